This is an optimization exercise on Yosys and OpenROAD, whose aim is small area and a short achievable clock period, not a production implementation. RTL that was checked went through simulation tests only; none was proved equivalent to the original. Runs are listed by start time; runs that overlapped did not see each other's results, and the first one shown may already differ from the original design. Some runs may be left out. An edit can pass the tests and still lose a function that they never use. Function not checked in runs 2 to 4: the RTL went through the layout flow alone. Power and IR drop assume default switching activity.

==> design/flow/run.sh <==
#!/bin/bash
# synth_recipe.tcl (not shown) runs the flow's synth.tcl, then flattens the netlist and writes it again
# the make line also repeats each setting of config.mk as NAME=value (left out here)
make -C /OpenROAD-flow-scripts/flow DESIGN_CONFIG=/design/flow/config.mk WORK_HOME=/design/flow/orfs CLKGATE_MAP_FILE= SYNTH_SCRIPT=/design/flow/synth_recipe.tcl finish
==> design/flow/config.mk <==
export PLATFORM = sky130hd
export DESIGN_NAME = CPU
export DESIGN_NICKNAME = CPU
export VERILOG_FILES = /design/flow/design.v
export SDC_FILE = /design/flow/constraint.sdc
export NUM_CORES = 4
export LEC_CHECK = 0
export CAP_MARGIN = 20
export CORE_MARGIN = 2
export CORE_UTILIZATION = 40
export PLACE_DENSITY = 0.6
export SLEW_MARGIN = 20
==> design/flow/constraint.sdc <==
create_clock -name core_clock -period 7.5 [get_ports {clk}]
set_input_delay 1.5000 -clock core_clock [delete_from_list [all_inputs] [get_ports {clk}]]
set_output_delay 1.5000 -clock core_clock [all_outputs]
set_load 0.01 [all_outputs]
==> design/flow/design.v <==
 `timescale 1ns/1ps
module SignExtension (
    input  wire [5:0]  immediate,
    input  wire        mode,   
    output wire [15:0] extended_immediate
);
    assign extended_immediate = (mode)
        ? {{10{immediate[5]}}, immediate}
        : {10'b0, immediate};
endmodule
 `timescale 1ns/1ps
module RegisterFile (
    input  wire        clk,
    input  wire        reset,
    input  wire [2:0]  rs,
    input  wire [2:0]  rt,
    input  wire [2:0]  rd,
    input  wire [15:0] wd,
    input  wire        we,       
    input  wire [15:0] rr_in,    
    input  wire        rr_we,    
    output wire [15:0] rs_data,
    output wire [15:0] rt_data,
    output wire [15:0] rr_out
);
    reg [15:0] regfile [7:0];
    reg [15:0] RR;
    integer i;
    always @(posedge clk or posedge reset) begin
        if (reset) begin
            for (i=0; i<8; i=i+1) begin
                regfile[i] <= 16'b0;
            end
            RR <= 16'b0;
        end else begin
            if (we && rd != 3'b000) begin
                regfile[rd] <= wd;
            end
            if (rr_we) begin
                RR <= rr_in;
            end
        end
    end
    assign rs_data = (rs == 3'b000) ? 16'b0 : regfile[rs];
    assign rt_data = (rt == 3'b000) ? 16'b0 : regfile[rt];
    assign rr_out  = RR;
endmodule
   `timescale 1ns/1ps
module ALU (
    input wire [15:0] a,
    input wire [15:0] b,
    input wire [3:0]  alu_control,  
    input wire [2:0]  Function,     
    input wire        signed_op,
    output reg [15:0] result,
    output reg        Z, 
    output reg        C, 
    output reg        V, 
    output reg        N
);
    always @(*) begin
        C      = 0;
        V      = 0;
        result = 16'b0;
        case (alu_control)
            4'b0000: begin
                case (Function)
                    3'b000: begin
                        result = a & b;
                    end
                    3'b001: begin
                        if (signed_op) begin
                            {C, result} = $signed(a) + $signed(b);
                            V = (a[15] == b[15]) && (result[15] != a[15]);
                        end else begin
                            {C, result} = a + b;
                            V = (a[15] & b[15] & ~result[15]) |
                                (~a[15] & ~b[15] & result[15]);
                        end
                    end
                    3'b010: begin
                        if (signed_op) begin
                            {C, result} = $signed(a) - $signed(b);
                            V = (a[15] != b[15]) && (result[15] != a[15]);
                        end else begin
                            {C, result} = a - b;
                            V = (a[15] & ~b[15] & ~result[15]) |
                                (~a[15] & b[15] & result[15]);
                        end
                    end
                    3'b011: begin
                        result = a << b[3:0];
                    end
                    3'b100: begin
                        result = a >> b[3:0];
                    end
                    default: result = 16'b0;
                endcase
            end
            4'b0010: begin
                result = a & b;
            end
            4'b0011: begin
                if (signed_op) begin
                    {C, result} = $signed(a) + $signed(b);
                    V = (a[15] == b[15]) && (result[15] != a[15]);
                end else begin
                    {C, result} = a + b;
                    V = (a[15] & b[15] & ~result[15]) |
                        (~a[15] & ~b[15] & result[15]);
                end
            end
            default: result = 16'b0;
        endcase
        N = result[15];
        Z = (result == 16'b0);
    end
endmodule
`timescale 1ns/1ps
module ControlUnit (
    input  wire [3:0] opcode,   
    input  wire [2:0] funct,    
    output reg        alu_src,
    output reg        mem_to_reg,
    output reg        reg_write,
    output reg        mem_read,
    output reg        mem_write,
    output reg [2:0]  branch,
    output reg [3:0]  alu_op,
    output reg        jump,
    output reg        call,
    output reg        ret,
    output reg        sign_extend,
    output reg        for_loop   
);
    always @(*) begin
        alu_src     = 0;
        mem_to_reg  = 0;
        reg_write   = 0;
        mem_read    = 0;
        mem_write   = 0;
        branch      = 3'b000;
        alu_op      = 4'b0000;  
        jump        = 0;
        call        = 0;
        ret         = 0;
        sign_extend = 0;
        for_loop    = 0;
        case (opcode)
            4'b0000: begin
                reg_write = 1;
                alu_op    = 4'b0000;
            end
            4'b0010: begin
                alu_src     = 1;
                reg_write   = 1;
                alu_op      = 4'b0010;
                sign_extend = 0;  
            end
            4'b0011: begin
                alu_src     = 1;
                reg_write   = 1;
                alu_op      = 4'b0011;
                sign_extend = 1;  
            end
            4'b0100: begin
                alu_src    = 1;
                mem_to_reg = 1;
                mem_read   = 1;
                reg_write  = 1;
                alu_op     = 3'b001; 
                sign_extend= 1;
            end
            4'b0101: begin
                alu_src     = 1;
                mem_write   = 1;
                alu_op      = 3'b001;
                sign_extend = 1;
            end
            4'b0110: begin
                branch      = 3'b001;  
                alu_op      = 3'b010;   
                sign_extend = 1;
            end
            4'b0111: begin
                branch      = 3'b010;  
                alu_op      = 3'b010;   
                sign_extend = 1;
            end
            4'b1000: begin
                for_loop    = 1;        
                reg_write   = 1;        
                alu_op      = 3'b010;  
                alu_src     = 0;        
            end
            4'b0001: begin
                case(funct)
                    3'b000: jump = 1;
                    3'b001: begin
                        call      = 1;
                        reg_write = 1;  
                    end
                    3'b010: ret = 1;
                    default: ;
                endcase
            end
            default: begin
            end
        endcase
    end
endmodule
`timescale 1ns/1ps
module ForwardingUnit (
    input  wire [2:0] id_ex_rs,	   				 
    input  wire [2:0] id_ex_rt,		  			 
    input  wire [2:0] ex_mem_rd,				 
    input  wire       ex_mem_reg_write,			 
    input  wire [2:0] mem_wb_rd,		 		 
    input  wire       mem_wb_reg_write,			 
    output reg  [1:0] forward_a,				 
    output reg  [1:0] forward_b				     
); 
    always @(*) begin
        forward_a = 2'b00;
        forward_b = 2'b00;
        if (ex_mem_reg_write && (ex_mem_rd != 3'b000) && (ex_mem_rd == id_ex_rs))
            forward_a = 2'b01;
        else if (mem_wb_reg_write && (mem_wb_rd != 3'b000) && (mem_wb_rd == id_ex_rs))
            forward_a = 2'b10;
        if (ex_mem_reg_write && (ex_mem_rd != 3'b000) && (ex_mem_rd == id_ex_rt))
            forward_b = 2'b01;	  
        else if (mem_wb_reg_write && (mem_wb_rd != 3'b000) && (mem_wb_rd == id_ex_rt))
            forward_b = 2'b10;    
    end
endmodule
 `timescale 1ns/1ps
module HazardDetectionUnit (
    input  wire       id_ex_mem_read,  
    input  wire [2:0] id_ex_rt,        
    input  wire [2:0] if_id_rs,        
    input  wire [2:0] if_id_rt,        
    output reg        stall
);
    always @(*) begin
        stall = 0;
        if (id_ex_mem_read &&
           ((id_ex_rt == if_id_rs) || (id_ex_rt == if_id_rt))) begin
            stall = 1;
        end
    end
endmodule
`timescale 1ns/1ps
module IF_ID (
    input  wire        clk,
    input  wire        rst,
    input  wire [15:0] pc_in,
    input  wire [15:0] instruction_in,
    input  wire        flush,
    input  wire        stall,
    output reg [15:0]  pc_out,
    output reg [15:0]  instruction_out
);
    always @(posedge clk or posedge rst) begin
        if (rst) begin
            pc_out          <= 16'b0;
            instruction_out <= 16'b0;
        end
        else if (flush) begin
            pc_out          <= 16'b0;
            instruction_out <= 16'b0;
        end
        else if (!stall) begin
            pc_out          <= pc_in;
            instruction_out <= instruction_in;
        end
    end
endmodule
`timescale 1ns/1ps
module ID_EX (
    input  wire clk,
    input  wire rst,
    input  wire [15:0] pc_in,
    input  wire [15:0] rd1_in,
    input  wire [15:0] rd2_in,
    input  wire [15:0] imm_in,
    input  wire [2:0]  rd_in,
    input  wire [2:0]  rs_in,
    input  wire [2:0]  rt_in,
    input  wire [2:0]  funct_in,
    input  wire [3:0]  alu_op_in,
    input  wire        alu_src_in,
    input  wire        mem_to_reg_in,
    input  wire        reg_write_in,
    input  wire        mem_read_in,
    input  wire        mem_write_in,
    input  wire [2:0]  branch_in,
    input  wire        jump_in,
    input  wire        call_in,
    input  wire        ret_in,
    input  wire        sign_extend_in,
    input  wire        for_loop_in,
    input  wire        stall,
    output reg [15:0]  pc_out,
    output reg [15:0]  rd1_out,
    output reg [15:0]  rd2_out,
    output reg [15:0]  imm_out,
    output reg [2:0]   rd_out,
    output reg [2:0]   rs_out,
    output reg [2:0]   rt_out,
    output reg [2:0]   funct_out,
    output reg [3:0]   alu_op_out,
    output reg         alu_src_out,
    output reg         mem_to_reg_out,
    output reg         reg_write_out,
    output reg         mem_read_out,
    output reg         mem_write_out,
    output reg [2:0]   branch_out,
    output reg         jump_out,
    output reg         call_out,
    output reg         ret_out,
    output reg         sign_extend_out,
    output reg         for_loop_out  
);
    always @(posedge clk or posedge rst) begin
        if (rst) begin
            pc_out          <= 16'b0;
            rd1_out         <= 16'b0;
            rd2_out         <= 16'b0;
            imm_out         <= 16'b0;
            rd_out          <= 3'b0;
            rs_out          <= 3'b0;
            rt_out          <= 3'b0;
            funct_out       <= 3'b0;
            alu_op_out      <= 4'b0;
            alu_src_out     <= 1'b0;
            mem_to_reg_out  <= 1'b0;
            reg_write_out   <= 1'b0;
            mem_read_out    <= 1'b0;
            mem_write_out   <= 1'b0;
            branch_out      <= 3'b0;
            jump_out        <= 1'b0;
            call_out        <= 1'b0;
            ret_out         <= 1'b0;
            sign_extend_out <= 1'b0;
            for_loop_out    <= 1'b0;
        end
        else if (stall) begin
            pc_out          <= pc_out;
            rd1_out         <= rd1_out;
            rd2_out         <= rd2_out;
            imm_out         <= imm_out;
            rd_out          <= rd_out;
            rs_out          <= rs_out;
            rt_out          <= rt_out;
            funct_out       <= funct_out;
            alu_op_out      <= alu_op_out;
            alu_src_out     <= alu_src_out;
            mem_to_reg_out  <= mem_to_reg_out;
            reg_write_out   <= reg_write_out;
            mem_read_out    <= mem_read_out;
            mem_write_out   <= mem_write_out;
            branch_out      <= branch_out;
            jump_out        <= jump_out;
            call_out        <= call_out;
            ret_out         <= ret_out;
            sign_extend_out <= sign_extend_out;
            for_loop_out    <= for_loop_out;
        end
        else begin
            pc_out          <= pc_in;
            rd1_out         <= rd1_in;
            rd2_out         <= rd2_in;
            imm_out         <= imm_in;
            rd_out          <= rd_in;
            rs_out          <= rs_in;
            rt_out          <= rt_in;
            funct_out       <= funct_in;
            alu_op_out      <= alu_op_in;
            alu_src_out     <= alu_src_in;
            mem_to_reg_out  <= mem_to_reg_in;
            reg_write_out   <= reg_write_in;
            mem_read_out    <= mem_read_in;
            mem_write_out   <= mem_write_in;
            branch_out      <= branch_in;
            jump_out        <= jump_in;
            call_out        <= call_in;
            ret_out         <= ret_in;
            sign_extend_out <= sign_extend_in;
            for_loop_out    <= for_loop_in;
        end
    end
endmodule
`timescale 1ns/1ps
module EX_MEM(
    input  wire clk,
    input  wire rst,
    input  wire [15:0] alu_result_in,
    input  wire [15:0] rd2_in,
    input  wire [2:0]  rd_in,
    input  wire [2:0]  funct_in,
    input  wire        mem_to_reg_in,
    input  wire        reg_write_in,
    input  wire        mem_read_in,
    input  wire        mem_write_in,
    input  wire [2:0]  branch_in,
    input  wire        jump_in,
    input  wire        call_in,
    input  wire        ret_in,
    input  wire [15:0] pc_in,
    input  wire [2:0]  rs_in,
    input  wire [2:0]  rt_in,
    input  wire        for_loop_in,       
    input  wire [15:0] rd1_in_forAddress,  
    output reg [15:0]  alu_result_out,
    output reg [15:0]  rd2_out,
    output reg [2:0]   rd_out,
    output reg [2:0]   funct_out,		  
    output reg         mem_to_reg_out,
    output reg         reg_write_out,
    output reg         mem_read_out,
    output reg         mem_write_out,
    output reg [2:0]   branch_out,
    output reg         jump_out,
    output reg         call_out,
    output reg         ret_out,
    output reg [15:0]  pc_out,
    output reg [2:0]   rs_out,
    output reg [2:0]   rt_out,
    output reg         for_loop_out,      
    output reg [15:0]  for_address_out    
);
    always @(posedge clk or posedge rst) begin
        if (rst) begin
            alu_result_out   <= 16'b0;
            rd2_out          <= 16'b0;
            rd_out           <= 3'b0;
            funct_out        <= 3'b0;
            mem_to_reg_out   <= 1'b0;
            reg_write_out    <= 1'b0;
            mem_read_out     <= 1'b0;
            mem_write_out    <= 1'b0;
            branch_out       <= 3'b0;
            jump_out         <= 1'b0;
            call_out         <= 1'b0;
            ret_out          <= 1'b0;
            pc_out           <= 16'b0;
            rs_out           <= 3'b0;
            rt_out           <= 3'b0;
            for_loop_out     <= 1'b0;
            for_address_out  <= 16'b0;
        end else begin
            alu_result_out   <= alu_result_in;
            rd2_out          <= rd2_in;
            rd_out           <= rd_in;
            funct_out        <= funct_in;
            mem_to_reg_out   <= mem_to_reg_in;
            reg_write_out    <= reg_write_in;
            mem_read_out     <= mem_read_in;
            mem_write_out    <= mem_write_in;
            branch_out       <= branch_in;
            jump_out         <= jump_in;
            call_out         <= call_in;
            ret_out          <= ret_in;
            pc_out           <= pc_in;
            rs_out           <= rs_in;
            rt_out           <= rt_in;
            for_loop_out     <= for_loop_in;
            for_address_out  <= rd1_in_forAddress;
        end
    end
endmodule
`timescale 1ns/1ps
module MEM_WB (
    input  wire        clk,
    input  wire        rst,
    input  wire [15:0] alu_result_in,
    input  wire [15:0] mem_data_in,
    input  wire [2:0]  rd_in,
    input  wire        mem_to_reg_in,
    input  wire        reg_write_in,
    input  wire [2:0]  funct_in,
    output reg [15:0]  alu_result_out,
    output reg [15:0]  mem_data_out,
    output reg [2:0]   rd_out,
    output reg         mem_to_reg_out,
    output reg         reg_write_out,
    output reg [2:0]   funct_out
);
    always @(posedge clk or posedge rst) begin
        if (rst) begin
            alu_result_out  <= 16'b0;
            mem_data_out    <= 16'b0;
            rd_out          <= 3'b0;
            mem_to_reg_out  <= 1'b0;
            reg_write_out   <= 1'b0;
            funct_out       <= 3'b0;
        end else begin
            alu_result_out  <= alu_result_in;
            mem_data_out    <= mem_data_in;
            rd_out          <= rd_in;
            mem_to_reg_out  <= mem_to_reg_in;
            reg_write_out   <= reg_write_in;
            funct_out       <= funct_in;
        end
    end
endmodule
 `timescale 1ns/1ps
module InstructionMemory (
    input  wire [15:0] addr, 
    input  wire        clk,
    input  wire [15:0] imem_rdata,
    output reg  [15:0] instruction
);
    always @(posedge clk) begin
        if (addr < 64)
            instruction <= imem_rdata;
        else
            instruction <= 16'hF000;
    end
endmodule
`timescale 1ns/1ps
module DataMemory (
    input  wire        clk,
    input  wire [15:0] addr,      
    input  wire [15:0] wd,        
    input  wire        we,        
    output reg  [15:0] rd,        
    input  wire [15:0] dmem_rdata,
    output wire        dmem_we,
    output wire [15:0] dmem_wdata
);
    assign dmem_we    = we && addr < 256;
    assign dmem_wdata = wd;
    always @(posedge clk) begin
        if (addr < 256)
            rd <= dmem_rdata;
        else
            rd <= 16'h0000;
    end
endmodule
`timescale 1ns/1ps
module PerformanceCounters (
    input  wire       clk,
    input  wire       rst,
    input  wire       instruction_executed,
    input  wire       load_instruction,
    input  wire       store_instruction,
    input  wire       alu_instruction,
    input  wire       control_instruction,
    input  wire       stall_cycle,
    output reg [15:0] total_instructions,
    output reg [15:0] total_loads,
    output reg [15:0] total_stores,
    output reg [15:0] total_alus,
    output reg [15:0] total_controls,
    output reg [15:0] total_cycles,
    output reg [15:0] total_stall_cycles
);
    always @(posedge clk or posedge rst) begin
        if (rst) begin
            total_instructions <= 0;
            total_loads        <= 0;
            total_stores       <= 0;
            total_alus         <= 0;
            total_controls     <= 0;
            total_cycles       <= 0;
            total_stall_cycles <= 0;
        end else begin
            total_cycles <= total_cycles + 1;
            if (stall_cycle)
                total_stall_cycles <= total_stall_cycles + 1;
            if (instruction_executed) begin
                total_instructions <= total_instructions + 1;
                if (load_instruction)
                    total_loads <= total_loads + 1;
                if (store_instruction)
                    total_stores <= total_stores + 1;
                if (alu_instruction)
                    total_alus <= total_alus + 1;
                if (control_instruction)
                    total_controls <= total_controls + 1;
            end
        end
    end
endmodule
`timescale 1ns/1ps
module CPU (
    input  wire clk,
    input  wire rst,
    output wire [15:0] total_instructions,
    output wire [15:0] total_loads,
    output wire [15:0] total_stores,
    output wire [15:0] total_alus,
    output wire [15:0] total_controls,
    output wire [15:0] total_cycles,
    output wire [15:0] total_stall_cycles,
    output reg  done,
    output wire [15:0] imem_addr,
    input  wire [15:0] imem_rdata,
    output wire [15:0] dmem_addr,
    output wire [15:0] dmem_wdata,
    output wire        dmem_we,
    input  wire [15:0] dmem_rdata
);
    reg [15:0] pc;
    wire [15:0] instruction;
    InstructionMemory imem(
        .addr(pc),
        .clk(clk),
        .imem_rdata(imem_rdata),
        .instruction(instruction)
    );
    assign imem_addr = pc;
    wire flush, stall;
    wire [15:0] if_id_pc, if_id_instruction;
    IF_ID if_id_reg(
        .clk(clk),
        .rst(rst),
        .pc_in(pc),
        .instruction_in(instruction),
        .flush(flush),
        .stall(stall),
        .pc_out(if_id_pc),
        .instruction_out(if_id_instruction)
    );
    wire [3:0] opcode = if_id_instruction[15:12];
    wire [2:0] rd     = if_id_instruction[11:9];
    wire [2:0] rs     = if_id_instruction[8:6];
    wire [2:0] rt     = if_id_instruction[5:3];
    wire [2:0] funct  = if_id_instruction[2:0];
    wire [5:0] imm6   = if_id_instruction[5:0];
    wire [15:0] rd1, rd2, rr_out;
    wire [2:0] mem_wb_rd;
    wire [15:0] mem_wb_wd;
    wire mem_wb_reg_write;
    wire alu_src, mem_to_reg, reg_write;
    wire mem_read, mem_write;
    wire [2:0] branch;
    wire [3:0] alu_op;
    wire jump, call, ret, sign_extend, for_loop;
    ControlUnit ctrl(
        .opcode(opcode),
        .funct(funct),
        .alu_src(alu_src),
        .mem_to_reg(mem_to_reg),
        .reg_write(reg_write),
        .mem_read(mem_read),
        .mem_write(mem_write),
        .branch(branch),
        .alu_op(alu_op),
        .jump(jump),
        .call(call),
        .ret(ret),
        .sign_extend(sign_extend),
        .for_loop(for_loop)
    );
    wire [15:0] next_pc_val = pc + 1;
    RegisterFile regfile(
        .clk(clk),
        .reset(rst),
        .rs(rs),
        .rt(rt),
        .rd(mem_wb_rd),
        .wd(mem_wb_wd),
        .we(mem_wb_reg_write),
        .rr_in(next_pc_val),
        .rr_we(call),
        .rs_data(rd1),
        .rt_data(rd2),
        .rr_out(rr_out)
    );
    wire [15:0] extended_imm;
    SignExtension sext(
        .immediate(imm6),
        .mode(sign_extend),
        .extended_immediate(extended_imm)
    );
    wire id_ex_mem_read;
    wire [2:0] id_ex_rt_internal;
    HazardDetectionUnit hazard(
        .id_ex_mem_read(id_ex_mem_read),
        .id_ex_rt(id_ex_rt_internal),
        .if_id_rs(rs),
        .if_id_rt(rt),
        .stall(stall)
    );
    wire [15:0] id_ex_pc, id_ex_rd1, id_ex_rd2, id_ex_imm;
    wire [2:0]  id_ex_rd, id_ex_funct;
    wire [3:0]  id_ex_alu_op;
    wire        id_ex_alu_src, id_ex_mem_to_reg, id_ex_reg_write;
    wire        id_ex_mem_write;
    wire [2:0]  id_ex_branch;
    wire        id_ex_jump, id_ex_call, id_ex_ret, id_ex_sign_extend;
    wire        id_ex_for_loop;
    wire [2:0]  id_ex_rs_internal;
    ID_EX id_ex_reg_inst(
        .clk(clk),
        .rst(rst),
        .pc_in(if_id_pc),
        .rd1_in(rd1),
        .rd2_in(rd2),
        .imm_in(extended_imm),
        .rd_in(rd),
        .rs_in(rs),
        .rt_in(rt),
        .funct_in(funct),
        .alu_op_in(alu_op),
        .alu_src_in(alu_src),
        .mem_to_reg_in(mem_to_reg),
        .reg_write_in(reg_write),
        .mem_read_in(mem_read),
        .mem_write_in(mem_write),
        .branch_in(branch),
        .jump_in(jump),
        .call_in(call),
        .ret_in(ret),
        .sign_extend_in(sign_extend),
        .for_loop_in(for_loop),
        .stall(stall),
        .pc_out(id_ex_pc),
        .rd1_out(id_ex_rd1),
        .rd2_out(id_ex_rd2),
        .imm_out(id_ex_imm),
        .rd_out(id_ex_rd),
        .rs_out(id_ex_rs_internal),
        .rt_out(id_ex_rt_internal),
        .funct_out(id_ex_funct),
        .alu_op_out(id_ex_alu_op),
        .alu_src_out(id_ex_alu_src),
        .mem_to_reg_out(id_ex_mem_to_reg),
        .reg_write_out(id_ex_reg_write),
        .mem_read_out(id_ex_mem_read),
        .mem_write_out(id_ex_mem_write),
        .branch_out(id_ex_branch),
        .jump_out(id_ex_jump),
        .call_out(id_ex_call),
        .ret_out(id_ex_ret),
        .sign_extend_out(id_ex_sign_extend),
        .for_loop_out(id_ex_for_loop)
    );
    wire [1:0] forward_a, forward_b;
    wire ex_mem_reg_write;
    wire ex_mem_rd;  
    wire [15:0] ex_mem_alu_result;
    ForwardingUnit fwd(
        .id_ex_rs(id_ex_rs_internal),
        .id_ex_rt(id_ex_rt_internal),
        .ex_mem_rd(ex_mem_rd),
        .ex_mem_reg_write(ex_mem_reg_write),
        .mem_wb_rd(mem_wb_rd),
        .mem_wb_reg_write(mem_wb_reg_write),
        .forward_a(forward_a),
        .forward_b(forward_b)
    );
    wire [15:0] forwarded_a = (forward_a == 2'b01) ? ex_mem_alu_result
                           : (forward_a == 2'b10) ? mem_wb_wd
                           : id_ex_rd1;
    wire [15:0] forwarded_b = (forward_b == 2'b01) ? ex_mem_alu_result
                           : (forward_b == 2'b10) ? mem_wb_wd
                           : id_ex_rd2;
    wire [15:0] normal_b    = (id_ex_alu_src) ? id_ex_imm : forwarded_b;
    wire [15:0] for_a = forwarded_b;   
    wire [15:0] for_b = 16'h0001;      
    wire [15:0] alu_in_a = (id_ex_for_loop) ? for_a : forwarded_a;
    wire [15:0] alu_in_b = (id_ex_for_loop) ? for_b : normal_b;
    wire [15:0] alu_result;
    wire Z, C, V, N;
    ALU alu_inst(
        .a(alu_in_a),
        .b(alu_in_b),
        .alu_control(id_ex_alu_op),
        .Function(id_ex_funct),
        .signed_op(id_ex_sign_extend),
        .result(alu_result),
        .Z(Z), .C(C), .V(V), .N(N)
    );
    wire [15:0] ex_mem_rd2;
    wire [2:0]  ex_mem_rd_out;
    wire [2:0]  ex_mem_funct;
    wire        ex_mem_mem_to_reg;
    wire        ex_mem_mem_read;
    wire        ex_mem_mem_write;
    wire [2:0]  ex_mem_branch;
    wire        ex_mem_jump;
    wire        ex_mem_call;
    wire        ex_mem_ret;
    wire [15:0] ex_mem_pc;
    wire [2:0]  ex_mem_rs;
    wire [2:0]  ex_mem_rt;
    wire        ex_mem_for_loop;
    wire [15:0] ex_mem_for_addr;  
    EX_MEM ex_mem_reg_inst(
        .clk(clk),
        .rst(rst),
        .alu_result_in(alu_result),
        .rd2_in(forwarded_b),
        .rd_in(id_ex_rd),
        .funct_in(id_ex_funct),
        .mem_to_reg_in(id_ex_mem_to_reg),
        .reg_write_in(id_ex_reg_write),
        .mem_read_in(id_ex_mem_read),
        .mem_write_in(id_ex_mem_write),
        .branch_in(id_ex_branch),
        .jump_in(id_ex_jump),
        .call_in(id_ex_call),
        .ret_in(id_ex_ret),
        .pc_in(id_ex_pc),
        .rs_in(id_ex_rs_internal),
        .rt_in(id_ex_rt_internal),
        .for_loop_in(id_ex_for_loop),
        .rd1_in_forAddress(id_ex_rd1),  
        .alu_result_out(ex_mem_alu_result),
        .rd2_out(ex_mem_rd2),
        .rd_out(ex_mem_rd_out),
        .funct_out(ex_mem_funct),
        .mem_to_reg_out(ex_mem_mem_to_reg),
        .reg_write_out(ex_mem_reg_write),
        .mem_read_out(ex_mem_mem_read),
        .mem_write_out(ex_mem_mem_write),
        .branch_out(ex_mem_branch),
        .jump_out(ex_mem_jump),
        .call_out(ex_mem_call),
        .ret_out(ex_mem_ret),
        .pc_out(ex_mem_pc),
        .rs_out(ex_mem_rs),
        .rt_out(ex_mem_rt),
        .for_loop_out(ex_mem_for_loop),
        .for_address_out(ex_mem_for_addr)
    );
    assign ex_mem_rd = ex_mem_rd_out;
    wire [15:0] mem_data_out;
    DataMemory dmem(
        .clk(clk),
        .addr(ex_mem_alu_result),
        .wd(ex_mem_rd2),
        .we(ex_mem_mem_write),
        .rd(mem_data_out),
        .dmem_rdata(dmem_rdata),
        .dmem_we(dmem_we),
        .dmem_wdata(dmem_wdata)
    );
    assign dmem_addr = ex_mem_alu_result;
    wire [15:0] mem_wb_alu_result, mem_wb_mem_data;
    wire        mem_wb_mem_to_reg;
    MEM_WB mem_wb_reg_inst(
        .clk(clk),
        .rst(rst),
        .alu_result_in(ex_mem_alu_result),
        .mem_data_in(mem_data_out),
        .rd_in(ex_mem_rd_out),
        .mem_to_reg_in(ex_mem_mem_to_reg),
        .reg_write_in(ex_mem_reg_write),
        .funct_in(ex_mem_funct),
        .alu_result_out(mem_wb_alu_result),
        .mem_data_out(mem_wb_mem_data),
        .rd_out(mem_wb_rd),
        .mem_to_reg_out(mem_wb_mem_to_reg),
        .reg_write_out(mem_wb_reg_write),
        .funct_out( )
    );
    assign mem_wb_wd = (mem_wb_mem_to_reg) ? mem_wb_mem_data : mem_wb_alu_result;
    wire instruction_executed = 1'b1; 
    wire load_instruction     = ex_mem_mem_read;
    wire store_instruction    = ex_mem_mem_write;
    wire alu_instruction      = ~(load_instruction | store_instruction);
    wire control_instruction  = (ex_mem_branch != 3'b000) || ex_mem_jump || ex_mem_call || ex_mem_ret || ex_mem_for_loop;
    wire stall_cycle          = stall;
    PerformanceCounters perf_counters_inst(
        .clk(clk),
        .rst(rst),
        .instruction_executed(instruction_executed),
        .load_instruction(load_instruction),
        .store_instruction(store_instruction),
        .alu_instruction(alu_instruction),
        .control_instruction(control_instruction),
        .stall_cycle(stall_cycle),
        .total_instructions(total_instructions),
        .total_loads(total_loads),
        .total_stores(total_stores),
        .total_alus(total_alus),
        .total_controls(total_controls),
        .total_cycles(total_cycles),
        .total_stall_cycles(total_stall_cycles)
    );
    localparam TOTAL_INSTR = 9;  
    localparam PIPE_DEPTH  = 5;
    reg [31:0] fetched_count;
    always @(posedge clk or posedge rst) begin
        if (rst) begin
            pc            <= 16'b0;
            fetched_count <= 0;
            done          <= 1'b0;
        end
        else if (!done) begin
            if (stall) begin
                pc <= pc;
            end
            else begin
                if (ex_mem_for_loop) begin
                    if (ex_mem_alu_result != 16'b0) begin
                        pc <= ex_mem_for_addr; 
                    end
                    else begin
                        pc <= pc + 1;
                    end
                end
                else if (ex_mem_branch == 3'b001 && (Z==1)) begin  
                    pc <= ex_mem_pc + id_ex_imm;  
                end
                else if (ex_mem_branch == 3'b010 && (Z==0)) begin  
                    pc <= ex_mem_pc + id_ex_imm;
                end
                else if (ex_mem_jump) begin
                    pc <= { ex_mem_pc[15:9], ex_mem_alu_result[8:0] };
                end
                else if (ex_mem_call) begin
                    pc <= ex_mem_alu_result;
                end
                else if (ex_mem_ret) begin
                    pc <= rr_out;
                end
                else begin
                    pc <= pc + 1;
                end
            end
            fetched_count <= fetched_count + 1;
            if (fetched_count >= (TOTAL_INSTR + PIPE_DEPTH))
                done <= 1'b1;
        end
        else begin
            pc <= pc;
        end
    end
    assign flush = 1'b0;  
endmodule
==> results of run 1 <==
## final cells by class
cell class	instances	share of cell area
Inverter	78	0.008695
Tap cell	950	0.03485
Sequential cell	539	0.3909
Antenna cell	1	0.00007338
Timing Repair Buffer	297	0.08115
Clock buffer	77	0.04942
Clock inverter	37	0.01589
Multi-Input combinational cell	2304	0.4190
## routing by layer
metal,track usage,vias up
met5,0,-
met4,0.1142,0
met3,0.05104,263
met2,0.4017,1121
met1,0.3828,12031
li1,-,11395
## Yosys cell counts, drive strengths merged, types with 58 or more instances
master | count | share of area
nand3 | 100 | 0.017
dfrtp | 507 | 0.44
nand4 | 64 | 0.014
clkbuf | 144 | 0.019
inv | 76 | 0.0099
ha | 58 | 0.025
o21ai | 205 | 0.036
nor2 | 273 | 0.036
xnor2 | 132 | 0.041
a21oi | 235 | 0.041
xor2 | 59 | 0.018
nand2 | 481 | 0.063
## critical path: stages, from the launching register on
cell and delay [ns]:
sky130_fd_sc_hd__dfrtp_1 0.51, sky130_fd_sc_hd__or2_1 0.30, sky130_fd_sc_hd__o21a_1 0.26, sky130_fd_sc_hd__nor3_4 0.49, sky130_fd_sc_hd__a211oi_1 0.24, sky130_fd_sc_hd__nor2_1 0.25
sky130_fd_sc_hd__ha_1 0.29, sky130_fd_sc_hd__inv_1 0.09, sky130_fd_sc_hd__fa_1 0.45, sky130_fd_sc_hd__nor2_1 0.15, sky130_fd_sc_hd__o221ai_1 0.19, sky130_fd_sc_hd__o2bb2ai_1 0.20
sky130_fd_sc_hd__o31a_1 0.32, sky130_fd_sc_hd__o22ai_2 0.23, sky130_fd_sc_hd__mux2_4 0.33, sky130_fd_sc_hd__a211oi_2 0.24, sky130_fd_sc_hd__a41oi_1 0.15, sky130_fd_sc_hd__a311o_1 0.37
sky130_fd_sc_hd__nor4_1 0.33, sky130_fd_sc_hd__nand4b_1 0.35, sky130_fd_sc_hd__or4_4 0.69, sky130_fd_sc_hd__and2_4 0.27, sky130_fd_sc_hd__o311ai_1 0.31
## what timing repair did
item,in CTS,in global routing
setup buffers,0,0
resized for setup,0,2
endpoints found under the setup margin,0,14
## how the worst min path moves through the flow
stage	start	end	slack (ns)	cells past startpoint
global route	dmem.rd[13]	mem_wb_reg_inst.mem_data_out[13]	0.33	0
detailed placement	dmem.rd[4]	mem_wb_reg_inst.mem_data_out[4]	0.32	0
CTS	dmem.rd[4]	mem_wb_reg_inst.mem_data_out[4]	0.33	0
floorplan	dmem.rd[0]	mem_wb_reg_inst.mem_data_out[0]	0.32	0
finish	dmem.rd[4]	mem_wb_reg_inst.mem_data_out[4]	0.33	0
global placement	dmem.rd[12]	mem_wb_reg_inst.mem_data_out[12]	0.32	0
## logic make-up (layout without fill, tap and decap cells)
group / after synthesis / count (layout)
multiplexers: 92 / 92
AND/OR/NAND/NOR: 1171 / 1171
XOR/XNOR: 191 / 191
AO/OA/AOI/OAI: 789 / 789
adder cells (fa/ha/maj): 61 / 61
flip-flops: 539 / 539
other: 0 / 1
buffers and inverters: 271 / 489
## per-stage QoR
step           worst slack (ns)  instance area (sq um)  instances  power, uW  setup TNS (ns)
6_report                 0.3939                  34100       4283       8169               0
5_1_grt                 0.01912                  34100       4282       8544               0
4_1_cts                  0.3809                  34070       4281       8237               0
3_5_place_dp             0.4175                  31850       4167       4920               0
3_3_place_gp             0.5910                  31840       4167       4907               0
2_1_floorplan           -0.8824                  28680       3114       4390         -447.37
## report_power, final
| part | total, uW | internal (uW) | switching (uW) |
|---|---|---|---|
| logic | 1310 | 612 | 698 |
| clock network | 3290 | 1980 | 1310 |
| registers | 3570 | 3240 | 327 |
==> impl_results.md, run 1 <==
- Power density of the placed cells: 239.5 nW/um^2
- Critical Path Sink Type: flip-flop
- Horizontal extent of the die: 271.8 um
- Final nets: 3375
- Count of input and output buffers: 195
- Detailed-routed wire length on met3: 8394 um
- Clock tree from TritonCTS: built
- Global-route wire length before repair: 153000 um
- Layout cells sized above 1: 0.09904
- Maximum clock skew at final layout: 0.02353 ns
- Met2 routed WL: 43290 um
- Flip-flop count of the largest register, all copies and words added: 112
- Clock latency reported for the late side of the worst-skew pair: 0.66 ns
- Detailed Route WL: 100400 um
- Regs by FF count: regfile.regfile (112), fetched_count (32)
- Storage element area: 13330 sq um
- Cell count after synthesis: 3114
- Number of buffers added to fix hold violations after cts: 0
- Maximum clock rate: 140.7 MHz
- Chip Height: 271.8 um
- Fraction of synthesized cell area in xor and xnor cells: 0.05860
- Most common cell after layout, fill and taps aside: sky130_fd_sc_hd__dfrtp_1
- Number of nets still failing antenna checks after routing: 0
- CTS buffer count: 60
- Vias in the first global route: 23592
- Mean instance size in the synthesized netlist: 9.209 sq um
- FP Rows: 98
- Register-to-Register Path Depth: 22
- Number of register bits inferred by synthesis: 539
- Reg-to-Reg Start: mem_wb_reg_inst.rd_out[0]
- Initial detailed-routing violation count: 2751
- CTS HTree Levels: 2
- Simple-gate share of the synthesized area: 0.1881
- Half-perimeter wire length after placement: 71110 um
- Clk buf depth: 3
- Root buffer cell: sky130_fd_sc_hd__clkbuf_16
- Post-route met1 wirelength: 43790 um
- Multi-input gate area: 14290 sq um
- Crit path to: pc[4]
- Global-route usage over all layers: 0.2694
- Startpoint of the worst setup timing path: mem_wb_reg_inst.rd_out[0]
- Portion of netlist area occupied by mux cells: 0.04389
- Top_reg_cell synth: sky130_fd_sc_hd__dfrtp_1
- Top fanout value on the critical path: 12
- Final worst path period share: 0.9475
- Most flop-heavy register: regfile.regfile
- Kind of launch point of the worst setup path: flip-flop
- Net count of the mapped netlist: 3209
- Routed length per instance: 23.44 um
- Total clock sinks: 539
- Placeable core region: 71240 sq um
- Via-to-Cell Ratio: 5.793
- Placer congestion estimate: 1.037
- Top-level port count: 196
- Detailed Routing Iterations Pass 1: 8
- Remaining global-route overflow: 0
- Worst hold slack after final layout: 0.3271 ns
- Commonest cells after routing, fill and taps aside: sky130_fd_sc_hd__dfrtp_1 (504), sky130_fd_sc_hd__nand2_1 (481), sky130_fd_sc_hd__nor2_1 (270)
- Worst slew slack as a fraction of its limit: 0.3096
- Share of synthesized registers carrying an async set or reset: 0.9406
- Util after Layout: 0.4787
- Kind of path behind the tightest hold check: reg2reg
- Adder-cell share of the synthesized area: 0.02740
- Max-slew violation total from the final report: 0
- Max Cap Viol: 0
- Synth warnings: 15
- Area fraction in compound gates after synthesis: 0.1776
- Leakage dissipation: 0.01477 uW
- Count of flip-flops with a built-in enable after synthesis: 0
- Clock slew at the register clock pins of the worst setup and hold paths: 0.06 ns
- Worst R2R End: pc[4]
- Highest metal layer with signal wires: met4
- Starting Density: 0.4025
- RSZ-0062 raised after global routing: no
- Min cycle time layout: 7.106 ns
- Required time of the critical path: 8.04 ns
- Final setup violation count: 0
- Die Footprint: 73850 sq um
- Largest net degree at the start of global routing: 172
- Vias post-DR: 24810
- Peak supply drop: 0.2402 mV
- Initial antenna violation count: 6
- Worst EP arrival: 7.64 ns
- Register-to-register setup slack: 0.39 ns
- Slew of the pin with the lowest slew margin: 1.032 ns
- Result of the run: timing/DRC/antenna clean
- Cell area after synthesis: 28680 sq um
- Critical setup path kind: reg2reg
- Sequential cell area fraction in the yosys report: 0.4648
- Total count of hold-check failures in the final report: 0
- Layout filler cell count: 6830
- Count of unique library cells instantiated by Yosys: 106
- Total DRC errors in the routed layout: 0
- Main combinational cell family by area after synthesis: simple AND/OR/NAND/NOR gates
- Layout overhead on the synthesized area: 18.93%
==> run 2, diff against run 1 <==
==> design/flow/design.v (replaced) <==
`timescale 1ns/1ps
module CPU (
    input  wire clk,
    input  wire rst,
    output wire [15:0] total_instructions,
    output wire [15:0] total_loads,
    output wire [15:0] total_stores,
    output wire [15:0] total_alus,
    output wire [15:0] total_controls,
    output wire [15:0] total_cycles,
    output wire [15:0] total_stall_cycles,
    output reg  done,
    output wire [15:0] imem_addr,
    input  wire [15:0] imem_rdata,
    output wire [15:0] dmem_addr,
    output wire [15:0] dmem_wdata,
    output wire        dmem_we,
    input  wire [15:0] dmem_rdata
);
    reg [15:0] pc;
    reg [3:0]  fc;
    reg        stall;
    reg [15:0] rr;
    reg [15:0] instr;                
    reg [15:0] if_pc;                
    reg [15:0] if_ir;
    reg [15:0] id_pc, id_rd1, id_rd2;
    reg [2:0]  id_rd, id_rt, id_fn;
    reg        id_sxb;
    reg        id_rw, id_lw, id_sw, id_ctl, id_for;
    reg        id_beq, id_bne, id_jmp, id_call, id_ret;
    reg        id_and, id_add, id_sub, id_sll, id_srl;
    reg        id_a_ex, id_a_wb, id_a_r1;
    reg        id_b_ex, id_b_wb, id_b_r2, id_b_im;
    reg        id_f_ex, id_f_wb, id_f_r2;
    reg [15:0] ex_alu, ex_wd;
    reg [15:0] ex_x;                 
    reg [2:0]  ex_rd;                
    reg        ex_rw, ex_lw, ex_sw, ex_ctl;
    reg        ex_fortk, ex_beq, ex_bne, ex_jmp, ex_call, ex_ret;
    reg [15:0] dm_rd;                
    reg [15:0] wb_wd;
    reg [2:0]  wb_rd;
    reg        wb_we;
    reg [15:0] rf [1:7];
    reg [7:1]  rv;
    reg [15:0] c_cyc, c_ld, c_st, c_alu, c_ctl, c_stl;
    assign imem_addr          = pc;
    assign dmem_addr          = ex_alu;
    assign dmem_wdata         = ex_wd;
    assign dmem_we            = ex_sw;
    assign total_instructions = c_cyc;
    assign total_cycles       = c_cyc;
    assign total_loads        = c_ld;
    assign total_stores       = c_st;
    assign total_alus         = c_alu;
    assign total_controls     = c_ctl;
    assign total_stall_cycles = c_stl;
    always @(posedge clk)
        instr <= (pc[15:6] == 10'd0) ? imem_rdata : 16'hF000;
    always @(posedge clk)
        if_pc <= pc;
    always @(posedge clk or posedge rst)
        if (rst) if_ir <= 16'b0;
        else     if_ir <= instr;
    wire [3:0] op   = if_ir[15:12];
    wire [2:0] d_rd = if_ir[11:9];
    wire [2:0] d_rs = if_ir[8:6];
    wire [2:0] d_rt = if_ir[5:3];
    wire [2:0] d_fn = if_ir[2:0];
    wire d_r    = (op == 4'd0);
    wire d_j    = (op == 4'd1);
    wire d_andi = (op == 4'd2);
    wire d_addi = (op == 4'd3);
    wire d_lw   = (op == 4'd4);
    wire d_sw   = (op == 4'd5);
    wire d_beq  = (op == 4'd6);
    wire d_bne  = (op == 4'd7);
    wire d_for  = (op == 4'd8);
    wire d_oth  = op[3] & (op[2:0] != 3'd0);
    wire d_byfn = d_r | d_j | d_oth;         
    wire d_jmp  = d_j & (d_fn == 3'd0);
    wire d_call = d_j & (d_fn == 3'd1);
    wire d_ret  = d_j & (d_fn == 3'd2);
    wire d_rw   = d_r | d_andi | d_addi | d_lw | d_for | d_call;
    wire d_sx   = d_addi | d_lw | d_sw | d_beq | d_bne;
    wire d_ctl  = d_beq | d_bne | d_jmp | d_call | d_ret | d_for;
    wire d_and  = (d_byfn & (d_fn == 3'd0)) | d_andi | d_beq | d_bne;
    wire d_add  = (d_byfn & (d_fn == 3'd1)) | d_addi;
    wire d_sub  = d_byfn & (d_fn == 3'd2);
    wire d_sll  = d_byfn & (d_fn == 3'd3);
    wire d_srl  = d_byfn & (d_fn == 3'd4);
    wire d_bim  = d_andi | d_addi;
    wire [15:0] rs_val = (d_rs != 3'd0 && rv[d_rs]) ? rf[d_rs] : 16'b0;
    wire [15:0] rt_val = (d_rt != 3'd0 && rv[d_rt]) ? rf[d_rt] : 16'b0;
    wire [2:0] n_rd = stall ? id_rd : d_rd;
    wire [2:0] n_rt = stall ? id_rt : d_rt;
    wire       ns   = ~stall;
    wire exfw   = id_rw & id_rd[0];                 
    wire wbv    = ex_rw & (ex_rd != 3'd0);          
    wire n_a_ex = exfw & (d_rs == 3'd1);
    wire n_a_wb = ~n_a_ex & wbv & (ex_rd == d_rs);
    wire n_f_ex = exfw & (n_rt == 3'd1);
    wire n_f_wb = ~n_f_ex & wbv & (ex_rd == n_rt);
    wire n_bim  = ns & d_bim;
    always @(posedge clk) begin
        id_pc   <= if_pc;
        id_rd1  <= rs_val;
        id_rd2  <= stall ? id_rd2 : rt_val;
        id_rd   <= n_rd;
        id_rt   <= n_rt;
        id_fn   <= d_fn;
        id_sxb  <= d_sx & if_ir[5];
        id_rw   <= stall | d_rw;
        id_lw   <= stall | d_lw;
        id_sw   <= ns & d_sw;
        id_ctl  <= ns & d_ctl;
        id_for  <= ns & d_for;
        id_beq  <= ns & d_beq;
        id_bne  <= ns & d_bne;
        id_jmp  <= ns & d_jmp;
        id_call <= ns & d_call;
        id_ret  <= ns & d_ret;
        id_and  <= ns & d_and;
        id_add  <= ns & d_add;
        id_sub  <= ns & d_sub;
        id_sll  <= ns & d_sll;
        id_srl  <= ns & d_srl;
        id_a_ex <= n_a_ex;
        id_a_wb <= n_a_wb;
        id_a_r1 <= ~n_a_ex & ~n_a_wb;
        id_f_ex <= n_f_ex;
        id_f_wb <= n_f_wb;
        id_f_r2 <= ~n_f_ex & ~n_f_wb;
        id_b_ex <= ~n_bim & n_f_ex;
        id_b_wb <= ~n_bim & n_f_wb;
        id_b_r2 <= ~n_bim & ~n_f_ex & ~n_f_wb;
        id_b_im <= n_bim;
    end
    always @(posedge clk or posedge rst)
        if (rst) stall <= 1'b0;
        else     stall <= stall | (d_lw & ((d_rt == instr[8:6]) | (d_rt == instr[5:3])));
    always @(posedge clk or posedge rst)
        if (rst)         rr <= 16'b0;
        else if (d_call) rr <= pc + 16'd1;
    wire [15:0] imm = {{10{id_sxb}}, id_rt, id_fn};
    wire [15:0] A  = ({16{id_a_ex}} & ex_alu) | ({16{id_a_wb}} & wb_wd)
                   | ({16{id_a_r1}} & id_rd1);
    wire [15:0] B  = ({16{id_b_ex}} & ex_alu) | ({16{id_b_wb}} & wb_wd)
                   | ({16{id_b_r2}} & id_rd2) | ({16{id_b_im}} & imm);
    wire [15:0] FB = ({16{id_f_ex}} & ex_alu) | ({16{id_f_wb}} & wb_wd)
                   | ({16{id_f_r2}} & id_rd2);
    wire [15:0] r_and = A & B;
    wire [15:0] r_add = A + B;
    wire [15:0] r_sub = A - B;
    wire [15:0] r_sll = A << B[3:0];
    wire [15:0] r_srl = A >> B[3:0];
    wire [15:0] result = ({16{id_and}} & r_and) | ({16{id_add}} & r_add)
                       | ({16{id_sub}} & r_sub) | ({16{id_sll}} & r_sll)
                       | ({16{id_srl}} & r_srl) | {15'b0, id_for & FB[0]};
    wire [15:0] m_r   = 16'hFFFF >> B[3:0];
    wire [15:0] m_l   = 16'hFFFF << B[3:0];
    wire nz_and = |r_and;
    wire nz_add = ((A ^ B) != {A[14:0] | B[14:0], 1'b0});
    wire nz_sub = (A != B);
    wire nz_sll = |(A & m_r);
    wire nz_srl = |(A & m_l);
    wire nz = (id_and & nz_and) | (id_add & nz_add) | (id_sub & nz_sub)
            | (id_sll & nz_sll) | (id_srl & nz_srl) | (id_for & FB[0]);
    always @(posedge clk or posedge rst)
        if (rst) begin
            ex_alu   <= 16'b0;
            ex_wd    <= 16'b0;
            ex_rw    <= 1'b0;
            ex_lw    <= 1'b0;
            ex_sw    <= 1'b0;
            ex_ctl   <= 1'b0;
            ex_fortk <= 1'b0;
            ex_beq   <= 1'b0;
            ex_bne   <= 1'b0;
            ex_jmp   <= 1'b0;
            ex_call  <= 1'b0;
            ex_ret   <= 1'b0;
        end else begin
            ex_alu   <= result;
            ex_wd    <= FB;
            ex_rw    <= id_rw;
            ex_lw    <= id_lw;
            ex_sw    <= id_sw;
            ex_ctl   <= id_ctl;
            ex_fortk <= id_for & FB[0];
            ex_beq   <= id_beq;
            ex_bne   <= id_bne;
            ex_jmp   <= id_jmp;
            ex_call  <= id_call;
            ex_ret   <= id_ret;
        end
    always @(posedge clk) begin
        ex_x  <= id_for ? id_rd1 : id_pc;
        ex_rd <= id_rd;
    end
    always @(posedge clk) begin
        dm_rd <= (ex_alu[15:8] == 8'd0) ? dmem_rdata : 16'b0;
        wb_wd <= ex_lw ? dm_rd : ex_alu;
        wb_rd <= ex_rd;
        wb_we <= ex_rw & (ex_rd != 3'd0);
    end
    integer i;
    always @(posedge clk)
        for (i = 1; i < 8; i = i + 1)
            if (wb_we && wb_rd == i) rf[i] <= wb_wd;
    always @(posedge clk or posedge rst)
        if (rst) rv <= 7'b0;
        else for (i = 1; i < 8; i = i + 1)
            if (wb_we && wb_rd == i) rv[i] <= 1'b1;
    wire        hold = done | stall;
    wire [15:0] pc1  = pc + 16'd1;
    wire [15:0] tgt  = ex_x + imm;
    wire        take = ~hold & ((ex_beq & ~nz) | (ex_bne & nz));
    wire [15:0] oth  = hold     ? pc
                     : ex_fortk ? ex_x
                     : ex_jmp   ? {ex_x[15:9], ex_alu[8:0]}
                     : ex_call  ? ex_alu
                     : ex_ret   ? rr
                     : pc1;
    always @(posedge clk or posedge rst)
        if (rst) begin
            pc   <= 16'b0;
            fc   <= 4'd0;
            done <= 1'b0;
        end else begin
            pc <= take ? tgt : oth;
            if (!done) begin
                fc <= fc + 4'd1;
                if (fc == 4'd14) done <= 1'b1;
            end
        end
    wire [15:0] c_sel = ex_lw ? c_ld : ex_sw ? c_st : c_alu;
    wire [15:0] c_inc = c_sel + 16'd1;
    always @(posedge clk or posedge rst)
        if (rst) begin
            c_cyc <= 16'b0;
            c_ld  <= 16'b0;
            c_st  <= 16'b0;
            c_alu <= 16'b0;
            c_ctl <= 16'b0;
            c_stl <= 16'b0;
        end else begin
            c_cyc <= c_cyc + 16'd1;
            if (ex_lw)               c_ld  <= c_inc;
            if (ex_sw)               c_st  <= c_inc;
            if (!(ex_lw | ex_sw))    c_alu <= c_inc;
            if (ex_ctl)              c_ctl <= c_ctl + 16'd1;
            if (stall)               c_stl <= c_stl + 16'd1;
        end
endmodule
--- a/design/flow/config.mk
+++ b/design/flow/config.mk
@@ -9,4 +9,5 @@
 export CORE_MARGIN = 2
 export CORE_UTILIZATION = 40
 export PLACE_DENSITY = 0.6
+export SETUP_SLACK_MARGIN = 4.5
 export SLEW_MARGIN = 20
==> run 2 against run 1 <==
  * Highest routed layer is now met5
  * Largest power group is now combinational logic
  * Worst hold slack lost 0.0073 ns
  * Still clean on timing, DRC and antenna
  * Power rose by 29%
  * Non-clock buffer count grew 91
  * Largest cell class is now flip-flops and latches
  * Utilization up 3.7 points
  * Final area is 11% lower
==> impl_results.md, run 2 <==
- Top_reg_cell synth: sky130_fd_sc_hd__dfrtp_1
- Global-route wire length before repair: 126000 um (-18%)
- Cell accounting for the most synthesized area: sky130_fd_sc_hd__dfrtp_1
- Final setup violation count: 0 (unchanged)
- Clock latency reported for the late side of the worst-skew pair: 0.60 ns (-0.06 ns)
- Most flop-heavy register: rf
- Vias in the first global route: 19595 (-17%)
- Layout cells sized above 1: 0.2086 (+0.1095)
- Clock tree from TritonCTS: built
- Remaining global-route overflow: 0 (unchanged)
- Worst EP arrival: 4.43 ns (-3.21 ns)
- Accumulated negative setup slack: 0 ns (unchanged)
- Max-slew violation total from the final report: 0 (unchanged)
- Initial antenna violation count: 6 (unchanged)
- Gate family responsible for the most delay along the worst path: simple AND/OR/NAND/NOR gates
- Leading cell types by total area after synthesis: sky130_fd_sc_hd__dfrtp_1 (21%), sky130_fd_sc_hd__edfxtp_1 (17%), sky130_fd_sc_hd__dfxtp_1 (13%), sky130_fd_sc_hd__ha_1 (4.6%), sky130_fd_sc_hd__xnor2_1 (3.6%)
- Number of register bits inferred by synthesis: 481 (-11%)
- Kind of path behind the tightest hold check: reg2reg
- Kind of launch point of the worst setup path: flip-flop
- Worst slew slack as a fraction of its limit: 0.2946 (-0.01503)
- Leakage dissipation: 0.01302 uW (-12%)
- Total count of hold-check failures in the final report: 0 (unchanged)
- Count of input and output buffers: 195 (unchanged)
- Top-area cell type share of the netlist area: 0.2092 (-0.2333)
- Final worst path period share: 0.5229 (-0.4245)
- CTS HTree Levels: 2 (unchanged)
- Number of buffers added to fix hold violations after cts: 0 (unchanged)
- Largest net degree at the start of global routing: 155 (-9.9%)
- Total DRC errors in the routed layout: 0 (unchanged)
- Most common cell after layout, fill and taps aside: sky130_fd_sc_hd__nand2_1
- Cell count after synthesis: 2319 (-26%)
- Crit path cell chain: nand2_1 -> nand2_2 -> ha_2 -> nor4_2 -> or4b_4 -> o21ai_2 -> o2111ai_2 -> a211oi_2 -> o311a_4 -> a31oi_4 -> or4b_1 -> o221ai_1
- Sequential cell area fraction in the yosys report: 0.5014 (+0.03663)
- Final nets: 2739 (-19%)
- Top fanout value on the critical path: 10 (-2)
- Half-perimeter wire length after placement: 56500 um (-21%)
- Post-Layout Cell Count: 3430 (-20%)
- Maximum clock rate: 255.0 MHz (+81%)
- Initial detailed-routing violation count: 2181 (-21%)
- Critical Path Sink Type: flip-flop
- Number of nets still failing antenna checks after routing: 0 (unchanged)
- Net count of the mapped netlist: 2444 (-24%)
- Commonest cells after routing, fill and taps aside: sky130_fd_sc_hd__nand2_1 (198), sky130_fd_sc_hd__nor2_1 (184), sky130_fd_sc_hd__buf_4 (161)
- Placeable core region: 58910 sq um (-17%)
- Vias post-DR: 20206 (-19%)
- Number of instances in the placed design: 3168 (-24%)
- Critical Path Slowest Stage Cell: sky130_fd_sc_hd__dfxtp_1
- RSZ-0062 raised after global routing: yes
- Most used standard cells in the synthesized netlist: sky130_fd_sc_hd__nand2_1 (214), sky130_fd_sc_hd__dfrtp_1 (199), sky130_fd_sc_hd__nor2_1 (187)
- Horizontal extent of the die: 248.0 um (-8.8%)
- Global-route usage over all layers: 0.2731 (+0.003695)
- Detailed Routing Iterations Pass 1: 8 (unchanged)
- Slew of the pin with the lowest slew margin: 1.045 ns (+0.01310 ns)
- Number of buffer and inverter instances along the worst setup path: 0 (-1)
- Share of synthesized registers carrying an async set or reset: 0.4137 (-0.5269)
- Power density of the placed cells: 345.6 nW/um^2 (+44%)
- CTS buffer count: 52 (-13%)
- Layout overhead on the synthesized area: 27.70%
- Routed length per instance: 24.95 um (+6.5%)
- FP Rows: 89 (-9.2%)
- Result of the run: timing/DRC/antenna clean
- Cell area after synthesis: 23810 sq um (-17%)
- Chip Height: 248.0 um (-8.8%)
- Total power after layout: 10510 uW (+29%)
- Util after Layout: 0.5161 (+0.03735)
- Layout filler cell count: 5273 (-23%)
- Instance count along the most critical hold path: 0 (unchanged)
- Clock slew at the register clock pins of the worst setup and hold paths: 0.07 ns (about the same)
- Root buffer cell: sky130_fd_sc_hd__clkbuf_16
- Most used standard cell by instance count after synthesis: sky130_fd_sc_hd__nand2_1
- Count of flip-flops with a built-in enable after synthesis: 131 (+131)
- Top-level port count: 196 (unchanged)
- Peak per-stage delay on the critical path: 0.63 ns (-0.06 ns)
- Total clock sinks: 481 (-11%)
- Min cycle time layout: 3.922 ns (-3.184 ns)
- Via-to-Cell Ratio: 5.891 (+1.7%)
- Maximum clock skew at final layout: 0.01929 ns (-0.004240 ns)
- Detailed Route WL: 85590 um (-15%)
- Starting Density: 0.4041 (+0.001608)
- Critical setup path kind: reg2reg
- Die Footprint: 61480 sq um (-17%)
- Synth warnings: 18 (+3)
- Mean instance size in the synthesized netlist: 10.27 sq um (+11%)
- Flip-flop count of the largest register, all copies and words added: 112 (unchanged)
- Required time of the critical path: 8.00 ns (-0.04 ns)
- Count of unique library cells instantiated by Yosys: 95 (-10%)
- Placer congestion estimate: 0.9784 (-5.7%)
- Logic depth of the worst setup path including buffers: 12 (-45%)
- Max Cap Viol: 0 (unchanged)
- Register-to-Register Path Depth: 12 (-45%)
- Clk buf depth: 3 (unchanged)
- Peak supply drop: 0.1923 mV (-20%)
==> run 2: cell count changes after synthesis, moves of 49 or more <==
cell / delta
sky130_fd_sc_hd__dfrtp_1: -308
sky130_fd_sc_hd__nand2_1: -267
sky130_fd_sc_hd__edfxtp_1: +131
sky130_fd_sc_hd__o21ai_0: -123
sky130_fd_sc_hd__dfxtp_1: +119
sky130_fd_sc_hd__a21oi_1: -94
sky130_fd_sc_hd__nor2_1: -85
sky130_fd_sc_hd__a22oi_1: +52
sky130_fd_sc_hd__nand3_1: -51
sky130_fd_sc_hd__clkbuf_1: -49
==> run 2: report_power, final <==
part	internal [uW]	leakage, uW	total (uW)	switching (uW)
logic	1680	0.00702	3880	2200
clock network	1700	0.000910	2780	1080
registers	3280	0.00508	3850	579
==> run 2: worst paths after layout <==
check | startpoint | end | slack [ns]
max reg2reg | wb_wd[9] | pc[6] | 3.58
max in group asynchronous | rst | c_stl[7] | 4.70
min in group asynchronous | rst | c_st[10] | 1.50
min | id_call | ex_call | 0.32
min reg2reg | id_call | ex_call | 0.32
max | wb_wd[9] | pc[6] | 3.58
==> run 2: metal layers <==
layer / global-route usage / share of wire
met5: 0 / 0.00065
met4: 0.1240 / 0.049
met3: 0.04715 / 0.079
met2: 0.4354 / 0.45
met1: 0.3629 / 0.42
==> run 2: area by class of cell <==
| cell class | instances | area, sq um | area share |
|---|---|---|---|
| clock inverter | 21 | 270.3 | 0.008890 |
| tap | 773 | 967.2 | 0.03181 |
| multi-input combinational | 1600 | 11550 | 0.3799 |
| inverter | 89 | 365.4 | 0.01202 |
| timing repair inverter | 2 | 15.01 | 0.0004939 |
| antenna | 1 | 2.502 | 0.00008231 |
| clock buffer | 75 | 1607 | 0.05285 |
| timing repair buffer | 388 | 3591 | 0.1181 |
| sequential | 481 | 12030 | 0.3959 |
==> run 2: per-stage QoR <==
stage          hold slack, ns  cell area, sq um  worst slack (ns)
5_1_grt                0.3300             30400             3.455
2_1_floorplan          0.3096             24000             3.408
6_report               0.3198             30400             3.578
3_5_place_dp           0.3121             26410             2.413
4_1_cts                0.3242             29900             3.541
3_3_place_gp           0.3135             26410             2.571
==> run 2: repair_timing <==
action	in CTS	in global routing
endpoints found under the setup margin	258	107
gates cloned	13	2
endpoints found under the hold margin	0	0
gates resized for setup	374	48
buffers inserted	118	32
pin swaps	75	33
==> run 2: cells by family (layout without fill, tap and decap cells) <==
logic type      after synthesis  count (layout)  synth area share
simple gates                677             679            0.1351
other cells                   0               1                 0
flops                       481             481            0.5014
mux                         105             105           0.04756
compound gates              568             571            0.1642
buf+inv                     243             575           0.04625
xor+xnor                    153             153           0.05629
fa+ha+maj                    92              92           0.04919
==> run 2: worst register-to-register path, cell delays in order, from the launching register on <==
cell and delay, ns:
sky130_fd_sc_hd__dfxtp_1 0.63, sky130_fd_sc_hd__nand2_1 0.14, sky130_fd_sc_hd__nand2_2 0.28, sky130_fd_sc_hd__ha_2 0.43
sky130_fd_sc_hd__nor4_2 0.22, sky130_fd_sc_hd__or4b_4 0.50, sky130_fd_sc_hd__o21ai_2 0.14, sky130_fd_sc_hd__o2111ai_2 0.14
sky130_fd_sc_hd__a211oi_2 0.20, sky130_fd_sc_hd__o311a_4 0.32, sky130_fd_sc_hd__a31oi_4 0.15, sky130_fd_sc_hd__or4b_1 0.58
sky130_fd_sc_hd__o221ai_1 0.09
==> run 3, diff against run 2 <==
--- a/design/flow/design.v
+++ b/design/flow/design.v
@@ -158,15 +158,16 @@
     wire [15:0] result = ({16{id_and}} & r_and) | ({16{id_add}} & r_add)
                        | ({16{id_sub}} & r_sub) | ({16{id_sll}} & r_sll)
                        | ({16{id_srl}} & r_srl) | {15'b0, id_for & FB[0]};
-    wire [15:0] m_r   = 16'hFFFF >> B[3:0];
-    wire [15:0] m_l   = 16'hFFFF << B[3:0];
-    wire nz_and = |r_and;
-    wire nz_add = ((A ^ B) != {A[14:0] | B[14:0], 1'b0});
-    wire nz_sub = (A != B);
-    wire nz_sll = |(A & m_r);
-    wire nz_srl = |(A & m_l);
-    wire nz = (id_and & nz_and) | (id_add & nz_add) | (id_sub & nz_sub)
-            | (id_sll & nz_sll) | (id_srl & nz_srl) | (id_for & FB[0]);
+    wire [15:0] m_r = 16'hFFFF >> B[3:0];
+    wire [15:0] m_l = 16'hFFFF << B[3:0];
+    wire [15:0] x_ab = A ^ B;
+    wire [15:0] o_ab = A | B;
+    wire [15:0] zv = ({16{id_add}} & (x_ab ^ {o_ab[14:0], 1'b0}))
+                   | ({16{id_sub}} & x_ab)
+                   | ({16{id_and}} & A & B)
+                   | ({16{id_sll}} & A & m_r)
+                   | ({16{id_srl}} & A & m_l);
+    wire nz = (|zv) | (id_for & FB[0]);
     always @(posedge clk or posedge rst)
         if (rst) begin
             ex_alu   <= 16'b0;
@@ -216,20 +217,21 @@
     wire        hold = done | stall;
     wire [15:0] pc1  = pc + 16'd1;
     wire [15:0] tgt  = ex_x + imm;
-    wire        take = ~hold & ((ex_beq & ~nz) | (ex_bne & nz));
-    wire [15:0] oth  = hold     ? pc
+    wire [15:0] base = hold     ? pc
                      : ex_fortk ? ex_x
                      : ex_jmp   ? {ex_x[15:9], ex_alu[8:0]}
                      : ex_call  ? ex_alu
                      : ex_ret   ? rr
                      : pc1;
+    wire [15:0] pc_nz = (~hold & ex_bne) ? tgt : base;
+    wire [15:0] pc_z  = (~hold & ex_beq) ? tgt : base;
     always @(posedge clk or posedge rst)
         if (rst) begin
             pc   <= 16'b0;
             fc   <= 4'd0;
             done <= 1'b0;
         end else begin
-            pc <= take ? tgt : oth;
+            pc <= nz ? pc_nz : pc_z;
             if (!done) begin
                 fc <= fc + 4'd1;
                 if (fc == 4'd14) done <= 1'b1;
==> run 3 against run 2 <==
  * Utilization rose by 0.12 points
  * First-iteration DRC count fell by 4.5%
  * Worst hold slack got worse by 0.0022 ns
  * Register-to-register slack gained 0.05 ns
  * Final area down 1.5%
  * Critical endpoint is now pc[2]
  * Via count is 0.56% lower
  * Critical path depth up 2
  * Largest cell class unchanged
  * Power increased by 18%
  * Non-clock buffer count down 19
  * Sequential cell count did not move
==> impl_results.md, run 3 <==
- Top fanout value on the critical path: 7 (-3)
- Kind of launch point of the worst setup path: flip-flop
- FP Rows: 88 (-1.1%)
- Final setup violation count: 0 (unchanged)
- Register-to-register setup slack: 3.63 ns (+0.05 ns)
- Synth warnings: 18 (unchanged)
- Global-route track usage on met2: 0.4408 (+0.005404)
- Met1 track demand over resource in global routing: 0.3775 (+0.01456)
- Sequential cell area fraction in the yosys report: 0.5071 (+0.005676)
- Final nets: 2705 (-1.2%)
- Detailed Routing Iterations Pass 1: 6 (-2)
- Number of register bits inferred by synthesis: 481 (unchanged)
- Reg-to-Reg Start: ex_alu[13]
- Clock slew at the register clock pins of the worst setup and hold paths: 0.06 ns (about the same)
- Accumulated negative setup slack: 0 ns (unchanged)
- Die Footprint: 60810 sq um (-1.1%)
- Crit path cell chain: a22oi_2 -> and3_4 -> inv_1 -> ha_4 -> xnor2_1 -> nor4_2 -> o2111ai_1 -> o31a_1 -> a2111oi_4 -> o2111ai_2 -> buf_4 -> o31a_4 -> or4_1 -> nand3_1
- Maximum clock rate: 258.4 MHz (+1.3%)
- Most common cell after layout, fill and taps aside: sky130_fd_sc_hd__nand2_1
- Critical Path Sink Type: flip-flop
- Placeable core region: 57920 sq um (-1.7%)
- Maximum clock skew at final layout: 0.02733 ns (+0.008043 ns)
- Half-perimeter wire length after placement: 58440 um (+3.4%)
- Slew of the pin with the lowest slew margin: 1.122 ns (+0.07730 ns)
- Post-Layout Cell Count: 3397 (-0.96%)
- RSZ-0062 raised after global routing: yes
- Cell area after synthesis: 23540 sq um (-1.1%)
- CTS HTree Levels: 2 (unchanged)
- Number of instances in the placed design: 3159 (-0.28%)
- Flip-flop count of the largest register, all copies and words added: 112 (unchanged)
- Max Cap Viol: 0 (unchanged)
- Clock tree from TritonCTS: built
- Top_reg_cell synth: sky130_fd_sc_hd__dfrtp_1
- Cell accounting for the most synthesized area: sky130_fd_sc_hd__dfrtp_1
- Worst slew slack as a fraction of its limit: 0.2491 (-0.04546)
- Count of input and output buffers: 195 (unchanged)
- Gate family responsible for the most delay along the worst path: compound AO/OA/AOI/OAI gates
- Min cycle time layout: 3.870 ns (-0.05176 ns)
- Critical setup path kind: reg2reg
- CTS buffer count: 51 (-1.9%)
- Clk buf depth: 3 (unchanged)
- Number of buffer and inverter instances along the worst setup path: 2 (+2)
- Remaining global-route overflow: 0 (unchanged)
- Placer congestion estimate: 0.9914 (+1.3%)
- Horizontal extent of the die: 246.6 um (-0.55%)
- Met3 track demand over resource in global routing: 0.05251 (+0.005360)
- Origin of the worst min-delay path: instr[0]
- Leading cell types by total area after synthesis: sky130_fd_sc_hd__dfrtp_1 (21%), sky130_fd_sc_hd__edfxtp_1 (17%), sky130_fd_sc_hd__dfxtp_1 (13%), sky130_fd_sc_hd__ha_1 (4.3%), sky130_fd_sc_hd__xnor2_1 (3.7%)
- Most flop-heavy register: rf
- Critical Path Slowest Stage Cell: sky130_fd_sc_hd__or4_1
- Multi-input gate area: 11420 sq um (-1.1%)
- Result of the run: timing/DRC/antenna clean
- Final worst path period share: 0.5160 (-0.006901)
- Global-route wire length before repair: 127700 um (+1.4%)
- Worst-case hold path end point: if_ir[0]
- Clock latency reported for the late side of the worst-skew pair: 0.63 ns (+0.03 ns)
- Chip Height: 246.6 um (-0.55%)
- Layout filler cell count: 5252 (-0.40%)
- Register-to-Register Path Depth: 14 (+2)
- Vias post-DR: 20093 (-0.56%)
- Worst R2R End: pc[2]
- Switching fraction of total power: 0.4112 (+0.04437)
- Detailed Route WL: 86110 um (+0.60%)
- Share of synthesized registers carrying an async set or reset: 0.4137 (unchanged)
- Initial antenna violation count: 2 (-4)
- Peak per-stage delay on the critical path: 0.52 ns (-0.11 ns)
- Top-area cell type share of the netlist area: 0.2115 (+0.002368)
- Cell count after synthesis: 2314 (-0.22%)
- Worst EP arrival: 4.42 ns (about the same)
- Root buffer cell: sky130_fd_sc_hd__clkbuf_16
- Net Switching: 5083 uW (+32%)
- Peak supply drop: 0.1817 mV (-5.5%)
- Most used standard cell by instance count after synthesis: sky130_fd_sc_hd__nand2_1
- Count of unique library cells instantiated by Yosys: 77 (-19%)
- Count of flip-flops with a built-in enable after synthesis: 131 (unchanged)
- Busiest grt layer: met2
- Net count of the mapped netlist: 2430 (-0.57%)
- Layout cells sized above 1: 0.2014 (-0.007140)
- Total clock sinks: 481 (unchanged)
- Vias in the first global route: 19475 (-0.61%)
- Starting Density: 0.4065 (+0.002322)
- Number of buffers added to fix hold violations after cts: 0 (unchanged)
- Leakage dissipation: 0.01274 uW (-2.1%)
- Layout overhead on the synthesized area: 27.26%
- Global-route usage over all layers: 0.2807 (+0.007591)
- Max-slew violation total from the final report: 0 (unchanged)
- Via-to-Cell Ratio: 5.915 (+0.41%)
- Kind of path behind the tightest hold check: reg2reg
- Instance count along the most critical hold path: 0 (unchanged)
- Register share of total power: 0.312 (-0.055)
- Combinational group share of total power: 0.479 (+0.110)
- Cell internal power dissipation: 7279 uW (+9.4%)
- Clock power frac: 0.209 (-0.055)
- Initial detailed-routing violation count: 2083 (-4.5%)
- Power density of the placed cells: 412.7 nW/um^2 (+19%)
- Required time of the critical path: 8.04 ns (+0.04 ns)
- Commonest cells after routing, fill and taps aside: sky130_fd_sc_hd__nand2_1 (187), sky130_fd_sc_hd__nor2_1 (186), sky130_fd_sc_hd__dfrtp_1 (161)
- Storage element area: 12040 sq um (about the same)
- Total count of hold-check failures in the final report: 0 (unchanged)
- Routed length per instance: 25.35 um (+1.6%)
- Largest net degree at the start of global routing: 75 (-52%)
- Top-level port count: 196 (unchanged)
- Mean instance size in the synthesized netlist: 10.17 sq um (-0.91%)
- Number of nets still failing antenna checks after routing: 0 (unchanged)
- Total DRC errors in the routed layout: 0 (unchanged)
- Most used standard cells in the synthesized netlist: sky130_fd_sc_hd__nand2_1 (202), sky130_fd_sc_hd__dfrtp_1 (199), sky130_fd_sc_hd__nor2_1 (190)
## run 3: cell count changes in the layout (fill, tap and decap cells not counted), sizes merged, moves of 8 or more
| cell | before | now |
|---|---|---|
| xor2 | 55 | 46 |
| nand4 | 31 | 19 |
| a22oi | 85 | 104 |
| nand2 | 215 | 203 |
| buf | 190 | 172 |
| ha | 88 | 80 |
| o211ai | 34 | 25 |
| o21ai | 81 | 94 |
## run 3: worst max path at each step
| stage | startpoint | end | slack, ns | cells past startpoint |
|---|---|---|---|---|
| 4_1_cts | id_rd2[5] | pc[12] | 3.76 | 14 |
| 2_1_floorplan | rst | c_alu[0] | 3.43 | 1 |
| 5_1_grt | id_rd2[5] | pc[9] | 3.55 | 14 |
| 3_5_place_dp | id_b_r2 | pc[1] | 2.60 | 13 |
| 3_3_place_gp | id_b_r2 | pc[3] | 2.78 | 13 |
| 6_report | ex_alu[13] | pc[2] | 3.63 | 14 |
## run 3: per-layer routing
layer,wire [um],vias up
li1,-,8979
met2,38790,978
met5,13,-
met1,36200,9936
met3,6823,198
met4,4285,2
## run 3: power groups by stage
| stage | Sequential, uW | Combinational, uW | Clock (uW) |
|---|---|---|---|
| after global routing | 3910 | 6310 | 2730 |
| after detailed placement | 3950 | 4830 | 0 |
| final | 3860 | 5920 | 2580 |
| after CTS | 3850 | 5580 | 2620 |
| after floorplan | 3720 | 3190 | 0 |
| after global placement | 3930 | 4820 | 0 |
## run 3: cell families after synthesis
kind of cell    share of synthesized area
buf+inv                           0.04380
xor+xnor                          0.05395
compound gates                     0.1734
simple gates                       0.1305
flops                              0.5071
fa+ha+maj                         0.04465
mux                               0.04661
## run 3: cell type report
cell class	count	area share
flip-flops and latches	481	0.4018
multi-input cells	1593	0.3812
repair buffers	369	0.1128
clock buffers	74	0.04958
well taps	765	0.03195
inverters	91	0.01332
clock inverters	21	0.008144
repair inverters	2	0.001086
diodes	1	0.00008353
## run 3: worst reg2reg max path: cells and delay by family (launching register included)
family | cells | cell delay, ns
buffers and inverters | 2 | 0.26
XOR/XNOR | 1 | 0.15
AO/OA/AOI/OAI | 6 | 1.51
AND/OR/NAND/NOR | 4 | 1.15
adder cells (fa/ha/maj) | 1 | 0.26
flip-flops | 1 | 0.48
## run 3: metrics by stage
step | power, uW | hold slack (ns) | setup slack [ns] | utilization | area, sq um
floorplan | 6908 | 0.3096 | 3.426 | - | 23760
finish | 12360 | 0.3176 | 3.630 | 0.5173 | 29960
CTS | 12060 | 0.3199 | 3.758 | 0.5122 | 29660
detailed placement | 8771 | 0.3143 | 2.603 | 0.4520 | 26180
global route | 12950 | 0.3188 | 3.548 | 0.5172 | 29960
global placement | 8752 | 0.3132 | 2.778 | 0.4520 | 26180
## run 3: repair_timing
item,CTS,global route
setup endpoints to repair,222,49
gates resized for setup,394,49
cloned,11,0
pin swaps,45,43
setup buffers,119,11
==> run 4, diff against run 3 <==
--- a/design/flow/design.v
+++ b/design/flow/design.v
@@ -1,3 +1,39 @@
+`timescale 1ns/1ps
+module PrefixAdd #(parameter N = 16) (
+    input  wire [N-1:0] a,
+    input  wire [N-1:0] b,
+    input  wire         cin,
+    output wire [N-1:0] s
+);
+    reg [N-1:0] g, p;
+    integer i, k;
+    always @(*) begin
+        g = a & b;
+        p = a | b;
+        g[0] = g[0] | (p[0] & cin);
+        for (k = 1; k < N; k = k * 2)
+            for (i = N - 1; i >= k; i = i - 1) begin
+                g[i] = g[i] | (p[i] & g[i-k]);
+                p[i] = p[i] & p[i-k];
+            end
+    end
+    wire [N-1:0] c = {g[N-2:0], cin};
+    assign s = (a ^ c) ^ b;
+endmodule
+module PrefixInc #(parameter N = 16) (
+    input  wire [N-1:0] a,
+    output wire [N-1:0] s
+);
+    reg [N-1:0] p;
+    integer i, k;
+    always @(*) begin
+        p = a;
+        for (k = 1; k < N; k = k * 2)
+            for (i = N - 1; i >= k; i = i - 1)
+                p[i] = p[i] & p[i-k];
+    end
+    assign s = a ^ {p[N-2:0], 1'b1};
+endmodule
 `timescale 1ns/1ps
 module CPU (
     input  wire clk,
@@ -45,6 +81,7 @@
     reg [15:0] rf [1:7];
     reg [7:1]  rv;
     reg [15:0] c_cyc, c_ld, c_st, c_alu, c_ctl, c_stl;
+    wire [15:0] pc1, tgt;
     assign imem_addr          = pc;
     assign dmem_addr          = ex_alu;
     assign dmem_wdata         = ex_wd;
@@ -142,7 +179,7 @@
         else     stall <= stall | (d_lw & ((d_rt == instr[8:6]) | (d_rt == instr[5:3])));
     always @(posedge clk or posedge rst)
         if (rst)         rr <= 16'b0;
-        else if (d_call) rr <= pc + 16'd1;
+        else if (d_call) rr <= pc1;
     wire [15:0] imm = {{10{id_sxb}}, id_rt, id_fn};
     wire [15:0] A  = ({16{id_a_ex}} & ex_alu) | ({16{id_a_wb}} & wb_wd)
                    | ({16{id_a_r1}} & id_rd1);
@@ -151,22 +188,24 @@
     wire [15:0] FB = ({16{id_f_ex}} & ex_alu) | ({16{id_f_wb}} & wb_wd)
                    | ({16{id_f_r2}} & id_rd2);
     wire [15:0] r_and = A & B;
-    wire [15:0] r_add = A + B;
-    wire [15:0] r_sub = A - B;
-    wire [15:0] r_sll = A << B[3:0];
-    wire [15:0] r_srl = A >> B[3:0];
+    wire [15:0] r_add, r_sub;
+    PrefixAdd #(16) u_add (.a(A), .b(B),  .cin(1'b0), .s(r_add));
+    PrefixAdd #(16) u_sub (.a(A), .b(~B), .cin(1'b1), .s(r_sub));
+    wire [15:0] r_sll = A << FB[3:0];
+    wire [15:0] r_srl = A >> FB[3:0];
     wire [15:0] result = ({16{id_and}} & r_and) | ({16{id_add}} & r_add)
                        | ({16{id_sub}} & r_sub) | ({16{id_sll}} & r_sll)
                        | ({16{id_srl}} & r_srl) | {15'b0, id_for & FB[0]};
-    wire [15:0] m_r = 16'hFFFF >> B[3:0];
-    wire [15:0] m_l = 16'hFFFF << B[3:0];
-    wire [15:0] x_ab = A ^ B;
+    wire [15:0] m_r = 16'hFFFF >> FB[3:0];
+    wire [15:0] m_l = 16'hFFFF << FB[3:0];
     wire [15:0] o_ab = A | B;
-    wire [15:0] zv = ({16{id_add}} & (x_ab ^ {o_ab[14:0], 1'b0}))
-                   | ({16{id_sub}} & x_ab)
-                   | ({16{id_and}} & A & B)
-                   | ({16{id_sll}} & A & m_r)
-                   | ({16{id_srl}} & A & m_l);
+    wire [15:0] z_add = (A ^ {o_ab[14:0], 1'b0}) ^ B;
+    wire [95:0] zv = {{16{id_add}} & z_add,
+                      {16{id_sub}} & A & ~B,
+                      {16{id_sub}} & ~A & B,
+                      {16{id_and}} & A & B,
+                      {16{id_sll}} & A & m_r,
+                      {16{id_srl}} & A & m_l};
     wire nz = (|zv) | (id_for & FB[0]);
     always @(posedge clk or posedge rst)
         if (rst) begin
@@ -215,8 +254,8 @@
         else for (i = 1; i < 8; i = i + 1)
             if (wb_we && wb_rd == i) rv[i] <= 1'b1;
     wire        hold = done | stall;
-    wire [15:0] pc1  = pc + 16'd1;
-    wire [15:0] tgt  = ex_x + imm;
+    PrefixInc #(16) u_pc1 (.a(pc), .s(pc1));
+    PrefixAdd #(16) u_tgt (.a(ex_x), .b(imm), .cin(1'b0), .s(tgt));
     wire [15:0] base = hold     ? pc
                      : ex_fortk ? ex_x
                      : ex_jmp   ? {ex_x[15:9], ex_alu[8:0]}
@@ -238,7 +277,11 @@
             end
         end
     wire [15:0] c_sel = ex_lw ? c_ld : ex_sw ? c_st : c_alu;
-    wire [15:0] c_inc = c_sel + 16'd1;
+    wire [15:0] c_inc, cyc_inc, ctl_inc, stl_inc;
+    PrefixInc #(16) u_cinc (.a(c_sel), .s(c_inc));
+    PrefixInc #(16) u_cyc  (.a(c_cyc), .s(cyc_inc));
+    PrefixInc #(16) u_ctl  (.a(c_ctl), .s(ctl_inc));
+    PrefixInc #(16) u_stl  (.a(c_stl), .s(stl_inc));
     always @(posedge clk or posedge rst)
         if (rst) begin
             c_cyc <= 16'b0;
@@ -248,11 +291,11 @@
             c_ctl <= 16'b0;
             c_stl <= 16'b0;
         end else begin
-            c_cyc <= c_cyc + 16'd1;
+            c_cyc <= cyc_inc;
             if (ex_lw)               c_ld  <= c_inc;
             if (ex_sw)               c_st  <= c_inc;
             if (!(ex_lw | ex_sw))    c_alu <= c_inc;
-            if (ex_ctl)              c_ctl <= c_ctl + 16'd1;
-            if (stall)               c_stl <= c_stl + 16'd1;
+            if (ex_ctl)              c_ctl <= ctl_inc;
+            if (stall)               c_stl <= stl_inc;
         end
 endmodule
--- a/design/flow/config.mk
+++ b/design/flow/config.mk
@@ -9,5 +9,5 @@
 export CORE_MARGIN = 2
 export CORE_UTILIZATION = 40
 export PLACE_DENSITY = 0.6
-export SETUP_SLACK_MARGIN = 4.5
+export SETUP_SLACK_MARGIN = 5.0
 export SLEW_MARGIN = 20
==> run 4 against run 3 <==
  * Clock-buffer cell count shrank 1
  * Final area grew 6.9%
  * Critical endpoint is now pc[13]
  * Critical path type unchanged
  * Still clean on timing, DRC and antenna
  * Setup slack better by 0.22 ns
==> impl_results.md, run 4 <==
- Count of flip-flops with a built-in enable after synthesis: 131 (unchanged)
- Worst R2R End: pc[13]
- Kind of path behind the tightest hold check: reg2reg
- Register-to-register setup slack: 3.85 ns (+0.22 ns)
- Total power after layout: 9260 uW (-25%)
- Most used standard cells in the synthesized netlist: sky130_fd_sc_hd__nor2_1 (223), sky130_fd_sc_hd__dfrtp_1 (199), sky130_fd_sc_hd__nand2_1 (184)
- CTS buffer count: 52 (+2.0%)
- Synth warnings: 20 (+2)
- Horizontal extent of the die: 244.6 um (-0.81%)
- Top-area cell type share of the netlist area: 0.2151 (+0.003544)
- Layout cells sized above 1: 0.3578 (+0.1564)
- Total DRC errors in the routed layout: 0 (unchanged)
- Maximum clock rate: 274.1 MHz (+6.1%)
- Worst hold slack after final layout: 0.3251 ns (+0.007452 ns)
- Util after Layout: 0.5571 (+0.03986)
- Required time of the critical path: 7.96 ns (-0.08 ns)
- Share of synthesized registers carrying an async set or reset: 0.4137 (unchanged)
- Worst EP arrival: 4.10 ns (-0.32 ns)
- Top fanout value on the critical path: 7 (unchanged)
- Placer congestion estimate: 0.9424 (-4.9%)
- Root buffer cell: sky130_fd_sc_hd__clkbuf_16
- Detailed Route WL: 85810 um (-0.34%)
- Post-Layout Cell Count: 3582 (+5.4%)
- Leading cell types by total area after synthesis: sky130_fd_sc_hd__dfrtp_1 (22%), sky130_fd_sc_hd__edfxtp_1 (17%), sky130_fd_sc_hd__dfxtp_1 (13%), sky130_fd_sc_hd__xnor2_1 (3.8%), sky130_fd_sc_hd__nor2_1 (3.6%)
- Startpoint of the worst setup timing path: ex_alu[0]
- Count of input and output buffers: 195 (unchanged)
- Peak supply drop: 0.2024 mV (+11%)
- Maximum clock skew at final layout: 0.06291 ns (+0.03557 ns)
- Leakage dissipation: 0.01363 uW (+7.0%)
- Critical Path Slowest Stage Cell: sky130_fd_sc_hd__or4_4
- Global-route usage over all layers: 0.2810 (+0.0003043)
- CTS HTree Levels: 2 (unchanged)
- Number of buffer and inverter instances along the worst setup path: 5 (+3)
- Via-to-Cell Ratio: 5.861 (-0.92%)
- Top-level port count: 196 (unchanged)
- Number of instances in the placed design: 3126 (-1.0%)
- Largest net degree at the start of global routing: 71 (-5.3%)
- Logic depth of the worst setup path including buffers: 15 (+1)
- Commonest cells after routing, fill and taps aside: sky130_fd_sc_hd__buf_4 (303), sky130_fd_sc_hd__nor2_1 (200), sky130_fd_sc_hd__nand2_1 (172)
- Clock slew at the register clock pins of the worst setup and hold paths: 0.06 ns (about the same)
- Ant diodes: 0 (-1)
- Net count of the mapped netlist: 2343 (-3.6%)
- Critical Path Sink Type: flip-flop
- Mean instance size in the synthesized netlist: 10.12 sq um (-0.49%)
- Starting Density: 0.4028 (-0.003634)
- Min cycle time layout: 3.648 ns (-0.2223 ns)
- Number of nets still failing antenna checks after routing: 0 (unchanged)
- Remaining global-route overflow: 0 (unchanged)
- Most common cell after layout, fill and taps aside: sky130_fd_sc_hd__buf_4
- Clk buf depth: 3 (unchanged)
- Top_reg_cell synth: sky130_fd_sc_hd__dfrtp_1
- Total count of hold-check failures in the final report: 0 (unchanged)
- Vias in the first global route: 20673 (+6.2%)
- Worst slew slack as a fraction of its limit: 0.2612 (+0.01205)
- Initial detailed-routing violation count: 2637 (+27%)
- Count of unique library cells instantiated by Yosys: 84 (+9.1%)
- Initial antenna violation count: 1 (-1)
- Critical setup path kind: reg2reg
- Placeable core region: 57480 sq um (-0.76%)
- Slew of the pin with the lowest slew margin: 1.107 ns (-0.01545 ns)
- Clock tree from TritonCTS: built
- Half-perimeter wire length after placement: 53700 um (-8.1%)
- Clock latency reported for the late side of the worst-skew pair: 0.64 ns (about the same)
- Layout overhead on the synthesized area: 38.31%
- Routed length per instance: 23.96 um (-5.5%)
- Cell count after synthesis: 2287 (-1.2%)
- RSZ-0062 raised after global routing: yes
- Max-slew violation total from the final report: 0 (unchanged)
- Max Cap Viol: 0 (unchanged)
- Power density of the placed cells: 289.2 nW/um^2 (-30%)
- Flip-flop count of the largest register, all copies and words added: 112 (unchanged)
- Kind of launch point of the worst setup path: flip-flop
- Crit path to: pc[13]
- Peak per-stage delay on the critical path: 0.54 ns (+0.02 ns)
- Crit path cell chain: a222oi_1 -> buf_4 -> buf_12 -> inv_2 -> xnor2_1 -> nand4_1 -> or4_4 -> a221oi_2 -> nand4b_1 -> mux2i_2 -> buf_6 -> buf_6 -> mux2i_1 -> a221oi_2 -> o21ai_1
- Most used standard cell by instance count after synthesis: sky130_fd_sc_hd__nor2_1
- Final worst path period share: 0.4864 (-0.02964)
- Detailed Routing Iterations Pass 1: 10 (+4)
- Gate family responsible for the most delay along the worst path: compound AO/OA/AOI/OAI gates
- Cell area after synthesis: 23150 sq um (-1.6%)
- Most flop-heavy register: rf
- Total clock sinks: 481 (unchanged)
- Result of the run: timing/DRC/antenna clean
- FP Rows: 88 (unchanged)
- Chip Height: 244.6 um (-0.81%)
- Register-to-Register Path Depth: 15 (+1)
- Reg-to-Reg Start: ex_alu[0]
- Final nets: 2829 (+4.6%)
- Vias post-DR: 20993 (+4.5%)
- Global-route wire length before repair: 128800 um (+0.86%)
- Die Footprint: 59820 sq um (-1.6%)
- Number of register bits inferred by synthesis: 481 (unchanged)
- Accumulated negative setup slack: 0 ns (unchanged)
- Sequential cell area fraction in the yosys report: 0.5156 (+0.008495)
- Final setup violation count: 0 (unchanged)
- Cell accounting for the most synthesized area: sky130_fd_sc_hd__dfrtp_1
## run 4: cell types whose count changed in the layout (fill, tap and decap cells not counted), moves of 14 or more
cell / before / now
sky130_fd_sc_hd__buf_2: 3 / 79
sky130_fd_sc_hd__o21ai_1: 7 / 26
sky130_fd_sc_hd__ha_1: 62 / 16
sky130_fd_sc_hd__nor2_1: 186 / 200
sky130_fd_sc_hd__xor2_1: 45 / 70
sky130_fd_sc_hd__dlygate4sd2_1: 143 / 0
sky130_fd_sc_hd__nand2_1: 187 / 172
sky130_fd_sc_hd__buf_6: 8 / 155
sky130_fd_sc_hd__o21ai_0: 80 / 66
sky130_fd_sc_hd__buf_4: 148 / 303
sky130_fd_sc_hd__inv_1: 76 / 30
sky130_fd_sc_hd__ha_4: 17 / 3
## run 4: per-stage QoR
step	area, sq um	setup slack (ns)
5_1_grt	32020	3.651
2_1_floorplan	23370	3.426
4_1_cts	31080	3.961
6_report	32020	3.852
3_5_place_dp	25890	2.776
3_3_place_gp	25890	2.705
## run 4: cells by family (layout without fill, tap and decap cells)
group                    Yosys count  after routing  synth area share
XOR/XNOR                         173            173           0.06604
adder cells (fa/ha/maj)           36             36           0.01827
buffers and inverters            210            740           0.03934
flip-flops                       481            481            0.5156
AND/OR/NAND/NOR                  676            676            0.1368
AO/OA/AOI/OAI                    613            613            0.1774
multiplexers                      98             98           0.04653
## run 4: report_power, final
group | internal, uW | switching (uW) | total, uW
Combinational | 1440 | 1550 | 2980
Clock | 1660 | 1090 | 2750
Sequential | 3100 | 420 | 3520
Total | 6200 | 3060 | 9260
## run 4: timing repair
item	CTS	global route
cloned	12	0
endpoints found under the setup margin	323	262
gates resized for setup	1044	114
setup buffers	289	57
pin swaps	64	59
hold buffers	0	0
## run 4: cell type report
| class | instances | area (sq um) |
|---|---|---|
| Timing Repair Buffer | 598 | 5371 |
| Timing Repair inverter | 2 | 12.51 |
| Sequential cell | 481 | 12050 |
| Tap cell | 765 | 957.2 |
| Multi-Input combinational cell | 1596 | 11560 |
| Fill cell | 4979 | 25450 |
| Inverter | 42 | 191.4 |
| Clock inverter | 25 | 349.1 |
| Clock buffer | 73 | 1523 |
## run 4: per-layer routing
layer  up-vias  global-route usage  part of all wire  wire length [um]
li1       9344                   -                 -                 -
met2      1076              0.4396              0.45             38870
met1     10359              0.3840              0.42             35910
met4         0              0.1142             0.044              3744
met5         -                   0                 0                 0
met3       214             0.05202             0.085              7283
## run 4: worst min path at each step
stage / start / endpoint / slack (ns) / cells after the start
2_1_floorplan: if_pc[0] / id_pc[0] / 0.31 / 0
3_3_place_gp: if_pc[4] / id_pc[4] / 0.31 / 0
3_5_place_dp: if_pc[7] / id_pc[7] / 0.31 / 0
4_1_cts: if_pc[7] / id_pc[7] / 0.33 / 0
5_1_grt: if_pc[2] / id_pc[2] / 0.33 / 0
6_report: id_lw / ex_lw / 0.33 / 0
## run 4: worst reg2reg max path: cells and delay by family, from the launching register on
family / cells / cell delay, ns
DFF: 1 / 0.44
and+or+nand+nor: 3 / 0.85
buffers and inverters: 5 / 0.68
muxes: 2 / 0.35
xor gates and xnor gates: 1 / 0.15
AOI/OAI and AO/OA: 4 / 1.01
==> run 5, diff against run 4 <==
--- a/design/flow/design.v
+++ b/design/flow/design.v
@@ -148,33 +148,55 @@
         id_rt   <= n_rt;
         id_fn   <= d_fn;
         id_sxb  <= d_sx & if_ir[5];
-        id_rw   <= stall | d_rw;
-        id_lw   <= stall | d_lw;
-        id_sw   <= ns & d_sw;
-        id_ctl  <= ns & d_ctl;
-        id_for  <= ns & d_for;
-        id_beq  <= ns & d_beq;
-        id_bne  <= ns & d_bne;
-        id_jmp  <= ns & d_jmp;
-        id_call <= ns & d_call;
-        id_ret  <= ns & d_ret;
-        id_and  <= ns & d_and;
-        id_add  <= ns & d_add;
-        id_sub  <= ns & d_sub;
-        id_sll  <= ns & d_sll;
-        id_srl  <= ns & d_srl;
         id_a_ex <= n_a_ex;
         id_a_wb <= n_a_wb;
         id_a_r1 <= ~n_a_ex & ~n_a_wb;
-        id_f_ex <= n_f_ex;
-        id_f_wb <= n_f_wb;
-        id_f_r2 <= ~n_f_ex & ~n_f_wb;
         id_b_ex <= ~n_bim & n_f_ex;
         id_b_wb <= ~n_bim & n_f_wb;
         id_b_r2 <= ~n_bim & ~n_f_ex & ~n_f_wb;
         id_b_im <= n_bim;
     end
     always @(posedge clk or posedge rst)
+        if (rst) begin
+            id_rw   <= 1'b0;
+            id_lw   <= 1'b0;
+            id_sw   <= 1'b0;
+            id_ctl  <= 1'b0;
+            id_for  <= 1'b0;
+            id_beq  <= 1'b0;
+            id_bne  <= 1'b0;
+            id_jmp  <= 1'b0;
+            id_call <= 1'b0;
+            id_ret  <= 1'b0;
+            id_and  <= 1'b0;
+            id_add  <= 1'b0;
+            id_sub  <= 1'b0;
+            id_sll  <= 1'b0;
+            id_srl  <= 1'b0;
+            id_f_ex <= 1'b0;
+            id_f_wb <= 1'b0;
+            id_f_r2 <= 1'b0;
+        end else begin
+            id_rw   <= stall | d_rw;
+            id_lw   <= stall | d_lw;
+            id_sw   <= ns & d_sw;
+            id_ctl  <= ns & d_ctl;
+            id_for  <= ns & d_for;
+            id_beq  <= ns & d_beq;
+            id_bne  <= ns & d_bne;
+            id_jmp  <= ns & d_jmp;
+            id_call <= ns & d_call;
+            id_ret  <= ns & d_ret;
+            id_and  <= ns & d_and;
+            id_add  <= ns & d_add;
+            id_sub  <= ns & d_sub;
+            id_sll  <= ns & d_sll;
+            id_srl  <= ns & d_srl;
+            id_f_ex <= n_f_ex;
+            id_f_wb <= n_f_wb;
+            id_f_r2 <= ~n_f_ex & ~n_f_wb;
+        end
+    always @(posedge clk or posedge rst)
         if (rst) stall <= 1'b0;
         else     stall <= stall | (d_lw & ((d_rt == instr[8:6]) | (d_rt == instr[5:3])));
     always @(posedge clk or posedge rst)
@@ -243,8 +265,10 @@
         dm_rd <= (ex_alu[15:8] == 8'd0) ? dmem_rdata : 16'b0;
         wb_wd <= ex_lw ? dm_rd : ex_alu;
         wb_rd <= ex_rd;
-        wb_we <= ex_rw & (ex_rd != 3'd0);
     end
+    always @(posedge clk or posedge rst)
+        if (rst) wb_we <= 1'b0;
+        else     wb_we <= ex_rw & (ex_rd != 3'd0);
     integer i;
     always @(posedge clk)
         for (i = 1; i < 8; i = i + 1)
--- a/design/flow/config.mk
+++ b/design/flow/config.mk
@@ -9,5 +9,5 @@
 export CORE_MARGIN = 2
 export CORE_UTILIZATION = 40
 export PLACE_DENSITY = 0.6
-export SETUP_SLACK_MARGIN = 5.0
+export SETUP_SLACK_MARGIN = 4.5
 export SLEW_MARGIN = 20
==> run 5 against run 4 <==
  * Global-route usage fell by 1.2 points
  * Largest cell class unchanged
  * First-iteration DRC count fell by 16%
  * Highest routed layer is now met5
  * Via count fell by 4.5%
  * Worst hold slack improved by 0.00055 ns
  * Critical path depth fell by 3
  * Non-clock buffer count fell by 198
  * Still clean on timing, DRC and antenna
  * Sequential power rose by 13%
  * Setup slack improved by 0.16 ns
  * Critical endpoint unchanged
  * Register-to-register slack improved by 0.16 ns
==> impl_results.md, run 5 <==
- Maximum clock skew at final layout: 0.02500 ns (-0.03791 ns)
- Routed length per instance: 24.31 um (+1.5%)
- Synth warnings: 20 (unchanged)
- Share of synthesized registers carrying an async set or reset: 0.4532 (+0.03950)
- Critical Path Sink Type: flip-flop
- RSZ-0062 raised after global routing: yes
- Most common cell after layout, fill and taps aside: sky130_fd_sc_hd__nand2_1
- Max Cap Viol: 0 (unchanged)
- Multi-input gate area: 11130 sq um (-3.8%)
- Clock latency reported for the late side of the worst-skew pair: 0.61 ns (-0.03 ns)
- Top-area cell type share of the netlist area: 0.2355 (+0.02046)
- Sequential cell area fraction in the yosys report: 0.5195 (+0.003939)
- Clock slew at the register clock pins of the worst setup and hold paths: 0.06 ns (about the same)
- Final worst path period share: 0.4651 (-0.02131)
- Starting Density: 0.4030 (about the same)
- Remaining global-route overflow: 0 (unchanged)
- Commonest cells after routing, fill and taps aside: sky130_fd_sc_hd__nand2_1 (204), sky130_fd_sc_hd__nor2_1 (203), sky130_fd_sc_hd__dfrtp_1 (169), sky130_fd_sc_hd__buf_4 (169), sky130_fd_sc_hd__dlygate4sd2_1 (139)
- Clk buf depth: 3 (unchanged)
- Cell accounting for the most synthesized area: sky130_fd_sc_hd__dfrtp_1
- Final worst slack: 4.012 ns (+0.1598 ns)
- Mean instance size in the synthesized netlist: 10.11 sq um (about the same)
- Initial antenna violation count: 5 (+4)
- Total count of hold-check failures in the final report: 0 (unchanged)
- Peak per-stage delay on the critical path: 0.47 ns (-0.07 ns)
- Worst setup slack before clock tree synthesis: 3.076 ns (+0.2993 ns)
- Critical setup path kind: reg2reg
- Final nets: 2640 (-6.7%)
- Chip Height: 244.6 um (about the same)
- Half-perimeter wire length after placement: 55040 um (+2.5%)
- Most used standard cells in the synthesized netlist: sky130_fd_sc_hd__nand2_1 (224), sky130_fd_sc_hd__dfrtp_1 (218), sky130_fd_sc_hd__nor2_1 (215)
- Worst EP arrival: 3.99 ns (-0.11 ns)
- Detailed Route WL: 82480 um (-3.9%)
- Total clock sinks: 481 (unchanged)
- Worst slew slack as a fraction of its limit: 0.2946 (+0.03341)
- Number of register bits inferred by synthesis: 481 (unchanged)
- FP Rows: 88 (unchanged)
- Cell count after synthesis: 2290 (+0.13%)
- Number of buffers added to fix hold violations after cts: 0 (unchanged)
- Global-route wire length before repair: 122900 um (-4.6%)
- Total DRC errors in the routed layout: 0 (unchanged)
- Vias post-DR: 20045 (-4.5%)
- Result of the run: timing/DRC/antenna clean
- Count of unique library cells instantiated by Yosys: 86 (+2.4%)
- Accumulated negative setup slack: 0 ns (unchanged)
- Kind of path behind the tightest hold check: reg2reg
- CTS buffer count: 52 (unchanged)
- Required time of the critical path: 8.01 ns (+0.05 ns)
- Flip-flop count of the largest register, all copies and words added: 112 (unchanged)
- Power density of the placed cells: 362.9 nW/um^2 (+25%)
- Crit path cell chain: a22o_2 -> or2_2 -> and2_4 -> nor4_4 -> o2111ai_2 -> o41ai_4 -> and4b_1 -> nand4_1 -> mux2i_2 -> nor2_4 -> buf_8 -> mux2i_1
- Min cycle time layout: 3.488 ns (-0.1598 ns)
- Placeable core region: 57480 sq um (unchanged)
- Layout filler cell count: 5152 (+3.5%)
- Clock tree from TritonCTS: built
- Top-level port count: 196 (unchanged)
- CTS HTree Levels: 2 (unchanged)
- Initial detailed-routing violation count: 2205 (-16%)
- Net count of the mapped netlist: 2346 (+0.13%)
- Slew of the pin with the lowest slew margin: 1.054 ns (-0.05250 ns)
- Peak supply drop: 0.2282 mV (+13%)
- Most flop-heavy register: rf
- Layout cells sized above 1: 0.2318 (-0.1260)
- Layout overhead on the synthesized area: 28.68%
- Final setup violation count: 0 (unchanged)
- Placer congestion estimate: 0.9948 (+5.6%)
- Detailed Routing Iterations Pass 1: 7 (-3)
- Largest net degree at the start of global routing: 147 (+110%)
- Top_reg_cell synth: sky130_fd_sc_hd__dfrtp_1
- Leakage dissipation: 0.01262 uW (-7.4%)
- Number of nets still failing antenna checks after routing: 0 (unchanged)
- Root buffer cell: sky130_fd_sc_hd__clkbuf_16
- Horizontal extent of the die: 244.6 um (about the same)
- Via-to-Cell Ratio: 5.908 (+0.80%)
- Storage element area: 12150 sq um (+0.79%)
- Vias in the first global route: 19642 (-5.0%)
- Util after Layout: 0.5185 (-0.03860)
- Most used standard cell by instance count after synthesis: sky130_fd_sc_hd__nand2_1
- Kind of launch point of the worst setup path: flip-flop
- Maximum clock rate: 286.7 MHz (+4.6%)
- Cell area after synthesis: 23160 sq um (about the same)
- Top fanout value on the critical path: 8 (+1)
- Count of input and output buffers: 195 (unchanged)
- Die Footprint: 59840 sq um (about the same)
- Leading cell types by total area after synthesis: sky130_fd_sc_hd__dfrtp_1 (24%), sky130_fd_sc_hd__edfxtp_1 (17%), sky130_fd_sc_hd__dfxtp_1 (11%), sky130_fd_sc_hd__xnor2_1 (4.0%), sky130_fd_sc_hd__nand2_1 (3.6%)
- Global-route usage over all layers: 0.2686 (-0.01246)
- Count of flip-flops with a built-in enable after synthesis: 131 (unchanged)
- Critical Path Slowest Stage Cell: sky130_fd_sc_hd__dfrtp_2
- Max-slew violation total from the final report: 0 (unchanged)
==> run 5: kinds of logic after synthesis <==
kind of cell    after synthesis  synth area share
mux                         107           0.05062
buf+inv                     214           0.03814
xor+xnor                    169           0.06391
compound gates              573            0.1656
flops                       481            0.5195
fa+ha+maj                    36           0.01826
simple gates                710            0.1440
==> run 5: power by group <==
part	switching, uW	internal (uW)
Clock	1060	1490
Combinational	2400	1880
Sequential	701	3280
Total	4170	6650
==> run 5: repair_timing <==
action	4_1_cts	5_1_grt
gates resized for setup	371	106
pin swaps	56	61
cloned	5	1
setup buffers	130	29
setup endpoints to repair	205	63
==> run 5: cell type report <==
type | count | share of cell area
Multi-Input combinational cell | 1595 | 0.3734
Tap cell | 765 | 0.03212
Timing Repair Buffer | 400 | 0.1221
Clock inverter | 27 | 0.008817
Antenna cell | 1 | 0.00008397
Clock buffer | 70 | 0.04832
Inverter | 53 | 0.007347
Sequential cell | 481 | 0.4076
Timing Repair inverter | 1 | 0.0001679
==> run 5: path summary, 6_finish.rpt <==
kind,from,slack (ns),to,depth (start not counted)
worst max-delay path,ex_alu[5],4.01,pc[13],12
worst min-delay path,if_pc[6],0.33,id_pc[6],0
worst max register to register,ex_alu[5],4.01,pc[13],12
worst min register to register,if_pc[6],0.33,id_pc[6],0
max in group asynchronous,rst,5.22,if_ir[5],3
min in group asynchronous,rst,1.39,ex_wd[0],3
==> run 5: critical path, delay by kind of cell (launching register included) <==
family | cells | cell delay, ns
multiplexers | 2 | 0.44
AO/OA/AOI/OAI | 3 | 0.78
AND/OR/NAND/NOR | 6 | 1.52
buffers and inverters | 1 | 0.17
flip-flops | 1 | 0.47
==> run 5: per-stage QoR <==
step           cell area (sq um)  instances  power [uW]  hold slack (ns)
6_report                   29800       3393       10820           0.3256
5_1_grt                    29800       3392       11340           0.3276
4_1_cts                    29150       3361       10570           0.3254
3_5_place_dp               25850       3129        7583           0.3121
3_3_place_gp               25850       3129        7560           0.3106
2_1_floorplan              23360       2290        6033           0.3096
==> run 5: routing by layer <==
layer	global-route usage	routed length [um]
met1	0.3610	34230
met3	0.05795	7380
met4	0.1031	3490
met5	0	38
met2	0.4244	37340
==> run 6, diff against run 5 <==
==> design/flow/flow/run.sh (new file) <==
#!/bin/bash
# The standard layout (standard synthesis, floorplan, placement, CTS,
# routing), with one change: every input and output port is buffered with
# sky130_fd_sc_hd__buf_2 instead of ORFS's default port buffer cell.
set -euo pipefail
export BUFFER_PORTS_ARGS="-buffer_cell sky130_fd_sc_hd__buf_2"
bash standard.sh > standard_flow.log 2>&1
==> design/flow/standard.sh (new file) <==
#!/bin/bash
# synth_recipe.tcl (not shown) runs the flow's synth.tcl, then flattens the netlist and writes it again
# the make line also repeats each setting of config.mk as NAME=value (left out here)
make -C /OpenROAD-flow-scripts/flow DESIGN_CONFIG=/design/flow/config.mk WORK_HOME=/design/flow/orfs CLKGATE_MAP_FILE= SYNTH_SCRIPT=/design/flow/synth_recipe.tcl "${@:-finish}"
--- a/design/flow/config.mk
+++ b/design/flow/config.mk
@@ -5,9 +5,13 @@
 export SDC_FILE = /design/flow/constraint.sdc
 export NUM_CORES = 4
 export LEC_CHECK = 0
+export ABC_AREA = 1
 export CAP_MARGIN = 20
 export CORE_MARGIN = 2
 export CORE_UTILIZATION = 40
+export CTS_BUF_LIST = sky130_fd_sc_hd__clkbuf_16
+export CTS_CLUSTER_DIAMETER = 80
+export CTS_CLUSTER_SIZE = 24
 export PLACE_DENSITY = 0.6
-export SETUP_SLACK_MARGIN = 4.5
+export SETUP_SLACK_MARGIN = 4.7
 export SLEW_MARGIN = 20
removed: design/flow/run.sh
==> run 6 against run 5 <==
  * Global-route usage is 0.49 points lower
  * Clock-buffer cell count is 39 lower
  * Maximum frequency is 23% higher
  * Setup slack better by 0.64 ns
  * Highest routed layer unchanged
  * Power is 8.5% higher
  * Synthesized cell count is 45% higher
  * First-iteration DRC count is 20% higher
  * Non-clock buffer count is 115 lower
  * Still clean on timing, DRC and antenna
==> impl_results.md, run 6 <==
- Maximum clock skew at final layout: 0.03519 ns (+0.01020 ns)
- Global-route wire length before repair: 133700 um (+8.8%)
- Max-slew violation total from the final report: 0 (unchanged)
- RSZ-0062 raised after global routing: yes
- Gate family responsible for the most delay along the worst path: flip-flops
- Kind of path behind the tightest hold check: reg2reg
- Largest net degree at the start of global routing: 118 (-20%)
- Final worst slack: 4.653 ns (+0.6417 ns)
- Starting Density: 0.4043 (+0.001384)
- Cell accounting for the most synthesized area: sky130_fd_sc_hd__dfrtp_1
- Worst setup slack before clock tree synthesis: 4.023 ns (+0.9472 ns)
- Highest metal layer with signal wires: met5
- Maximum clock rate: 351.3 MHz (+23%)
- Leading cell types by total area after synthesis: sky130_fd_sc_hd__dfrtp_1 (21%), sky130_fd_sc_hd__edfxtp_1 (15%), sky130_fd_sc_hd__nand2_1 (15%), sky130_fd_sc_hd__dfxtp_1 (10%), sky130_fd_sc_hd__nor2_1 (5.0%)
- Detailed Routing Iterations Pass 1: 8 (+1)
- Clock latency reported for the late side of the worst-skew pair: 0.65 ns (+0.04 ns)
- Kind of launch point of the worst setup path: flip-flop
- Horizontal extent of the die: 256.5 um (+4.9%)
- CTS HTree Levels: 1 (-1)
- Required time of the critical path: 6.00 ns (-2.01 ns)
- Critical Path Slowest Stage Cell: sky130_fd_sc_hd__dfrtp_4
- Top_reg_cell synth: sky130_fd_sc_hd__dfrtp_1
- Total count of hold-check failures in the final report: 0 (unchanged)
- CTS buffer count: 31 (-40%)
- Vias post-DR: 23393 (+17%)
- Share of synthesized registers carrying an async set or reset: 0.4532 (unchanged)
- Final setup violation count: 0 (unchanged)
- Peak supply drop: 0.2171 mV (-4.9%)
- Initial detailed-routing violation count: 2638 (+20%)
- Mean instance size in the synthesized netlist: 7.676 sq um (-24%)
- Initial antenna violation count: 7 (+2)
- Min cycle time layout: 2.847 ns (-0.6417 ns)
- Clock tree from TritonCTS: built
- Accumulated negative setup slack: 0 ns (unchanged)
- Top-area cell type share of the netlist area: 0.2139 (-0.02167)
- Top fanout value on the critical path: 2 (-6)
- Layout cells sized above 1: 0.1572 (-0.07458)
- Most used standard cell by instance count after synthesis: sky130_fd_sc_hd__nand2_1
- Commonest cells after routing, fill and taps aside: sky130_fd_sc_hd__nand2_1 (1020), sky130_fd_sc_hd__inv_1 (336), sky130_fd_sc_hd__nor2_1 (335)
- Flip-flop count of the largest register, all copies and words added: 112 (unchanged)
- Global-route usage over all layers: 0.2637 (-0.004884)
- Final nets: 3567 (+35%)
- Layout filler cell count: 6446 (+25%)
- Detailed-routed wire length on met3: 7842 um (+6.3%)
- Most used standard cells in the synthesized netlist: sky130_fd_sc_hd__nand2_1 (1026), sky130_fd_sc_hd__nor2_1 (343), sky130_fd_sc_hd__inv_1 (332)
- Detailed Route WL: 88660 um (+7.5%)
- Crit path cell chain: buf_6
- Chip Height: 256.5 um (+4.9%)
- Sequential cell area fraction in the yosys report: 0.4717 (-0.04778)
- Most common cell after layout, fill and taps aside: sky130_fd_sc_hd__nand2_1
- FP Rows: 92 (+4.5%)
- Count of input and output buffers: 195 (unchanged)
- Most flop-heavy register: rf
- Placer congestion estimate: 1.015 (+2.0%)
- Critical Path Sink Type: output port
- Critical setup path kind: reg2out
- Top-level port count: 196 (unchanged)
- Result of the run: timing/DRC/antenna clean
- Total clock sinks: 481 (unchanged)
- Power density of the placed cells: 403.1 nW/um^2 (+11%)
- Worst EP arrival: 1.35 ns (-2.64 ns)
- Util after Layout: 0.4615 (-0.05701)
- Layout overhead on the synthesized area: 14.14%
- Count of unique library cells instantiated by Yosys: 59 (-31%)
- Number of buffers added to fix hold violations after cts: 0 (unchanged)
- Cell area after synthesis: 25510 sq um (+10%)
- Number of nets still failing antenna checks after routing: 0 (unchanged)
- Clk buf depth: 3 (unchanged)
- Number of register bits inferred by synthesis: 481 (unchanged)
- Via-to-Cell Ratio: 5.337 (-9.7%)
- Vias in the first global route: 21847 (+11%)
- Root buffer cell: sky130_fd_sc_hd__clkbuf_16
- Die Footprint: 65800 sq um (+10%)
- Placeable core region: 63080 sq um (+9.8%)
- Worst slew slack as a fraction of its limit: 0.2993 (+0.004698)
- Half-perimeter wire length after placement: 63210 um (+15%)
- Slew of the pin with the lowest slew margin: 1.040 ns (-0.01414 ns)
- Peak per-stage delay on the critical path: 0.57 ns (+0.10 ns)
- Routed length per instance: 20.23 um (-17%)
- Remaining global-route overflow: 0 (unchanged)
- Cell count after synthesis: 3323 (+45%)
- Post-route met1 wirelength: 39260 um (+15%)
- Net count of the mapped netlist: 3379 (+44%)
- Leakage dissipation: 0.01440 uW (+14%)
- Met2 routed WL: 38030 um (+1.8%)
- Number of buffer and inverter instances along the worst setup path: 1 (unchanged)
- Max Cap Viol: 0 (unchanged)
- Final worst path period share: 0.3795 (-0.08557)
- Count of flip-flops with a built-in enable after synthesis: 131 (unchanged)
- Clock slew at the register clock pins of the worst setup and hold paths: 0.09 ns (+0.03 ns)
- Total DRC errors in the routed layout: 0 (unchanged)
- Synth warnings: 20 (unchanged)
-- run 6: metal layers --
layer | global-route usage | vias to the layer above
met5 | 0 | -
met4 | 0.09109 | 12
met3 | 0.04221 | 188
met2 | 0.4042 | 1120
met1 | 0.3778 | 10928
li1 | - | 11145
-- run 6: repair_timing --
action,4_1_cts,5_1_grt
setup buffers,49,15
endpoints found under the setup margin,142,78
gates resized for setup,80,50
gates cloned,1,1
hold endpoints to repair,0,0
pin swaps,2,5
-- run 6: worst paths after layout --
check / slack (ns) / cells after the start / endpoint / startpoint
max: 4.65 / 1 / dmem_addr[7] / ex_alu[7]
min: 0.33 / 0 / if_ir[0] / instr[0]
max reg2reg: 4.83 / 8 / ex_alu[4] / ex_alu[0]
min reg2reg: 0.33 / 0 / if_ir[0] / instr[0]
max in group asynchronous: 5.24 / 4 / ex_lw / rst
min in group asynchronous: 0.85 / 2 / c_cyc[6] / rst
-- run 6: worst register-to-register path, delay by kind of cell, from the launching register on --
family	cells	cell delay, ns
flops	1	0.49
fa+ha+maj	1	0.36
compound gates	3	0.78
simple gates	4	0.89
-- run 6: layout make-up --
type | instances | area [sq um] | share of cell area
sequential | 481 | 12100 | 0.4157
multi-input combinational | 2359 | 11640 | 0.3999
timing repair buffer | 285 | 1844 | 0.06335
inverter | 353 | 1356 | 0.04659
tap | 846 | 1059 | 0.03636
clock buffer | 31 | 775.7 | 0.02665
clock inverter | 27 | 329.1 | 0.01130
antenna | 1 | 2.502 | 0.00008596
-- run 6: logic make-up (layout without fill, tap and decap cells) --
family / after synthesis / after routing / synth area share
fa+ha+maj: 22 / 22 / 0.01109
mux: 17 / 17 / 0.007456
buf+inv: 484 / 696 / 0.07962
flops: 481 / 481 / 0.4717
xor+xnor: 85 / 85 / 0.02919
other cells: 0 / 1 / 0
simple gates: 1805 / 1806 / 0.3048
compound gates: 429 / 429 / 0.09610
-- run 6: where the power goes --
part	leakage (uW)	internal, uW	switching, uW	total, uW
clock network	0.000567	891	1050	1940
logic	0.00865	1800	4080	5880
registers	0.00518	3310	608	3920
-- run 6: per-stage QoR --
step | hold slack [ns] | cells | power (uW) | area (sq um)
final | 0.3317 | 4383 | 11740 | 29110
after global routing | 0.3357 | 4382 | 12500 | 29110
after CTS | 0.3328 | 4366 | 11470 | 28780
after detailed placement | 0.3121 | 4258 | 9382 | 27060
after global placement | 0.3103 | 4257 | 9389 | 27040
after floorplan | 0.3096 | 3323 | 7483 | 25510
==> run 7, diff against run 6 <==
--- a/design/flow/design.v
+++ b/design/flow/design.v
@@ -22,17 +22,19 @@
 endmodule
 module PrefixInc #(parameter N = 16) (
     input  wire [N-1:0] a,
+    input  wire         cin,
     output wire [N-1:0] s
 );
     reg [N-1:0] p;
     integer i, k;
     always @(*) begin
         p = a;
+        p[0] = a[0] & cin;
         for (k = 1; k < N; k = k * 2)
             for (i = N - 1; i >= k; i = i - 1)
                 p[i] = p[i] & p[i-k];
     end
-    assign s = a ^ {p[N-2:0], 1'b1};
+    assign s = a ^ {p[N-2:0], cin};
 endmodule
 `timescale 1ns/1ps
 module CPU (
@@ -278,7 +280,7 @@
         else for (i = 1; i < 8; i = i + 1)
             if (wb_we && wb_rd == i) rv[i] <= 1'b1;
     wire        hold = done | stall;
-    PrefixInc #(16) u_pc1 (.a(pc), .s(pc1));
+    PrefixInc #(16) u_pc1 (.a(pc), .cin(1'b1), .s(pc1));
     PrefixAdd #(16) u_tgt (.a(ex_x), .b(imm), .cin(1'b0), .s(tgt));
     wire [15:0] base = hold     ? pc
                      : ex_fortk ? ex_x
@@ -300,12 +302,13 @@
                 if (fc == 4'd14) done <= 1'b1;
             end
         end
-    wire [15:0] c_sel = ex_lw ? c_ld : ex_sw ? c_st : c_alu;
-    wire [15:0] c_inc, cyc_inc, ctl_inc, stl_inc;
-    PrefixInc #(16) u_cinc (.a(c_sel), .s(c_inc));
-    PrefixInc #(16) u_cyc  (.a(c_cyc), .s(cyc_inc));
-    PrefixInc #(16) u_ctl  (.a(c_ctl), .s(ctl_inc));
-    PrefixInc #(16) u_stl  (.a(c_stl), .s(stl_inc));
+    wire [15:0] ld_n, st_n, alu_n, cyc_n, ctl_n, stl_n;
+    PrefixInc #(16) u_ld  (.a(c_ld),  .cin(ex_lw),            .s(ld_n));
+    PrefixInc #(16) u_st  (.a(c_st),  .cin(ex_sw),            .s(st_n));
+    PrefixInc #(16) u_alu (.a(c_alu), .cin(~(ex_lw | ex_sw)), .s(alu_n));
+    PrefixInc #(16) u_cyc (.a(c_cyc), .cin(1'b1),             .s(cyc_n));
+    PrefixInc #(16) u_ctl (.a(c_ctl), .cin(ex_ctl),           .s(ctl_n));
+    PrefixInc #(16) u_stl (.a(c_stl), .cin(stall),            .s(stl_n));
     always @(posedge clk or posedge rst)
         if (rst) begin
             c_cyc <= 16'b0;
@@ -315,11 +318,11 @@
             c_ctl <= 16'b0;
             c_stl <= 16'b0;
         end else begin
-            c_cyc <= cyc_inc;
-            if (ex_lw)               c_ld  <= c_inc;
-            if (ex_sw)               c_st  <= c_inc;
-            if (!(ex_lw | ex_sw))    c_alu <= c_inc;
-            if (ex_ctl)              c_ctl <= ctl_inc;
-            if (stall)               c_stl <= stl_inc;
+            c_cyc <= cyc_n;
+            c_ld  <= ld_n;
+            c_st  <= st_n;
+            c_alu <= alu_n;
+            c_ctl <= ctl_n;
+            c_stl <= stl_n;
         end
 endmodule
==> run 7 against run 6 <==
  * Critical path depth stayed put
  * Maximum frequency rose by 1.1%
  * Clock-buffer cell count grew 1
  * Wire length shrank 3.9%
  * Non-clock buffer count is 12 lower
  * Worst hold slack got worse by 0.0021 ns
==> impl_results.md, run 7 <==
- Detailed Route WL: 85200 um (-3.9%)
- Via-to-Cell Ratio: 5.340 (about the same)
- Flip-flop count of the largest register, all copies and words added: 112 (unchanged)
- Min cycle time layout: 2.817 ns (-0.02997 ns)
- Critical Path Slowest Stage Cell: sky130_fd_sc_hd__dfrtp_4
- Count of input and output buffers: 195 (unchanged)
- Total power after layout: 9895 uW (-16%)
- Worst hold slack after final layout: 0.3297 ns (-0.002065 ns)
- Kind of launch point of the worst setup path: flip-flop
- Net count of the mapped netlist: 3186 (-5.7%)
- Crit path cell chain: buf_6
- Leading cell types by total area after synthesis: sky130_fd_sc_hd__dfrtp_1 (22%), sky130_fd_sc_hd__edfxtp_1 (16%), sky130_fd_sc_hd__nand2_1 (14%), sky130_fd_sc_hd__dfxtp_1 (11%), sky130_fd_sc_hd__nor2_1 (4.9%)
- Reg-to-Reg Start: ex_alu[5]
- Clock tree from TritonCTS: built
- Global-route usage over all layers: 0.2592 (-0.004530)
- Kind of path behind the tightest hold check: reg2reg
- Combinational group share of total power: 0.440 (-0.061)
- Maximum clock skew at final layout: 0.04033 ns (+0.005137 ns)
- Power density of the placed cells: 348.6 nW/um^2 (-14%)
- Layout Cell Area excl Fill: 28390 sq um (-2.5%)
- Initial antenna violation count: 1 (-6)
- Starting Density: 0.4033 (-0.0009925)
- Clock latency reported for the late side of the worst-skew pair: 0.63 ns (-0.02 ns)
- Result of the run: timing/DRC/antenna clean
- Worst R2R End: pc[14]
- Adder-cell share of the synthesized area: 0.01491 (+0.003820)
- Top-area cell type share of the netlist area: 0.2196 (+0.005687)
- Cell accounting for the most synthesized area: sky130_fd_sc_hd__dfrtp_1
- Worst EP arrival: 1.32 ns (-0.03 ns)
- Most common cell after layout, fill and taps aside: sky130_fd_sc_hd__nand2_1
- Remaining global-route overflow: 0 (unchanged)
- Final worst path period share: 0.3755 (-0.003996)
- Final worst slack: 4.683 ns (+0.02997 ns)
- Maximum clock rate: 355.0 MHz (+1.1%)
- Chip Height: 253.2 um (-1.3%)
- Number of register bits inferred by synthesis: 481 (unchanged)
- Cell internal power dissipation: 5400 uW (-10%)
- Switching fraction of total power: 0.4543 (-0.03419)
- Worst setup slack before clock tree synthesis: 3.829 ns (-0.1938 ns)
- Storage element area: 12120 sq um (+0.11%)
- Cell count after synthesis: 3123 (-6.0%)
- Die Footprint: 64120 sq um (-2.5%)
- Sequential cell area fraction in the yosys report: 0.4843 (+0.01254)
- Horizontal extent of the die: 253.2 um (-1.3%)
- Max-slew violation total from the final report: 0 (unchanged)
- Placer congestion estimate: 0.9833 (-3.1%)
- Layout filler cell count: 6116 (-5.1%)
- Main combinational cell family by area after synthesis: simple AND/OR/NAND/NOR gates
- Cell area after synthesis: 24850 sq um (-2.6%)
- Startpoint of the worst setup timing path: ex_alu[8]
- Worst slew slack as a fraction of its limit: 0.3150 (+0.01569)
- RSZ-0062 raised after global routing: yes
- Slew of the pin with the lowest slew margin: 1.018 ns (-0.02193 ns)
- CTS HTree Levels: 1 (unchanged)
- Number of buffers added to fix hold violations after cts: 0 (unchanged)
- Clock slew at the register clock pins of the worst setup and hold paths: 0.10 ns (about the same)
- Register share of total power: 0.369 (+0.035)
- Clock power frac: 0.191 (+0.026)
- Total count of hold-check failures in the final report: 0 (unchanged)
- Top fanout value on the critical path: 2 (unchanged)
- Critical Path Sink Type: output port
- Final setup violation count: 0 (unchanged)
- Count of unique library cells instantiated by Yosys: 56 (-5.1%)
- Number of nets still failing antenna checks after routing: 0 (unchanged)
- Required time of the critical path: 6.00 ns (about the same)
- Instance count along the most critical hold path: 0 (unchanged)
- Register-to-register setup slack: 4.76 ns (-0.07 ns)
- Initial detailed-routing violation count: 2339 (-11%)
- Count of flip-flops with a built-in enable after synthesis: 131 (unchanged)
- CTS buffer count: 30 (-3.2%)
- Simple-gate share of the synthesized area: 0.2908 (-0.01400)
- Final nets: 3383 (-5.2%)
- Commonest cells after routing, fill and taps aside: sky130_fd_sc_hd__nand2_1 (908), sky130_fd_sc_hd__nor2_1 (318), sky130_fd_sc_hd__inv_1 (290)
- Most used standard cell by instance count after synthesis: sky130_fd_sc_hd__nand2_1
- Instance area at placement: 26460 sq um (-2.2%)
- Max Cap Viol: 0 (unchanged)
- Register-to-Register Path Depth: 15 (+7)
- Most used standard cells in the synthesized netlist: sky130_fd_sc_hd__nand2_1 (921), sky130_fd_sc_hd__nor2_1 (323), sky130_fd_sc_hd__inv_1 (287)
- Layout overhead on the synthesized area: 14.26%
- Most flop-heavy register: rf
- Vias post-DR: 22326 (-4.6%)
- Total clock sinks: 481 (unchanged)
- Critical setup path kind: reg2out
- Global-route wire length before repair: 126400 um (-5.4%)
- Area fraction in compound gates after synthesis: 0.08833 (-0.007769)
- Layout cells sized above 1: 0.1618 (+0.004591)
- Half-perimeter wire length after placement: 60210 um (-4.7%)
- Mean instance size in the synthesized netlist: 7.956 sq um (+3.6%)
- Synth warnings: 20 (unchanged)
- Portion of netlist area occupied by mux cells: 0.01133 (+0.003875)
- Clk buf depth: 3 (unchanged)
- Top_reg_cell synth: sky130_fd_sc_hd__dfrtp_1
- Share of synthesized registers carrying an async set or reset: 0.4532 (unchanged)
- Placeable core region: 61600 sq um (-2.4%)
- Routed length per instance: 20.38 um (+0.74%)
- Multi-input gate area: 11270 sq um (-3.2%)
- Peak per-stage delay on the critical path: 0.55 ns (-0.02 ns)
- FP Rows: 91 (-1.1%)
- Logic depth of the worst setup path including buffers: 1 (unchanged)
- Peak supply drop: 0.2079 mV (-4.2%)
- Net Switching: 4496 uW (-22%)
- Accumulated negative setup slack: 0 ns (unchanged)
- Detailed Routing Iterations Pass 1: 6 (-2)
- Fraction of synthesized cell area in xor and xnor cells: 0.03983 (+0.01065)
- Number of buffer and inverter instances along the worst setup path: 1 (unchanged)
- Gate family responsible for the most delay along the worst path: flip-flops
- Top-level port count: 196 (unchanged)
- Leakage dissipation: 0.01396 uW (-3.1%)
- Vias in the first global route: 20823 (-4.7%)
- Largest net degree at the start of global routing: 139 (+18%)
- Crit path to: dmem_addr[8]
- Total DRC errors in the routed layout: 0 (unchanged)
- Root buffer cell: sky130_fd_sc_hd__clkbuf_16
[run 7: cell count changes after synthesis, moves of 12 or more]
cell | previous run | this run
sky130_fd_sc_hd__inv_1 | 332 | 287
sky130_fd_sc_hd__o21ai_0 | 178 | 132
sky130_fd_sc_hd__xnor2_1 | 35 | 47
sky130_fd_sc_hd__nand2_1 | 1026 | 921
sky130_fd_sc_hd__nand2_4 | 15 | 2
sky130_fd_sc_hd__clkbuf_1 | 75 | 60
sky130_fd_sc_hd__xor2_1 | 50 | 66
sky130_fd_sc_hd__nor2_1 | 343 | 323
[run 7: how the worst min path moves through the flow]
stage                         start        end  slack, ns
after global routing      if_pc[11]  id_pc[11]       0.34
after global placement    if_pc[15]  id_pc[15]       0.31
after floorplan            if_pc[0]   id_pc[0]       0.31
after CTS                 instr[12]  if_ir[12]       0.33
after detailed placement  if_pc[14]  id_pc[14]       0.31
final                     if_pc[11]  id_pc[11]       0.33
[run 7: timing repair]
| action | CTS | global route |
|---|---|---|
| buffers inserted | 38 | 19 |
| gates cloned | 1 | 3 |
| endpoints found under the setup margin | 95 | 49 |
| pin swaps | 2 | 9 |
| resized for setup | 81 | 46 |
[run 7: power groups by stage]
| stage | Clock (uW) | Combinational [uW] | Sequential [uW] |
|---|---|---|---|
| after floorplan | 0 | 2790 | 3470 |
| after global placement | 0 | 3910 | 3710 |
| after detailed placement | 0 | 3900 | 3710 |
| after CTS | 1930 | 4050 | 3640 |
| after global routing | 2020 | 4770 | 3690 |
| final | 1890 | 4350 | 3650 |
[run 7: per-stage QoR]
step           std cells    util
4_1_cts             4158  0.4557
3_3_place_gp        4064  0.4295
3_5_place_dp        4064  0.4295
6_report            4181  0.4609
2_1_floorplan       3123       -
5_1_grt             4180  0.4608
[run 7: cell type report]
cell class                      instances  share of cell area
Antenna cell                            1          0.00008815
Clock inverter                         23            0.009652
Tap cell                              837             0.03689
Timing Repair Buffer                  273             0.05990
Timing Repair inverter                  1           0.0001763
Clock buffer                           32             0.02821
Inverter                              308             0.04112
Multi-Input combinational cell       2225              0.3972
Sequential cell                       481              0.4268
[run 7: worst reg2reg max path: cells and delay by family (launching register included)]
family / cells / cell delay [ns]
buf+inv: 2 / 0.48
simple gates: 13 / 1.70
flops: 1 / 0.53
[run 7: routing by layer]
metal / share of wire / global-route usage / up-vias / wire length, um
li1: - / - / 10634 / -
met1: 0.44 / 0.3651 / 10433 / 37140
met2: 0.42 / 0.3953 / 1087 / 35830
met3: 0.095 / 0.04770 / 172 / 8083
met4: 0.049 / 0.09721 / 0 / 4148
met5: 0 / 0 / - / 0
[run 7: cells by family after synthesis]
| family | Yosys count |
|---|---|
| compound gates | 380 |
| flops | 481 |
| fa+ha+maj | 29 |
| simple gates | 1675 |
| buf+inv | 420 |
| xor+xnor | 113 |
| mux | 25 |
==> run 8, diff against run 7 <==
--- a/design/flow/config.mk
+++ b/design/flow/config.mk
@@ -8,10 +8,10 @@
 export ABC_AREA = 1
 export CAP_MARGIN = 20
 export CORE_MARGIN = 2
-export CORE_UTILIZATION = 40
+export CORE_UTILIZATION = 70
 export CTS_BUF_LIST = sky130_fd_sc_hd__clkbuf_16
 export CTS_CLUSTER_DIAMETER = 80
 export CTS_CLUSTER_SIZE = 24
-export PLACE_DENSITY = 0.6
+export PLACE_DENSITY = 0.9
 export SETUP_SLACK_MARGIN = 4.7
 export SLEW_MARGIN = 20
==> run 8 against run 7 <==
  * Still clean
  * Final area fell by 2.9%
  * Non-clock buffer count shrank 12
  * Worst hold slack improved by 0.0062 ns
  * Sequential power rose by 2%
  * Clock-buffer cell count decreased by 7
  * Critical path depth did not move
  * Maximum frequency shrank 3.1%
  * First-iteration DRC count grew 110%
  * Register-to-register slack got worse by 0.14 ns
  * Final cell count shrank 9.6%
  * Largest power group unchanged
==> impl_results.md, run 8 <==
- Result of the run: timing/DRC/antenna clean
- Required time of the critical path: 6.00 ns (about the same)
- Cell area after synthesis: 24850 sq um (unchanged)
- FP Rows: 68 (-25%)
- Routed length per instance: 25.49 um (+25%)
- Global-route wire length before repair: 133900 um (+5.9%)
- RSZ-0062 raised after global routing: yes
- Flip-flop count of the largest register, all copies and words added: 112 (unchanged)
- Worst EP arrival: 1.41 ns (+0.09 ns)
- Vias in the first global route: 23297 (+12%)
- Count of flip-flops with a built-in enable after synthesis: 131 (unchanged)
- Total power after layout: 10050 uW (+1.6%)
- Net count of the mapped netlist: 3186 (unchanged)
- Count of input and output buffers: 195 (unchanged)
- Most used standard cells in the synthesized netlist: sky130_fd_sc_hd__nand2_1 (921), sky130_fd_sc_hd__nor2_1 (323), sky130_fd_sc_hd__inv_1 (287)
- CTS HTree Levels: 1 (unchanged)
- Total DRC errors in the routed layout: 0 (unchanged)
- Peak per-stage delay on the critical path: 0.58 ns (+0.03 ns)
- Total clock sinks: 481 (unchanged)
- Max-slew violation total from the final report: 0 (unchanged)
- Reg-to-Reg Start: ex_call
- Share of synthesized registers carrying an async set or reset: 0.4532 (unchanged)
- Critical Path Slowest Stage Cell: sky130_fd_sc_hd__dfrtp_2
- Worst slew slack as a fraction of its limit: 0.2223 (-0.09266)
- Total count of hold-check failures in the final report: 0 (unchanged)
- Remaining global-route overflow: 0 (unchanged)
- Clock latency reported for the late side of the worst-skew pair: 0.63 ns (about the same)
- Top-area cell type share of the netlist area: 0.2196 (unchanged)
- Critical Path Sink Type: output port
- Commonest cells after routing, fill and taps aside: sky130_fd_sc_hd__nand2_1 (909), sky130_fd_sc_hd__nor2_1 (313), sky130_fd_sc_hd__inv_1 (295)
- Max Cap Viol: 0 (unchanged)
- Starting Density: 0.7157 (+0.3124)
- Maximum clock skew at final layout: 0.04282 ns (+0.002491 ns)
- Kind of path behind the tightest hold check: reg2reg
- Placer congestion estimate: 1.048 (+6.5%)
- Via-to-Cell Ratio: 6.844 (+28%)
- Most flop-heavy register: rf
- Final setup violation count: 0 (unchanged)
- Die Footprint: 37020 sq um (-42%)
- Gate family responsible for the most delay along the worst path: flip-flops
- Origin of the worst min-delay path: if_pc[5]
- Initial detailed-routing violation count: 4904 (+110%)
- Detailed Route WL: 96350 um (+13%)
- Placeable core region: 34710 sq um (-44%)
- Maximum clock rate: 344.0 MHz (-3.1%)
- Layout cells sized above 1: 0.1566 (-0.005251)
- Register-to-Register Path Depth: 10 (-5)
- Top-level port count: 196 (unchanged)
- Mean instance size in the synthesized netlist: 7.956 sq um (unchanged)
- Cell count after synthesis: 3123 (unchanged)
- Clock tree from TritonCTS: built
- Worst R2R End: pc[0]
- Synth warnings: 20 (unchanged)
- Instance count along the most critical hold path: 0 (unchanged)
- Top fanout value on the critical path: 6 (+4)
- Chip Height: 192.4 um (-24%)
- Most used standard cell by instance count after synthesis: sky130_fd_sc_hd__nand2_1
- Number of buffers added to fix hold violations after cts: 0 (unchanged)
- Worst-case hold path end point: id_pc[5]
- Horizontal extent of the die: 192.4 um (-24%)
- Slew of the pin with the lowest slew margin: 1.165 ns (+0.1471 ns)
- Most common cell after layout, fill and taps aside: sky130_fd_sc_hd__nand2_1
- Root buffer cell: sky130_fd_sc_hd__clkbuf_16
- Vias post-DR: 25872 (+16%)
- Top_reg_cell synth: sky130_fd_sc_hd__dfrtp_1
- Clk buf depth: 3 (unchanged)
- Leading cell types by total area after synthesis: sky130_fd_sc_hd__dfrtp_1 (22%), sky130_fd_sc_hd__edfxtp_1 (16%), sky130_fd_sc_hd__nand2_1 (14%), sky130_fd_sc_hd__dfxtp_1 (11%), sky130_fd_sc_hd__nor2_1 (4.9%)
- Register-to-register setup slack: 4.62 ns (-0.14 ns)
- Kind of launch point of the worst setup path: flip-flop
- Layout overhead on the synthesized area: 10.99%
- Leakage dissipation: 0.01373 uW (-1.7%)
- Half-perimeter wire length after placement: 63070 um (+4.7%)
- Largest net degree at the start of global routing: 145 (+4.3%)
- Clock slew at the register clock pins of the worst setup and hold paths: 0.11 ns (about the same)
- Initial antenna violation count: 11 (+10)
- Detailed Routing Iterations Pass 1: 17 (+11)
- Number of buffer and inverter instances along the worst setup path: 1 (unchanged)
- Count of unique library cells instantiated by Yosys: 56 (unchanged)
- Power density of the placed cells: 364.5 nW/um^2 (+4.6%)
- Final nets: 3366 (-0.50%)
- Critical setup path kind: reg2out
- Cell accounting for the most synthesized area: sky130_fd_sc_hd__dfrtp_1
- Accumulated negative setup slack: 0 ns (unchanged)
- Crit path cell chain: buf_2
- Peak supply drop: 0.3644 mV (+75%)
- Number of register bits inferred by synthesis: 481 (unchanged)
- Number of nets still failing antenna checks after routing: 0 (unchanged)
- Sequential cell area fraction in the yosys report: 0.4843 (unchanged)
- Global-route usage over all layers: 0.4815 (+0.2224)
- CTS buffer count: 25 (-17%)
- Final worst path period share: 0.3876 (+0.01203)
- Min cycle time layout: 2.907 ns (+0.09021 ns)
run 8: worst max path at each step:
stage,start,cells after the start,slack (ns),end
2_1_floorplan,rst,1,3.16,c_alu[0]
3_3_place_gp,id_f_r2,9,4.20,pc[12]
3_5_place_dp,id_f_r2,13,4.13,pc[13]
4_1_cts,ex_alu[6],1,4.70,dmem_addr[6]
5_1_grt,ex_call,10,4.57,pc[0]
6_report,ex_alu[2],1,4.59,dmem_addr[2]
run 8: timing repair:
action	4_1_cts	5_1_grt
setup endpoints to repair	84	57
gates cloned	1	4
pin swaps	3	3
setup buffers	22	30
gates resized for setup	57	55
hold endpoints to repair	0	0
run 8: layer usage:
metal | part of all wire | GRT usage | wire (um) | up-vias
li1 | - | - | - | 10590
met1 | 0.32 | 0.5884 | 30810 | 11595
met2 | 0.42 | 0.7351 | 40270 | 2756
met3 | 0.16 | 0.1560 | 15060 | 921
met4 | 0.10 | 0.3150 | 10050 | 10
met5 | 0.0017 | 0 | 164 | -
run 8: final cells by class:
type                            instances  area (sq um)
Clock inverter                         20         128.9
Timing Repair Buffer                  261          1609
Clock buffer                           25         625.6
Fill cell                            2125          7138
Sequential cell                       481         12110
Antenna cell                            4         10.01
Timing Repair inverter                  1         5.005
Inverter                              308          1171
Tap cell                              455         569.3
Multi-Input combinational cell       2225         11350
run 8: per-stage QoR:
| stage | instances | cell area [sq um] | worst slack, ns | hold WS, ns | util |
|---|---|---|---|---|---|
| floorplan | 3123 | 24850 | 3.160 | 0.3096 | - |
| global placement | 3672 | 25930 | 4.204 | 0.3112 | 0.7469 |
| detailed placement | 3672 | 25930 | 4.134 | 0.3121 | 0.7469 |
| CTS | 3740 | 26990 | 4.703 | 0.3323 | 0.7775 |
| global route | 3777 | 27570 | 4.572 | 0.3407 | 0.7942 |
| finish | 3780 | 27580 | 4.593 | 0.3358 | 0.7944 |
run 8: report_power, final:
part	total [uW]	switching [uW]	internal (uW)
logic	4780	3350	1440
clock network	1530	898	630
registers	3740	584	3150
run 8: cell families (layout without fill, tap and decap cells):
kind of cell	Yosys count	after routing	share of synthesized area
AND/OR/NAND/NOR	1675	1678	0.2908
flip-flops	481	481	0.4843
buffers and inverters	420	615	0.07050
AO/OA/AOI/OAI	380	380	0.08833
XOR/XNOR	113	113	0.03983
adder cells (fa/ha/maj)	29	29	0.01491
multiplexers	25	25	0.01133
other	0	4	0
==> run 9, diff against run 8 <==
--- a/design/flow/config.mk
+++ b/design/flow/config.mk
@@ -8,10 +8,10 @@
 export ABC_AREA = 1
 export CAP_MARGIN = 20
 export CORE_MARGIN = 2
-export CORE_UTILIZATION = 70
+export CORE_UTILIZATION = 40
 export CTS_BUF_LIST = sky130_fd_sc_hd__clkbuf_16
 export CTS_CLUSTER_DIAMETER = 80
 export CTS_CLUSTER_SIZE = 24
-export PLACE_DENSITY = 0.9
-export SETUP_SLACK_MARGIN = 4.7
+export PLACE_DENSITY = 0.6
+export SETUP_SLACK_MARGIN = 5.0
 export SLEW_MARGIN = 20
==> run 9 against run 8 <==
  * Sequential share of layout area shrank 4.8 points
  * Synthesized area unchanged
  * Sequential power is 3% lower
  * Synthesized cell count did not move
  * Largest power group unchanged
  * Wire length fell by 7.4%
  * Die area up 73%
  * Critical endpoint is now dmem_addr[1]
  * Clock-buffer cell count is 7 higher
  * Maximum frequency is 2.8% higher
==> impl_results.md, run 9 <==
- Register-to-register setup slack: 4.83 ns (+0.21 ns)
- Post-Layout Cell Count: 4365 (+15%)
- Multi-input gate area: 11840 sq um (+4.3%)
- Instance area at placement: 26460 sq um (+2.0%)
- Top-level port count: 196 (unchanged)
- Vias post-DR: 23399 (-9.6%)
- Starting Density: 0.4033 (-0.3124)
- Worst slew slack as a fraction of its limit: 0.3406 (+0.1183)
- Final worst slack: 4.672 ns (+0.07891 ns)
- Routed length per instance: 20.44 um (-20%)
- Sequential cell area fraction in the yosys report: 0.4843 (unchanged)
- Adder-cell share of the synthesized area: 0.01491 (unchanged)
- FP Rows: 91 (+34%)
- Top_reg_cell synth: sky130_fd_sc_hd__dfrtp_1
- Crit path cell chain: buf_12 -> buf_8
- Top fanout value on the critical path: 2 (-4)
- Total count of hold-check failures in the final report: 0 (unchanged)
- Final nets: 3567 (+6.0%)
- Number of buffers added to fix hold violations after cts: 0 (unchanged)
- Global-route wire length before repair: 132100 um (-1.4%)
- Result of the run: timing/DRC/antenna clean
- Layout cells sized above 1: 0.2393 (+0.08272)
- Kind of launch point of the worst setup path: flip-flop
- Mean instance size in the synthesized netlist: 7.956 sq um (unchanged)
- Chip Height: 253.2 um (+32%)
- Maximum clock rate: 353.6 MHz (+2.8%)
- Total clock sinks: 481 (unchanged)
- Cell accounting for the most synthesized area: sky130_fd_sc_hd__dfrtp_1
- Number of instances in the placed design: 4064 (+11%)
- Peak per-stage delay on the critical path: 0.45 ns (-0.13 ns)
- Count of unique library cells instantiated by Yosys: 56 (unchanged)
- Critical Path Slowest Stage Cell: sky130_fd_sc_hd__dfrtp_2
- Clock slew at the register clock pins of the worst setup and hold paths: 0.10 ns (about the same)
- Detailed Routing Iterations Pass 1: 6 (-11)
- Placer congestion estimate: 0.9833 (-6.1%)
- Remaining global-route overflow: 0 (unchanged)
- Portion of netlist area occupied by mux cells: 0.01133 (unchanged)
- Vias in the first global route: 21914 (-5.9%)
- Initial detailed-routing violation count: 2433 (-50%)
- Logic depth of the worst setup path including buffers: 2 (+1)
- Critical setup path kind: reg2out
- Register-to-Register Path Depth: 19 (+9)
- Power density of the placed cells: 345.6 nW/um^2 (-5.2%)
- Worst setup slack before clock tree synthesis: 3.829 ns (-0.3048 ns)
- Clock latency reported for the late side of the worst-skew pair: 0.63 ns (about the same)
- Accumulated negative setup slack: 0 ns (unchanged)
- Worst EP arrival: 1.33 ns (-0.08 ns)
- Main combinational cell family by area after synthesis: simple AND/OR/NAND/NOR gates
- Worst R2R End: pc[5]
- Simple-gate share of the synthesized area: 0.2908 (unchanged)
- Final setup violation count: 0 (unchanged)
- Area fraction in compound gates after synthesis: 0.08833 (unchanged)
- Clk buf depth: 3 (unchanged)
- Most common cell after layout, fill and taps aside: sky130_fd_sc_hd__nand2_1
- CTS buffer count: 30 (+20%)
- Placeable core region: 61600 sq um (+77%)
- Top-area cell type share of the netlist area: 0.2196 (unchanged)
- Number of buffer and inverter instances along the worst setup path: 2 (+1)
- Count of input and output buffers: 195 (unchanged)
- Cell count after synthesis: 3123 (unchanged)
- Initial antenna violation count: 3 (-8)
- Layout filler cell count: 5881 (+180%)
- Detailed Route WL: 89220 um (-7.4%)
- Root buffer cell: sky130_fd_sc_hd__clkbuf_16
- Number of register bits inferred by synthesis: 481 (unchanged)
- Maximum clock skew at final layout: 0.03625 ns (-0.006575 ns)
- Max-slew violation total from the final report: 0 (unchanged)
- RSZ-0062 raised after global routing: yes
- Flip-flop count of the largest register, all copies and words added: 112 (unchanged)
- Commonest cells after routing, fill and taps aside: sky130_fd_sc_hd__nand2_1 (857), sky130_fd_sc_hd__nor2_1 (304), sky130_fd_sc_hd__inv_1 (281)
- Startpoint of the worst setup timing path: ex_alu[1]
- Peak supply drop: 0.2117 mV (-42%)
- Required time of the critical path: 6.00 ns (about the same)
- Final worst path period share: 0.3770 (-0.01052)
- Fraction of synthesized cell area in xor and xnor cells: 0.03983 (unchanged)
- Critical Path Sink Type: output port
- Origin of the worst min-delay path: if_pc[11]
- CTS HTree Levels: 1 (unchanged)
- Min cycle time layout: 2.828 ns (-0.07891 ns)
- Most used standard cell by instance count after synthesis: sky130_fd_sc_hd__nand2_1
- Largest net degree at the start of global routing: 139 (-4.1%)
- Gate family responsible for the most delay along the worst path: flip-flops
- Clock tree from TritonCTS: built
- Synth warnings: 20 (unchanged)
- Layout overhead on the synthesized area: 24.63%
- Die Footprint: 64120 sq um (+73%)
- Layout Cell Area excl Fill: 30960 sq um (+12%)
- Crit path to: dmem_addr[1]
- Via-to-Cell Ratio: 5.361 (-22%)
- Share of synthesized registers carrying an async set or reset: 0.4532 (unchanged)
- Global-route usage over all layers: 0.2718 (-0.2098)
- Most flop-heavy register: rf
- Storage element area: 12120 sq um (+0.13%)
- Half-perimeter wire length after placement: 60210 um (-4.5%)
- Most used standard cells in the synthesized netlist: sky130_fd_sc_hd__nand2_1 (921), sky130_fd_sc_hd__nor2_1 (323), sky130_fd_sc_hd__inv_1 (287)
- Slew of the pin with the lowest slew margin: 0.9815 ns (-0.1838 ns)
- Net count of the mapped netlist: 3186 (unchanged)
- Total DRC errors in the routed layout: 0 (unchanged)
- Max Cap Viol: 0 (unchanged)
- Cell area after synthesis: 24850 sq um (unchanged)
- Total power after layout: 10700 uW (+6.5%)
- Leading cell types by total area after synthesis: sky130_fd_sc_hd__dfrtp_1 (22%), sky130_fd_sc_hd__edfxtp_1 (16%), sky130_fd_sc_hd__nand2_1 (14%), sky130_fd_sc_hd__dfxtp_1 (11%), sky130_fd_sc_hd__nor2_1 (4.9%)
- Number of nets still failing antenna checks after routing: 0 (unchanged)
- Kind of path behind the tightest hold check: reg2reg
- Horizontal extent of the die: 253.2 um (+32%)
- Leakage dissipation: 0.01515 uW (+10%)
- Reg-to-Reg Start: ex_alu[2]
- Count of flip-flops with a built-in enable after synthesis: 131 (unchanged)
-- run 9: worst min path at each step --
stage / endpoint / cells past startpoint
2_1_floorplan: id_pc[0] / 0
3_3_place_gp: id_pc[15] / 0
3_5_place_dp: id_pc[14] / 0
4_1_cts: if_ir[12] / 0
5_1_grt: id_pc[11] / 0
6_report: id_pc[11] / 0
-- run 9: kinds of logic (layout without fill, tap and decap cells) --
logic type,count (synthesis),after routing
AO/OA/AOI/OAI,380,380
XOR/XNOR,113,113
adder cells (fa/ha/maj),29,29
buffers and inverters,420,820
flip-flops,481,481
multiplexers,25,25
other,0,1
AND/OR/NAND/NOR,1675,1679
-- run 9: where the power goes --
group | total (uW) | switching [uW] | leakage, uW | internal, uW
sequential | 3640 | 480 | 0.00523 | 3160
clock | 1890 | 1000 | 0.000559 | 892
combinational | 5170 | 3320 | 0.00936 | 1840
total | 10700 | 4810 | 0.0152 | 5890
-- run 9: area by class of cell --
class	instances	share of cell area
flip-flops and latches	481	0.3915
multi-input cells	2226	0.3823
repair buffers	455	0.1188
inverters	308	0.03839
well taps	837	0.03382
clock buffers	32	0.02586
clock inverters	23	0.008849
repair inverters	2	0.0004041
diodes	1	0.00008081
-- run 9: repair_timing --
| item | in CTS | in global routing |
|---|---|---|
| pin swaps | 14 | 46 |
| gates resized for setup | 227 | 186 |
| gates cloned | 4 | 3 |
| setup endpoints to repair | 227 | 305 |
| setup buffers | 170 | 68 |
-- run 9: routing by layer --
metal  track usage  vias to the layer above  share of wire
li1              -                    11009              -
met1        0.3726                    11009           0.42
met2        0.4104                     1144           0.42
met3       0.06219                      231           0.10
met4        0.1173                        6          0.052
met5             0                        -        0.00038
-- run 9: per-stage QoR --
stage	util	hold slack [ns]
6_report	0.5027	0.3298
5_1_grt	0.5027	0.3381
4_1_cts	0.4817	0.3328
3_5_place_dp	0.4295	0.3121
3_3_place_gp	0.4295	0.3095
2_1_floorplan	-	0.3096
==> run 10, diff against run 9 <==
--- a/design/flow/config.mk
+++ b/design/flow/config.mk
@@ -8,10 +8,10 @@
 export ABC_AREA = 1
 export CAP_MARGIN = 20
 export CORE_MARGIN = 2
-export CORE_UTILIZATION = 40
+export CORE_UTILIZATION = 60
 export CTS_BUF_LIST = sky130_fd_sc_hd__clkbuf_16
 export CTS_CLUSTER_DIAMETER = 80
 export CTS_CLUSTER_SIZE = 24
-export PLACE_DENSITY = 0.6
-export SETUP_SLACK_MARGIN = 5.0
+export PLACE_DENSITY = 0.8
+export SETUP_SLACK_MARGIN = 4.7
 export SLEW_MARGIN = 20
==> run 10 against run 9 <==
  * Die area decreased by 33%
  * Final area fell by 10%
  * Largest cell class unchanged
  * Non-clock buffer count decreased by 191
  * Clock-buffer cell count shrank 4
  * Clock skew rose by 0.034 ns
  * Synthesized cell count unchanged
  * Critical path depth grew 4
  * Maximum frequency barely moved
  * Critical endpoint is now id_rd2[14]
  * Setup slack lost 0.0011 ns
  * Power fell by 5.6%
==> impl_results.md, run 10 <==
- Top-area cell type share of the netlist area: 0.2196 (unchanged)
- Crit path cell chain: inv_1 -> ha_1 -> nand2_1 -> and3_2 -> nand2_1 -> a31oi_1
- Total DRC errors in the routed layout: 0 (unchanged)
- Clk buf depth: 3 (unchanged)
- Count of flip-flops with a built-in enable after synthesis: 131 (unchanged)
- Total count of hold-check failures in the final report: 0 (unchanged)
- Count of unique library cells instantiated by Yosys: 56 (unchanged)
- Register-to-register setup slack: 4.67 ns (-0.16 ns)
- Maximum clock rate: 353.5 MHz (about the same)
- Net count of the mapped netlist: 3186 (unchanged)
- FP Rows: 74 (-19%)
- Largest net degree at the start of global routing: 154 (+11%)
- Detailed Routing Iterations Pass 1: 10 (+4)
- Kind of path behind the tightest hold check: reg2reg
- Via-to-Cell Ratio: 6.105 (+14%)
- Routed length per instance: 22.56 um (+10%)
- Total clock sinks: 481 (unchanged)
- Worst slew slack as a fraction of its limit: 0.2438 (-0.09683)
- Clock tree from TritonCTS: built
- Required time of the critical path: 7.89 ns (+1.89 ns)
- CTS buffer count: 28 (-6.7%)
- Vias post-DR: 23613 (+0.91%)
- Layout Cell Area excl Fill: 27850 sq um (-10%)
- Final worst path period share: 0.3772 (about the same)
- Critical Path Sink Type: flip-flop
- Horizontal extent of the die: 207.5 um (-18%)
- Register-to-Register Path Depth: 6 (-13)
- Most used standard cells in the synthesized netlist: sky130_fd_sc_hd__nand2_1 (921), sky130_fd_sc_hd__nor2_1 (323), sky130_fd_sc_hd__inv_1 (287)
- Accumulated negative setup slack: 0 ns (unchanged)
- RSZ-0062 raised after global routing: yes
- Most used standard cell by instance count after synthesis: sky130_fd_sc_hd__nand2_1
- Global-route usage over all layers: 0.3874 (+0.1156)
- Placeable core region: 40830 sq um (-34%)
- Max Cap Viol: 0 (unchanged)
- Top cell by count, worst path: sky130_fd_sc_hd__nand2_1
- Final setup violation count: 0 (unchanged)
- Peak per-stage delay on the critical path: 0.65 ns (+0.20 ns)
- Mean instance size in the synthesized netlist: 7.956 sq um (unchanged)
- Critical setup path kind: reg2reg
- Initial detailed-routing violation count: 3209 (+32%)
- Half-perimeter wire length after placement: 62360 um (+3.6%)
- Number of nets still failing antenna checks after routing: 0 (unchanged)
- Synth warnings: 20 (unchanged)
- Remaining global-route overflow: 0 (unchanged)
- Cell count after synthesis: 3123 (unchanged)
- Clock latency reported for the late side of the worst-skew pair: 0.65 ns (+0.02 ns)
- Clock slew at the register clock pins of the worst setup and hold paths: 0.10 ns (about the same)
- Commonest cells after routing, fill and taps aside: sky130_fd_sc_hd__nand2_1 (909), sky130_fd_sc_hd__nor2_1 (316), sky130_fd_sc_hd__inv_1 (290)
- Global-route wire length before repair: 128700 um (-2.6%)
- Kind of launch point of the worst setup path: flip-flop
- Chip Height: 207.5 um (-18%)
- Root buffer cell: sky130_fd_sc_hd__clkbuf_16
- Leakage dissipation: 0.01380 uW (-8.9%)
- Cell area after synthesis: 24850 sq um (unchanged)
- Max-slew violation total from the final report: 0 (unchanged)
- Share of synthesized registers carrying an async set or reset: 0.4532 (unchanged)
- Final nets: 3375 (-5.4%)
- Instance count along the most critical hold path: 0 (unchanged)
- Power density of the placed cells: 362.5 nW/um^2 (+4.9%)
- CTS HTree Levels: 1 (unchanged)
- Top-level port count: 196 (unchanged)
- Vias in the first global route: 22136 (+1.0%)
- Result of the run: timing/DRC/antenna clean
- Most common cell after layout, fill and taps aside: sky130_fd_sc_hd__nand2_1
- Slew of the pin with the lowest slew margin: 1.124 ns (+0.1424 ns)
- Peak supply drop: 0.2939 mV (+39%)
- Util after Layout: 0.6821 (+0.1794)
- Instance area at placement: 26020 sq um (-1.7%)
- Critical Path Slowest Stage Cell: sky130_fd_sc_hd__nand2_1
- Layout cells sized above 1: 0.1599 (-0.07943)
- Starting Density: 0.6085 (+0.2051)
- Number of register bits inferred by synthesis: 481 (unchanged)
- Min cycle time layout: 2.829 ns (+0.001070 ns)
- Sequential cell area fraction in the yosys report: 0.4843 (unchanged)
- Placer congestion estimate: 1.006 (+2.3%)
- Detailed Route WL: 87250 um (-2.2%)
- Initial antenna violation count: 7 (+4)
- Count of input and output buffers: 195 (unchanged)
- Maximum clock skew at final layout: 0.07074 ns (+0.03450 ns)
- Cell accounting for the most synthesized area: sky130_fd_sc_hd__dfrtp_1
- Top fanout value on the critical path: 17 (+15)
- Worst EP arrival: 3.22 ns (+1.89 ns)
- Layout overhead on the synthesized area: 12.10%
- Flip-flop count of the largest register, all copies and words added: 112 (unchanged)
- Leading cell types by total area after synthesis: sky130_fd_sc_hd__dfrtp_1 (22%), sky130_fd_sc_hd__edfxtp_1 (16%), sky130_fd_sc_hd__nand2_1 (14%), sky130_fd_sc_hd__dfxtp_1 (11%), sky130_fd_sc_hd__nor2_1 (4.9%)
- Most flop-heavy register: rf
- Top_reg_cell synth: sky130_fd_sc_hd__dfrtp_1
- Die Footprint: 43050 sq um (-33%)
-- run 10: cell counts after synthesis --
No cell type changed its count.
-- run 10: where the power goes --
group	switching [uW]	internal, uW	total [uW]
Sequential	527	3180	3700
Clock	950	758	1710
Combinational	3260	1430	4690
-- run 10: kinds of logic after synthesis --
| kind of cell | after synthesis | synth area share |
|---|---|---|
| multiplexers | 25 | 0.01133 |
| AO/OA/AOI/OAI | 380 | 0.08833 |
| XOR/XNOR | 113 | 0.03983 |
| buffers and inverters | 420 | 0.07050 |
| adder cells (fa/ha/maj) | 29 | 0.01491 |
| AND/OR/NAND/NOR | 1675 | 0.2908 |
| flip-flops | 481 | 0.4843 |
-- run 10: routing by layer --
layer,up-vias,global-route usage,share of wire
met2,1662,0.6195,0.45
met3,324,0.07731,0.11
li1,10637,-,-
met1,10984,0.5108,0.38
met5,-,0.01335,0.0012
met4,6,0.1766,0.060
-- run 10: timing repair --
item / in CTS / in global routing
resized for setup: 68 / 56
gates cloned: 1 / 6
hold buffers: 0 / 0
endpoints found under the setup margin: 89 / 126
pin swaps: 2 / 8
buffers inserted: 38 / 20
-- run 10: per-stage QoR --
stage,hold WS [ns],std cells,setup slack [ns],power (uW)
after floorplan,0.3096,3123,3.160,6263
after global placement,0.3109,3749,4.127,7559
after detailed placement,0.3143,3749,4.094,7610
after CTS,0.3244,3840,4.690,9659
after global routing,0.3315,3867,4.654,10610
final,0.3263,3868,4.671,10100
-- run 10: critical path: cells and delay by family (launching register included) --
family | cells | cell delay [ns]
AOI/OAI and AO/OA | 1 | 0.33
buffers and inverters | 1 | 0.18
DFF | 1 | 0.49
and+or+nand+nor | 3 | 1.34
adders and majority gates | 1 | 0.21
-- run 10: area by class of cell --
cell class,instances,area [sq um]
tap,532,665.6
clock inverter,24,237.7
sequential,481,12120
antenna,2,5.005
clock buffer,28,700.7
inverter,308,1167
multi-input combinational,2228,11370
timing repair buffer,264,1575
fill,3252,12980
timing repair inverter,1,5.005
-- run 10: worst paths after layout --
| path | end | from |
|---|---|---|
| hold reg to reg | id_pc[7] | if_pc[7] |
| min in group asynchronous | c_stl[0] | rst |
| hold / removal | id_pc[7] | if_pc[7] |
| setup / recovery | id_rd2[14] | if_ir[4] |
| setup reg to reg | id_rd2[14] | if_ir[4] |
| max in group asynchronous | stall | rst |
==> run 11, diff against run 10 <==
--- a/design/flow/design.v
+++ b/design/flow/design.v
@@ -20,6 +20,30 @@
     wire [N-1:0] c = {g[N-2:0], cin};
     assign s = (a ^ c) ^ b;
 endmodule
+module BKAdd #(parameter N = 16) (
+    input  wire [N-1:0] a,
+    input  wire [N-1:0] b,
+    output wire [N-1:0] s
+);
+    reg [N-1:0] g, p;
+    integer i, k;
+    always @(*) begin
+        g = a & b;
+        p = a | b;
+        for (k = 1; k < N; k = k * 2)
+            for (i = 2*k - 1; i < N; i = i + 2*k) begin
+                g[i] = g[i] | (p[i] & g[i-k]);
+                p[i] = p[i] & p[i-k];
+            end
+        for (k = N / 4; k >= 1; k = k / 2)
+            for (i = 3*k - 1; i < N; i = i + 2*k) begin
+                g[i] = g[i] | (p[i] & g[i-k]);
+                p[i] = p[i] & p[i-k];
+            end
+    end
+    wire [N-1:0] c = {g[N-2:0], 1'b0};
+    assign s = (a ^ c) ^ b;
+endmodule
 module PrefixInc #(parameter N = 16) (
     input  wire [N-1:0] a,
     input  wire         cin,
@@ -31,7 +55,10 @@
         p = a;
         p[0] = a[0] & cin;
         for (k = 1; k < N; k = k * 2)
-            for (i = N - 1; i >= k; i = i - 1)
+            for (i = 2*k - 1; i < N; i = i + 2*k)
+                p[i] = p[i] & p[i-k];
+        for (k = N / 4; k >= 1; k = k / 2)
+            for (i = 3*k - 1; i < N; i = i + 2*k)
                 p[i] = p[i] & p[i-k];
     end
     assign s = a ^ {p[N-2:0], cin};
@@ -281,7 +308,7 @@
             if (wb_we && wb_rd == i) rv[i] <= 1'b1;
     wire        hold = done | stall;
     PrefixInc #(16) u_pc1 (.a(pc), .cin(1'b1), .s(pc1));
-    PrefixAdd #(16) u_tgt (.a(ex_x), .b(imm), .cin(1'b0), .s(tgt));
+    BKAdd #(16) u_tgt (.a(ex_x), .b(imm), .s(tgt));
     wire [15:0] base = hold     ? pc
                      : ex_fortk ? ex_x
                      : ex_jmp   ? {ex_x[15:9], ex_alu[8:0]}
--- a/design/flow/config.mk
+++ b/design/flow/config.mk
@@ -8,10 +8,10 @@
 export ABC_AREA = 1
 export CAP_MARGIN = 20
 export CORE_MARGIN = 2
-export CORE_UTILIZATION = 60
+export CORE_UTILIZATION = 40
 export CTS_BUF_LIST = sky130_fd_sc_hd__clkbuf_16
 export CTS_CLUSTER_DIAMETER = 80
 export CTS_CLUSTER_SIZE = 24
-export PLACE_DENSITY = 0.8
+export PLACE_DENSITY = 0.6
 export SETUP_SLACK_MARGIN = 4.7
 export SLEW_MARGIN = 20
==> run 11 against run 10 <==
  * Still clean
  * Die area up 45%
  * Combinational power down 35%
  * Register-to-register slack about the same
  * Utilization down 22 points
  * Synthesized cell count down 8.0%
  * Clock-buffer cell count up 1
  * Global-route usage down 12 points
  * First-iteration DRC count down 34%
  * Sequential cell count unchanged
  * Worst hold slack worse by 0.0076 ns
  * Largest cell class unchanged
==> impl_results.md, run 11 <==
- Power density of the placed cells: 303.5 nW/um^2 (-16%)
- Layout cells sized above 1: 0.1839 (+0.02403)
- Peak supply drop: 0.2000 mV (-32%)
- Remaining global-route overflow: 0 (unchanged)
- Total clock sinks: 481 (unchanged)
- Final setup violation count: 0 (unchanged)
- Clock latency reported for the late side of the worst-skew pair: 0.64 ns (about the same)
- Critical Path Slowest Stage Cell: sky130_fd_sc_hd__dfrtp_2
- Number of register bits inferred by synthesis: 481 (unchanged)
- Flip-flop count of the largest register, all copies and words added: 112 (unchanged)
- Top_reg_cell synth: sky130_fd_sc_hd__dfrtp_1
- Origin of the worst min-delay path: if_pc[15]
- Detailed Route WL: 85800 um (-1.7%)
- Initial antenna violation count: 8 (+1)
- Kind of launch point of the worst setup path: flip-flop
- Result of the run: timing/DRC/antenna clean
- Slew of the pin with the lowest slew margin: 0.9816 ns (-0.1423 ns)
- Clock slew at the register clock pins of the worst setup and hold paths: 0.11 ns (about the same)
- Critical Path Sink Type: flip-flop
- Top-level port count: 196 (unchanged)
- Number of nets still failing antenna checks after routing: 0 (unchanged)
- Register-to-Register Path Depth: 10 (+4)
- Initial detailed-routing violation count: 2127 (-34%)
- Horizontal extent of the die: 250.2 um (+21%)
- Placer congestion estimate: 1.010 (+0.34%)
- Instance count along the most critical hold path: 0 (unchanged)
- Register-to-register setup slack: 4.66 ns (about the same)
- Leakage dissipation: 0.01419 uW (+2.8%)
- CTS buffer count: 29 (+3.6%)
- Number of instances in the placed design: 3765 (+0.43%)
- Clock tree from TritonCTS: built
- Net count of the mapped netlist: 2993 (-6.1%)
- Top cell by count, worst path: sky130_fd_sc_hd__nand2_1
- Global-route usage over all layers: 0.2662 (-0.1212)
- Global-route track usage on met2: 0.4186 (-0.2010)
- Worst EP arrival: 3.27 ns (+0.05 ns)
- Post-Layout Cell Count: 3889 (+0.54%)
- Accumulated negative setup slack: 0 ns (unchanged)
- Gate family responsible for the most delay along the worst path: simple AND/OR/NAND/NOR gates
- Placeable core region: 60130 sq um (+47%)
- Largest net degree at the start of global routing: 110 (-29%)
- Die Footprint: 62600 sq um (+45%)
- Count of flip-flops with a built-in enable after synthesis: 131 (unchanged)
- Chip Height: 250.2 um (+21%)
- Share of synthesized registers carrying an async set or reset: 0.4532 (unchanged)
- Reg-to-Reg Start: id_f_wb
- Number of buffers added to fix hold violations after cts: 0 (unchanged)
- Most used standard cell by instance count after synthesis: sky130_fd_sc_hd__nand2_1
- Max-slew violation total from the final report: 0 (unchanged)
- Number of buffer and inverter instances along the worst setup path: 0 (-1)
- RSZ-0062 raised after global routing: yes
- Most common cell after layout, fill and taps aside: sky130_fd_sc_hd__nand2_1
- Global-route wire length before repair: 127400 um (-0.99%)
- Total DRC errors in the routed layout: 0 (unchanged)
- Count of unique library cells instantiated by Yosys: 60 (+7.1%)
- Met1 track demand over resource in global routing: 0.3643 (-0.1464)
- Final nets: 3201 (-5.2%)
- Worst-case hold path end point: id_pc[15]
- Routed length per instance: 22.06 um (-2.2%)
- Via-to-Cell Ratio: 5.512 (-9.7%)
- Count of input and output buffers: 195 (unchanged)
- Detailed Routing Iterations Pass 1: 5 (-5)
- Required time of the critical path: 7.93 ns (+0.04 ns)
- Util after Layout: 0.4634 (-0.2187)
- Crit path cell chain: nand2_2 -> nand3_4 -> nand2_1 -> nand2_1 -> nand2_1 -> o21ai_0 -> o21ai_0 -> nor2_1 -> nor3_1 -> nand3_1
- Cell area after synthesis: 24240 sq um (-2.4%)
- Critical setup path kind: reg2reg
- Synth warnings: 21 (+5.0%)
- Startpoint of the worst setup timing path: id_f_wb
- Worst slew slack as a fraction of its limit: 0.3456 (+0.1018)
- Vias in the first global route: 20490 (-7.4%)
- Kind of path behind the tightest hold check: reg2reg
- Sequential cell area fraction in the yosys report: 0.4963 (+0.01200)
- Mean instance size in the synthesized netlist: 8.436 sq um (+6.0%)
- Root buffer cell: sky130_fd_sc_hd__clkbuf_16
- Clk buf depth: 3 (unchanged)
- Min cycle time layout: 2.844 ns (+0.01497 ns)
- Most flop-heavy register: rf
- Maximum clock rate: 351.6 MHz (-0.53%)
- Cell count after synthesis: 2874 (-8.0%)
- Top-area cell type share of the netlist area: 0.2250 (+0.005439)
- CTS HTree Levels: 1 (unchanged)
- Most used standard cells in the synthesized netlist: sky130_fd_sc_hd__nand2_1 (822), sky130_fd_sc_hd__inv_1 (280), sky130_fd_sc_hd__nor2_1 (233)
- Vias post-DR: 21436 (-9.2%)
- Final worst path period share: 0.3792 (+0.001996)
- Commonest cells after routing, fill and taps aside: sky130_fd_sc_hd__nand2_1 (808), sky130_fd_sc_hd__inv_1 (287), sky130_fd_sc_hd__nor2_1 (227)
- Leading cell types by total area after synthesis: sky130_fd_sc_hd__dfrtp_1 (23%), sky130_fd_sc_hd__edfxtp_1 (16%), sky130_fd_sc_hd__nand2_1 (13%), sky130_fd_sc_hd__dfxtp_1 (11%), sky130_fd_sc_hd__inv_1 (4.3%)
- Top fanout value on the critical path: 16 (-1)
- Max Cap Viol: 0 (unchanged)
- Maximum clock skew at final layout: 0.03785 ns (-0.03290 ns)
- Peak per-stage delay on the critical path: 0.54 ns (-0.11 ns)
- Half-perimeter wire length after placement: 61990 um (-0.59%)
- Worst R2R End: ex_alu[14]
- Layout filler cell count: 5855 (+80%)
- Met3 track demand over resource in global routing: 0.05414 (-0.02317)
- Layout overhead on the synthesized area: 14.94%
- FP Rows: 90 (+22%)
- Starting Density: 0.4032 (-0.2053)
- Total count of hold-check failures in the final report: 0 (unchanged)
- Busiest grt layer: met2
- Cell accounting for the most synthesized area: sky130_fd_sc_hd__dfrtp_1
==> run 11: metrics by stage <==
step,hold WS [ns],setup WS [ns],area (sq um),power [uW]
floorplan,0.3096,3.160,24250,5274
global placement,0.3113,4.056,25810,6381
detailed placement,0.3138,4.124,25810,6393
CTS,0.3251,4.615,27450,8323
global route,0.3359,4.596,27860,8897
finish,0.3187,4.656,27870,8458
==> run 11: cell type report <==
class | instances | area [sq um] | share of cell area
sequential | 481 | 12110 | 0.4344
multi-input combinational | 1980 | 10830 | 0.3886
timing repair buffer | 286 | 1833 | 0.06578
inverter | 304 | 1149 | 0.04122
tap | 782 | 978.4 | 0.03511
clock buffer | 29 | 725.7 | 0.02604
clock inverter | 25 | 240.2 | 0.008621
antenna | 2 | 5.005 | 0.0001796
==> run 11: layer usage <==
| layer | wire, um | share of wire | vias to the layer above |
|---|---|---|---|
| met5 | 52 | 0.00061 | - |
| met4 | 3464 | 0.040 | 8 |
| met3 | 7969 | 0.093 | 185 |
| met2 | 38180 | 0.44 | 1065 |
| met1 | 36130 | 0.42 | 10335 |
| li1 | - | - | 9843 |
==> run 11: repair_timing <==
| item | CTS | global route |
|---|---|---|
| cloned | 0 | 2 |
| endpoints found under the hold margin | 0 | 0 |
| endpoints found under the setup margin | 91 | 54 |
| pin swaps | 16 | 18 |
| resized for setup | 105 | 62 |
| setup buffers | 46 | 17 |
==> run 11: worst max-delay path by stage <==
stage | to | slack, ns | cells past startpoint
after detailed placement | ex_alu[10] | 4.12 | 3
after floorplan | c_alu[0] | 3.16 | 1
after global routing | ex_alu[14] | 4.60 | 10
final | ex_alu[14] | 4.66 | 10
after CTS | ex_alu[14] | 4.61 | 14
after global placement | ex_alu[11] | 4.06 | 8
==> run 11: worst reg2reg max path: stages, from the launching register on <==
cell and delay (ns):
sky130_fd_sc_hd__dfrtp_2 0.54, sky130_fd_sc_hd__nand2_2 0.24, sky130_fd_sc_hd__nand3_4 0.29, sky130_fd_sc_hd__nand2_1 0.18, sky130_fd_sc_hd__nand2_1 0.08, sky130_fd_sc_hd__nand2_1 0.05
sky130_fd_sc_hd__o21ai_0 0.19, sky130_fd_sc_hd__o21ai_0 0.38, sky130_fd_sc_hd__nor2_1 0.10, sky130_fd_sc_hd__nor3_1 0.31, sky130_fd_sc_hd__nand3_1 0.29
==> run 11: logic make-up after synthesis <==
family / count (synthesis) / synth area share
AOI/OAI and AO/OA: 381 / 0.09310
xor gates and xnor gates: 80 / 0.02890
adders and majority gates: 85 / 0.04634
buffers and inverters: 415 / 0.07215
DFF: 481 / 0.4963
muxes: 22 / 0.01017
and+or+nand+nor: 1410 / 0.2531
==> run 11: power by group <==
group	total [uW]	switching, uW	internal, uW
clock network	1740	987	756
logic	3060	2050	1010
registers	3660	492	3170
total	8460	3530	4930
==> run 12, diff against run 11 <==
--- a/design/flow/design.v
+++ b/design/flow/design.v
@@ -158,9 +158,10 @@
     wire d_srl  = d_byfn & (d_fn == 3'd4);
     wire d_bim  = d_andi | d_addi;
     wire [15:0] rs_val = (d_rs != 3'd0 && rv[d_rs]) ? rf[d_rs] : 16'b0;
-    wire [15:0] rt_val = (d_rt != 3'd0 && rv[d_rt]) ? rf[d_rt] : 16'b0;
     wire [2:0] n_rd = stall ? id_rd : d_rd;
     wire [2:0] n_rt = stall ? id_rt : d_rt;
+    wire stall_n = stall | (d_lw & ((d_rt == instr[8:6]) | (d_rt == instr[5:3])));
+    wire [15:0] rt_val = (n_rt != 3'd0 && rv[n_rt]) ? rf[n_rt] : 16'b0;
     wire       ns   = ~stall;
     wire exfw   = id_rw & id_rd[0];                 
     wire wbv    = ex_rw & (ex_rd != 3'd0);          
@@ -172,7 +173,7 @@
     always @(posedge clk) begin
         id_pc   <= if_pc;
         id_rd1  <= rs_val;
-        id_rd2  <= stall ? id_rd2 : rt_val;
+        id_rd2  <= rt_val;
         id_rd   <= n_rd;
         id_rt   <= n_rt;
         id_fn   <= d_fn;
@@ -227,7 +228,7 @@
         end
     always @(posedge clk or posedge rst)
         if (rst) stall <= 1'b0;
-        else     stall <= stall | (d_lw & ((d_rt == instr[8:6]) | (d_rt == instr[5:3])));
+        else     stall <= stall_n;
     always @(posedge clk or posedge rst)
         if (rst)         rr <= 16'b0;
         else if (d_call) rr <= pc1;
@@ -298,14 +299,15 @@
     always @(posedge clk or posedge rst)
         if (rst) wb_we <= 1'b0;
         else     wb_we <= ex_rw & (ex_rd != 3'd0);
+    wire rf_we = wb_we & ~stall_n;
     integer i;
     always @(posedge clk)
         for (i = 1; i < 8; i = i + 1)
-            if (wb_we && wb_rd == i) rf[i] <= wb_wd;
+            if (rf_we && wb_rd == i) rf[i] <= wb_wd;
     always @(posedge clk or posedge rst)
         if (rst) rv <= 7'b0;
         else for (i = 1; i < 8; i = i + 1)
-            if (wb_we && wb_rd == i) rv[i] <= 1'b1;
+            if (rf_we && wb_rd == i) rv[i] <= 1'b1;
     wire        hold = done | stall;
     PrefixInc #(16) u_pc1 (.a(pc), .cin(1'b1), .s(pc1));
     BKAdd #(16) u_tgt (.a(ex_x), .b(imm), .s(tgt));
==> run 12 against run 11 <==
  * Combinational power rose by 43%
  * Clock power increased by 3%
  * Die area fell by 1.1%
  * Utilization increased by 0.85 points
  * Synthesized area fell by 1.1%
  * Still clean on timing, DRC and antenna
  * Final cell count shrank 0.95%
  * Final area is 0.14% higher
  * Critical path depth stayed put
  * Maximum frequency shrank 2.0%
  * Setup slack got worse by 0.058 ns
  * Non-clock buffer count is 13 higher
==> impl_results.md, run 12 <==
- Power density of the placed cells: 352.8 nW/um^2 (+16%)
- Min cycle time layout: 2.901 ns (+0.05754 ns)
- Routed length per instance: 23.60 um (+7.0%)
- Count of flip-flops with a built-in enable after synthesis: 115 (-12%)
- CTS HTree Levels: 1 (unchanged)
- Horizontal extent of the die: 248.9 um (-0.54%)
- Clk buf depth: 3 (unchanged)
- Placer congestion estimate: 0.9746 (-3.5%)
- Count of input and output buffers: 195 (unchanged)
- Critical setup path kind: reg2reg
- Leakage dissipation: 0.01403 uW (-1.2%)
- Worst EP arrival: 3.38 ns (+0.11 ns)
- Required time of the critical path: 7.97 ns (+0.04 ns)
- Detailed Route WL: 90920 um (+6.0%)
- Placeable core region: 59130 sq um (-1.7%)
- Leading cell types by total area after synthesis: sky130_fd_sc_hd__dfrtp_1 (23%), sky130_fd_sc_hd__edfxtp_1 (14%), sky130_fd_sc_hd__nand2_1 (13%), sky130_fd_sc_hd__dfxtp_1 (12%), sky130_fd_sc_hd__inv_1 (4.2%)
- Final worst path period share: 0.3869 (+0.007672)
- Sequential cell area fraction in the yosys report: 0.4950 (-0.001215)
- Final nets: 3176 (-0.78%)
- Chip Height: 248.9 um (-0.54%)
- Reg-to-Reg Start: ex_alu[2]
- Half-perimeter wire length after placement: 66010 um (+6.5%)
- Final setup violation count: 0 (unchanged)
- Total DRC errors in the routed layout: 0 (unchanged)
- Worst slew slack as a fraction of its limit: 0.2653 (-0.08027)
- Most common cell after layout, fill and taps aside: sky130_fd_sc_hd__nand2_1
- Number of nets still failing antenna checks after routing: 0 (unchanged)
- Top-level port count: 196 (unchanged)
- Root buffer cell: sky130_fd_sc_hd__clkbuf_16
- Startpoint of the worst setup timing path: ex_alu[2]
- Initial detailed-routing violation count: 2138 (+0.52%)
- Clock slew at the register clock pins of the worst setup and hold paths: 0.09 ns (-0.02 ns)
- Vias in the first global route: 20381 (-0.53%)
- Total power after layout: 9844 uW (+16%)
- Maximum clock skew at final layout: 0.04199 ns (+0.004147 ns)
- Top_reg_cell synth: sky130_fd_sc_hd__dfrtp_1
- Max Cap Viol: 0 (unchanged)
- Peak supply drop: 0.1967 mV (-1.7%)
- Die Footprint: 61930 sq um (-1.1%)
- Slew of the pin with the lowest slew margin: 1.102 ns (+0.1204 ns)
- Final worst slack: 4.599 ns (-0.05754 ns)
- Clock latency reported for the late side of the worst-skew pair: 0.64 ns (about the same)
- Maximum clock rate: 344.7 MHz (-2.0%)
- Global-route usage over all layers: 0.2832 (+0.01698)
- Top-area cell type share of the netlist area: 0.2275 (+0.002477)
- Layout cells sized above 1: 0.1936 (+0.009672)
- Synth warnings: 21 (unchanged)
- Top fanout value on the critical path: 23 (+7)
- Remaining global-route overflow: 0 (unchanged)
- Flip-flop count of the largest register, all copies and words added: 112 (unchanged)
- Count of unique library cells instantiated by Yosys: 61 (+1.7%)
- Mean instance size in the synthesized netlist: 8.468 sq um (+0.38%)
- Share of synthesized registers carrying an async set or reset: 0.4532 (unchanged)
- Layout overhead on the synthesized area: 16.37%
- Critical Path Sink Type: flip-flop
- Detailed Routing Iterations Pass 1: 6 (+1)
- Result of the run: timing/DRC/antenna clean
- Cell accounting for the most synthesized area: sky130_fd_sc_hd__dfrtp_1
- Vias post-DR: 21361 (-0.35%)
- Via-to-Cell Ratio: 5.545 (+0.61%)
- Net count of the mapped netlist: 2951 (-1.4%)
- Total clock sinks: 481 (unchanged)
- Layout filler cell count: 5713 (-2.4%)
- Total count of hold-check failures in the final report: 0 (unchanged)
- Kind of launch point of the worst setup path: flip-flop
- Util after Layout: 0.4719 (+0.008510)
- Worst setup slack before clock tree synthesis: 3.888 ns (-0.2354 ns)
- Cell count after synthesis: 2832 (-1.5%)
- Number of register bits inferred by synthesis: 481 (unchanged)
- RSZ-0062 raised after global routing: yes
- Global-route wire length before repair: 132200 um (+3.7%)
- Largest net degree at the start of global routing: 155 (+41%)
- Cell area after synthesis: 23980 sq um (-1.1%)
- Commonest cells after routing, fill and taps aside: sky130_fd_sc_hd__nand2_1 (800), sky130_fd_sc_hd__inv_1 (264), sky130_fd_sc_hd__nor2_1 (208)
- Accumulated negative setup slack: 0 ns (unchanged)
- Max-slew violation total from the final report: 0 (unchanged)
- Origin of the worst min-delay path: instr[9]
- Worst hold slack after final layout: 0.3327 ns (+0.01392 ns)
- Most used standard cell by instance count after synthesis: sky130_fd_sc_hd__nand2_1
- Ant diodes: 0 (-2)
- FP Rows: 89 (-1.1%)
- Kind of path behind the tightest hold check: reg2reg
- Most used standard cells in the synthesized netlist: sky130_fd_sc_hd__nand2_1 (815), sky130_fd_sc_hd__inv_1 (270), sky130_fd_sc_hd__dfrtp_1 (218)
- Most flop-heavy register: rf
- CTS buffer count: 29 (unchanged)
- Clock tree from TritonCTS: built
- Initial antenna violation count: 4 (-4)
- Starting Density: 0.4056 (+0.002369)
- Number of buffers added to fix hold violations after cts: 0 (unchanged)
==> run 12: cell types whose count changed after synthesis, sizes merged, moves of 6 or more <==
cell	previous run	this run
a21oi	101	82
a31oi	18	12
dfxtp	132	148
edfxtp	131	115
inv	300	279
nand2	863	852
nand4	44	52
o2111ai	2	9
o211ai	16	23
o22ai	42	29
or2	11	18
==> run 12: where the power goes <==
| group | leakage [uW] | switching, uW | internal, uW |
|---|---|---|---|
| clock | 0.000513 | 982 | 806 |
| sequential | 0.00517 | 532 | 3150 |
| combinational | 0.00835 | 2980 | 1400 |
==> run 12: routing by layer <==
| metal | part of all wire | track usage |
|---|---|---|
| met1 | 0.43 | 0.3915 |
| met2 | 0.45 | 0.4489 |
| met3 | 0.088 | 0.04744 |
| met4 | 0.038 | 0.09957 |
| met5 | 0.00041 | 0 |
==> run 12: timing repair <==
| action | CTS | global route |
|---|---|---|
| gates resized for setup | 110 | 89 |
| setup endpoints to repair | 84 | 166 |
| setup buffers | 52 | 31 |
| hold endpoints to repair | 0 | 0 |
| pin swaps | 7 | 23 |
| cloned | 1 | 3 |
==> run 12: worst max-delay path, cell delays in order (launching register included) <==
cell and delay, ns:
sky130_fd_sc_hd__dfrtp_2 0.43, sky130_fd_sc_hd__buf_4 0.15, sky130_fd_sc_hd__nand2_1 0.05, sky130_fd_sc_hd__nand3_1 0.11, sky130_fd_sc_hd__buf_12 0.21, sky130_fd_sc_hd__clkinvlp_4 0.18, sky130_fd_sc_hd__buf_4 0.20, sky130_fd_sc_hd__o21ai_0 0.66
sky130_fd_sc_hd__nor2_1 0.16, sky130_fd_sc_hd__nor3_1 0.45, sky130_fd_sc_hd__nand3_1 0.13
==> run 12: path summary, 6_finish.rpt <==
check                                   to  cells past startpoint  slack [ns]
worst max-delay path            ex_alu[12]                     10        4.60
worst min-delay path              if_ir[9]                      0        0.33
worst max register to register  ex_alu[12]                     10        4.60
worst min register to register    if_ir[9]                      0        0.33
max in group asynchronous       ex_alu[15]                      4        5.18
min in group asynchronous        c_cyc[14]                      3        1.07
==> run 12: kinds of logic (layout without fill, tap and decap cells) <==
group | Yosys count | in the layout | synth area share
AND/OR/NAND/NOR | 1397 | 1399 | 0.2529
multiplexers | 27 | 27 | 0.01263
flip-flops | 481 | 481 | 0.4950
AO/OA/AOI/OAI | 373 | 373 | 0.09418
adder cells (fa/ha/maj) | 85 | 85 | 0.04685
buffers and inverters | 389 | 634 | 0.06913
XOR/XNOR | 80 | 80 | 0.02922
==> run 12: cell type report <==
type                            instances  area, sq um  area share
Inverter                              281         1091     0.03910
Clock buffer                           30        750.7     0.02690
Timing Repair Buffer                  299         2036     0.07295
Tap cell                              773        967.2     0.03466
Timing Repair inverter                  1        5.005   0.0001793
Clock inverter                         23        249.0    0.008923
Sequential cell                       481        11960      0.4285
Multi-Input combinational cell       1964        10850      0.3888
==> run 12: through the flow <==
stage / instances / instance area [sq um]
detailed placement: 3712 / 25510
global route: 3852 / 27910
CTS: 3818 / 27270
floorplan: 2832 / 23980
finish: 3852 / 27910
global placement: 3711 / 25500

## port drivers added, routing unchanged
The flow's constraints put no driver on any port. The routed layouts listed below were extracted and timed again, unchanged, in two steps. Step 1 sets driving cells, clkbuf_16 on the clock port and buf_2 on the other inputs (assumed; they add their load-dependent delay and slew). Step 2, shift: input delay + t, output delay - t, t = (earliest + latest rising clock arrival at the registers) / 2. This alone moves slack from input paths to output paths. Three values: ideal ports, drivers, drivers and shift; two values: the first two.
run | t (ns) | setup WS [ns] | worst setup path at the end | worst register clock-pin slew, ns | pins driven straight from the clock port
run 1 | 0.706 | 0.394 / 0.394 / 0.394 | register to register | 0.08 / 0.08 | 1
run 2 | 0.653 | 3.578 / 3.578 / 3.578 | register to register | 0.07 / 0.07 | 1
run 3 | 0.675 | 3.630 / 3.630 / 3.630 | register to register | 0.07 / 0.07 | 1
run 4 | 0.663 | 3.852 / 3.852 / 3.852 | register to register | 0.06 / 0.06 | 1
run 5 | 0.656 | 4.012 / 4.012 / 4.012 | register to register | 0.07 / 0.07 | 1
run 6 | 0.694 | 4.653 / 4.590 / 4.586 | input, reset recovery | 0.10 / 0.10 | 1
run 7 | 0.679 | 4.683 / 4.613 / 4.452 | input, reset recovery | 0.10 / 0.10 | 1
run 8 | 0.668 | 4.593 / 4.534 / 4.371 | input, reset recovery | 0.11 / 0.11 | 1
run 9 | 0.676 | 4.672 / 4.606 / 4.601 | input, reset recovery | 0.10 / 0.10 | 1
run 10 | 0.671 | 4.671 / 4.635 / 4.418 | input, reset recovery | 0.10 / 0.10 | 1
run 11 | 0.680 | 4.656 / 4.612 / 4.611 | input, reset recovery | 0.11 / 0.11 | 1
run 12 | 0.682 | 4.599 / 4.573 / 4.536 | input, reset recovery | 0.10 / 0.10 | 1
After both steps setup and hold are still met in every run listed. For run 10, which loses most, drivers alone change the setup slack by -0.036 ns; drivers and shift together by -0.253 ns. The worst setup slack also covers recovery checks on asynchronous resets.
